What follows belongs to an exercise in optimizing a design on an open flow for a short achievable clock period and few clock cycles; a production flow would make more cautious choices.
RTL that was checked went through simulation tests only; none was proved equivalent to the original.
Runs are listed by start time; runs that overlapped did not see each other's results, and the first one shown may already differ from the original design.
The series may have gaps, and a smaller design here may also do less where the tests do not look.
For runs 2 and 3, only the layout was checked, not whether the RTL still works.
Power figures rest on the tool's default switching activity, not on a simulated workload.

`flow/run.sh`:
```
#!/bin/bash
# synth_recipe.tcl (not shown) runs the flow's synth.tcl, then flattens the netlist and writes it again
# the make line also repeats each setting of config.mk as NAME=value (left out here)
make -C /OpenROAD-flow-scripts/flow DESIGN_CONFIG=/design/flow/config.mk WORK_HOME=/design/flow/orfs CLKGATE_MAP_FILE= SYNTH_SCRIPT=/design/flow/synth_recipe.tcl finish
```
`flow/config.mk`:
```
export PLATFORM = sky130hd
export DESIGN_NAME = PMIPS_TOP
export DESIGN_NICKNAME = PMIPS_TOP
export VERILOG_FILES = /design/flow/design.v
export SDC_FILE = /design/flow/constraint.sdc
export NUM_CORES = 4
export LEC_CHECK = 0
export ABC_CLOCK_PERIOD_IN_PS = 3000
export CAP_MARGIN = 20
export CORE_MARGIN = 2
export CORE_UTILIZATION = 30
export GPL_ROUTABILITY_DRIVEN = 1
export PLACE_DENSITY = 0.5
export SETUP_SLACK_MARGIN = 5
export SLEW_MARGIN = 20
```
`flow/constraint.sdc`:
```
create_clock -name core_clock -period 12.0 [get_ports {CLK}]
set_input_delay 2.4000 -clock core_clock [delete_from_list [all_inputs] [get_ports {CLK}]]
set_output_delay 2.4000 -clock core_clock [all_outputs]
set_load 0.01 [all_outputs]
```
`flow/design.v`:
```
module mul_tree1 (
  input  wire [31:0] a,
  input  wire [31:0] b,
  output wire [176:0] q
);
  wire pp0_0 = b[0] & a[0];
  wire pp0_1 = b[0] & a[1];
  wire pp1_0 = b[1] & a[0];
  wire pp0_2 = b[0] & a[2];
  wire pp1_1 = b[1] & a[1];
  wire pp2_0 = b[2] & a[0];
  wire pp0_3 = b[0] & a[3];
  wire pp1_2 = b[1] & a[2];
  wire pp2_1 = b[2] & a[1];
  wire pp3_0 = b[3] & a[0];
  wire pp0_4 = b[0] & a[4];
  wire pp1_3 = b[1] & a[3];
  wire pp2_2 = b[2] & a[2];
  wire pp3_1 = b[3] & a[1];
  wire pp4_0 = b[4] & a[0];
  wire pp0_5 = b[0] & a[5];
  wire pp1_4 = b[1] & a[4];
  wire pp2_3 = b[2] & a[3];
  wire pp3_2 = b[3] & a[2];
  wire pp4_1 = b[4] & a[1];
  wire pp5_0 = b[5] & a[0];
  wire pp0_6 = b[0] & a[6];
  wire pp1_5 = b[1] & a[5];
  wire pp2_4 = b[2] & a[4];
  wire pp3_3 = b[3] & a[3];
  wire pp4_2 = b[4] & a[2];
  wire pp5_1 = b[5] & a[1];
  wire pp6_0 = b[6] & a[0];
  wire pp0_7 = b[0] & a[7];
  wire pp1_6 = b[1] & a[6];
  wire pp2_5 = b[2] & a[5];
  wire pp3_4 = b[3] & a[4];
  wire pp4_3 = b[4] & a[3];
  wire pp5_2 = b[5] & a[2];
  wire pp6_1 = b[6] & a[1];
  wire pp7_0 = b[7] & a[0];
  wire pp0_8 = b[0] & a[8];
  wire pp1_7 = b[1] & a[7];
  wire pp2_6 = b[2] & a[6];
  wire pp3_5 = b[3] & a[5];
  wire pp4_4 = b[4] & a[4];
  wire pp5_3 = b[5] & a[3];
  wire pp6_2 = b[6] & a[2];
  wire pp7_1 = b[7] & a[1];
  wire pp8_0 = b[8] & a[0];
  wire pp0_9 = b[0] & a[9];
  wire pp1_8 = b[1] & a[8];
  wire pp2_7 = b[2] & a[7];
  wire pp3_6 = b[3] & a[6];
  wire pp4_5 = b[4] & a[5];
  wire pp5_4 = b[5] & a[4];
  wire pp6_3 = b[6] & a[3];
  wire pp7_2 = b[7] & a[2];
  wire pp8_1 = b[8] & a[1];
  wire pp9_0 = b[9] & a[0];
  wire pp0_10 = b[0] & a[10];
  wire pp1_9 = b[1] & a[9];
  wire pp2_8 = b[2] & a[8];
  wire pp3_7 = b[3] & a[7];
  wire pp4_6 = b[4] & a[6];
  wire pp5_5 = b[5] & a[5];
  wire pp6_4 = b[6] & a[4];
  wire pp7_3 = b[7] & a[3];
  wire pp8_2 = b[8] & a[2];
  wire pp9_1 = b[9] & a[1];
  wire pp10_0 = b[10] & a[0];
  wire pp0_11 = b[0] & a[11];
  wire pp1_10 = b[1] & a[10];
  wire pp2_9 = b[2] & a[9];
  wire pp3_8 = b[3] & a[8];
  wire pp4_7 = b[4] & a[7];
  wire pp5_6 = b[5] & a[6];
  wire pp6_5 = b[6] & a[5];
  wire pp7_4 = b[7] & a[4];
  wire pp8_3 = b[8] & a[3];
  wire pp9_2 = b[9] & a[2];
  wire pp10_1 = b[10] & a[1];
  wire pp11_0 = b[11] & a[0];
  wire pp0_12 = b[0] & a[12];
  wire pp1_11 = b[1] & a[11];
  wire pp2_10 = b[2] & a[10];
  wire pp3_9 = b[3] & a[9];
  wire pp4_8 = b[4] & a[8];
  wire pp5_7 = b[5] & a[7];
  wire pp6_6 = b[6] & a[6];
  wire pp7_5 = b[7] & a[5];
  wire pp8_4 = b[8] & a[4];
  wire pp9_3 = b[9] & a[3];
  wire pp10_2 = b[10] & a[2];
  wire pp11_1 = b[11] & a[1];
  wire pp12_0 = b[12] & a[0];
  wire pp0_13 = b[0] & a[13];
  wire pp1_12 = b[1] & a[12];
  wire pp2_11 = b[2] & a[11];
  wire pp3_10 = b[3] & a[10];
  wire pp4_9 = b[4] & a[9];
  wire pp5_8 = b[5] & a[8];
  wire pp6_7 = b[6] & a[7];
  wire pp7_6 = b[7] & a[6];
  wire pp8_5 = b[8] & a[5];
  wire pp9_4 = b[9] & a[4];
  wire pp10_3 = b[10] & a[3];
  wire pp11_2 = b[11] & a[2];
  wire pp12_1 = b[12] & a[1];
  wire pp13_0 = b[13] & a[0];
  wire pp0_14 = b[0] & a[14];
  wire pp1_13 = b[1] & a[13];
  wire pp2_12 = b[2] & a[12];
  wire pp3_11 = b[3] & a[11];
  wire pp4_10 = b[4] & a[10];
  wire pp5_9 = b[5] & a[9];
  wire pp6_8 = b[6] & a[8];
  wire pp7_7 = b[7] & a[7];
  wire pp8_6 = b[8] & a[6];
  wire pp9_5 = b[9] & a[5];
  wire pp10_4 = b[10] & a[4];
  wire pp11_3 = b[11] & a[3];
  wire pp12_2 = b[12] & a[2];
  wire pp13_1 = b[13] & a[1];
  wire pp14_0 = b[14] & a[0];
  wire pp0_15 = b[0] & a[15];
  wire pp1_14 = b[1] & a[14];
  wire pp2_13 = b[2] & a[13];
  wire pp3_12 = b[3] & a[12];
  wire pp4_11 = b[4] & a[11];
  wire pp5_10 = b[5] & a[10];
  wire pp6_9 = b[6] & a[9];
  wire pp7_8 = b[7] & a[8];
  wire pp8_7 = b[8] & a[7];
  wire pp9_6 = b[9] & a[6];
  wire pp10_5 = b[10] & a[5];
  wire pp11_4 = b[11] & a[4];
  wire pp12_3 = b[12] & a[3];
  wire pp13_2 = b[13] & a[2];
  wire pp14_1 = b[14] & a[1];
  wire pp15_0 = b[15] & a[0];
  wire pp0_16 = b[0] & a[16];
  wire pp1_15 = b[1] & a[15];
  wire pp2_14 = b[2] & a[14];
  wire pp3_13 = b[3] & a[13];
  wire pp4_12 = b[4] & a[12];
  wire pp5_11 = b[5] & a[11];
  wire pp6_10 = b[6] & a[10];
  wire pp7_9 = b[7] & a[9];
  wire pp8_8 = b[8] & a[8];
  wire pp9_7 = b[9] & a[7];
  wire pp10_6 = b[10] & a[6];
  wire pp11_5 = b[11] & a[5];
  wire pp12_4 = b[12] & a[4];
  wire pp13_3 = b[13] & a[3];
  wire pp14_2 = b[14] & a[2];
  wire pp15_1 = b[15] & a[1];
  wire pp16_0 = b[16] & a[0];
  wire pp0_17 = b[0] & a[17];
  wire pp1_16 = b[1] & a[16];
  wire pp2_15 = b[2] & a[15];
  wire pp3_14 = b[3] & a[14];
  wire pp4_13 = b[4] & a[13];
  wire pp5_12 = b[5] & a[12];
  wire pp6_11 = b[6] & a[11];
  wire pp7_10 = b[7] & a[10];
  wire pp8_9 = b[8] & a[9];
  wire pp9_8 = b[9] & a[8];
  wire pp10_7 = b[10] & a[7];
  wire pp11_6 = b[11] & a[6];
  wire pp12_5 = b[12] & a[5];
  wire pp13_4 = b[13] & a[4];
  wire pp14_3 = b[14] & a[3];
  wire pp15_2 = b[15] & a[2];
  wire pp16_1 = b[16] & a[1];
  wire pp17_0 = b[17] & a[0];
  wire pp0_18 = b[0] & a[18];
  wire pp1_17 = b[1] & a[17];
  wire pp2_16 = b[2] & a[16];
  wire pp3_15 = b[3] & a[15];
  wire pp4_14 = b[4] & a[14];
  wire pp5_13 = b[5] & a[13];
  wire pp6_12 = b[6] & a[12];
  wire pp7_11 = b[7] & a[11];
  wire pp8_10 = b[8] & a[10];
  wire pp9_9 = b[9] & a[9];
  wire pp10_8 = b[10] & a[8];
  wire pp11_7 = b[11] & a[7];
  wire pp12_6 = b[12] & a[6];
  wire pp13_5 = b[13] & a[5];
  wire pp14_4 = b[14] & a[4];
  wire pp15_3 = b[15] & a[3];
  wire pp16_2 = b[16] & a[2];
  wire pp17_1 = b[17] & a[1];
  wire pp18_0 = b[18] & a[0];
  wire pp0_19 = b[0] & a[19];
  wire pp1_18 = b[1] & a[18];
  wire pp2_17 = b[2] & a[17];
  wire pp3_16 = b[3] & a[16];
  wire pp4_15 = b[4] & a[15];
  wire pp5_14 = b[5] & a[14];
  wire pp6_13 = b[6] & a[13];
  wire pp7_12 = b[7] & a[12];
  wire pp8_11 = b[8] & a[11];
  wire pp9_10 = b[9] & a[10];
  wire pp10_9 = b[10] & a[9];
  wire pp11_8 = b[11] & a[8];
  wire pp12_7 = b[12] & a[7];
  wire pp13_6 = b[13] & a[6];
  wire pp14_5 = b[14] & a[5];
  wire pp15_4 = b[15] & a[4];
  wire pp16_3 = b[16] & a[3];
  wire pp17_2 = b[17] & a[2];
  wire pp18_1 = b[18] & a[1];
  wire pp19_0 = b[19] & a[0];
  wire pp0_20 = b[0] & a[20];
  wire pp1_19 = b[1] & a[19];
  wire pp2_18 = b[2] & a[18];
  wire pp3_17 = b[3] & a[17];
  wire pp4_16 = b[4] & a[16];
  wire pp5_15 = b[5] & a[15];
  wire pp6_14 = b[6] & a[14];
  wire pp7_13 = b[7] & a[13];
  wire pp8_12 = b[8] & a[12];
  wire pp9_11 = b[9] & a[11];
  wire pp10_10 = b[10] & a[10];
  wire pp11_9 = b[11] & a[9];
  wire pp12_8 = b[12] & a[8];
  wire pp13_7 = b[13] & a[7];
  wire pp14_6 = b[14] & a[6];
  wire pp15_5 = b[15] & a[5];
  wire pp16_4 = b[16] & a[4];
  wire pp17_3 = b[17] & a[3];
  wire pp18_2 = b[18] & a[2];
  wire pp19_1 = b[19] & a[1];
  wire pp20_0 = b[20] & a[0];
  wire pp0_21 = b[0] & a[21];
  wire pp1_20 = b[1] & a[20];
  wire pp2_19 = b[2] & a[19];
  wire pp3_18 = b[3] & a[18];
  wire pp4_17 = b[4] & a[17];
  wire pp5_16 = b[5] & a[16];
  wire pp6_15 = b[6] & a[15];
  wire pp7_14 = b[7] & a[14];
  wire pp8_13 = b[8] & a[13];
  wire pp9_12 = b[9] & a[12];
  wire pp10_11 = b[10] & a[11];
  wire pp11_10 = b[11] & a[10];
  wire pp12_9 = b[12] & a[9];
  wire pp13_8 = b[13] & a[8];
  wire pp14_7 = b[14] & a[7];
  wire pp15_6 = b[15] & a[6];
  wire pp16_5 = b[16] & a[5];
  wire pp17_4 = b[17] & a[4];
  wire pp18_3 = b[18] & a[3];
  wire pp19_2 = b[19] & a[2];
  wire pp20_1 = b[20] & a[1];
  wire pp21_0 = b[21] & a[0];
  wire pp0_22 = b[0] & a[22];
  wire pp1_21 = b[1] & a[21];
  wire pp2_20 = b[2] & a[20];
  wire pp3_19 = b[3] & a[19];
  wire pp4_18 = b[4] & a[18];
  wire pp5_17 = b[5] & a[17];
  wire pp6_16 = b[6] & a[16];
  wire pp7_15 = b[7] & a[15];
  wire pp8_14 = b[8] & a[14];
  wire pp9_13 = b[9] & a[13];
  wire pp10_12 = b[10] & a[12];
  wire pp11_11 = b[11] & a[11];
  wire pp12_10 = b[12] & a[10];
  wire pp13_9 = b[13] & a[9];
  wire pp14_8 = b[14] & a[8];
  wire pp15_7 = b[15] & a[7];
  wire pp16_6 = b[16] & a[6];
  wire pp17_5 = b[17] & a[5];
  wire pp18_4 = b[18] & a[4];
  wire pp19_3 = b[19] & a[3];
  wire pp20_2 = b[20] & a[2];
  wire pp21_1 = b[21] & a[1];
  wire pp22_0 = b[22] & a[0];
  wire pp0_23 = b[0] & a[23];
  wire pp1_22 = b[1] & a[22];
  wire pp2_21 = b[2] & a[21];
  wire pp3_20 = b[3] & a[20];
  wire pp4_19 = b[4] & a[19];
  wire pp5_18 = b[5] & a[18];
  wire pp6_17 = b[6] & a[17];
  wire pp7_16 = b[7] & a[16];
  wire pp8_15 = b[8] & a[15];
  wire pp9_14 = b[9] & a[14];
  wire pp10_13 = b[10] & a[13];
  wire pp11_12 = b[11] & a[12];
  wire pp12_11 = b[12] & a[11];
  wire pp13_10 = b[13] & a[10];
  wire pp14_9 = b[14] & a[9];
  wire pp15_8 = b[15] & a[8];
  wire pp16_7 = b[16] & a[7];
  wire pp17_6 = b[17] & a[6];
  wire pp18_5 = b[18] & a[5];
  wire pp19_4 = b[19] & a[4];
  wire pp20_3 = b[20] & a[3];
  wire pp21_2 = b[21] & a[2];
  wire pp22_1 = b[22] & a[1];
  wire pp23_0 = b[23] & a[0];
  wire pp0_24 = b[0] & a[24];
  wire pp1_23 = b[1] & a[23];
  wire pp2_22 = b[2] & a[22];
  wire pp3_21 = b[3] & a[21];
  wire pp4_20 = b[4] & a[20];
  wire pp5_19 = b[5] & a[19];
  wire pp6_18 = b[6] & a[18];
  wire pp7_17 = b[7] & a[17];
  wire pp8_16 = b[8] & a[16];
  wire pp9_15 = b[9] & a[15];
  wire pp10_14 = b[10] & a[14];
  wire pp11_13 = b[11] & a[13];
  wire pp12_12 = b[12] & a[12];
  wire pp13_11 = b[13] & a[11];
  wire pp14_10 = b[14] & a[10];
  wire pp15_9 = b[15] & a[9];
  wire pp16_8 = b[16] & a[8];
  wire pp17_7 = b[17] & a[7];
  wire pp18_6 = b[18] & a[6];
  wire pp19_5 = b[19] & a[5];
  wire pp20_4 = b[20] & a[4];
  wire pp21_3 = b[21] & a[3];
  wire pp22_2 = b[22] & a[2];
  wire pp23_1 = b[23] & a[1];
  wire pp24_0 = b[24] & a[0];
  wire pp0_25 = b[0] & a[25];
  wire pp1_24 = b[1] & a[24];
  wire pp2_23 = b[2] & a[23];
  wire pp3_22 = b[3] & a[22];
  wire pp4_21 = b[4] & a[21];
  wire pp5_20 = b[5] & a[20];
  wire pp6_19 = b[6] & a[19];
  wire pp7_18 = b[7] & a[18];
  wire pp8_17 = b[8] & a[17];
  wire pp9_16 = b[9] & a[16];
  wire pp10_15 = b[10] & a[15];
  wire pp11_14 = b[11] & a[14];
  wire pp12_13 = b[12] & a[13];
  wire pp13_12 = b[13] & a[12];
  wire pp14_11 = b[14] & a[11];
  wire pp15_10 = b[15] & a[10];
  wire pp16_9 = b[16] & a[9];
  wire pp17_8 = b[17] & a[8];
  wire pp18_7 = b[18] & a[7];
  wire pp19_6 = b[19] & a[6];
  wire pp20_5 = b[20] & a[5];
  wire pp21_4 = b[21] & a[4];
  wire pp22_3 = b[22] & a[3];
  wire pp23_2 = b[23] & a[2];
  wire pp24_1 = b[24] & a[1];
  wire pp25_0 = b[25] & a[0];
  wire pp0_26 = b[0] & a[26];
  wire pp1_25 = b[1] & a[25];
  wire pp2_24 = b[2] & a[24];
  wire pp3_23 = b[3] & a[23];
  wire pp4_22 = b[4] & a[22];
  wire pp5_21 = b[5] & a[21];
  wire pp6_20 = b[6] & a[20];
  wire pp7_19 = b[7] & a[19];
  wire pp8_18 = b[8] & a[18];
  wire pp9_17 = b[9] & a[17];
  wire pp10_16 = b[10] & a[16];
  wire pp11_15 = b[11] & a[15];
  wire pp12_14 = b[12] & a[14];
  wire pp13_13 = b[13] & a[13];
  wire pp14_12 = b[14] & a[12];
  wire pp15_11 = b[15] & a[11];
  wire pp16_10 = b[16] & a[10];
  wire pp17_9 = b[17] & a[9];
  wire pp18_8 = b[18] & a[8];
  wire pp19_7 = b[19] & a[7];
  wire pp20_6 = b[20] & a[6];
  wire pp21_5 = b[21] & a[5];
  wire pp22_4 = b[22] & a[4];
  wire pp23_3 = b[23] & a[3];
  wire pp24_2 = b[24] & a[2];
  wire pp25_1 = b[25] & a[1];
  wire pp26_0 = b[26] & a[0];
  wire pp0_27 = b[0] & a[27];
  wire pp1_26 = b[1] & a[26];
  wire pp2_25 = b[2] & a[25];
  wire pp3_24 = b[3] & a[24];
  wire pp4_23 = b[4] & a[23];
  wire pp5_22 = b[5] & a[22];
  wire pp6_21 = b[6] & a[21];
  wire pp7_20 = b[7] & a[20];
  wire pp8_19 = b[8] & a[19];
  wire pp9_18 = b[9] & a[18];
  wire pp10_17 = b[10] & a[17];
  wire pp11_16 = b[11] & a[16];
  wire pp12_15 = b[12] & a[15];
  wire pp13_14 = b[13] & a[14];
  wire pp14_13 = b[14] & a[13];
  wire pp15_12 = b[15] & a[12];
  wire pp16_11 = b[16] & a[11];
  wire pp17_10 = b[17] & a[10];
  wire pp18_9 = b[18] & a[9];
  wire pp19_8 = b[19] & a[8];
  wire pp20_7 = b[20] & a[7];
  wire pp21_6 = b[21] & a[6];
  wire pp22_5 = b[22] & a[5];
  wire pp23_4 = b[23] & a[4];
  wire pp24_3 = b[24] & a[3];
  wire pp25_2 = b[25] & a[2];
  wire pp26_1 = b[26] & a[1];
  wire pp27_0 = b[27] & a[0];
  wire pp0_28 = b[0] & a[28];
  wire pp1_27 = b[1] & a[27];
  wire pp2_26 = b[2] & a[26];
  wire pp3_25 = b[3] & a[25];
  wire pp4_24 = b[4] & a[24];
  wire pp5_23 = b[5] & a[23];
  wire pp6_22 = b[6] & a[22];
  wire pp7_21 = b[7] & a[21];
  wire pp8_20 = b[8] & a[20];
  wire pp9_19 = b[9] & a[19];
  wire pp10_18 = b[10] & a[18];
  wire pp11_17 = b[11] & a[17];
  wire pp12_16 = b[12] & a[16];
  wire pp13_15 = b[13] & a[15];
  wire pp14_14 = b[14] & a[14];
  wire pp15_13 = b[15] & a[13];
  wire pp16_12 = b[16] & a[12];
  wire pp17_11 = b[17] & a[11];
  wire pp18_10 = b[18] & a[10];
  wire pp19_9 = b[19] & a[9];
  wire pp20_8 = b[20] & a[8];
  wire pp21_7 = b[21] & a[7];
  wire pp22_6 = b[22] & a[6];
  wire pp23_5 = b[23] & a[5];
  wire pp24_4 = b[24] & a[4];
  wire pp25_3 = b[25] & a[3];
  wire pp26_2 = b[26] & a[2];
  wire pp27_1 = b[27] & a[1];
  wire pp28_0 = b[28] & a[0];
  wire pp0_29 = b[0] & a[29];
  wire pp1_28 = b[1] & a[28];
  wire pp2_27 = b[2] & a[27];
  wire pp3_26 = b[3] & a[26];
  wire pp4_25 = b[4] & a[25];
  wire pp5_24 = b[5] & a[24];
  wire pp6_23 = b[6] & a[23];
  wire pp7_22 = b[7] & a[22];
  wire pp8_21 = b[8] & a[21];
  wire pp9_20 = b[9] & a[20];
  wire pp10_19 = b[10] & a[19];
  wire pp11_18 = b[11] & a[18];
  wire pp12_17 = b[12] & a[17];
  wire pp13_16 = b[13] & a[16];
  wire pp14_15 = b[14] & a[15];
  wire pp15_14 = b[15] & a[14];
  wire pp16_13 = b[16] & a[13];
  wire pp17_12 = b[17] & a[12];
  wire pp18_11 = b[18] & a[11];
  wire pp19_10 = b[19] & a[10];
  wire pp20_9 = b[20] & a[9];
  wire pp21_8 = b[21] & a[8];
  wire pp22_7 = b[22] & a[7];
  wire pp23_6 = b[23] & a[6];
  wire pp24_5 = b[24] & a[5];
  wire pp25_4 = b[25] & a[4];
  wire pp26_3 = b[26] & a[3];
  wire pp27_2 = b[27] & a[2];
  wire pp28_1 = b[28] & a[1];
  wire pp29_0 = b[29] & a[0];
  wire pp0_30 = b[0] & a[30];
  wire pp1_29 = b[1] & a[29];
  wire pp2_28 = b[2] & a[28];
  wire pp3_27 = b[3] & a[27];
  wire pp4_26 = b[4] & a[26];
  wire pp5_25 = b[5] & a[25];
  wire pp6_24 = b[6] & a[24];
  wire pp7_23 = b[7] & a[23];
  wire pp8_22 = b[8] & a[22];
  wire pp9_21 = b[9] & a[21];
  wire pp10_20 = b[10] & a[20];
  wire pp11_19 = b[11] & a[19];
  wire pp12_18 = b[12] & a[18];
  wire pp13_17 = b[13] & a[17];
  wire pp14_16 = b[14] & a[16];
  wire pp15_15 = b[15] & a[15];
  wire pp16_14 = b[16] & a[14];
  wire pp17_13 = b[17] & a[13];
  wire pp18_12 = b[18] & a[12];
  wire pp19_11 = b[19] & a[11];
  wire pp20_10 = b[20] & a[10];
  wire pp21_9 = b[21] & a[9];
  wire pp22_8 = b[22] & a[8];
  wire pp23_7 = b[23] & a[7];
  wire pp24_6 = b[24] & a[6];
  wire pp25_5 = b[25] & a[5];
  wire pp26_4 = b[26] & a[4];
  wire pp27_3 = b[27] & a[3];
  wire pp28_2 = b[28] & a[2];
  wire pp29_1 = b[29] & a[1];
  wire pp30_0 = b[30] & a[0];
  wire pp0_31 = b[0] & a[31];
  wire pp1_30 = b[1] & a[30];
  wire pp2_29 = b[2] & a[29];
  wire pp3_28 = b[3] & a[28];
  wire pp4_27 = b[4] & a[27];
  wire pp5_26 = b[5] & a[26];
  wire pp6_25 = b[6] & a[25];
  wire pp7_24 = b[7] & a[24];
  wire pp8_23 = b[8] & a[23];
  wire pp9_22 = b[9] & a[22];
  wire pp10_21 = b[10] & a[21];
  wire pp11_20 = b[11] & a[20];
  wire pp12_19 = b[12] & a[19];
  wire pp13_18 = b[13] & a[18];
  wire pp14_17 = b[14] & a[17];
  wire pp15_16 = b[15] & a[16];
  wire pp16_15 = b[16] & a[15];
  wire pp17_14 = b[17] & a[14];
  wire pp18_13 = b[18] & a[13];
  wire pp19_12 = b[19] & a[12];
  wire pp20_11 = b[20] & a[11];
  wire pp21_10 = b[21] & a[10];
  wire pp22_9 = b[22] & a[9];
  wire pp23_8 = b[23] & a[8];
  wire pp24_7 = b[24] & a[7];
  wire pp25_6 = b[25] & a[6];
  wire pp26_5 = b[26] & a[5];
  wire pp27_4 = b[27] & a[4];
  wire pp28_3 = b[28] & a[3];
  wire pp29_2 = b[29] & a[2];
  wire pp30_1 = b[30] & a[1];
  wire pp31_0 = b[31] & a[0];
  wire p1 = pp0_28 ^ pp1_27;
  wire p2 = pp0_28 & pp1_27;
  wire p3 = pp0_29 ^ pp1_28 ^ pp2_27;
  wire p4 = (pp0_29 & pp1_28) | (pp0_29 & pp2_27) | (pp1_28 & pp2_27);
  wire p5 = pp3_26 ^ pp4_25;
  wire p6 = pp3_26 & pp4_25;
  wire p7 = pp0_30 ^ pp1_29 ^ pp2_28;
  wire p8 = (pp0_30 & pp1_29) | (pp0_30 & pp2_28) | (pp1_29 & pp2_28);
  wire p9 = pp3_27 ^ pp4_26 ^ pp5_25;
  wire p10 = (pp3_27 & pp4_26) | (pp3_27 & pp5_25) | (pp4_26 & pp5_25);
  wire p11 = pp6_24 ^ pp7_23;
  wire p12 = pp6_24 & pp7_23;
  wire p13 = pp0_31 ^ pp1_30 ^ pp2_29;
  wire p14 = (pp0_31 & pp1_30) | (pp0_31 & pp2_29) | (pp1_30 & pp2_29);
  wire p15 = pp3_28 ^ pp4_27 ^ pp5_26;
  wire p16 = (pp3_28 & pp4_27) | (pp3_28 & pp5_26) | (pp4_27 & pp5_26);
  wire p17 = pp6_25 ^ pp7_24 ^ pp8_23;
  wire p18 = (pp6_25 & pp7_24) | (pp6_25 & pp8_23) | (pp7_24 & pp8_23);
  wire p19 = pp9_22 ^ pp10_21;
  wire p20 = pp9_22 & pp10_21;
  wire p21 = pp0_19 ^ pp1_18;
  wire p22 = pp0_19 & pp1_18;
  wire p23 = pp0_20 ^ pp1_19 ^ pp2_18;
  wire p24 = (pp0_20 & pp1_19) | (pp0_20 & pp2_18) | (pp1_19 & pp2_18);
  wire p25 = pp3_17 ^ pp4_16;
  wire p26 = pp3_17 & pp4_16;
  wire p27 = pp0_21 ^ pp1_20 ^ pp2_19;
  wire p28 = (pp0_21 & pp1_20) | (pp0_21 & pp2_19) | (pp1_20 & pp2_19);
  wire p29 = pp3_18 ^ pp4_17 ^ pp5_16;
  wire p30 = (pp3_18 & pp4_17) | (pp3_18 & pp5_16) | (pp4_17 & pp5_16);
  wire p31 = pp6_15 ^ pp7_14;
  wire p32 = pp6_15 & pp7_14;
  wire p33 = pp0_22 ^ pp1_21 ^ pp2_20;
  wire p34 = (pp0_22 & pp1_21) | (pp0_22 & pp2_20) | (pp1_21 & pp2_20);
  wire p35 = pp3_19 ^ pp4_18 ^ pp5_17;
  wire p36 = (pp3_19 & pp4_18) | (pp3_19 & pp5_17) | (pp4_18 & pp5_17);
  wire p37 = pp6_16 ^ pp7_15 ^ pp8_14;
  wire p38 = (pp6_16 & pp7_15) | (pp6_16 & pp8_14) | (pp7_15 & pp8_14);
  wire p39 = pp9_13 ^ pp10_12;
  wire p40 = pp9_13 & pp10_12;
  wire p41 = pp0_23 ^ pp1_22 ^ pp2_21;
  wire p42 = (pp0_23 & pp1_22) | (pp0_23 & pp2_21) | (pp1_22 & pp2_21);
  wire p43 = pp3_20 ^ pp4_19 ^ pp5_18;
  wire p44 = (pp3_20 & pp4_19) | (pp3_20 & pp5_18) | (pp4_19 & pp5_18);
  wire p45 = pp6_17 ^ pp7_16 ^ pp8_15;
  wire p46 = (pp6_17 & pp7_16) | (pp6_17 & pp8_15) | (pp7_16 & pp8_15);
  wire p47 = pp9_14 ^ pp10_13 ^ pp11_12;
  wire p48 = (pp9_14 & pp10_13) | (pp9_14 & pp11_12) | (pp10_13 & pp11_12);
  wire p49 = pp12_11 ^ pp13_10;
  wire p50 = pp12_11 & pp13_10;
  wire p51 = pp0_24 ^ pp1_23 ^ pp2_22;
  wire p52 = (pp0_24 & pp1_23) | (pp0_24 & pp2_22) | (pp1_23 & pp2_22);
  wire p53 = pp3_21 ^ pp4_20 ^ pp5_19;
  wire p54 = (pp3_21 & pp4_20) | (pp3_21 & pp5_19) | (pp4_20 & pp5_19);
  wire p55 = pp6_18 ^ pp7_17 ^ pp8_16;
  wire p56 = (pp6_18 & pp7_17) | (pp6_18 & pp8_16) | (pp7_17 & pp8_16);
  wire p57 = pp9_15 ^ pp10_14 ^ pp11_13;
  wire p58 = (pp9_15 & pp10_14) | (pp9_15 & pp11_13) | (pp10_14 & pp11_13);
  wire p59 = pp12_12 ^ pp13_11 ^ pp14_10;
  wire p60 = (pp12_12 & pp13_11) | (pp12_12 & pp14_10) | (pp13_11 & pp14_10);
  wire p61 = pp15_9 ^ pp16_8;
  wire p62 = pp15_9 & pp16_8;
  wire p63 = pp0_25 ^ pp1_24 ^ pp2_23;
  wire p64 = (pp0_25 & pp1_24) | (pp0_25 & pp2_23) | (pp1_24 & pp2_23);
  wire p65 = pp3_22 ^ pp4_21 ^ pp5_20;
  wire p66 = (pp3_22 & pp4_21) | (pp3_22 & pp5_20) | (pp4_21 & pp5_20);
  wire p67 = pp6_19 ^ pp7_18 ^ pp8_17;
  wire p68 = (pp6_19 & pp7_18) | (pp6_19 & pp8_17) | (pp7_18 & pp8_17);
  wire p69 = pp9_16 ^ pp10_15 ^ pp11_14;
  wire p70 = (pp9_16 & pp10_15) | (pp9_16 & pp11_14) | (pp10_15 & pp11_14);
  wire p71 = pp12_13 ^ pp13_12 ^ pp14_11;
  wire p72 = (pp12_13 & pp13_12) | (pp12_13 & pp14_11) | (pp13_12 & pp14_11);
  wire p73 = pp15_10 ^ pp16_9 ^ pp17_8;
  wire p74 = (pp15_10 & pp16_9) | (pp15_10 & pp17_8) | (pp16_9 & pp17_8);
  wire p75 = pp18_7 ^ pp19_6;
  wire p76 = pp18_7 & pp19_6;
  wire p77 = pp0_26 ^ pp1_25 ^ pp2_24;
  wire p78 = (pp0_26 & pp1_25) | (pp0_26 & pp2_24) | (pp1_25 & pp2_24);
  wire p79 = pp3_23 ^ pp4_22 ^ pp5_21;
  wire p80 = (pp3_23 & pp4_22) | (pp3_23 & pp5_21) | (pp4_22 & pp5_21);
  wire p81 = pp6_20 ^ pp7_19 ^ pp8_18;
  wire p82 = (pp6_20 & pp7_19) | (pp6_20 & pp8_18) | (pp7_19 & pp8_18);
  wire p83 = pp9_17 ^ pp10_16 ^ pp11_15;
  wire p84 = (pp9_17 & pp10_16) | (pp9_17 & pp11_15) | (pp10_16 & pp11_15);
  wire p85 = pp12_14 ^ pp13_13 ^ pp14_12;
  wire p86 = (pp12_14 & pp13_13) | (pp12_14 & pp14_12) | (pp13_13 & pp14_12);
  wire p87 = pp15_11 ^ pp16_10 ^ pp17_9;
  wire p88 = (pp15_11 & pp16_10) | (pp15_11 & pp17_9) | (pp16_10 & pp17_9);
  wire p89 = pp18_8 ^ pp19_7 ^ pp20_6;
  wire p90 = (pp18_8 & pp19_7) | (pp18_8 & pp20_6) | (pp19_7 & pp20_6);
  wire p91 = pp21_5 ^ pp22_4;
  wire p92 = pp21_5 & pp22_4;
  wire p93 = pp0_27 ^ pp1_26 ^ pp2_25;
  wire p94 = (pp0_27 & pp1_26) | (pp0_27 & pp2_25) | (pp1_26 & pp2_25);
  wire p95 = pp3_24 ^ pp4_23 ^ pp5_22;
  wire p96 = (pp3_24 & pp4_23) | (pp3_24 & pp5_22) | (pp4_23 & pp5_22);
  wire p97 = pp6_21 ^ pp7_20 ^ pp8_19;
  wire p98 = (pp6_21 & pp7_20) | (pp6_21 & pp8_19) | (pp7_20 & pp8_19);
  wire p99 = pp9_18 ^ pp10_17 ^ pp11_16;
  wire p100 = (pp9_18 & pp10_17) | (pp9_18 & pp11_16) | (pp10_17 & pp11_16);
  wire p101 = pp12_15 ^ pp13_14 ^ pp14_13;
  wire p102 = (pp12_15 & pp13_14) | (pp12_15 & pp14_13) | (pp13_14 & pp14_13);
  wire p103 = pp15_12 ^ pp16_11 ^ pp17_10;
  wire p104 = (pp15_12 & pp16_11) | (pp15_12 & pp17_10) | (pp16_11 & pp17_10);
  wire p105 = pp18_9 ^ pp19_8 ^ pp20_7;
  wire p106 = (pp18_9 & pp19_8) | (pp18_9 & pp20_7) | (pp19_8 & pp20_7);
  wire p107 = pp21_6 ^ pp22_5 ^ pp23_4;
  wire p108 = (pp21_6 & pp22_5) | (pp21_6 & pp23_4) | (pp22_5 & pp23_4);
  wire p109 = pp24_3 ^ pp25_2;
  wire p110 = pp24_3 & pp25_2;
  wire p111 = pp2_26 ^ pp3_25 ^ pp4_24;
  wire p112 = (pp2_26 & pp3_25) | (pp2_26 & pp4_24) | (pp3_25 & pp4_24);
  wire p113 = pp5_23 ^ pp6_22 ^ pp7_21;
  wire p114 = (pp5_23 & pp6_22) | (pp5_23 & pp7_21) | (pp6_22 & pp7_21);
  wire p115 = pp8_20 ^ pp9_19 ^ pp10_18;
  wire p116 = (pp8_20 & pp9_19) | (pp8_20 & pp10_18) | (pp9_19 & pp10_18);
  wire p117 = pp11_17 ^ pp12_16 ^ pp13_15;
  wire p118 = (pp11_17 & pp12_16) | (pp11_17 & pp13_15) | (pp12_16 & pp13_15);
  wire p119 = pp14_14 ^ pp15_13 ^ pp16_12;
  wire p120 = (pp14_14 & pp15_13) | (pp14_14 & pp16_12) | (pp15_13 & pp16_12);
  wire p121 = pp17_11 ^ pp18_10 ^ pp19_9;
  wire p122 = (pp17_11 & pp18_10) | (pp17_11 & pp19_9) | (pp18_10 & pp19_9);
  wire p123 = pp20_8 ^ pp21_7 ^ pp22_6;
  wire p124 = (pp20_8 & pp21_7) | (pp20_8 & pp22_6) | (pp21_7 & pp22_6);
  wire p125 = pp23_5 ^ pp24_4 ^ pp25_3;
  wire p126 = (pp23_5 & pp24_4) | (pp23_5 & pp25_3) | (pp24_4 & pp25_3);
  wire p127 = pp26_2 ^ pp27_1 ^ pp28_0;
  wire p128 = (pp26_2 & pp27_1) | (pp26_2 & pp28_0) | (pp27_1 & pp28_0);
  wire p129 = pp5_24 ^ pp6_23 ^ pp7_22;
  wire p130 = (pp5_24 & pp6_23) | (pp5_24 & pp7_22) | (pp6_23 & pp7_22);
  wire p131 = pp8_21 ^ pp9_20 ^ pp10_19;
  wire p132 = (pp8_21 & pp9_20) | (pp8_21 & pp10_19) | (pp9_20 & pp10_19);
  wire p133 = pp11_18 ^ pp12_17 ^ pp13_16;
  wire p134 = (pp11_18 & pp12_17) | (pp11_18 & pp13_16) | (pp12_17 & pp13_16);
  wire p135 = pp14_15 ^ pp15_14 ^ pp16_13;
  wire p136 = (pp14_15 & pp15_14) | (pp14_15 & pp16_13) | (pp15_14 & pp16_13);
  wire p137 = pp17_12 ^ pp18_11 ^ pp19_10;
  wire p138 = (pp17_12 & pp18_11) | (pp17_12 & pp19_10) | (pp18_11 & pp19_10);
  wire p139 = pp20_9 ^ pp21_8 ^ pp22_7;
  wire p140 = (pp20_9 & pp21_8) | (pp20_9 & pp22_7) | (pp21_8 & pp22_7);
  wire p141 = pp23_6 ^ pp24_5 ^ pp25_4;
  wire p142 = (pp23_6 & pp24_5) | (pp23_6 & pp25_4) | (pp24_5 & pp25_4);
  wire p143 = pp26_3 ^ pp27_2 ^ pp28_1;
  wire p144 = (pp26_3 & pp27_2) | (pp26_3 & pp28_1) | (pp27_2 & pp28_1);
  wire p145 = pp29_0 ^ p3 ^ p5;
  wire p146 = (pp29_0 & p3) | (pp29_0 & p5) | (p3 & p5);
  wire p147 = pp8_22 ^ pp9_21 ^ pp10_20;
  wire p148 = (pp8_22 & pp9_21) | (pp8_22 & pp10_20) | (pp9_21 & pp10_20);
  wire p149 = pp11_19 ^ pp12_18 ^ pp13_17;
  wire p150 = (pp11_19 & pp12_18) | (pp11_19 & pp13_17) | (pp12_18 & pp13_17);
  wire p151 = pp14_16 ^ pp15_15 ^ pp16_14;
  wire p152 = (pp14_16 & pp15_15) | (pp14_16 & pp16_14) | (pp15_15 & pp16_14);
  wire p153 = pp17_13 ^ pp18_12 ^ pp19_11;
  wire p154 = (pp17_13 & pp18_12) | (pp17_13 & pp19_11) | (pp18_12 & pp19_11);
  wire p155 = pp20_10 ^ pp21_9 ^ pp22_8;
  wire p156 = (pp20_10 & pp21_9) | (pp20_10 & pp22_8) | (pp21_9 & pp22_8);
  wire p157 = pp23_7 ^ pp24_6 ^ pp25_5;
  wire p158 = (pp23_7 & pp24_6) | (pp23_7 & pp25_5) | (pp24_6 & pp25_5);
  wire p159 = pp26_4 ^ pp27_3 ^ pp28_2;
  wire p160 = (pp26_4 & pp27_3) | (pp26_4 & pp28_2) | (pp27_3 & pp28_2);
  wire p161 = pp29_1 ^ pp30_0 ^ p7;
  wire p162 = (pp29_1 & pp30_0) | (pp29_1 & p7) | (pp30_0 & p7);
  wire p163 = p9 ^ p11 ^ p4;
  wire p164 = (p9 & p11) | (p9 & p4) | (p11 & p4);
  wire p165 = pp11_20 ^ pp12_19 ^ pp13_18;
  wire p166 = (pp11_20 & pp12_19) | (pp11_20 & pp13_18) | (pp12_19 & pp13_18);
  wire p167 = pp14_17 ^ pp15_16 ^ pp16_15;
  wire p168 = (pp14_17 & pp15_16) | (pp14_17 & pp16_15) | (pp15_16 & pp16_15);
  wire p169 = pp17_14 ^ pp18_13 ^ pp19_12;
  wire p170 = (pp17_14 & pp18_13) | (pp17_14 & pp19_12) | (pp18_13 & pp19_12);
  wire p171 = pp20_11 ^ pp21_10 ^ pp22_9;
  wire p172 = (pp20_11 & pp21_10) | (pp20_11 & pp22_9) | (pp21_10 & pp22_9);
  wire p173 = pp23_8 ^ pp24_7 ^ pp25_6;
  wire p174 = (pp23_8 & pp24_7) | (pp23_8 & pp25_6) | (pp24_7 & pp25_6);
  wire p175 = pp26_5 ^ pp27_4 ^ pp28_3;
  wire p176 = (pp26_5 & pp27_4) | (pp26_5 & pp28_3) | (pp27_4 & pp28_3);
  wire p177 = pp29_2 ^ pp30_1 ^ pp31_0;
  wire p178 = (pp29_2 & pp30_1) | (pp29_2 & pp31_0) | (pp30_1 & pp31_0);
  wire p179 = p13 ^ p15 ^ p17;
  wire p180 = (p13 & p15) | (p13 & p17) | (p15 & p17);
  wire p181 = p19 ^ p8 ^ p10;
  wire p182 = (p19 & p8) | (p19 & p10) | (p8 & p10);
  wire p183 = pp0_13 ^ pp1_12;
  wire p184 = pp0_13 & pp1_12;
  wire p185 = pp0_14 ^ pp1_13 ^ pp2_12;
  wire p186 = (pp0_14 & pp1_13) | (pp0_14 & pp2_12) | (pp1_13 & pp2_12);
  wire p187 = pp3_11 ^ pp4_10;
  wire p188 = pp3_11 & pp4_10;
  wire p189 = pp0_15 ^ pp1_14 ^ pp2_13;
  wire p190 = (pp0_15 & pp1_14) | (pp0_15 & pp2_13) | (pp1_14 & pp2_13);
  wire p191 = pp3_12 ^ pp4_11 ^ pp5_10;
  wire p192 = (pp3_12 & pp4_11) | (pp3_12 & pp5_10) | (pp4_11 & pp5_10);
  wire p193 = pp6_9 ^ pp7_8;
  wire p194 = pp6_9 & pp7_8;
  wire p195 = pp0_16 ^ pp1_15 ^ pp2_14;
  wire p196 = (pp0_16 & pp1_15) | (pp0_16 & pp2_14) | (pp1_15 & pp2_14);
  wire p197 = pp3_13 ^ pp4_12 ^ pp5_11;
  wire p198 = (pp3_13 & pp4_12) | (pp3_13 & pp5_11) | (pp4_12 & pp5_11);
  wire p199 = pp6_10 ^ pp7_9 ^ pp8_8;
  wire p200 = (pp6_10 & pp7_9) | (pp6_10 & pp8_8) | (pp7_9 & pp8_8);
  wire p201 = pp9_7 ^ pp10_6;
  wire p202 = pp9_7 & pp10_6;
  wire p203 = pp0_17 ^ pp1_16 ^ pp2_15;
  wire p204 = (pp0_17 & pp1_16) | (pp0_17 & pp2_15) | (pp1_16 & pp2_15);
  wire p205 = pp3_14 ^ pp4_13 ^ pp5_12;
  wire p206 = (pp3_14 & pp4_13) | (pp3_14 & pp5_12) | (pp4_13 & pp5_12);
  wire p207 = pp6_11 ^ pp7_10 ^ pp8_9;
  wire p208 = (pp6_11 & pp7_10) | (pp6_11 & pp8_9) | (pp7_10 & pp8_9);
  wire p209 = pp9_8 ^ pp10_7 ^ pp11_6;
  wire p210 = (pp9_8 & pp10_7) | (pp9_8 & pp11_6) | (pp10_7 & pp11_6);
  wire p211 = pp12_5 ^ pp13_4;
  wire p212 = pp12_5 & pp13_4;
  wire p213 = pp0_18 ^ pp1_17 ^ pp2_16;
  wire p214 = (pp0_18 & pp1_17) | (pp0_18 & pp2_16) | (pp1_17 & pp2_16);
  wire p215 = pp3_15 ^ pp4_14 ^ pp5_13;
  wire p216 = (pp3_15 & pp4_14) | (pp3_15 & pp5_13) | (pp4_14 & pp5_13);
  wire p217 = pp6_12 ^ pp7_11 ^ pp8_10;
  wire p218 = (pp6_12 & pp7_11) | (pp6_12 & pp8_10) | (pp7_11 & pp8_10);
  wire p219 = pp9_9 ^ pp10_8 ^ pp11_7;
  wire p220 = (pp9_9 & pp10_8) | (pp9_9 & pp11_7) | (pp10_8 & pp11_7);
  wire p221 = pp12_6 ^ pp13_5 ^ pp14_4;
  wire p222 = (pp12_6 & pp13_5) | (pp12_6 & pp14_4) | (pp13_5 & pp14_4);
  wire p223 = pp15_3 ^ pp16_2;
  wire p224 = pp15_3 & pp16_2;
  wire p225 = pp2_17 ^ pp3_16 ^ pp4_15;
  wire p226 = (pp2_17 & pp3_16) | (pp2_17 & pp4_15) | (pp3_16 & pp4_15);
  wire p227 = pp5_14 ^ pp6_13 ^ pp7_12;
  wire p228 = (pp5_14 & pp6_13) | (pp5_14 & pp7_12) | (pp6_13 & pp7_12);
  wire p229 = pp8_11 ^ pp9_10 ^ pp10_9;
  wire p230 = (pp8_11 & pp9_10) | (pp8_11 & pp10_9) | (pp9_10 & pp10_9);
  wire p231 = pp11_8 ^ pp12_7 ^ pp13_6;
  wire p232 = (pp11_8 & pp12_7) | (pp11_8 & pp13_6) | (pp12_7 & pp13_6);
  wire p233 = pp14_5 ^ pp15_4 ^ pp16_3;
  wire p234 = (pp14_5 & pp15_4) | (pp14_5 & pp16_3) | (pp15_4 & pp16_3);
  wire p235 = pp17_2 ^ pp18_1 ^ pp19_0;
  wire p236 = (pp17_2 & pp18_1) | (pp17_2 & pp19_0) | (pp18_1 & pp19_0);
  wire p237 = pp5_15 ^ pp6_14 ^ pp7_13;
  wire p238 = (pp5_15 & pp6_14) | (pp5_15 & pp7_13) | (pp6_14 & pp7_13);
  wire p239 = pp8_12 ^ pp9_11 ^ pp10_10;
  wire p240 = (pp8_12 & pp9_11) | (pp8_12 & pp10_10) | (pp9_11 & pp10_10);
  wire p241 = pp11_9 ^ pp12_8 ^ pp13_7;
  wire p242 = (pp11_9 & pp12_8) | (pp11_9 & pp13_7) | (pp12_8 & pp13_7);
  wire p243 = pp14_6 ^ pp15_5 ^ pp16_4;
  wire p244 = (pp14_6 & pp15_5) | (pp14_6 & pp16_4) | (pp15_5 & pp16_4);
  wire p245 = pp17_3 ^ pp18_2 ^ pp19_1;
  wire p246 = (pp17_3 & pp18_2) | (pp17_3 & pp19_1) | (pp18_2 & pp19_1);
  wire p247 = pp20_0 ^ p23 ^ p25;
  wire p248 = (pp20_0 & p23) | (pp20_0 & p25) | (p23 & p25);
  wire p249 = pp8_13 ^ pp9_12 ^ pp10_11;
  wire p250 = (pp8_13 & pp9_12) | (pp8_13 & pp10_11) | (pp9_12 & pp10_11);
  wire p251 = pp11_10 ^ pp12_9 ^ pp13_8;
  wire p252 = (pp11_10 & pp12_9) | (pp11_10 & pp13_8) | (pp12_9 & pp13_8);
  wire p253 = pp14_7 ^ pp15_6 ^ pp16_5;
  wire p254 = (pp14_7 & pp15_6) | (pp14_7 & pp16_5) | (pp15_6 & pp16_5);
  wire p255 = pp17_4 ^ pp18_3 ^ pp19_2;
  wire p256 = (pp17_4 & pp18_3) | (pp17_4 & pp19_2) | (pp18_3 & pp19_2);
  wire p257 = pp20_1 ^ pp21_0 ^ p27;
  wire p258 = (pp20_1 & pp21_0) | (pp20_1 & p27) | (pp21_0 & p27);
  wire p259 = p29 ^ p31 ^ p24;
  wire p260 = (p29 & p31) | (p29 & p24) | (p31 & p24);
  wire p261 = pp11_11 ^ pp12_10 ^ pp13_9;
  wire p262 = (pp11_11 & pp12_10) | (pp11_11 & pp13_9) | (pp12_10 & pp13_9);
  wire p263 = pp14_8 ^ pp15_7 ^ pp16_6;
  wire p264 = (pp14_8 & pp15_7) | (pp14_8 & pp16_6) | (pp15_7 & pp16_6);
  wire p265 = pp17_5 ^ pp18_4 ^ pp19_3;
  wire p266 = (pp17_5 & pp18_4) | (pp17_5 & pp19_3) | (pp18_4 & pp19_3);
  wire p267 = pp20_2 ^ pp21_1 ^ pp22_0;
  wire p268 = (pp20_2 & pp21_1) | (pp20_2 & pp22_0) | (pp21_1 & pp22_0);
  wire p269 = p33 ^ p35 ^ p37;
  wire p270 = (p33 & p35) | (p33 & p37) | (p35 & p37);
  wire p271 = p39 ^ p28 ^ p30;
  wire p272 = (p39 & p28) | (p39 & p30) | (p28 & p30);
  wire p273 = pp14_9 ^ pp15_8 ^ pp16_7;
  wire p274 = (pp14_9 & pp15_8) | (pp14_9 & pp16_7) | (pp15_8 & pp16_7);
  wire p275 = pp17_6 ^ pp18_5 ^ pp19_4;
  wire p276 = (pp17_6 & pp18_5) | (pp17_6 & pp19_4) | (pp18_5 & pp19_4);
  wire p277 = pp20_3 ^ pp21_2 ^ pp22_1;
  wire p278 = (pp20_3 & pp21_2) | (pp20_3 & pp22_1) | (pp21_2 & pp22_1);
  wire p279 = pp23_0 ^ p41 ^ p43;
  wire p280 = (pp23_0 & p41) | (pp23_0 & p43) | (p41 & p43);
  wire p281 = p45 ^ p47 ^ p49;
  wire p282 = (p45 & p47) | (p45 & p49) | (p47 & p49);
  wire p283 = p34 ^ p36 ^ p38;
  wire p284 = (p34 & p36) | (p34 & p38) | (p36 & p38);
  wire p285 = pp17_7 ^ pp18_6 ^ pp19_5;
  wire p286 = (pp17_7 & pp18_6) | (pp17_7 & pp19_5) | (pp18_6 & pp19_5);
  wire p287 = pp20_4 ^ pp21_3 ^ pp22_2;
  wire p288 = (pp20_4 & pp21_3) | (pp20_4 & pp22_2) | (pp21_3 & pp22_2);
  wire p289 = pp23_1 ^ pp24_0 ^ p51;
  wire p290 = (pp23_1 & pp24_0) | (pp23_1 & p51) | (pp24_0 & p51);
  wire p291 = p53 ^ p55 ^ p57;
  wire p292 = (p53 & p55) | (p53 & p57) | (p55 & p57);
  wire p293 = p59 ^ p61 ^ p42;
  wire p294 = (p59 & p61) | (p59 & p42) | (p61 & p42);
  wire p295 = p44 ^ p46 ^ p48;
  wire p296 = (p44 & p46) | (p44 & p48) | (p46 & p48);
  wire p297 = pp20_5 ^ pp21_4 ^ pp22_3;
  wire p298 = (pp20_5 & pp21_4) | (pp20_5 & pp22_3) | (pp21_4 & pp22_3);
  wire p299 = pp23_2 ^ pp24_1 ^ pp25_0;
  wire p300 = (pp23_2 & pp24_1) | (pp23_2 & pp25_0) | (pp24_1 & pp25_0);
  wire p301 = p63 ^ p65 ^ p67;
  wire p302 = (p63 & p65) | (p63 & p67) | (p65 & p67);
  wire p303 = p69 ^ p71 ^ p73;
  wire p304 = (p69 & p71) | (p69 & p73) | (p71 & p73);
  wire p305 = p75 ^ p52 ^ p54;
  wire p306 = (p75 & p52) | (p75 & p54) | (p52 & p54);
  wire p307 = p56 ^ p58 ^ p60;
  wire p308 = (p56 & p58) | (p56 & p60) | (p58 & p60);
  wire p309 = pp23_3 ^ pp24_2 ^ pp25_1;
  wire p310 = (pp23_3 & pp24_2) | (pp23_3 & pp25_1) | (pp24_2 & pp25_1);
  wire p311 = pp26_0 ^ p77 ^ p79;
  wire p312 = (pp26_0 & p77) | (pp26_0 & p79) | (p77 & p79);
  wire p313 = p81 ^ p83 ^ p85;
  wire p314 = (p81 & p83) | (p81 & p85) | (p83 & p85);
  wire p315 = p87 ^ p89 ^ p91;
  wire p316 = (p87 & p89) | (p87 & p91) | (p89 & p91);
  wire p317 = p64 ^ p66 ^ p68;
  wire p318 = (p64 & p66) | (p64 & p68) | (p66 & p68);
  wire p319 = p70 ^ p72 ^ p74;
  wire p320 = (p70 & p72) | (p70 & p74) | (p72 & p74);
  wire p321 = pp26_1 ^ pp27_0 ^ p93;
  wire p322 = (pp26_1 & pp27_0) | (pp26_1 & p93) | (pp27_0 & p93);
  wire p323 = p95 ^ p97 ^ p99;
  wire p324 = (p95 & p97) | (p95 & p99) | (p97 & p99);
  wire p325 = p101 ^ p103 ^ p105;
  wire p326 = (p101 & p103) | (p101 & p105) | (p103 & p105);
  wire p327 = p107 ^ p109 ^ p78;
  wire p328 = (p107 & p109) | (p107 & p78) | (p109 & p78);
  wire p329 = p80 ^ p82 ^ p84;
  wire p330 = (p80 & p82) | (p80 & p84) | (p82 & p84);
  wire p331 = p86 ^ p88 ^ p90;
  wire p332 = (p86 & p88) | (p86 & p90) | (p88 & p90);
  wire p333 = p1 ^ p111 ^ p113;
  wire p334 = (p1 & p111) | (p1 & p113) | (p111 & p113);
  wire p335 = p115 ^ p117 ^ p119;
  wire p336 = (p115 & p117) | (p115 & p119) | (p117 & p119);
  wire p337 = p121 ^ p123 ^ p125;
  wire p338 = (p121 & p123) | (p121 & p125) | (p123 & p125);
  wire p339 = p127 ^ p94 ^ p96;
  wire p340 = (p127 & p94) | (p127 & p96) | (p94 & p96);
  wire p341 = p98 ^ p100 ^ p102;
  wire p342 = (p98 & p100) | (p98 & p102) | (p100 & p102);
  wire p343 = p104 ^ p106 ^ p108;
  wire p344 = (p104 & p106) | (p104 & p108) | (p106 & p108);
  wire p345 = p2 ^ p129 ^ p131;
  wire p346 = (p2 & p129) | (p2 & p131) | (p129 & p131);
  wire p347 = p133 ^ p135 ^ p137;
  wire p348 = (p133 & p135) | (p133 & p137) | (p135 & p137);
  wire p349 = p139 ^ p141 ^ p143;
  wire p350 = (p139 & p141) | (p139 & p143) | (p141 & p143);
  wire p351 = p145 ^ p112 ^ p114;
  wire p352 = (p145 & p112) | (p145 & p114) | (p112 & p114);
  wire p353 = p116 ^ p118 ^ p120;
  wire p354 = (p116 & p118) | (p116 & p120) | (p118 & p120);
  wire p355 = p122 ^ p124 ^ p126;
  wire p356 = (p122 & p124) | (p122 & p126) | (p124 & p126);
  wire p357 = p6 ^ p147 ^ p149;
  wire p358 = (p6 & p147) | (p6 & p149) | (p147 & p149);
  wire p359 = p151 ^ p153 ^ p155;
  wire p360 = (p151 & p153) | (p151 & p155) | (p153 & p155);
  wire p361 = p157 ^ p159 ^ p161;
  wire p362 = (p157 & p159) | (p157 & p161) | (p159 & p161);
  wire p363 = p163 ^ p130 ^ p132;
  wire p364 = (p163 & p130) | (p163 & p132) | (p130 & p132);
  wire p365 = p134 ^ p136 ^ p138;
  wire p366 = (p134 & p136) | (p134 & p138) | (p136 & p138);
  wire p367 = p140 ^ p142 ^ p144;
  wire p368 = (p140 & p142) | (p140 & p144) | (p142 & p144);
  wire p369 = p12 ^ p165 ^ p167;
  wire p370 = (p12 & p165) | (p12 & p167) | (p165 & p167);
  wire p371 = p169 ^ p171 ^ p173;
  wire p372 = (p169 & p171) | (p169 & p173) | (p171 & p173);
  wire p373 = p175 ^ p177 ^ p179;
  wire p374 = (p175 & p177) | (p175 & p179) | (p177 & p179);
  wire p375 = p181 ^ p148 ^ p150;
  wire p376 = (p181 & p148) | (p181 & p150) | (p148 & p150);
  wire p377 = p152 ^ p154 ^ p156;
  wire p378 = (p152 & p154) | (p152 & p156) | (p154 & p156);
  wire p379 = p158 ^ p160 ^ p162;
  wire p380 = (p158 & p160) | (p158 & p162) | (p160 & p162);
  wire p381 = pp0_9 ^ pp1_8;
  wire p382 = pp0_9 & pp1_8;
  wire p383 = pp0_10 ^ pp1_9 ^ pp2_8;
  wire p384 = (pp0_10 & pp1_9) | (pp0_10 & pp2_8) | (pp1_9 & pp2_8);
  wire p385 = pp3_7 ^ pp4_6;
  wire p386 = pp3_7 & pp4_6;
  wire p387 = pp0_11 ^ pp1_10 ^ pp2_9;
  wire p388 = (pp0_11 & pp1_10) | (pp0_11 & pp2_9) | (pp1_10 & pp2_9);
  wire p389 = pp3_8 ^ pp4_7 ^ pp5_6;
  wire p390 = (pp3_8 & pp4_7) | (pp3_8 & pp5_6) | (pp4_7 & pp5_6);
  wire p391 = pp6_5 ^ pp7_4;
  wire p392 = pp6_5 & pp7_4;
  wire p393 = pp0_12 ^ pp1_11 ^ pp2_10;
  wire p394 = (pp0_12 & pp1_11) | (pp0_12 & pp2_10) | (pp1_11 & pp2_10);
  wire p395 = pp3_9 ^ pp4_8 ^ pp5_7;
  wire p396 = (pp3_9 & pp4_8) | (pp3_9 & pp5_7) | (pp4_8 & pp5_7);
  wire p397 = pp6_6 ^ pp7_5 ^ pp8_4;
  wire p398 = (pp6_6 & pp7_5) | (pp6_6 & pp8_4) | (pp7_5 & pp8_4);
  wire p399 = pp9_3 ^ pp10_2;
  wire p400 = pp9_3 & pp10_2;
  wire p401 = pp2_11 ^ pp3_10 ^ pp4_9;
  wire p402 = (pp2_11 & pp3_10) | (pp2_11 & pp4_9) | (pp3_10 & pp4_9);
  wire p403 = pp5_8 ^ pp6_7 ^ pp7_6;
  wire p404 = (pp5_8 & pp6_7) | (pp5_8 & pp7_6) | (pp6_7 & pp7_6);
  wire p405 = pp8_5 ^ pp9_4 ^ pp10_3;
  wire p406 = (pp8_5 & pp9_4) | (pp8_5 & pp10_3) | (pp9_4 & pp10_3);
  wire p407 = pp11_2 ^ pp12_1 ^ pp13_0;
  wire p408 = (pp11_2 & pp12_1) | (pp11_2 & pp13_0) | (pp12_1 & pp13_0);
  wire p409 = pp5_9 ^ pp6_8 ^ pp7_7;
  wire p410 = (pp5_9 & pp6_8) | (pp5_9 & pp7_7) | (pp6_8 & pp7_7);
  wire p411 = pp8_6 ^ pp9_5 ^ pp10_4;
  wire p412 = (pp8_6 & pp9_5) | (pp8_6 & pp10_4) | (pp9_5 & pp10_4);
  wire p413 = pp11_3 ^ pp12_2 ^ pp13_1;
  wire p414 = (pp11_3 & pp12_2) | (pp11_3 & pp13_1) | (pp12_2 & pp13_1);
  wire p415 = pp14_0 ^ p185 ^ p187;
  wire p416 = (pp14_0 & p185) | (pp14_0 & p187) | (p185 & p187);
  wire p417 = pp8_7 ^ pp9_6 ^ pp10_5;
  wire p418 = (pp8_7 & pp9_6) | (pp8_7 & pp10_5) | (pp9_6 & pp10_5);
  wire p419 = pp11_4 ^ pp12_3 ^ pp13_2;
  wire p420 = (pp11_4 & pp12_3) | (pp11_4 & pp13_2) | (pp12_3 & pp13_2);
  wire p421 = pp14_1 ^ pp15_0 ^ p189;
  wire p422 = (pp14_1 & pp15_0) | (pp14_1 & p189) | (pp15_0 & p189);
  wire p423 = p191 ^ p193 ^ p186;
  wire p424 = (p191 & p193) | (p191 & p186) | (p193 & p186);
  wire p425 = pp11_5 ^ pp12_4 ^ pp13_3;
  wire p426 = (pp11_5 & pp12_4) | (pp11_5 & pp13_3) | (pp12_4 & pp13_3);
  wire p427 = pp14_2 ^ pp15_1 ^ pp16_0;
  wire p428 = (pp14_2 & pp15_1) | (pp14_2 & pp16_0) | (pp15_1 & pp16_0);
  wire p429 = p195 ^ p197 ^ p199;
  wire p430 = (p195 & p197) | (p195 & p199) | (p197 & p199);
  wire p431 = p201 ^ p190 ^ p192;
  wire p432 = (p201 & p190) | (p201 & p192) | (p190 & p192);
  wire p433 = pp14_3 ^ pp15_2 ^ pp16_1;
  wire p434 = (pp14_3 & pp15_2) | (pp14_3 & pp16_1) | (pp15_2 & pp16_1);
  wire p435 = pp17_0 ^ p203 ^ p205;
  wire p436 = (pp17_0 & p203) | (pp17_0 & p205) | (p203 & p205);
  wire p437 = p207 ^ p209 ^ p211;
  wire p438 = (p207 & p209) | (p207 & p211) | (p209 & p211);
  wire p439 = p196 ^ p198 ^ p200;
  wire p440 = (p196 & p198) | (p196 & p200) | (p198 & p200);
  wire p441 = pp17_1 ^ pp18_0 ^ p213;
  wire p442 = (pp17_1 & pp18_0) | (pp17_1 & p213) | (pp18_0 & p213);
  wire p443 = p215 ^ p217 ^ p219;
  wire p444 = (p215 & p217) | (p215 & p219) | (p217 & p219);
  wire p445 = p221 ^ p223 ^ p204;
  wire p446 = (p221 & p223) | (p221 & p204) | (p223 & p204);
  wire p447 = p206 ^ p208 ^ p210;
  wire p448 = (p206 & p208) | (p206 & p210) | (p208 & p210);
  wire p449 = p21 ^ p225 ^ p227;
  wire p450 = (p21 & p225) | (p21 & p227) | (p225 & p227);
  wire p451 = p229 ^ p231 ^ p233;
  wire p452 = (p229 & p231) | (p229 & p233) | (p231 & p233);
  wire p453 = p235 ^ p214 ^ p216;
  wire p454 = (p235 & p214) | (p235 & p216) | (p214 & p216);
  wire p455 = p218 ^ p220 ^ p222;
  wire p456 = (p218 & p220) | (p218 & p222) | (p220 & p222);
  wire p457 = p22 ^ p237 ^ p239;
  wire p458 = (p22 & p237) | (p22 & p239) | (p237 & p239);
  wire p459 = p241 ^ p243 ^ p245;
  wire p460 = (p241 & p243) | (p241 & p245) | (p243 & p245);
  wire p461 = p247 ^ p226 ^ p228;
  wire p462 = (p247 & p226) | (p247 & p228) | (p226 & p228);
  wire p463 = p230 ^ p232 ^ p234;
  wire p464 = (p230 & p232) | (p230 & p234) | (p232 & p234);
  wire p465 = p26 ^ p249 ^ p251;
  wire p466 = (p26 & p249) | (p26 & p251) | (p249 & p251);
  wire p467 = p253 ^ p255 ^ p257;
  wire p468 = (p253 & p255) | (p253 & p257) | (p255 & p257);
  wire p469 = p259 ^ p238 ^ p240;
  wire p470 = (p259 & p238) | (p259 & p240) | (p238 & p240);
  wire p471 = p242 ^ p244 ^ p246;
  wire p472 = (p242 & p244) | (p242 & p246) | (p244 & p246);
  wire p473 = p32 ^ p261 ^ p263;
  wire p474 = (p32 & p261) | (p32 & p263) | (p261 & p263);
  wire p475 = p265 ^ p267 ^ p269;
  wire p476 = (p265 & p267) | (p265 & p269) | (p267 & p269);
  wire p477 = p271 ^ p250 ^ p252;
  wire p478 = (p271 & p250) | (p271 & p252) | (p250 & p252);
  wire p479 = p254 ^ p256 ^ p258;
  wire p480 = (p254 & p256) | (p254 & p258) | (p256 & p258);
  wire p481 = p40 ^ p273 ^ p275;
  wire p482 = (p40 & p273) | (p40 & p275) | (p273 & p275);
  wire p483 = p277 ^ p279 ^ p281;
  wire p484 = (p277 & p279) | (p277 & p281) | (p279 & p281);
  wire p485 = p283 ^ p262 ^ p264;
  wire p486 = (p283 & p262) | (p283 & p264) | (p262 & p264);
  wire p487 = p266 ^ p268 ^ p270;
  wire p488 = (p266 & p268) | (p266 & p270) | (p268 & p270);
  wire p489 = p50 ^ p285 ^ p287;
  wire p490 = (p50 & p285) | (p50 & p287) | (p285 & p287);
  wire p491 = p289 ^ p291 ^ p293;
  wire p492 = (p289 & p291) | (p289 & p293) | (p291 & p293);
  wire p493 = p295 ^ p274 ^ p276;
  wire p494 = (p295 & p274) | (p295 & p276) | (p274 & p276);
  wire p495 = p278 ^ p280 ^ p282;
  wire p496 = (p278 & p280) | (p278 & p282) | (p280 & p282);
  wire p497 = p62 ^ p297 ^ p299;
  wire p498 = (p62 & p297) | (p62 & p299) | (p297 & p299);
  wire p499 = p301 ^ p303 ^ p305;
  wire p500 = (p301 & p303) | (p301 & p305) | (p303 & p305);
  wire p501 = p307 ^ p286 ^ p288;
  wire p502 = (p307 & p286) | (p307 & p288) | (p286 & p288);
  wire p503 = p290 ^ p292 ^ p294;
  wire p504 = (p290 & p292) | (p290 & p294) | (p292 & p294);
  wire p505 = p76 ^ p309 ^ p311;
  wire p506 = (p76 & p309) | (p76 & p311) | (p309 & p311);
  wire p507 = p313 ^ p315 ^ p317;
  wire p508 = (p313 & p315) | (p313 & p317) | (p315 & p317);
  wire p509 = p319 ^ p298 ^ p300;
  wire p510 = (p319 & p298) | (p319 & p300) | (p298 & p300);
  wire p511 = p302 ^ p304 ^ p306;
  wire p512 = (p302 & p304) | (p302 & p306) | (p304 & p306);
  wire p513 = p92 ^ p321 ^ p323;
  wire p514 = (p92 & p321) | (p92 & p323) | (p321 & p323);
  wire p515 = p325 ^ p327 ^ p329;
  wire p516 = (p325 & p327) | (p325 & p329) | (p327 & p329);
  wire p517 = p331 ^ p310 ^ p312;
  wire p518 = (p331 & p310) | (p331 & p312) | (p310 & p312);
  wire p519 = p314 ^ p316 ^ p318;
  wire p520 = (p314 & p316) | (p314 & p318) | (p316 & p318);
  wire p521 = p110 ^ p333 ^ p335;
  wire p522 = (p110 & p333) | (p110 & p335) | (p333 & p335);
  wire p523 = p337 ^ p339 ^ p341;
  wire p524 = (p337 & p339) | (p337 & p341) | (p339 & p341);
  wire p525 = p343 ^ p322 ^ p324;
  wire p526 = (p343 & p322) | (p343 & p324) | (p322 & p324);
  wire p527 = p326 ^ p328 ^ p330;
  wire p528 = (p326 & p328) | (p326 & p330) | (p328 & p330);
  wire p529 = p128 ^ p345 ^ p347;
  wire p530 = (p128 & p345) | (p128 & p347) | (p345 & p347);
  wire p531 = p349 ^ p351 ^ p353;
  wire p532 = (p349 & p351) | (p349 & p353) | (p351 & p353);
  wire p533 = p355 ^ p334 ^ p336;
  wire p534 = (p355 & p334) | (p355 & p336) | (p334 & p336);
  wire p535 = p338 ^ p340 ^ p342;
  wire p536 = (p338 & p340) | (p338 & p342) | (p340 & p342);
  wire p537 = p146 ^ p357 ^ p359;
  wire p538 = (p146 & p357) | (p146 & p359) | (p357 & p359);
  wire p539 = p361 ^ p363 ^ p365;
  wire p540 = (p361 & p363) | (p361 & p365) | (p363 & p365);
  wire p541 = p367 ^ p346 ^ p348;
  wire p542 = (p367 & p346) | (p367 & p348) | (p346 & p348);
  wire p543 = p350 ^ p352 ^ p354;
  wire p544 = (p350 & p352) | (p350 & p354) | (p352 & p354);
  wire p545 = p164 ^ p369 ^ p371;
  wire p546 = (p164 & p369) | (p164 & p371) | (p369 & p371);
  wire p547 = p373 ^ p375 ^ p377;
  wire p548 = (p373 & p375) | (p373 & p377) | (p375 & p377);
  wire p549 = p379 ^ p358 ^ p360;
  wire p550 = (p379 & p358) | (p379 & p360) | (p358 & p360);
  wire p551 = p362 ^ p364 ^ p366;
  wire p552 = (p362 & p364) | (p362 & p366) | (p364 & p366);
  wire p553 = pp0_6 ^ pp1_5;
  wire p554 = pp0_6 & pp1_5;
  wire p555 = pp0_7 ^ pp1_6 ^ pp2_5;
  wire p556 = (pp0_7 & pp1_6) | (pp0_7 & pp2_5) | (pp1_6 & pp2_5);
  wire p557 = pp3_4 ^ pp4_3;
  wire p558 = pp3_4 & pp4_3;
  wire p559 = pp0_8 ^ pp1_7 ^ pp2_6;
  wire p560 = (pp0_8 & pp1_7) | (pp0_8 & pp2_6) | (pp1_7 & pp2_6);
  wire p561 = pp3_5 ^ pp4_4 ^ pp5_3;
  wire p562 = (pp3_5 & pp4_4) | (pp3_5 & pp5_3) | (pp4_4 & pp5_3);
  wire p563 = pp6_2 ^ pp7_1;
  wire p564 = pp6_2 & pp7_1;
  wire p565 = pp2_7 ^ pp3_6 ^ pp4_5;
  wire p566 = (pp2_7 & pp3_6) | (pp2_7 & pp4_5) | (pp3_6 & pp4_5);
  wire p567 = pp5_4 ^ pp6_3 ^ pp7_2;
  wire p568 = (pp5_4 & pp6_3) | (pp5_4 & pp7_2) | (pp6_3 & pp7_2);
  wire p569 = pp8_1 ^ pp9_0 ^ p381;
  wire p570 = (pp8_1 & pp9_0) | (pp8_1 & p381) | (pp9_0 & p381);
  wire p571 = pp5_5 ^ pp6_4 ^ pp7_3;
  wire p572 = (pp5_5 & pp6_4) | (pp5_5 & pp7_3) | (pp6_4 & pp7_3);
  wire p573 = pp8_2 ^ pp9_1 ^ pp10_0;
  wire p574 = (pp8_2 & pp9_1) | (pp8_2 & pp10_0) | (pp9_1 & pp10_0);
  wire p575 = p383 ^ p385 ^ p382;
  wire p576 = (p383 & p385) | (p383 & p382) | (p385 & p382);
  wire p577 = pp8_3 ^ pp9_2 ^ pp10_1;
  wire p578 = (pp8_3 & pp9_2) | (pp8_3 & pp10_1) | (pp9_2 & pp10_1);
  wire p579 = pp11_0 ^ p387 ^ p389;
  wire p580 = (pp11_0 & p387) | (pp11_0 & p389) | (p387 & p389);
  wire p581 = p391 ^ p384 ^ p386;
  wire p582 = (p391 & p384) | (p391 & p386) | (p384 & p386);
  wire p583 = pp11_1 ^ pp12_0 ^ p393;
  wire p584 = (pp11_1 & pp12_0) | (pp11_1 & p393) | (pp12_0 & p393);
  wire p585 = p395 ^ p397 ^ p399;
  wire p586 = (p395 & p397) | (p395 & p399) | (p397 & p399);
  wire p587 = p388 ^ p390 ^ p392;
  wire p588 = (p388 & p390) | (p388 & p392) | (p390 & p392);
  wire p589 = p183 ^ p401 ^ p403;
  wire p590 = (p183 & p401) | (p183 & p403) | (p401 & p403);
  wire p591 = p405 ^ p407 ^ p394;
  wire p592 = (p405 & p407) | (p405 & p394) | (p407 & p394);
  wire p593 = p396 ^ p398 ^ p400;
  wire p594 = (p396 & p398) | (p396 & p400) | (p398 & p400);
  wire p595 = p184 ^ p409 ^ p411;
  wire p596 = (p184 & p409) | (p184 & p411) | (p409 & p411);
  wire p597 = p413 ^ p415 ^ p402;
  wire p598 = (p413 & p415) | (p413 & p402) | (p415 & p402);
  wire p599 = p404 ^ p406 ^ p408;
  wire p600 = (p404 & p406) | (p404 & p408) | (p406 & p408);
  wire p601 = p188 ^ p417 ^ p419;
  wire p602 = (p188 & p417) | (p188 & p419) | (p417 & p419);
  wire p603 = p421 ^ p423 ^ p410;
  wire p604 = (p421 & p423) | (p421 & p410) | (p423 & p410);
  wire p605 = p412 ^ p414 ^ p416;
  wire p606 = (p412 & p414) | (p412 & p416) | (p414 & p416);
  wire p607 = p194 ^ p425 ^ p427;
  wire p608 = (p194 & p425) | (p194 & p427) | (p425 & p427);
  wire p609 = p429 ^ p431 ^ p418;
  wire p610 = (p429 & p431) | (p429 & p418) | (p431 & p418);
  wire p611 = p420 ^ p422 ^ p424;
  wire p612 = (p420 & p422) | (p420 & p424) | (p422 & p424);
  wire p613 = p202 ^ p433 ^ p435;
  wire p614 = (p202 & p433) | (p202 & p435) | (p433 & p435);
  wire p615 = p437 ^ p439 ^ p426;
  wire p616 = (p437 & p439) | (p437 & p426) | (p439 & p426);
  wire p617 = p428 ^ p430 ^ p432;
  wire p618 = (p428 & p430) | (p428 & p432) | (p430 & p432);
  wire p619 = p212 ^ p441 ^ p443;
  wire p620 = (p212 & p441) | (p212 & p443) | (p441 & p443);
  wire p621 = p445 ^ p447 ^ p434;
  wire p622 = (p445 & p447) | (p445 & p434) | (p447 & p434);
  wire p623 = p436 ^ p438 ^ p440;
  wire p624 = (p436 & p438) | (p436 & p440) | (p438 & p440);
  wire p625 = p224 ^ p449 ^ p451;
  wire p626 = (p224 & p449) | (p224 & p451) | (p449 & p451);
  wire p627 = p453 ^ p455 ^ p442;
  wire p628 = (p453 & p455) | (p453 & p442) | (p455 & p442);
  wire p629 = p444 ^ p446 ^ p448;
  wire p630 = (p444 & p446) | (p444 & p448) | (p446 & p448);
  wire p631 = p236 ^ p457 ^ p459;
  wire p632 = (p236 & p457) | (p236 & p459) | (p457 & p459);
  wire p633 = p461 ^ p463 ^ p450;
  wire p634 = (p461 & p463) | (p461 & p450) | (p463 & p450);
  wire p635 = p452 ^ p454 ^ p456;
  wire p636 = (p452 & p454) | (p452 & p456) | (p454 & p456);
  wire p637 = p248 ^ p465 ^ p467;
  wire p638 = (p248 & p465) | (p248 & p467) | (p465 & p467);
  wire p639 = p469 ^ p471 ^ p458;
  wire p640 = (p469 & p471) | (p469 & p458) | (p471 & p458);
  wire p641 = p460 ^ p462 ^ p464;
  wire p642 = (p460 & p462) | (p460 & p464) | (p462 & p464);
  wire p643 = p260 ^ p473 ^ p475;
  wire p644 = (p260 & p473) | (p260 & p475) | (p473 & p475);
  wire p645 = p477 ^ p479 ^ p466;
  wire p646 = (p477 & p479) | (p477 & p466) | (p479 & p466);
  wire p647 = p468 ^ p470 ^ p472;
  wire p648 = (p468 & p470) | (p468 & p472) | (p470 & p472);
  wire p649 = p272 ^ p481 ^ p483;
  wire p650 = (p272 & p481) | (p272 & p483) | (p481 & p483);
  wire p651 = p485 ^ p487 ^ p474;
  wire p652 = (p485 & p487) | (p485 & p474) | (p487 & p474);
  wire p653 = p476 ^ p478 ^ p480;
  wire p654 = (p476 & p478) | (p476 & p480) | (p478 & p480);
  wire p655 = p284 ^ p489 ^ p491;
  wire p656 = (p284 & p489) | (p284 & p491) | (p489 & p491);
  wire p657 = p493 ^ p495 ^ p482;
  wire p658 = (p493 & p495) | (p493 & p482) | (p495 & p482);
  wire p659 = p484 ^ p486 ^ p488;
  wire p660 = (p484 & p486) | (p484 & p488) | (p486 & p488);
  wire p661 = p296 ^ p497 ^ p499;
  wire p662 = (p296 & p497) | (p296 & p499) | (p497 & p499);
  wire p663 = p501 ^ p503 ^ p490;
  wire p664 = (p501 & p503) | (p501 & p490) | (p503 & p490);
  wire p665 = p492 ^ p494 ^ p496;
  wire p666 = (p492 & p494) | (p492 & p496) | (p494 & p496);
  wire p667 = p308 ^ p505 ^ p507;
  wire p668 = (p308 & p505) | (p308 & p507) | (p505 & p507);
  wire p669 = p509 ^ p511 ^ p498;
  wire p670 = (p509 & p511) | (p509 & p498) | (p511 & p498);
  wire p671 = p500 ^ p502 ^ p504;
  wire p672 = (p500 & p502) | (p500 & p504) | (p502 & p504);
  wire p673 = p320 ^ p513 ^ p515;
  wire p674 = (p320 & p513) | (p320 & p515) | (p513 & p515);
  wire p675 = p517 ^ p519 ^ p506;
  wire p676 = (p517 & p519) | (p517 & p506) | (p519 & p506);
  wire p677 = p508 ^ p510 ^ p512;
  wire p678 = (p508 & p510) | (p508 & p512) | (p510 & p512);
  wire p679 = p332 ^ p521 ^ p523;
  wire p680 = (p332 & p521) | (p332 & p523) | (p521 & p523);
  wire p681 = p525 ^ p527 ^ p514;
  wire p682 = (p525 & p527) | (p525 & p514) | (p527 & p514);
  wire p683 = p516 ^ p518 ^ p520;
  wire p684 = (p516 & p518) | (p516 & p520) | (p518 & p520);
  wire p685 = p344 ^ p529 ^ p531;
  wire p686 = (p344 & p529) | (p344 & p531) | (p529 & p531);
  wire p687 = p533 ^ p535 ^ p522;
  wire p688 = (p533 & p535) | (p533 & p522) | (p535 & p522);
  wire p689 = p524 ^ p526 ^ p528;
  wire p690 = (p524 & p526) | (p524 & p528) | (p526 & p528);
  wire p691 = p356 ^ p537 ^ p539;
  wire p692 = (p356 & p537) | (p356 & p539) | (p537 & p539);
  wire p693 = p541 ^ p543 ^ p530;
  wire p694 = (p541 & p543) | (p541 & p530) | (p543 & p530);
  wire p695 = p532 ^ p534 ^ p536;
  wire p696 = (p532 & p534) | (p532 & p536) | (p534 & p536);
  wire p697 = p368 ^ p545 ^ p547;
  wire p698 = (p368 & p545) | (p368 & p547) | (p545 & p547);
  wire p699 = p549 ^ p551 ^ p538;
  wire p700 = (p549 & p551) | (p549 & p538) | (p551 & p538);
  wire p701 = p540 ^ p542 ^ p544;
  wire p702 = (p540 & p542) | (p540 & p544) | (p542 & p544);
  assign q[0] = pp0_0;
  assign q[1] = pp0_1;
  assign q[2] = pp1_0;
  assign q[3] = pp0_2;
  assign q[4] = pp1_1;
  assign q[5] = pp2_0;
  assign q[6] = pp0_3;
  assign q[7] = pp1_2;
  assign q[8] = pp2_1;
  assign q[9] = pp3_0;
  assign q[10] = pp0_4;
  assign q[11] = pp1_3;
  assign q[12] = pp2_2;
  assign q[13] = pp3_1;
  assign q[14] = pp4_0;
  assign q[15] = pp0_5;
  assign q[16] = pp1_4;
  assign q[17] = pp2_3;
  assign q[18] = pp3_2;
  assign q[19] = pp4_1;
  assign q[20] = pp5_0;
  assign q[21] = pp2_4;
  assign q[22] = pp3_3;
  assign q[23] = pp4_2;
  assign q[24] = pp5_1;
  assign q[25] = pp6_0;
  assign q[26] = p553;
  assign q[27] = pp5_2;
  assign q[28] = pp6_1;
  assign q[29] = pp7_0;
  assign q[30] = p555;
  assign q[31] = p557;
  assign q[32] = p554;
  assign q[33] = pp8_0;
  assign q[34] = p559;
  assign q[35] = p561;
  assign q[36] = p563;
  assign q[37] = p556;
  assign q[38] = p558;
  assign q[39] = p565;
  assign q[40] = p567;
  assign q[41] = p569;
  assign q[42] = p560;
  assign q[43] = p562;
  assign q[44] = p564;
  assign q[45] = p571;
  assign q[46] = p573;
  assign q[47] = p575;
  assign q[48] = p566;
  assign q[49] = p568;
  assign q[50] = p570;
  assign q[51] = p577;
  assign q[52] = p579;
  assign q[53] = p581;
  assign q[54] = p572;
  assign q[55] = p574;
  assign q[56] = p576;
  assign q[57] = p583;
  assign q[58] = p585;
  assign q[59] = p587;
  assign q[60] = p578;
  assign q[61] = p580;
  assign q[62] = p582;
  assign q[63] = p589;
  assign q[64] = p591;
  assign q[65] = p593;
  assign q[66] = p584;
  assign q[67] = p586;
  assign q[68] = p588;
  assign q[69] = p595;
  assign q[70] = p597;
  assign q[71] = p599;
  assign q[72] = p590;
  assign q[73] = p592;
  assign q[74] = p594;
  assign q[75] = p601;
  assign q[76] = p603;
  assign q[77] = p605;
  assign q[78] = p596;
  assign q[79] = p598;
  assign q[80] = p600;
  assign q[81] = p607;
  assign q[82] = p609;
  assign q[83] = p611;
  assign q[84] = p602;
  assign q[85] = p604;
  assign q[86] = p606;
  assign q[87] = p613;
  assign q[88] = p615;
  assign q[89] = p617;
  assign q[90] = p608;
  assign q[91] = p610;
  assign q[92] = p612;
  assign q[93] = p619;
  assign q[94] = p621;
  assign q[95] = p623;
  assign q[96] = p614;
  assign q[97] = p616;
  assign q[98] = p618;
  assign q[99] = p625;
  assign q[100] = p627;
  assign q[101] = p629;
  assign q[102] = p620;
  assign q[103] = p622;
  assign q[104] = p624;
  assign q[105] = p631;
  assign q[106] = p633;
  assign q[107] = p635;
  assign q[108] = p626;
  assign q[109] = p628;
  assign q[110] = p630;
  assign q[111] = p637;
  assign q[112] = p639;
  assign q[113] = p641;
  assign q[114] = p632;
  assign q[115] = p634;
  assign q[116] = p636;
  assign q[117] = p643;
  assign q[118] = p645;
  assign q[119] = p647;
  assign q[120] = p638;
  assign q[121] = p640;
  assign q[122] = p642;
  assign q[123] = p649;
  assign q[124] = p651;
  assign q[125] = p653;
  assign q[126] = p644;
  assign q[127] = p646;
  assign q[128] = p648;
  assign q[129] = p655;
  assign q[130] = p657;
  assign q[131] = p659;
  assign q[132] = p650;
  assign q[133] = p652;
  assign q[134] = p654;
  assign q[135] = p661;
  assign q[136] = p663;
  assign q[137] = p665;
  assign q[138] = p656;
  assign q[139] = p658;
  assign q[140] = p660;
  assign q[141] = p667;
  assign q[142] = p669;
  assign q[143] = p671;
  assign q[144] = p662;
  assign q[145] = p664;
  assign q[146] = p666;
  assign q[147] = p673;
  assign q[148] = p675;
  assign q[149] = p677;
  assign q[150] = p668;
  assign q[151] = p670;
  assign q[152] = p672;
  assign q[153] = p679;
  assign q[154] = p681;
  assign q[155] = p683;
  assign q[156] = p674;
  assign q[157] = p676;
  assign q[158] = p678;
  assign q[159] = p685;
  assign q[160] = p687;
  assign q[161] = p689;
  assign q[162] = p680;
  assign q[163] = p682;
  assign q[164] = p684;
  assign q[165] = p691;
  assign q[166] = p693;
  assign q[167] = p695;
  assign q[168] = p686;
  assign q[169] = p688;
  assign q[170] = p690;
  assign q[171] = p697;
  assign q[172] = p699;
  assign q[173] = p701;
  assign q[174] = p692;
  assign q[175] = p694;
  assign q[176] = p696;
endmodule
module mul_tree2 (
  input  wire [176:0] q,
  output wire [31:0] x,
  output wire [31:0] y
);
  wire t1 = q[10] ^ q[11];
  wire t2 = q[10] & q[11];
  wire t3 = q[15] ^ q[16] ^ q[17];
  wire t4 = (q[15] & q[16]) | (q[15] & q[17]) | (q[16] & q[17]);
  wire t5 = q[18] ^ q[19];
  wire t6 = q[18] & q[19];
  wire t7 = q[21] ^ q[22] ^ q[23];
  wire t8 = (q[21] & q[22]) | (q[21] & q[23]) | (q[22] & q[23]);
  wire t9 = q[24] ^ q[25] ^ q[26];
  wire t10 = (q[24] & q[25]) | (q[24] & q[26]) | (q[25] & q[26]);
  wire t11 = q[27] ^ q[28] ^ q[29];
  wire t12 = (q[27] & q[28]) | (q[27] & q[29]) | (q[28] & q[29]);
  wire t13 = q[30] ^ q[31] ^ q[32];
  wire t14 = (q[30] & q[31]) | (q[30] & q[32]) | (q[31] & q[32]);
  wire t15 = q[33] ^ q[34] ^ q[35];
  wire t16 = (q[33] & q[34]) | (q[33] & q[35]) | (q[34] & q[35]);
  wire t17 = q[36] ^ q[37] ^ q[38];
  wire t18 = (q[36] & q[37]) | (q[36] & q[38]) | (q[37] & q[38]);
  wire t19 = q[39] ^ q[40] ^ q[41];
  wire t20 = (q[39] & q[40]) | (q[39] & q[41]) | (q[40] & q[41]);
  wire t21 = q[42] ^ q[43] ^ q[44];
  wire t22 = (q[42] & q[43]) | (q[42] & q[44]) | (q[43] & q[44]);
  wire t23 = q[45] ^ q[46] ^ q[47];
  wire t24 = (q[45] & q[46]) | (q[45] & q[47]) | (q[46] & q[47]);
  wire t25 = q[48] ^ q[49] ^ q[50];
  wire t26 = (q[48] & q[49]) | (q[48] & q[50]) | (q[49] & q[50]);
  wire t27 = q[51] ^ q[52] ^ q[53];
  wire t28 = (q[51] & q[52]) | (q[51] & q[53]) | (q[52] & q[53]);
  wire t29 = q[54] ^ q[55] ^ q[56];
  wire t30 = (q[54] & q[55]) | (q[54] & q[56]) | (q[55] & q[56]);
  wire t31 = q[57] ^ q[58] ^ q[59];
  wire t32 = (q[57] & q[58]) | (q[57] & q[59]) | (q[58] & q[59]);
  wire t33 = q[60] ^ q[61] ^ q[62];
  wire t34 = (q[60] & q[61]) | (q[60] & q[62]) | (q[61] & q[62]);
  wire t35 = q[63] ^ q[64] ^ q[65];
  wire t36 = (q[63] & q[64]) | (q[63] & q[65]) | (q[64] & q[65]);
  wire t37 = q[66] ^ q[67] ^ q[68];
  wire t38 = (q[66] & q[67]) | (q[66] & q[68]) | (q[67] & q[68]);
  wire t39 = q[69] ^ q[70] ^ q[71];
  wire t40 = (q[69] & q[70]) | (q[69] & q[71]) | (q[70] & q[71]);
  wire t41 = q[72] ^ q[73] ^ q[74];
  wire t42 = (q[72] & q[73]) | (q[72] & q[74]) | (q[73] & q[74]);
  wire t43 = q[75] ^ q[76] ^ q[77];
  wire t44 = (q[75] & q[76]) | (q[75] & q[77]) | (q[76] & q[77]);
  wire t45 = q[78] ^ q[79] ^ q[80];
  wire t46 = (q[78] & q[79]) | (q[78] & q[80]) | (q[79] & q[80]);
  wire t47 = q[81] ^ q[82] ^ q[83];
  wire t48 = (q[81] & q[82]) | (q[81] & q[83]) | (q[82] & q[83]);
  wire t49 = q[84] ^ q[85] ^ q[86];
  wire t50 = (q[84] & q[85]) | (q[84] & q[86]) | (q[85] & q[86]);
  wire t51 = q[87] ^ q[88] ^ q[89];
  wire t52 = (q[87] & q[88]) | (q[87] & q[89]) | (q[88] & q[89]);
  wire t53 = q[90] ^ q[91] ^ q[92];
  wire t54 = (q[90] & q[91]) | (q[90] & q[92]) | (q[91] & q[92]);
  wire t55 = q[93] ^ q[94] ^ q[95];
  wire t56 = (q[93] & q[94]) | (q[93] & q[95]) | (q[94] & q[95]);
  wire t57 = q[96] ^ q[97] ^ q[98];
  wire t58 = (q[96] & q[97]) | (q[96] & q[98]) | (q[97] & q[98]);
  wire t59 = q[99] ^ q[100] ^ q[101];
  wire t60 = (q[99] & q[100]) | (q[99] & q[101]) | (q[100] & q[101]);
  wire t61 = q[102] ^ q[103] ^ q[104];
  wire t62 = (q[102] & q[103]) | (q[102] & q[104]) | (q[103] & q[104]);
  wire t63 = q[105] ^ q[106] ^ q[107];
  wire t64 = (q[105] & q[106]) | (q[105] & q[107]) | (q[106] & q[107]);
  wire t65 = q[108] ^ q[109] ^ q[110];
  wire t66 = (q[108] & q[109]) | (q[108] & q[110]) | (q[109] & q[110]);
  wire t67 = q[111] ^ q[112] ^ q[113];
  wire t68 = (q[111] & q[112]) | (q[111] & q[113]) | (q[112] & q[113]);
  wire t69 = q[114] ^ q[115] ^ q[116];
  wire t70 = (q[114] & q[115]) | (q[114] & q[116]) | (q[115] & q[116]);
  wire t71 = q[117] ^ q[118] ^ q[119];
  wire t72 = (q[117] & q[118]) | (q[117] & q[119]) | (q[118] & q[119]);
  wire t73 = q[120] ^ q[121] ^ q[122];
  wire t74 = (q[120] & q[121]) | (q[120] & q[122]) | (q[121] & q[122]);
  wire t75 = q[123] ^ q[124] ^ q[125];
  wire t76 = (q[123] & q[124]) | (q[123] & q[125]) | (q[124] & q[125]);
  wire t77 = q[126] ^ q[127] ^ q[128];
  wire t78 = (q[126] & q[127]) | (q[126] & q[128]) | (q[127] & q[128]);
  wire t79 = q[129] ^ q[130] ^ q[131];
  wire t80 = (q[129] & q[130]) | (q[129] & q[131]) | (q[130] & q[131]);
  wire t81 = q[132] ^ q[133] ^ q[134];
  wire t82 = (q[132] & q[133]) | (q[132] & q[134]) | (q[133] & q[134]);
  wire t83 = q[135] ^ q[136] ^ q[137];
  wire t84 = (q[135] & q[136]) | (q[135] & q[137]) | (q[136] & q[137]);
  wire t85 = q[138] ^ q[139] ^ q[140];
  wire t86 = (q[138] & q[139]) | (q[138] & q[140]) | (q[139] & q[140]);
  wire t87 = q[141] ^ q[142] ^ q[143];
  wire t88 = (q[141] & q[142]) | (q[141] & q[143]) | (q[142] & q[143]);
  wire t89 = q[144] ^ q[145] ^ q[146];
  wire t90 = (q[144] & q[145]) | (q[144] & q[146]) | (q[145] & q[146]);
  wire t91 = q[147] ^ q[148] ^ q[149];
  wire t92 = (q[147] & q[148]) | (q[147] & q[149]) | (q[148] & q[149]);
  wire t93 = q[150] ^ q[151] ^ q[152];
  wire t94 = (q[150] & q[151]) | (q[150] & q[152]) | (q[151] & q[152]);
  wire t95 = q[153] ^ q[154] ^ q[155];
  wire t96 = (q[153] & q[154]) | (q[153] & q[155]) | (q[154] & q[155]);
  wire t97 = q[156] ^ q[157] ^ q[158];
  wire t98 = (q[156] & q[157]) | (q[156] & q[158]) | (q[157] & q[158]);
  wire t99 = q[159] ^ q[160] ^ q[161];
  wire t100 = (q[159] & q[160]) | (q[159] & q[161]) | (q[160] & q[161]);
  wire t101 = q[162] ^ q[163] ^ q[164];
  wire t102 = (q[162] & q[163]) | (q[162] & q[164]) | (q[163] & q[164]);
  wire t103 = q[165] ^ q[166] ^ q[167];
  wire t104 = (q[165] & q[166]) | (q[165] & q[167]) | (q[166] & q[167]);
  wire t105 = q[168] ^ q[169] ^ q[170];
  wire t106 = (q[168] & q[169]) | (q[168] & q[170]) | (q[169] & q[170]);
  wire t107 = q[171] ^ q[172] ^ q[173];
  wire t108 = (q[171] & q[172]) | (q[171] & q[173]) | (q[172] & q[173]);
  wire t109 = q[174] ^ q[175] ^ q[176];
  wire t110 = (q[174] & q[175]) | (q[174] & q[176]) | (q[175] & q[176]);
  wire t111 = q[6] ^ q[7];
  wire t112 = q[6] & q[7];
  wire t113 = q[12] ^ q[13] ^ q[14];
  wire t114 = (q[12] & q[13]) | (q[12] & q[14]) | (q[13] & q[14]);
  wire t115 = q[20] ^ t3 ^ t5;
  wire t116 = (q[20] & t3) | (q[20] & t5) | (t3 & t5);
  wire t117 = t7 ^ t9 ^ t4;
  wire t118 = (t7 & t9) | (t7 & t4) | (t9 & t4);
  wire t119 = t11 ^ t13 ^ t8;
  wire t120 = (t11 & t13) | (t11 & t8) | (t13 & t8);
  wire t121 = t15 ^ t17 ^ t12;
  wire t122 = (t15 & t17) | (t15 & t12) | (t17 & t12);
  wire t123 = t19 ^ t21 ^ t16;
  wire t124 = (t19 & t21) | (t19 & t16) | (t21 & t16);
  wire t125 = t23 ^ t25 ^ t20;
  wire t126 = (t23 & t25) | (t23 & t20) | (t25 & t20);
  wire t127 = t27 ^ t29 ^ t24;
  wire t128 = (t27 & t29) | (t27 & t24) | (t29 & t24);
  wire t129 = t31 ^ t33 ^ t28;
  wire t130 = (t31 & t33) | (t31 & t28) | (t33 & t28);
  wire t131 = t35 ^ t37 ^ t32;
  wire t132 = (t35 & t37) | (t35 & t32) | (t37 & t32);
  wire t133 = t39 ^ t41 ^ t36;
  wire t134 = (t39 & t41) | (t39 & t36) | (t41 & t36);
  wire t135 = t43 ^ t45 ^ t40;
  wire t136 = (t43 & t45) | (t43 & t40) | (t45 & t40);
  wire t137 = t47 ^ t49 ^ t44;
  wire t138 = (t47 & t49) | (t47 & t44) | (t49 & t44);
  wire t139 = t51 ^ t53 ^ t48;
  wire t140 = (t51 & t53) | (t51 & t48) | (t53 & t48);
  wire t141 = t55 ^ t57 ^ t52;
  wire t142 = (t55 & t57) | (t55 & t52) | (t57 & t52);
  wire t143 = t59 ^ t61 ^ t56;
  wire t144 = (t59 & t61) | (t59 & t56) | (t61 & t56);
  wire t145 = t63 ^ t65 ^ t60;
  wire t146 = (t63 & t65) | (t63 & t60) | (t65 & t60);
  wire t147 = t67 ^ t69 ^ t64;
  wire t148 = (t67 & t69) | (t67 & t64) | (t69 & t64);
  wire t149 = t71 ^ t73 ^ t68;
  wire t150 = (t71 & t73) | (t71 & t68) | (t73 & t68);
  wire t151 = t75 ^ t77 ^ t72;
  wire t152 = (t75 & t77) | (t75 & t72) | (t77 & t72);
  wire t153 = t79 ^ t81 ^ t76;
  wire t154 = (t79 & t81) | (t79 & t76) | (t81 & t76);
  wire t155 = t83 ^ t85 ^ t80;
  wire t156 = (t83 & t85) | (t83 & t80) | (t85 & t80);
  wire t157 = t87 ^ t89 ^ t84;
  wire t158 = (t87 & t89) | (t87 & t84) | (t89 & t84);
  wire t159 = t91 ^ t93 ^ t88;
  wire t160 = (t91 & t93) | (t91 & t88) | (t93 & t88);
  wire t161 = t95 ^ t97 ^ t92;
  wire t162 = (t95 & t97) | (t95 & t92) | (t97 & t92);
  wire t163 = t99 ^ t101 ^ t96;
  wire t164 = (t99 & t101) | (t99 & t96) | (t101 & t96);
  wire t165 = t103 ^ t105 ^ t100;
  wire t166 = (t103 & t105) | (t103 & t100) | (t105 & t100);
  wire t167 = t107 ^ t109 ^ t104;
  wire t168 = (t107 & t109) | (t107 & t104) | (t109 & t104);
  wire t169 = q[3] ^ q[4];
  wire t170 = q[3] & q[4];
  wire t171 = q[8] ^ q[9] ^ t111;
  wire t172 = (q[8] & q[9]) | (q[8] & t111) | (q[9] & t111);
  wire t173 = t1 ^ t113 ^ t112;
  wire t174 = (t1 & t113) | (t1 & t112) | (t113 & t112);
  wire t175 = t2 ^ t115 ^ t114;
  wire t176 = (t2 & t115) | (t2 & t114) | (t115 & t114);
  wire t177 = t6 ^ t117 ^ t116;
  wire t178 = (t6 & t117) | (t6 & t116) | (t117 & t116);
  wire t179 = t10 ^ t119 ^ t118;
  wire t180 = (t10 & t119) | (t10 & t118) | (t119 & t118);
  wire t181 = t14 ^ t121 ^ t120;
  wire t182 = (t14 & t121) | (t14 & t120) | (t121 & t120);
  wire t183 = t18 ^ t123 ^ t122;
  wire t184 = (t18 & t123) | (t18 & t122) | (t123 & t122);
  wire t185 = t22 ^ t125 ^ t124;
  wire t186 = (t22 & t125) | (t22 & t124) | (t125 & t124);
  wire t187 = t26 ^ t127 ^ t126;
  wire t188 = (t26 & t127) | (t26 & t126) | (t127 & t126);
  wire t189 = t30 ^ t129 ^ t128;
  wire t190 = (t30 & t129) | (t30 & t128) | (t129 & t128);
  wire t191 = t34 ^ t131 ^ t130;
  wire t192 = (t34 & t131) | (t34 & t130) | (t131 & t130);
  wire t193 = t38 ^ t133 ^ t132;
  wire t194 = (t38 & t133) | (t38 & t132) | (t133 & t132);
  wire t195 = t42 ^ t135 ^ t134;
  wire t196 = (t42 & t135) | (t42 & t134) | (t135 & t134);
  wire t197 = t46 ^ t137 ^ t136;
  wire t198 = (t46 & t137) | (t46 & t136) | (t137 & t136);
  wire t199 = t50 ^ t139 ^ t138;
  wire t200 = (t50 & t139) | (t50 & t138) | (t139 & t138);
  wire t201 = t54 ^ t141 ^ t140;
  wire t202 = (t54 & t141) | (t54 & t140) | (t141 & t140);
  wire t203 = t58 ^ t143 ^ t142;
  wire t204 = (t58 & t143) | (t58 & t142) | (t143 & t142);
  wire t205 = t62 ^ t145 ^ t144;
  wire t206 = (t62 & t145) | (t62 & t144) | (t145 & t144);
  wire t207 = t66 ^ t147 ^ t146;
  wire t208 = (t66 & t147) | (t66 & t146) | (t147 & t146);
  wire t209 = t70 ^ t149 ^ t148;
  wire t210 = (t70 & t149) | (t70 & t148) | (t149 & t148);
  wire t211 = t74 ^ t151 ^ t150;
  wire t212 = (t74 & t151) | (t74 & t150) | (t151 & t150);
  wire t213 = t78 ^ t153 ^ t152;
  wire t214 = (t78 & t153) | (t78 & t152) | (t153 & t152);
  wire t215 = t82 ^ t155 ^ t154;
  wire t216 = (t82 & t155) | (t82 & t154) | (t155 & t154);
  wire t217 = t86 ^ t157 ^ t156;
  wire t218 = (t86 & t157) | (t86 & t156) | (t157 & t156);
  wire t219 = t90 ^ t159 ^ t158;
  wire t220 = (t90 & t159) | (t90 & t158) | (t159 & t158);
  wire t221 = t94 ^ t161 ^ t160;
  wire t222 = (t94 & t161) | (t94 & t160) | (t161 & t160);
  wire t223 = t98 ^ t163 ^ t162;
  wire t224 = (t98 & t163) | (t98 & t162) | (t163 & t162);
  wire t225 = t102 ^ t165 ^ t164;
  wire t226 = (t102 & t165) | (t102 & t164) | (t165 & t164);
  wire t227 = t106 ^ t167 ^ t166;
  wire t228 = (t106 & t167) | (t106 & t166) | (t167 & t166);
  assign x[0] = q[0];
  assign y[0] = 1'b0;
  assign x[1] = q[1];
  assign y[1] = q[2];
  assign x[2] = q[5];
  assign y[2] = t169;
  assign x[3] = t171;
  assign y[3] = t170;
  assign x[4] = t173;
  assign y[4] = t172;
  assign x[5] = t175;
  assign y[5] = t174;
  assign x[6] = t177;
  assign y[6] = t176;
  assign x[7] = t179;
  assign y[7] = t178;
  assign x[8] = t181;
  assign y[8] = t180;
  assign x[9] = t183;
  assign y[9] = t182;
  assign x[10] = t185;
  assign y[10] = t184;
  assign x[11] = t187;
  assign y[11] = t186;
  assign x[12] = t189;
  assign y[12] = t188;
  assign x[13] = t191;
  assign y[13] = t190;
  assign x[14] = t193;
  assign y[14] = t192;
  assign x[15] = t195;
  assign y[15] = t194;
  assign x[16] = t197;
  assign y[16] = t196;
  assign x[17] = t199;
  assign y[17] = t198;
  assign x[18] = t201;
  assign y[18] = t200;
  assign x[19] = t203;
  assign y[19] = t202;
  assign x[20] = t205;
  assign y[20] = t204;
  assign x[21] = t207;
  assign y[21] = t206;
  assign x[22] = t209;
  assign y[22] = t208;
  assign x[23] = t211;
  assign y[23] = t210;
  assign x[24] = t213;
  assign y[24] = t212;
  assign x[25] = t215;
  assign y[25] = t214;
  assign x[26] = t217;
  assign y[26] = t216;
  assign x[27] = t219;
  assign y[27] = t218;
  assign x[28] = t221;
  assign y[28] = t220;
  assign x[29] = t223;
  assign y[29] = t222;
  assign x[30] = t225;
  assign y[30] = t224;
  assign x[31] = t227;
  assign y[31] = t226;
endmodule
module PMIPS_TOP (
    input  wire CLK,RST,
    output wire [31:0] imem_addr,
    input  wire [31:0] imem_rdata,
    output wire [31:0] dmem_addr,
    output wire [31:0] dmem_wdata,
    output wire        dmem_we,
    input  wire [31:0] dmem_rdata
);
reg  [31:2] pc_f;
reg  [31:0] ins_d;
reg  [31:2] pcp4_d;
reg         v_d;
reg  [31:0] opa_e, opb_e, ops_e;
reg         fam_e, faw_e, fbm_e, fbw_e, fsm_e, fsw_e;
reg         sub_e, slt_e;
reg         we_e, slow_e, lw_e, mul_e, sw_e, br_e;
reg  [4:0]  dst_e;
reg  [31:2] btgt_e;
reg  [31:0] alu_m, st_m;
reg         we_m, slow_m, lw_m, mul_m, sw_m;
reg  [4:0]  dst_m;
reg  [31:0] res_w;
reg         we_w;
reg  [4:0]  dst_w;
wire [32*32-1:0] rf_flat;
assign rf_flat[31:0] = 32'd0;
genvar gi;
generate
  for (gi = 1; gi < 32; gi = gi + 1) begin : RF
    reg [31:0] r;
    always @(posedge CLK or negedge RST) begin
      if (!RST) r <= 32'd0;
      else if (we_w && dst_w == gi) r <= res_w;
    end
    assign rf_flat[gi*32 +: 32] = r;
  end
endgenerate
wire [31:2] pcp4_f = pc_f + 30'd1;
assign imem_addr = {pc_f, 2'b00};
wire [5:0]  op_d = ins_d[31:26];
wire [4:0]  rs_d = ins_d[25:21];
wire [4:0]  rt_d = ins_d[20:16];
wire [4:0]  rd_d = ins_d[15:11];
wire [5:0]  fn_d = ins_d[5:0];
wire [31:0] imm_d = {{16{ins_d[15]}}, ins_d[15:0]};
wire is_r    = (op_d == 6'b000000);
wire is_addi = (op_d == 6'b001000);
wire is_lw   = (op_d == 6'b100011);
wire is_sw   = (op_d == 6'b101011);
wire is_beq  = (op_d == 6'b000100);
wire is_j    = (op_d == 6'b000010);
wire same_d  = (rs_d == rt_d);
wire is_sub  = is_r && (fn_d == 6'b100010);
wire is_slt  = is_r && (fn_d == 6'b101010);
wire is_mul  = is_r && (fn_d == 6'b011100);
wire [4:0] dst_d = is_r ? rd_d : rt_d;
wire wr_d   = (is_r || is_addi || is_lw) && (dst_d != 5'd0);
wire use_rs = is_r || is_addi || is_lw || is_sw || (is_beq && !same_d);
wire use_rt = is_r || is_sw || (is_beq && !same_d);
wire use_imm = is_addi || is_lw || is_sw;
wire rs_e = we_e && (dst_e == rs_d);
wire rs_m = we_m && (dst_m == rs_d);
wire rs_w = we_w && (dst_w == rs_d);
wire rt_e = we_e && (dst_e == rt_d);
wire rt_m = we_m && (dst_m == rt_d);
wire rt_w = we_w && (dst_w == rt_d);
wire stall_d = v_d && slow_e && ((use_rs && rs_e) || (use_rt && rt_e));
wire [31:0] rf_rs = rf_flat[rs_d*32 +: 32];
wire [31:0] rf_rt = rf_flat[rt_d*32 +: 32];
wire [31:0] rsv_d = (rs_m && !slow_m) ? alu_m : rs_w ? res_w : rf_rs;
wire [31:0] rtv_d = (rt_m && !slow_m) ? alu_m : rt_w ? res_w : rf_rt;
wire [31:2] btgt_d = pcp4_d + imm_d[29:0];
wire [31:2] jtgt_d = {pcp4_d[31:28], ins_d[25:0]};
wire jmp_d   = is_j && (ins_d[25:0] != pcp4_d[27:2]);
wire bsame_d = is_beq && same_d && (ins_d[15:0] != 16'd0);
wire bdiff_d = is_beq && !same_d && (ins_d[15:0] != 16'd0);
wire [31:2] jtgt_d_sel = is_j ? jtgt_d : btgt_d;
wire [31:0] srca = fam_e ? alu_m : faw_e ? res_w : opa_e;
wire [31:0] srcb = fbm_e ? alu_m : fbw_e ? res_w : opb_e;
wire [31:0] stv  = fsm_e ? alu_m : fsw_e ? res_w : ops_e;
wire [31:0] sum_e = srca + srcb;
wire [31:0] dif_e = srca - srcb;
wire        ltu_e = srca < srcb;
wire [31:0] alu_e = sub_e ? dif_e : slt_e ? {32{ltu_e}} : sum_e;
wire redirect_e = br_e && (srca == srcb);
wire redirect_d = v_d && (jmp_d || bsame_d) && !redirect_e;
wire [176:0] mq_e;
mul_tree1 MT1 (.a(srca), .b(srcb), .q(mq_e));
reg  [176:0] mq_m;
assign dmem_addr  = alu_m;
assign dmem_wdata = st_m;
assign dmem_we    = sw_m;
wire [31:0] mx_m, my_m;
mul_tree2 MT2 (.q(mq_m), .x(mx_m), .y(my_m));
wire [31:0] mul_res_m = mx_m + my_m;
wire go_d = v_d && !stall_d && !redirect_e;    
always @(posedge CLK or negedge RST) begin
  if (!RST) begin
    pc_f <= 30'd0;
    v_d  <= 1'b0;
    we_e <= 1'b0; slow_e <= 1'b0; sw_e <= 1'b0; br_e <= 1'b0;
    we_m <= 1'b0; slow_m <= 1'b0; sw_m <= 1'b0;
    we_w <= 1'b0;
  end else begin
    if (redirect_e)      pc_f <= btgt_e;
    else if (redirect_d) pc_f <= jtgt_d_sel;
    else if (!stall_d)   pc_f <= pcp4_f;
    if (redirect_e || redirect_d) v_d <= 1'b0;
    else if (!stall_d)            v_d <= 1'b1;
    we_e   <= go_d && wr_d;
    slow_e <= go_d && wr_d && (is_lw || is_mul);
    sw_e   <= go_d && is_sw;
    br_e   <= go_d && bdiff_d;
    we_m   <= we_e;
    slow_m <= slow_e;
    sw_m   <= sw_e;
    we_w   <= we_m;
  end
end
always @(posedge CLK) begin
  if (!stall_d) begin
    ins_d  <= imem_rdata;
    pcp4_d <= pcp4_f;
  end
  opa_e  <= rsv_d;
  opb_e  <= use_imm ? imm_d : rtv_d;
  ops_e  <= rtv_d;
  fam_e  <= rs_e;
  faw_e  <= !rs_e && rs_m && slow_m;
  fbm_e  <= !use_imm && rt_e;
  fbw_e  <= !use_imm && !rt_e && rt_m && slow_m;
  fsm_e  <= rt_e;
  fsw_e  <= !rt_e && rt_m && slow_m;
  sub_e  <= is_sub || is_beq;
  slt_e  <= is_slt;
  lw_e   <= is_lw;
  mul_e  <= is_mul;
  dst_e  <= dst_d;
  btgt_e <= btgt_d;
  alu_m  <= alu_e;
  st_m   <= stv;
  lw_m   <= lw_e;
  mul_m  <= mul_e;
  dst_m  <= dst_e;
  mq_m   <= mq_e;
  res_w  <= lw_m ? dmem_rdata : mul_m ? mul_res_m : alu_m;
  dst_w  <= dst_m;
end
endmodule
```
==> impl_results.md, run 1 <==
- Status: finished clean
- Crit path max-delay family: simple AND/OR/NAND/NOR gates
- Vias in the first global route: 64,960
- Clk slew on worst S/H paths: 0.06 ns
- Non-filler cells, final: 11,570
- Final hold violation count: 0
- Max frequency: 175.0 MHz
- Largest net degree at the start of global routing: 171
- Root buf cell: clkbuf_16
- I/O pin cnt: 163
- # hold bufs at CTS: 0
- Setup WS pre-CTS: 6.359 ns
- Part of the power in the clock network: 44.5%
- Final setup violation count: 0
- Worst-margin pin slew: 1.159 ns
- Max-slew headroom: 22.75%
- Area leader, netlist: dfrtp_1
- Critical path arrival: 6.52 ns
- Mapped cell area: 90,990 um2
- CP Buf/Inv Count: 5
- Initial DRC Count: 5,706
- Psw: 3545 uW
- Clock H-tree levels: 4
- Clk Latency, worst-skew pair: 0.90 ns
- Post-synth ARST share: 67.87%
- Clock Sinks: 1,519
- Layout fillers: 29,810
- Tmin final: 5.715 ns
- PostCTS Resize Cnt: 0
- Ys flop type: dfrtp_1
- First-pass GRT wire length: 488,000 um
- Row Count: 202
- Initial core utilization: 30.10%
- PD cells: 125.2 nW/um2
- Mapped Cells: 7,519
- Largest buffer count on any clock path: 4
- Crit. End Element: flip-flop
- Via Count: 62,590
- WHS Path Cells: 0
- CTS tree: yes
- Crit-path cells: buf_4 -> mux2i_1 -> nor2_1 -> a21oi_2 -> inv_1 -> ha_1 -> nand2_1 -> nor3_1 -> nand4_1 -> buf_4 -> nand2_1 -> buf_4 -> inv_2 -> nand2_1 -> o221ai_1 -> a31oi_1
- Final ANT Viol Nets: 0
- FF-to-FF path depth: 16
- Hold Path End: mul_m
- Combinational power share: 12.4%
- Fin nets: 8,058
- Die H: 554.7 um
- Sequential area share after synthesis: 39.77%
- DR WL/cell: 29.39 um
- Port bufs: 160
- Layout cells sized above 1: 29.55%
- Ranking of synthesized cells by area: dfrtp_1, mux4_2, mux2_2
- Post-DP HPWL: 220,900 um
- Hold Path Class: flip-flop to flip-flop
- Final setup skew: 0.09013 ns
- Post-route cell area: 103,200 um2
- Post-synth EDFFs: 62
- FF-to-FF End: pc_f[23]
- Die width: 554.7 um
- Power Internal: 9373 uW
- Initial antenna violation count: 15
- Placed Instances: 11,220
- CP max stage cell: a21oi_2
- P_leak: 0.04605 uW
- Max-Cap Viols: 0
- Flop pwr share: 43.1%
- CP Data Required Time: 12.81 ns
- TritonCTS buffer count: 182
- Max VDD drop: 138.3 uV
- Area post-placement: 96,980 um2
- Final worst-path cycle share: 47.63%
- Netlist cell types: 88
- Router iterations before antenna repair: 6
- RSZ-0062 raised after global routing: false
- Final WS setup: 6.285 ns
- Routability congestion estimate: 0.9162
- Net Sw Frac: 27.44%
- Area delta synth->final: 13.37%
- #FFs+latches synth: 1,519
- Total GRT Usage: 21.79%
- Crit Path Max Fanout: 32
- R2r startpoint: faw_e
- Synthesis Warnings: 1
- Synth top area share: 28.35%
- Crit path launch type: flip-flop
- Max stage delay on crit path: 0.82 ns
- R2r setup slk: 6.28 ns
- HP Start: mul_e
- Remaining Overflow, GRT: 0
- Syn avg cell area: 12.10 um2
- Setup TNS: 0 ns
- Setup bufs post-CTS: 0
- Final WL: 340,000 um
- Count of final max-slew check failures: 0
- DRC Markers: 0
- CP Class: flip-flop to flip-flop
- Total power: 12,920 uW
- Total core area: 302,300 um2
- Vias/cell: 5.410
- Die area: 307,700 um2
[power by group through the flow]
stage	sequential, uW	combinational (uW)	clock (uW)
after detailed placement	5660	1590	0
after CTS	5560	1600	5880
after global routing	5580	1730	6080
after global placement	5660	1590	0
after floorplan	5580	978	0
final	5560	1600	5750
[logic make-up (layout without fill, tap and decap cells)]
group | count (synthesis) | in the layout | synth area share, %
adder cells (fa/ha/maj) | 562 | 562 | 11.11
flip-flops | 1519 | 1519 | 39.77
other | 1 | 18 | 0.004121
buffers and inverters | 1267 | 1323 | 5.350
XOR/XNOR | 192 | 192 | 1.848
AND/OR/NAND/NOR | 1264 | 1264 | 5.866
AO/OA/AOI/OAI | 848 | 848 | 6.098
multiplexers | 1866 | 1866 | 29.95
[stage by stage]
| stage | hold slack [ns] | utilization (%) |
|---|---|---|
| after CTS | 0.3281 | 34.11 |
| after detailed placement | 0.3149 | 32.08 |
| after floorplan | 0.3096 | - |
| final | 0.3268 | 34.13 |
| after global routing | 0.3365 | 34.12 |
| after global placement | 0.3117 | 32.06 |
[sequential cells by signal, indices dropped and copies added, names as in the netlist, 32 cells and up]
signal  cells
ins_d      32
st_m       32
mq_m      177
res_w      32
RF.r      992
alu_m      32
opa_e      32
ops_e      32
opb_e      32
[cell usage after synthesis, types with 24 or more instances]
library cell  count
clkbuf_1        399
ha_1            152
nand2_1         367
a22o_1           63
xnor2_1         123
o21ai_1          36
buf_2            67
xor2_1           69
edfxtp_1         62
dfxtp_1         426
mux4_2          576
nor2b_1          26
nor2_1          654
dfrtp_1        1031
buf_1           145
mux2i_1         195
o21ai_0         151
a21o_1           54
o21a_1           60
nand3_1          47
inv_1           630
and3_1           24
o211ai_1         31
nor3_1           26
fa_1            410
a21oi_1         238
mux2_2         1086
a31oi_1          29
[layer usage]
| layer | routed length, um | global-route usage [%] | share of wire (%) |
|---|---|---|---|
| met1 | 145500 | 29.15 | 43 |
| met2 | 159700 | 35.33 | 47 |
| met3 | 19550 | 3.203 | 5.7 |
| met4 | 15240 | 8.826 | 4.5 |
| met5 | 22 | 0 | 0.0065 |
[layout by cell type, fill, tap and decap left out, types with 186 or more instances in the layout]
master	netlist	layout
a21oi_1	238	228
clkbuf_16	0	186
dfrtp_1	1031	1031
dfxtp_1	426	415
fa_1	410	410
inv_1	630	630
mux2_2	1086	1086
mux2i_1	195	195
mux4_2	576	576
nand2_1	367	356
nor2_1	654	640
[cell type report]
| cell class | instances | area [um2] | area share (%) |
|---|---|---|---|
| Inverter | 641 | 2406 | 2.332 |
| Sequential cell | 1519 | 36200 | 35.09 |
| Clock buffer | 265 | 5331 | 5.168 |
| Multi-Input combinational cell | 4734 | 50230 | 48.69 |
| Antenna cell | 16 | 40.04 | 0.03881 |
| Tap cell | 3978 | 4977 | 4.825 |
| Clock inverter | 65 | 812.0 | 0.7871 |
| Timing Repair Buffer | 352 | 3168 | 3.071 |
[worst max-delay path by stage]
stage / start / endpoint / cells after the start
final: faw_e / pc_f[23] / 16
after global routing: faw_e / pc_f[23] / 16
after floorplan: fbw_e / alu_m[29] / 19
after global placement: faw_e / pc_f[25] / 16
after detailed placement: faw_e / pc_f[23] / 16
after CTS: faw_e / pc_f[23] / 16
Testbench counts, summed over its fixed seeds: cycles 36,707.
## Run 2: large edit since run 1, in outline
flow/design.v: 1861 -> 2083 lines; modules unchanged: 0
  mul_tree1: edited, 1413 -> 1252 lines, not shown
  mul_tree2: edited, 298 -> 620 lines, shown in part
  PMIPS_TOP: edited, 150 -> 211 lines
==> module mul_tree2 as of run 2, first 41 of 620 lines <==
module mul_tree2 (
  input  wire [337:0] q,
  output wire [31:0] x,
  output wire [31:0] y
);
  wire t1 = q[45] ^ q[46];
  wire t2 = q[45] & q[46];
  wire t3 = q[55] ^ q[56] ^ q[57];
  wire t4 = (q[55] & q[56]) | (q[55] & q[57]) | (q[56] & q[57]);
  wire t5 = q[58] ^ q[59];
  wire t6 = q[58] & q[59];
  wire t7 = q[66] ^ q[67] ^ q[68];
  wire t8 = (q[66] & q[67]) | (q[66] & q[68]) | (q[67] & q[68]);
  wire t9 = q[69] ^ q[70] ^ q[71];
  wire t10 = (q[69] & q[70]) | (q[69] & q[71]) | (q[70] & q[71]);
  wire t11 = q[72] ^ q[73];
  wire t12 = q[72] & q[73];
  wire t13 = q[78] ^ q[79] ^ q[80];
  wire t14 = (q[78] & q[79]) | (q[78] & q[80]) | (q[79] & q[80]);
  wire t15 = q[81] ^ q[82] ^ q[83];
  wire t16 = (q[81] & q[82]) | (q[81] & q[83]) | (q[82] & q[83]);
  wire t17 = q[84] ^ q[85] ^ q[86];
  wire t18 = (q[84] & q[85]) | (q[84] & q[86]) | (q[85] & q[86]);
  wire t19 = q[87] ^ q[88];
  wire t20 = q[87] & q[88];
  wire t21 = q[91] ^ q[92] ^ q[93];
  wire t22 = (q[91] & q[92]) | (q[91] & q[93]) | (q[92] & q[93]);
  wire t23 = q[94] ^ q[95] ^ q[96];
  wire t24 = (q[94] & q[95]) | (q[94] & q[96]) | (q[95] & q[96]);
  wire t25 = q[97] ^ q[98] ^ q[99];
  wire t26 = (q[97] & q[98]) | (q[97] & q[99]) | (q[98] & q[99]);
  wire t27 = q[100] ^ q[101] ^ q[102];
  wire t28 = (q[100] & q[101]) | (q[100] & q[102]) | (q[101] & q[102]);
  wire t29 = q[104] ^ q[105] ^ q[106];
  wire t30 = (q[104] & q[105]) | (q[104] & q[106]) | (q[105] & q[106]);
  wire t31 = q[107] ^ q[108] ^ q[109];
  wire t32 = (q[107] & q[108]) | (q[107] & q[109]) | (q[108] & q[109]);
  wire t33 = q[110] ^ q[111] ^ q[112];
  wire t34 = (q[110] & q[111]) | (q[110] & q[112]) | (q[111] & q[112]);
  wire t35 = q[113] ^ q[114] ^ q[115];
  wire t36 = (q[113] & q[114]) | (q[113] & q[115]) | (q[114] & q[115]);
==> module PMIPS_TOP as of run 2 <==
module PMIPS_TOP (
    input  wire CLK,RST,
    output wire [31:0] imem_addr,
    input  wire [31:0] imem_rdata,
    output wire [31:0] dmem_addr,
    output wire [31:0] dmem_wdata,
    output wire        dmem_we,
    input  wire [31:0] dmem_rdata
);
localparam MQW = 338;    
reg  [31:2] pc_f;
reg         bv [0:3];
reg  [11:2] btag [0:3];
reg  [31:2] bdst [0:3];
reg  [1:0]  brr;
reg  [31:0] ins_d;
reg  [31:2] pc_d, pcp4_d, npc_d;
reg         v_d, hit_d;
reg  [1:0]  hidx_d;
reg  [31:0] opa_e, opb_e, ops_e;
reg         fa_e, fb_e, fs_e, na_e, nb_e, ns_e;
reg         add_e, sub_e, slt_e;
reg         we_e, lw_e, mul_e, sw_e, br_e;
reg  [4:0]  dst_e;
reg  [31:2] btgt_e, pcp4_e;
reg  [11:2] pc_e;
reg         pt_e, hit_e;
reg  [1:0]  hidx_e;
reg  [31:0] alu_m, st_m;
reg         we_m, lw_m, mul_m, sw_m;
reg  [4:0]  dst_m;
reg  [MQW-1:0] mq_m;
reg  [31:0] res_w, mx_w, my_w;
reg         we_w, mul_w;
reg  [4:0]  dst_w;
wire [31:0] mul_w_res = mx_w + my_w;
wire [31:0] wres = mul_w ? mul_w_res : res_w;
wire [32*32-1:0] rf_flat;
assign rf_flat[31:0] = 32'd0;
genvar gi;
generate
  for (gi = 1; gi < 32; gi = gi + 1) begin : RF
    reg [31:0] r;
    always @(posedge CLK or negedge RST) begin
      if (!RST) r <= 32'd0;
      else if (we_w && dst_w == gi) r <= wres;
    end
    assign rf_flat[gi*32 +: 32] = r;
  end
endgenerate
wire [31:2] pcp4_f = pc_f + 30'd1;
assign imem_addr = {pc_f, 2'b00};
wire [3:0] bhit;
genvar gb;
generate
  for (gb = 0; gb < 4; gb = gb + 1) begin : BH
    assign bhit[gb] = bv[gb] && (btag[gb] == pc_f[11:2]);
  end
endgenerate
wire        hit_f  = |bhit;
wire [1:0]  hidx_f = {bhit[3] | bhit[2], bhit[3] | bhit[1]};
wire [31:2] ptgt_f = ({30{bhit[0]}} & bdst[0]) | ({30{bhit[1]}} & bdst[1]) |
                     ({30{bhit[2]}} & bdst[2]) | ({30{bhit[3]}} & bdst[3]);
wire [31:2] npc_f  = hit_f ? ptgt_f : pcp4_f;
wire [5:0]  op_d = ins_d[31:26];
wire [4:0]  rs_d = ins_d[25:21];
wire [4:0]  rt_d = ins_d[20:16];
wire [4:0]  rd_d = ins_d[15:11];
wire [5:0]  fn_d = ins_d[5:0];
wire [31:0] imm_d = {{16{ins_d[15]}}, ins_d[15:0]};
wire is_r    = (op_d == 6'b000000);
wire is_addi = (op_d == 6'b001000);
wire is_lw   = (op_d == 6'b100011);
wire is_sw   = (op_d == 6'b101011);
wire is_beq  = (op_d == 6'b000100);
wire is_j    = (op_d == 6'b000010);
wire same_d  = (rs_d == rt_d);
wire is_sub  = is_r && (fn_d == 6'b100010);
wire is_slt  = is_r && (fn_d == 6'b101010);
wire is_mul  = is_r && (fn_d == 6'b011100);
wire [4:0] dst_d = is_r ? rd_d : rt_d;
wire wr_d   = (is_r || is_addi || is_lw) && (dst_d != 5'd0);
wire use_rs = is_r || is_addi || is_lw || is_sw || (is_beq && !same_d);
wire use_rt = is_r || is_sw || (is_beq && !same_d);
wire use_imm = is_addi || is_lw || is_sw;
wire rs_e = we_e && (dst_e == rs_d);
wire rs_m = we_m && (dst_m == rs_d);
wire rs_w = we_w && (dst_w == rs_d);
wire rt_e = we_e && (dst_e == rt_d);
wire rt_m = we_m && (dst_m == rt_d);
wire rt_w = we_w && (dst_w == rt_d);
wire slow_e = lw_e || mul_e;
wire stall_d = v_d && ((use_rs && rs_e && slow_e) || (use_rt && rt_e && slow_e) ||
                       (use_rs && rs_m && !rs_e && mul_m) || (use_rt && rt_m && !rt_e && mul_m));
wire [31:0] mval = lw_m ? dmem_rdata : alu_m;
wire [31:0] rf_rs = rf_flat[rs_d*32 +: 32];
wire [31:0] rf_rt = rf_flat[rt_d*32 +: 32];
wire [31:0] rsv_d = rs_m ? mval : rs_w ? wres : rf_rs;
wire [31:0] rtv_d = rt_m ? mval : rt_w ? wres : rf_rt;
wire [31:2] btgt_d = pcp4_d + imm_d[29:0];
wire [31:2] jtgt_d = {pcp4_d[31:28], ins_d[25:0]};
wire bsame_d = is_beq && same_d;
wire bdiff_d = is_beq && !same_d && (ins_d[15:0] != 16'd0);
wire [31:2] ca = pcp4_d, cb = imm_d[29:0], cc = npc_d;
wire [31:2] cgen = (ca & cb) | ((ca | cb) & ~cc);
wire tk_ok = ((ca ^ cb ^ cc) == {cgen[30:2], 1'b0});
wire nt_ok = (npc_d == pcp4_d);
wire jp_ok = (npc_d == jtgt_d);
wire ok_d  = is_j ? jp_ok : bsame_d ? tk_ok : bdiff_d ? (tk_ok || nt_ok) : nt_ok;
wire [31:2] rtgt_d = is_j ? jtgt_d : bsame_d ? btgt_d : pcp4_d;
wire [31:0] srca = ({32{fa_e}} & alu_m) | ({32{na_e}} & opa_e);
wire [31:0] srcb = ({32{fb_e}} & alu_m) | ({32{nb_e}} & opb_e);
wire [31:0] stv  = ({32{fs_e}} & alu_m) | ({32{ns_e}} & ops_e);
wire [31:0] sum_e = srca + srcb;
wire [32:0] dif_e = {1'b0, srca} + {1'b0, ~srcb} + 33'd1;
wire        ltu_e = !dif_e[32];
wire [31:0] alu_e = ({32{add_e}} & sum_e) | ({32{sub_e}} & dif_e[31:0]) | {32{slt_e && ltu_e}};
wire eq_e       = (srca == srcb);
wire redirect_e = br_e && (eq_e != pt_e);
wire [31:2] etgt_e = pt_e ? pcp4_e : btgt_e;
wire redirect_d = v_d && !ok_d && !redirect_e;
wire bins_e = br_e && eq_e && !pt_e;
wire bins_d = redirect_d && (is_j || bsame_d);
wire [MQW-1:0] mq_e;
mul_tree1 MT1 (.a(srca), .b(srcb), .q(mq_e));
assign dmem_addr  = alu_m;
assign dmem_wdata = st_m;
assign dmem_we    = sw_m;
wire [31:0] mx_m, my_m;
mul_tree2 MT2 (.q(mq_m), .x(mx_m), .y(my_m));
wire go_d = v_d && !stall_d && !redirect_e;    
always @(posedge CLK or negedge RST) begin
  if (!RST) begin
    pc_f <= 30'd0;
    v_d  <= 1'b0;
    bv[0] <= 1'b0; bv[1] <= 1'b0; bv[2] <= 1'b0; bv[3] <= 1'b0;
    brr  <= 2'd0;
    we_e <= 1'b0; lw_e <= 1'b0; mul_e <= 1'b0; sw_e <= 1'b0; br_e <= 1'b0;
    we_m <= 1'b0; lw_m <= 1'b0; mul_m <= 1'b0; sw_m <= 1'b0;
    we_w <= 1'b0; mul_w <= 1'b0;
  end else begin
    if (redirect_e)      pc_f <= etgt_e;
    else if (redirect_d) pc_f <= rtgt_d;
    else if (!stall_d)   pc_f <= npc_f;
    if (bins_e) begin
      bv[hit_e ? hidx_e : brr] <= 1'b1;
      if (!hit_e) brr <= brr + 2'd1;
    end else if (bins_d) begin
      bv[hit_d ? hidx_d : brr] <= 1'b1;
      if (!hit_d) brr <= brr + 2'd1;
    end
    if (redirect_e || redirect_d) v_d <= 1'b0;
    else if (!stall_d)            v_d <= 1'b1;
    we_e   <= go_d && wr_d;
    lw_e   <= go_d && wr_d && is_lw;
    mul_e  <= go_d && wr_d && is_mul;
    sw_e   <= go_d && is_sw;
    br_e   <= go_d && bdiff_d;
    we_m   <= we_e;
    lw_m   <= lw_e;
    mul_m  <= mul_e;
    sw_m   <= sw_e;
    we_w   <= we_m;
    mul_w  <= mul_m;
  end
end
always @(posedge CLK) begin
  if (!stall_d) begin
    ins_d  <= imem_rdata;
    pc_d   <= pc_f;
    pcp4_d <= pcp4_f;
    npc_d  <= npc_f;
    hit_d  <= hit_f;
    hidx_d <= hidx_f;
  end
  if (bins_e) begin
    btag[hit_e ? hidx_e : brr] <= pc_e;
    bdst[hit_e ? hidx_e : brr] <= btgt_e;
  end else if (bins_d) begin
    btag[hit_d ? hidx_d : brr] <= pc_d[11:2];
    bdst[hit_d ? hidx_d : brr] <= rtgt_d;
  end
  opa_e  <= rsv_d;
  opb_e  <= use_imm ? imm_d : rtv_d;
  ops_e  <= rtv_d;
  fa_e   <= rs_e;
  na_e   <= !rs_e;
  fb_e   <= !use_imm && rt_e;
  nb_e   <= use_imm || !rt_e;
  fs_e   <= rt_e;
  ns_e   <= !rt_e;
  add_e  <= !(is_sub || is_slt);
  sub_e  <= is_sub;
  slt_e  <= is_slt;
  dst_e  <= dst_d;
  btgt_e <= btgt_d;
  pcp4_e <= pcp4_d;
  pc_e   <= pc_d[11:2];
  pt_e   <= tk_ok;
  hit_e  <= hit_d;
  hidx_e <= hidx_d;
  alu_m  <= alu_e;
  st_m   <= stv;
  dst_m  <= dst_e;
  mq_m   <= mq_e;
  res_w  <= mval;
  mx_w   <= mx_m;
  my_w   <= my_m;
  dst_w  <= dst_m;
end
endmodule
removed: flow/run.sh
==> flow/flow/run.sh (new file) <==
#!/bin/bash
set -euo pipefail
MARGIN=8.4
bash standard.sh SETUP_SLACK_MARGIN=$MARGIN finish > standard.log 2>&1
==> flow/standard.sh (new file) <==
#!/bin/bash
# synth_recipe.tcl (not shown) runs the flow's synth.tcl, then flattens the netlist and writes it again
# the make line also repeats each setting of config.mk as NAME=value (left out here)
make -C /OpenROAD-flow-scripts/flow DESIGN_CONFIG=/design/flow/config.mk WORK_HOME=/design/flow/orfs CLKGATE_MAP_FILE= SYNTH_SCRIPT=/design/flow/synth_recipe.tcl "${@:-finish}"
--- a/flow/config.mk
+++ b/flow/config.mk
@@ -8,8 +8,9 @@
 export ABC_CLOCK_PERIOD_IN_PS = 3000
 export CAP_MARGIN = 20
 export CORE_MARGIN = 2
-export CORE_UTILIZATION = 30
+export CORE_UTILIZATION = 45
+export CTS_CLUSTER_DIAMETER = 60
+export CTS_CLUSTER_SIZE = 30
 export GPL_ROUTABILITY_DRIVEN = 1
-export PLACE_DENSITY = 0.5
-export SETUP_SLACK_MARGIN = 5
+export PLACE_DENSITY = 0.65
 export SLEW_MARGIN = 20
==> impl_results.md, run 2 <==
- Status: finished clean
- Total GRT Usage: 33.17%
- Synthesis Warnings: 2
- Number of flip-flops in the largest register: 992
- Root buf cell: clkbuf_16
- Fin util: 53.77%
- Combinational power share: 20.4%
- I/O pin cnt: 163
- Final setup violation count: 0
- Post-synth EDFFs: 265
- FF-to-FF End: pc_f[7]
- Initial antenna violation count: 17
- PD cells: 137.5 nW/um2
- CP max stage cell: dfxtp_4
- Largest regs: RF.r (992), mq_m (338), bdst (120)
- Largest buffer count on any clock path: 3
- Power Internal: 11,370 uW
- Via Count: 80,070
- Top post-synthesis cells by count: nand2_1, dfrtp_1, o21ai_0
- Max stage delay on crit path: 0.39 ns
- Clock H-tree levels: 4
- Die area: 236,100 um2
- CP Data Required Time: 12.79 ns
- Commonest non-fill, non-tap cell in the layout: nand2_1
- Tmin final: 4.110 ns
- Crit-path cells: buf_6 -> buf_16 -> a22oi_2 -> buf_12 -> clkinvlp_4 -> ha_4 -> and3_4 -> nand4_1 -> nor4_4 -> xor2_1 -> buf_4 -> buf_6 -> nand2_4 -> buf_12 -> buf_12 -> nand2_8 -> clkinvlp_4 -> nand2_8 -> buf_12 -> o22ai_1 -> a21oi_1
- Max frequency: 243.3 MHz
- Clk slew on worst S/H paths: 0.11 ns
- Syn avg cell area: 11.07 um2
- Vias in the first global route: 79,400
- Clk Latency, worst-skew pair: 0.89 ns
- Total core area: 230,600 um2
- Fin nets: 10,340
- Net Sw Frac: 33.31%
- CP Class: flip-flop to flip-flop
- Clock Sinks: 1,996
- First-pass GRT wire length: 567,200 um
- DRC Markers: 0
- Row Count: 176
- Port bufs: 160
- Crit Path Max Fanout: 8
- Layout cells sized above 1: 24.13%
- Psw: 5675 uW
- Largest net degree at the start of global routing: 192
- Initial DRC Count: 9,880
- R2r setup slk: 7.89 ns
- Setup TNS: 0 ns
- Die H: 485.9 um
- DR WL/cell: 30.95 um
- Max VDD drop: 113.1 uV
- TritonCTS buffer count: 150
- R2r startpoint: fa_e
- Post-DP HPWL: 247,100 um
- CTS tree: yes
- P_leak: 0.05116 uW
- Die width: 485.9 um
- Ranking of synthesized cells by area: dfrtp_1, dfxtp_1, mux4_2
- Area leader, netlist: dfrtp_1
- Worst-margin pin slew: 1.137 ns
- HP Start: mq_m[2]
- Final WL: 396,800 um
- Hold Path End: my_w[1]
- Remaining Overflow, GRT: 0
- Area delta synth->final: 18.61%
- CP Buf/Inv Count: 10
- Final setup skew: 0.1014 ns
- Router iterations before antenna repair: 7
- Routability congestion estimate: 1.008
- CP Launch Point: fa_e
- Synth top area share: 24.90%
- Cell mode on critical path: buf_12
- Post-synth ARST share: 52.10%
- Netlist cell types: 93
- Initial core utilization: 45.33%
- Critical path arrival: 4.90 ns
- Crit. End Element: flip-flop
- Part of the power in the clock network: 33.9%
- Total power: 17,040 uW
- Final worst-path cycle share: 34.25%
- Flop pwr share: 45.7%
- Final hold violation count: 0
- Setup WS pre-CTS: 6.235 ns
- Final ANT Viol Nets: 0
- Layout fillers: 19,130
- Final WS setup: 7.890 ns
- Most frequent cells in the layout: nand2_1, dfrtp_1, o21ai_0
- Count of final max-slew check failures: 0
- Largest reg by FF count: RF.r
- Ys flop type: dfrtp_1
- Sequential area share after synthesis: 45.75%
- Crit path launch type: flip-flop
- Max-slew headroom: 23.95%
- RSZ-0062 raised after global routing: true
- Max-Cap Viols: 0
- Mapped Cells: 9,444
- Hold Path Class: flip-flop to flip-flop
- Mapped cell area: 104,500 um2
- Crit path max-delay family: buffers and inverters
- Vias/cell: 6.245
- #FFs+latches synth: 1,996
- FF-to-FF path depth: 21
- WHS Path Cells: 0
- Most common cell in the netlist: nand2_1
- # hold bufs at CTS: 0
-- run 2: cell count changes after synthesis, moves of 83 or more --
| cell | before | now |
|---|---|---|
| a22oi_1 | 14 | 97 |
| buf_1 | 145 | 44 |
| clkbuf_1 | 399 | 506 |
| dfxtp_1 | 426 | 691 |
| edfxtp_1 | 62 | 265 |
| mux2_2 | 1086 | 196 |
| mux2i_1 | 195 | 87 |
| nand2_1 | 367 | 1323 |
| o21ai_0 | 151 | 1023 |
-- run 2: metrics by stage --
stage               cells  hold WS, ns  area, um2
global placement    12100       0.3151     109300
finish              12820       0.3407     124000
detailed placement  12100       0.3143     109300
CTS                 12730       0.3489     122100
floorplan            9445       0.3096     105200
global route        12810       0.3421     123900
-- run 2: power groups by stage --
| stage | Combinational (uW) | Clock [uW] | Sequential [uW] |
|---|---|---|---|
| floorplan | 1780 | 0 | 7680 |
| global placement | 2680 | 0 | 7950 |
| detailed placement | 2720 | 0 | 7950 |
| CTS | 3240 | 5820 | 7750 |
| global route | 3640 | 6070 | 7810 |
| finish | 3480 | 5780 | 7780 |
-- run 2: cell families (layout without fill, tap and decap cells) --
family	Yosys count	after routing	synth area share (%)
mux	847	847	15.10
xor+xnor	289	289	2.422
compound gates	2005	2019	11.76
fa+ha+maj	620	620	10.58
simple gates	2370	2373	9.428
other cells	1	12	0.003588
buf+inv	1316	1639	4.955
flops	1996	1996	45.75
-- run 2: worst max-delay path by stage --
| stage | end | slack (ns) | depth (start not counted) |
|---|---|---|---|
| finish | pc_f[7] | 7.89 | 21 |
| global route | pc_f[19] | 7.76 | 22 |
| floorplan | bdst[1][0] | 7.99 | 15 |
| global placement | alu_m[17] | 6.26 | 14 |
| detailed placement | alu_m[17] | 6.24 | 14 |
| CTS | bdst[3][28] | 7.86 | 19 |
-- run 2: per-layer routing --
layer	track usage [%]	vias up	share of wire (%)
met5	0	-	0.045
met4	18.88	14	6.9
met3	9.183	1222	12
met2	49.78	4979	44
met1	43.33	40400	37
li1	-	33450	-
-- run 2: cell type report --
| cell class | instances | area, um2 | share of cell area (%) |
|---|---|---|---|
| diodes | 10 | 25.02 | 0.02019 |
| clock buffers | 158 | 3867 | 3.120 |
| clock inverters | 121 | 1842 | 1.486 |
| inverters | 625 | 2510 | 2.025 |
| multi-input cells | 6150 | 54840 | 44.24 |
| flip-flops and latches | 1996 | 48020 | 38.73 |
| well taps | 3026 | 3786 | 3.054 |
| repair buffers | 735 | 9081 | 7.326 |
-- run 2: repair_timing --
action                                  in CTS  in global routing
pin swaps                                  113                 64
resized for setup                         1287                215
cloned                                      69                 12
buffers inserted                           284                 64
endpoints found under the setup margin    1290               1001
==> run 3: changes to the inputs <==
--- a/flow/design.v
+++ b/flow/design.v
@@ -1880,17 +1880,23 @@
     input  wire [31:0] dmem_rdata
 );
 localparam MQW = 338;    
-reg  [31:2] pc_f;
+reg  [31:2] pc_f, pcx_f;
 reg         bv [0:3];
 reg  [11:2] btag [0:3];
 reg  [31:2] bdst [0:3];
 reg  [1:0]  brr;
+reg         bw_v;
+reg  [1:0]  bw_i;
+reg  [11:2] bw_tag;
+reg  [31:2] bw_dst;
 reg  [31:0] ins_d;
 reg  [31:2] pc_d, pcp4_d, npc_d;
 reg         v_d, hit_d;
 reg  [1:0]  hidx_d;
 reg  [31:0] opa_e, opb_e, ops_e;
 reg         fa_e, fb_e, fs_e, na_e, nb_e, ns_e;
+reg         fam_e, nam_e, fbm_e, nbm_e;      
+reg         kill_e;                          
 reg         add_e, sub_e, slt_e;
 reg         we_e, lw_e, mul_e, sw_e, br_e;
 reg  [4:0]  dst_e;
@@ -1898,7 +1904,7 @@
 reg  [11:2] pc_e;
 reg         pt_e, hit_e;
 reg  [1:0]  hidx_e;
-reg  [31:0] alu_m, st_m;
+reg  [31:0] alu_m, st_m, addr_m;
 reg         we_m, lw_m, mul_m, sw_m;
 reg  [4:0]  dst_m;
 reg  [MQW-1:0] mq_m;
@@ -1921,7 +1927,7 @@
   end
 endgenerate
 wire [31:2] pcp4_f = pc_f + 30'd1;
-assign imem_addr = {pc_f, 2'b00};
+assign imem_addr = {pcx_f, 2'b00};
 wire [3:0] bhit;
 genvar gb;
 generate
@@ -1987,24 +1993,35 @@
 wire [32:0] dif_e = {1'b0, srca} + {1'b0, ~srcb} + 33'd1;
 wire        ltu_e = !dif_e[32];
 wire [31:0] alu_e = ({32{add_e}} & sum_e) | ({32{sub_e}} & dif_e[31:0]) | {32{slt_e && ltu_e}};
-wire eq_e       = (srca == srcb);
-wire redirect_e = br_e && (eq_e != pt_e);
+wire eq_ab = (opa_e == opb_e);
+wire eq_mb = (alu_m == opb_e);
+wire eq_am = (opa_e == alu_m);
+wire eq_e  = (fa_e && fb_e) || (fa_e && nb_e && eq_mb) || (na_e && fb_e && eq_am) ||
+             (na_e && nb_e && eq_ab);
+wire redirect_e = br_e && !kill_e && (eq_e != pt_e);
 wire [31:2] etgt_e = pt_e ? pcp4_e : btgt_e;
 wire redirect_d = v_d && !ok_d && !redirect_e;
-wire bins_e = br_e && eq_e && !pt_e;
+wire bins_e = br_e && !kill_e && eq_e && !pt_e;
 wire bins_d = redirect_d && (is_j || bsame_d);
 wire [MQW-1:0] mq_e;
-mul_tree1 MT1 (.a(srca), .b(srcb), .q(mq_e));
-assign dmem_addr  = alu_m;
+wire [31:0] mula = ({32{fam_e}} & alu_m) | ({32{nam_e}} & opa_e);
+wire [31:0] mulb = ({32{fbm_e}} & alu_m) | ({32{nbm_e}} & opb_e);
+mul_tree1 MT1 (.a(mula), .b(mulb), .q(mq_e));
+assign dmem_addr  = addr_m;
 assign dmem_wdata = st_m;
 assign dmem_we    = sw_m;
 wire [31:0] mx_m, my_m;
 mul_tree2 MT2 (.q(mq_m), .x(mx_m), .y(my_m));
-wire go_d = v_d && !stall_d && !redirect_e;    
+wire go_d = v_d && !stall_d;    
+wire        redir = redirect_e || redirect_d;
+wire [31:2] rtgt  = redirect_e ? etgt_e : rtgt_d;
 always @(posedge CLK or negedge RST) begin
   if (!RST) begin
     pc_f <= 30'd0;
+    pcx_f <= 30'd0;
     v_d  <= 1'b0;
+    kill_e <= 1'b0;
+    bw_v <= 1'b0;
     bv[0] <= 1'b0; bv[1] <= 1'b0; bv[2] <= 1'b0; bv[3] <= 1'b0;
     brr  <= 2'd0;
     we_e <= 1'b0; lw_e <= 1'b0; mul_e <= 1'b0; sw_e <= 1'b0; br_e <= 1'b0;
@@ -2014,13 +2031,18 @@
     if (redirect_e)      pc_f <= etgt_e;
     else if (redirect_d) pc_f <= rtgt_d;
     else if (!stall_d)   pc_f <= npc_f;
+    if (redir)           pcx_f <= rtgt;
+    else if (!stall_d)   pcx_f <= npc_f;
+    bw_v <= bins_e || bins_d;
     if (bins_e) begin
-      bv[hit_e ? hidx_e : brr] <= 1'b1;
+      bw_i <= hit_e ? hidx_e : brr;
       if (!hit_e) brr <= brr + 2'd1;
     end else if (bins_d) begin
-      bv[hit_d ? hidx_d : brr] <= 1'b1;
+      bw_i <= hit_d ? hidx_d : brr;
       if (!hit_d) brr <= brr + 2'd1;
     end
+    if (bw_v) bv[bw_i] <= 1'b1;
+    kill_e <= redirect_e;
     if (redirect_e || redirect_d) v_d <= 1'b0;
     else if (!stall_d)            v_d <= 1'b1;
     we_e   <= go_d && wr_d;
@@ -2028,10 +2050,10 @@
     mul_e  <= go_d && wr_d && is_mul;
     sw_e   <= go_d && is_sw;
     br_e   <= go_d && bdiff_d;
-    we_m   <= we_e;
-    lw_m   <= lw_e;
-    mul_m  <= mul_e;
-    sw_m   <= sw_e;
+    we_m   <= we_e && !kill_e;
+    lw_m   <= lw_e && !kill_e;
+    mul_m  <= mul_e && !kill_e;
+    sw_m   <= sw_e && !kill_e;
     we_w   <= we_m;
     mul_w  <= mul_m;
   end
@@ -2046,11 +2068,15 @@
     hidx_d <= hidx_f;
   end
   if (bins_e) begin
-    btag[hit_e ? hidx_e : brr] <= pc_e;
-    bdst[hit_e ? hidx_e : brr] <= btgt_e;
-  end else if (bins_d) begin
-    btag[hit_d ? hidx_d : brr] <= pc_d[11:2];
-    bdst[hit_d ? hidx_d : brr] <= rtgt_d;
+    bw_tag <= pc_e;
+    bw_dst <= btgt_e;
+  end else begin
+    bw_tag <= pc_d[11:2];
+    bw_dst <= rtgt_d;
+  end
+  if (bw_v) begin
+    btag[bw_i] <= bw_tag;
+    bdst[bw_i] <= bw_dst;
   end
   opa_e  <= rsv_d;
   opb_e  <= use_imm ? imm_d : rtv_d;
@@ -2061,6 +2087,10 @@
   nb_e   <= use_imm || !rt_e;
   fs_e   <= rt_e;
   ns_e   <= !rt_e;
+  fam_e  <= is_mul && rs_e;
+  nam_e  <= is_mul && !rs_e;
+  fbm_e  <= is_mul && rt_e;
+  nbm_e  <= is_mul && !rt_e;
   add_e  <= !(is_sub || is_slt);
   sub_e  <= is_sub;
   slt_e  <= is_slt;
@@ -2072,6 +2102,7 @@
   hit_e  <= hit_d;
   hidx_e <= hidx_d;
   alu_m  <= alu_e;
+  addr_m <= sum_e;
   st_m   <= stv;
   dst_m  <= dst_e;
   mq_m   <= mq_e;
==> flow/flow/run.sh (replaced) <==
#!/bin/bash
set -euo pipefail
MARGIN=8.3
bash standard.sh SETUP_SLACK_MARGIN=$MARGIN finish > standard.log 2>&1
==> impl_results.md, run 3 <==
- Status: finished clean
- Worst-margin pin slew: 1.204 ns
- Sequential area share after synthesis: 46.17%
- R2r startpoint: nb_e
- Setup TNS: 0 ns
- P_leak: 0.05072 uW
- # hold bufs at CTS: 0
- Root buf cell: clkbuf_16
- I/O pin cnt: 163
- Total power: 17,750 uW
- Port bufs: 160
- FF-to-FF End: alu_m[1]
- Most frequent cells in the layout: nand2_1, o21ai_0, dfrtp_1
- Die H: 495.6 um
- Via Count: 81,100
- Area leader, netlist: dfrtp_1
- Max stage delay on crit path: 0.50 ns
- TritonCTS buffer count: 158
- CTS tree: yes
- Final ANT Viol Nets: 0
- Largest reg by FF count: RF.r
- Netlist cell types: 90
- Ys flop type: dfrtp_1
- Final hold violation count: 0
- Initial core utilization: 45.25%
- Die width: 495.6 um
- Vias/cell: 6.162
- Largest net degree at the start of global routing: 183
- Crit path max-delay family: flip-flops
- Total GRT Usage: 31.94%
- Count of final max-slew check failures: 0
- DRC Markers: 0
- DR WL/cell: 30.33 um
- Synth top area share: 24.67%
- Row Count: 180
- Post-synth EDFFs: 267
- CP Launch Point: pcx_f[13]
- PD cells: 143.6 nW/um2
- Layout cells sized above 1: 18.85%
- Max VDD drop: 175.5 uV
- Fin util: 51.42%
- Final setup skew: 0.05812 ns
- First-pass GRT wire length: 568,000 um
- Max-slew headroom: 19.71%
- Hold Path End: mx_w[1]
- Mapped cell area: 108,700 um2
- Max frequency: 253.0 MHz
- Largest regs: RF.r (992), mq_m (338), bdst (120)
- Synthesis Warnings: 2
- #FFs+latches synth: 2,106
- Final worst-path cycle share: 32.94%
- Mapped Cells: 9,857
- Remaining Overflow, GRT: 0
- Largest buffer count on any clock path: 3
- Ranking of synthesized cells by area: dfrtp_1, dfxtp_1, mux4_2
- Critical path arrival: 1.55 ns
- Final WS setup: 8.048 ns
- Crit. End Element: primary output
- Clock Sinks: 2,106
- Clk slew on worst S/H paths: 0.10 ns
- Post-synth ARST share: 50.90%
- Router iterations before antenna repair: 8
- CP Data Required Time: 9.60 ns
- Final WL: 399,200 um
- RSZ-0062 raised after global routing: true
- Total core area: 240,300 um2
- Most common cell in the netlist: nand2_1
- Hold Path Class: flip-flop to flip-flop
- Final setup violation count: 0
- CP max stage cell: dfrtp_2
- Fin nets: 10,520
- Crit-path cells: buf_6
- Commonest non-fill, non-tap cell in the layout: nand2_1
- Crit path launch type: flip-flop
- WHS Path Cells: 0
- Area delta synth->final: 13.65%
- CP Class: flip-flop to primary output
- Number of flip-flops in the largest register: 992
- CP Buf/Inv Count: 1
- Top post-synthesis cells by count: nand2_1, o21ai_0, dfrtp_1
- R2r setup slk: 8.23 ns
- Layout fillers: 20,850
- Initial DRC Count: 9,442
- Vias in the first global route: 80,230
- Routability congestion estimate: 0.9894
- Initial antenna violation count: 23
- Max-Cap Viols: 0
- Post-DP HPWL: 254,200 um
- Setup WS pre-CTS: 6.594 ns
- Syn avg cell area: 11.03 um2
- FF-to-FF path depth: 14
- Clk Latency, worst-skew pair: 0.88 ns
- Crit Path Max Fanout: 2
- HP Start: mq_m[1]
- Die area: 245,600 um2
- Clock H-tree levels: 4
- Tmin final: 3.952 ns
==> run 3: changes by cell type after synthesis, moves of 55 or more <==
cell / change
mux2_2: -115
a21oi_1: +106
clkbuf_1: +90
xor2_1: +81
mux2i_1: +78
dfxtp_1: +76
xnor2_1: +75
o21ai_0: +55
==> run 3: metal layers <==
metal  share of wire [%]  up-vias  global-route usage, %
met3                  10     1075                  7.378
met4                 6.3        8                  17.03
met2                  45     4488                  48.83
met1                  39    41350                  42.43
li1                    -    34180                      -
met5               0.013        -                      0
==> run 3: cell type report <==
type | count | area (um2) | share of cell area [%]
antenna | 11 | 27.53 | 0.02227
clock inverter | 117 | 1764 | 1.428
tap | 3185 | 3985 | 3.225
sequential | 2106 | 50500 | 40.87
clock buffer | 175 | 4217 | 3.412
timing repair buffer | 557 | 5961 | 4.824
inverter | 615 | 2320 | 1.877
timing repair inverter | 1 | 7.507 | 0.006075
multi-input combinational | 6395 | 54790 | 44.34
==> run 3: what timing repair did <==
item	in CTS	in global routing
setup endpoints to repair	683	586
cloned	20	18
pin swaps	30	44
buffers inserted	90	69
gates resized for setup	798	146
==> run 3: where the power goes <==
group	switching (uW)	internal (uW)	leakage [uW]
clock	3170	2940	0.00289
sequential	655	7790	0.0235
combinational	1860	1330	0.0243
==> run 3: logic make-up after synthesis <==
| logic type | Yosys count | synth area share [%] |
|---|---|---|
| and+or+nand+nor | 2361 | 9.045 |
| AOI/OAI and AO/OA | 2143 | 11.94 |
| DFF | 2106 | 46.17 |
| buffers and inverters | 1359 | 4.808 |
| muxes | 822 | 14.29 |
| adders and majority gates | 620 | 10.17 |
| xor gates and xnor gates | 445 | 3.584 |
| other | 1 | 0.003449 |
==> run 3: how the worst max path moves through the flow <==
stage / to / slack, ns / cells past startpoint
after floorplan: pc_f[27] / 8.11 / 12
after global placement: pc_d[4] / 6.59 / 9
after detailed placement: pcp4_d[6] / 6.59 / 9
after CTS: imem_addr[13] / 8.02 / 1
after global routing: imem_addr[15] / 8.02 / 1
final: imem_addr[13] / 8.05 / 1
==> run 3: stage by stage <==
| step | instance area [um2] | instances | hold slack (ns) |
|---|---|---|---|
| finish | 123600 | 13160 | 0.3364 |
| CTS | 122000 | 13060 | 0.3326 |
| detailed placement | 113700 | 12660 | 0.3128 |
| global route | 123600 | 13160 | 0.3378 |
| floorplan | 109000 | 9858 | 0.3096 |
| global placement | 113700 | 12660 | 0.3114 |
==> run 4: changes to the inputs <==
--- a/flow/design.v
+++ b/flow/design.v
@@ -1939,7 +1939,9 @@
 wire [1:0]  hidx_f = {bhit[3] | bhit[2], bhit[3] | bhit[1]};
 wire [31:2] ptgt_f = ({30{bhit[0]}} & bdst[0]) | ({30{bhit[1]}} & bdst[1]) |
                      ({30{bhit[2]}} & bdst[2]) | ({30{bhit[3]}} & bdst[3]);
-wire [31:2] npc_f  = hit_f ? ptgt_f : pcp4_f;
+wire        jmp_f  = (imem_rdata[31:26] == 6'b000010);
+wire [31:2] jtgt_f = {pcp4_f[31:28], imem_rdata[25:0]};
+wire [31:2] npc_f  = jmp_f ? jtgt_f : hit_f ? ptgt_f : pcp4_f;
 wire [5:0]  op_d = ins_d[31:26];
 wire [4:0]  rs_d = ins_d[25:21];
 wire [4:0]  rt_d = ins_d[20:16];
==> impl_results.md, run 4 <==
- Post-synth EDFFs: 267
- FF-to-FF End: alu_m[23]
- Final setup violation count: 0
- Root buf cell: clkbuf_16
- DR WL/cell: 29.32 um
- Mapped cell area: 109,500 um2
- Crit. End Element: flip-flop
- Final hold violation count: 0
- Commonest non-fill, non-tap cell in the layout: nand2_1
- Largest net degree at the start of global routing: 171
- CP Class: flip-flop to flip-flop
- Router iterations before antenna repair: 8
- Crit-path cells: buf_12 -> a22oi_2 -> ha_4 -> inv_2 -> fa_2 -> nor2b_4 -> o211ai_1 -> a311oi_2 -> a211o_1 -> nand4_1 -> a31o_4 -> o21bai_4 -> a211o_1 -> a31oi_4 -> buf_6 -> buf_16 -> a221o_1
- Area delta synth->final: 13.62%
- Multiplexer share of the synthesized area: 14.30%
- Syn avg cell area: 10.97 um2
- Fin nets: 10,640
- Ys flop type: dfrtp_1
- Crit path max-delay family: compound AO/OA/AOI/OAI gates
- Via Count: 82,540
- CP Launch Point: na_e
- Max frequency: 251.8 MHz
- CTS tree: yes
- Netlist cell types: 90
- CP Buf/Inv Count: 4
- Remaining Overflow, GRT: 0
- First-pass GRT wire length: 564,800 um
- Layer with the highest usage: met2
- Setup crit end: alu_m[23]
- Sequential area share after synthesis: 45.83%
- #FFs+latches synth: 2,106
- Post-Synth XOR/XNOR Area: 3.526%
- Worst path depth: 17
- CP Data Required Time: 12.80 ns
- Final WL: 390,100 um
- Number of flip-flops in the largest register: 992
- Hold Path Class: flip-flop to flip-flop
- Total core area: 242,500 um2
- Routability congestion estimate: 0.9884
- Worst-margin pin slew: 1.217 ns
- Adder-Cell Fraction of Synth Area: 10.09%
- Cell mode on critical path: a211o_1
- Total GRT Usage: 30.93%
- Most common cell in the netlist: nand2_1
- Largest reg by FF count: RF.r
- Max-Cap Viols: 0
- Initial DRC Count: 9,917
- Vias in the first global route: 82,280
- FF-to-FF path depth: 17
- Largest buffer count on any clock path: 3
- Total power: 17,640 uW
- Simple-Gate Fraction of Synth Area: 9.396%
- Count of final max-slew check failures: 0
- Die area: 247,400 um2
- Max stage delay on crit path: 0.40 ns
- Final ANT Viol Nets: 0
- R2r setup slk: 8.03 ns
- Initial core utilization: 45.16%
- Synthesis Warnings: 2
- Grt met2 use: 47.08%
- Post-synth ARST share: 50.90%
- # hold bufs at CTS: 0
- P_leak: 0.05089 uW
- Largest family of logic cells by synthesized area: multiplexers
- PD cells: 141.7 nW/um2
- Die H: 497.4 um
- Final worst-path cycle share: 33.09%
- Clock H-tree levels: 4
- Vias/cell: 6.205
- Met1 Resource Use GR: 40.65%
- Max-slew headroom: 18.40%
- Max VDD drop: 126.9 uV
- Crit Path Max Fanout: 5
- Most frequent cells in the layout: nand2_1, o21ai_0, dfrtp_1
- Setup TNS: 0 ns
- Ranking of synthesized cells by area: dfrtp_1, dfxtp_1, mux4_2
- Area leader, netlist: dfrtp_1
- CP max stage cell: dfxtp_4
- Die width: 497.4 um
- RSZ-0062 raised after global routing: true
- Post-synthesis compound-gate area fraction: 11.85%
- R2r startpoint: na_e
- DRC Markers: 0
- Row Count: 181
- Synth top area share: 24.49%
- Port bufs: 160
- Post-DP HPWL: 248,200 um
- Critical path arrival: 4.77 ns
- I/O pin cnt: 163
- Mapped Cells: 9,986
- Clk slew on worst S/H paths: 0.09 ns
- Status: finished clean
- Layout cells sized above 1: 18.90%
- Largest regs: RF.r (992), mq_m (338), bdst (120)
- Tmin final: 3.971 ns
- Clock Sinks: 2,106
- Clk Latency, worst-skew pair: 0.87 ns
- Top post-synthesis cells by count: nand2_1, o21ai_0, dfrtp_1
- GRT met3 Usage: 7.146%
- Final setup skew: 0.05045 ns
- Initial antenna violation count: 18
- TritonCTS buffer count: 156
- Crit path launch type: flip-flop
-- run 4: where the power goes --
part | switching [uW] | internal, uW
sequential | 639 | 7790
combinational | 1840 | 1350
clock | 3200 | 2820
-- run 4: kinds of logic (layout without fill, tap and decap cells) --
kind of cell             count (synthesis)  count (layout)
XOR/XNOR                               441             441
multiplexers                           831             831
AND/OR/NAND/NOR                       2435            2437
flip-flops                            2106            2106
AO/OA/AOI/OAI                         2160            2167
buffers and inverters                 1392            1488
other                                    1              11
adder cells (fa/ha/maj)                620             620
-- run 4: final cells by class --
cell class,count,area (um2)
Antenna cell,9,22.52
Clock buffer,170,4093
Clock inverter,122,1744
Fill cell,21000,118100
Inverter,626,2390
Multi-Input combinational cell,6498,55850
Sequential cell,2106,50320
Tap cell,3202,4006
Timing Repair Buffer,569,6033
Timing Repair inverter,1,5.005
-- run 4: per-stage QoR --
stage,hold WS [ns],instance area (um2),instances,util [%],worst slack (ns)
3_3_place_gp,0.3130,114000,12780,47.01,6.375
6_report,0.3301,124500,13300,51.31,8.029
4_1_cts,0.3338,122700,13220,50.58,8.069
3_5_place_dp,0.3143,114000,12780,47.02,6.411
2_1_floorplan,0.3096,109700,9987,-,8.016
5_1_grt,0.3332,124400,13300,51.31,8.004
-- run 4: worst min path at each step --
stage               startpoint      end  slack (ns)  cells past startpoint
global route           mq_m[1]  mx_w[1]        0.33                      0
detailed placement     mq_m[1]  mx_w[1]        0.31                      0
global placement       mq_m[0]  mx_w[0]        0.31                      0
CTS                    mq_m[1]  mx_w[1]        0.33                      0
finish                 mq_m[1]  mx_w[1]        0.33                      0
floorplan              mq_m[0]  mx_w[0]        0.31                      0
-- run 4: timing repair --
| action | in CTS | in global routing |
|---|---|---|
| buffers inserted | 123 | 57 |
| pin swaps | 53 | 61 |
| resized for setup | 738 | 246 |
| setup endpoints to repair | 896 | 782 |
| gates cloned | 31 | 14 |
-- run 4: layer usage --
layer | share of wire (%) | up-vias
met5 | 0.020 | -
met4 | 6.9 | 12
met3 | 11 | 1120
met2 | 45 | 4896
met1 | 38 | 41890
li1 | - | 34630
Testbench counts for the RTL of run 4, summed over its fixed seeds: cycles 34,777.
==> run 5: changes to the inputs <==
--- a/flow/design.v
+++ b/flow/design.v
@@ -1890,27 +1890,37 @@
 reg  [11:2] bw_tag;
 reg  [31:2] bw_dst;
 reg  [31:0] ins_d;
-reg  [31:2] pc_d, pcp4_d, npc_d;
+reg  [31:2] pcp4_d;
+reg  [11:2] pc_d;
 reg         v_d, hit_d;
+reg  [31:0] rsoh_d, rtoh_d;      
+reg         seq_d, tk_ok_d;      
 reg  [1:0]  hidx_d;
 reg  [31:0] opa_e, opb_e, ops_e;
-reg         fa_e, fb_e, fs_e, na_e, nb_e, ns_e;
+reg         fs_e, ns_e;
+reg         c_ab, c_Ab, c_aB, c_AB;
+reg         eqab_e;                          
+reg         s_ab, s_Ab, s_aB, s_AB, d_ab, d_Ab, d_aB;
 reg         fam_e, nam_e, fbm_e, nbm_e;      
 reg         kill_e;                          
-reg         add_e, sub_e, slt_e;
-reg         we_e, lw_e, mul_e, sw_e, br_e;
+reg         slt_e;
+reg         we_e, lw_e, mul_e, sltw_e, sw_e, br_e;
 reg  [4:0]  dst_e;
 reg  [31:2] btgt_e, pcp4_e;
 reg  [11:2] pc_e;
 reg         pt_e, hit_e;
 reg  [1:0]  hidx_e;
 reg  [31:0] alu_m, st_m, addr_m;
+reg         sltv_m;              
 reg         we_m, lw_m, mul_m, sw_m;
 reg  [4:0]  dst_m;
 reg  [MQW-1:0] mq_m;
 reg  [31:0] res_w, mx_w, my_w;
 reg         we_w, mul_w;
 reg  [4:0]  dst_w;
+reg  [31:0] res_x;
+reg         we_x;
+reg  [4:0]  dst_x;
 wire [31:0] mul_w_res = mx_w + my_w;
 wire [31:0] wres = mul_w ? mul_w_res : res_w;
 wire [32*32-1:0] rf_flat;
@@ -1921,7 +1931,7 @@
     reg [31:0] r;
     always @(posedge CLK or negedge RST) begin
       if (!RST) r <= 32'd0;
-      else if (we_w && dst_w == gi) r <= wres;
+      else if (we_x && dst_x == gi) r <= res_x;
     end
     assign rf_flat[gi*32 +: 32] = r;
   end
@@ -1942,6 +1952,17 @@
 wire        jmp_f  = (imem_rdata[31:26] == 6'b000010);
 wire [31:2] jtgt_f = {pcp4_f[31:28], imem_rdata[25:0]};
 wire [31:2] npc_f  = jmp_f ? jtgt_f : hit_f ? ptgt_f : pcp4_f;
+wire [31:2] ka = pcp4_f, kb = {{14{imem_rdata[15]}}, imem_rdata[15:0]};
+wire [3:0] tk_f;
+generate
+  for (gb = 0; gb < 4; gb = gb + 1) begin : TK
+    wire [31:2] kc = bdst[gb];
+    wire [31:2] kgen = (ka & kb) | ((ka | kb) & ~kc);
+    assign tk_f[gb] = ((ka ^ kb ^ kc) == {kgen[30:2], 1'b0});
+  end
+endgenerate
+wire tk_ok_f = hit_f ? |(bhit & tk_f) : (imem_rdata[15:0] == 16'd0);
+wire seq_f   = !jmp_f && !hit_f;
 wire [5:0]  op_d = ins_d[31:26];
 wire [4:0]  rs_d = ins_d[25:21];
 wire [4:0]  rt_d = ins_d[20:16];
@@ -1963,47 +1984,62 @@
 wire use_rs = is_r || is_addi || is_lw || is_sw || (is_beq && !same_d);
 wire use_rt = is_r || is_sw || (is_beq && !same_d);
 wire use_imm = is_addi || is_lw || is_sw;
+wire add_d   = !(is_sub || is_slt);
 wire rs_e = we_e && (dst_e == rs_d);
 wire rs_m = we_m && (dst_m == rs_d);
 wire rs_w = we_w && (dst_w == rs_d);
+wire rs_x = we_x && (dst_x == rs_d);
 wire rt_e = we_e && (dst_e == rt_d);
 wire rt_m = we_m && (dst_m == rt_d);
 wire rt_w = we_w && (dst_w == rt_d);
-wire slow_e = lw_e || mul_e;
+wire rt_x = we_x && (dst_x == rt_d);
+wire fwa_d = rs_e;
+wire fwb_d = !use_imm && rt_e;
+wire slow_e = lw_e || mul_e || sltw_e;
 wire stall_d = v_d && ((use_rs && rs_e && slow_e) || (use_rt && rt_e && slow_e) ||
                        (use_rs && rs_m && !rs_e && mul_m) || (use_rt && rt_m && !rt_e && mul_m));
-wire [31:0] mval = lw_m ? dmem_rdata : alu_m;
-wire [31:0] rf_rs = rf_flat[rs_d*32 +: 32];
-wire [31:0] rf_rt = rf_flat[rt_d*32 +: 32];
-wire [31:0] rsv_d = rs_m ? mval : rs_w ? wres : rf_rs;
-wire [31:0] rtv_d = rt_m ? mval : rt_w ? wres : rf_rt;
+wire [31:0] aluv_m = alu_m | {32{sltv_m}};
+wire [31:0] mval = lw_m ? dmem_rdata : aluv_m;
+reg  [31:0] rf_rs, rf_rt;
+integer ri;
+always @(*) begin
+  rf_rs = 32'd0;
+  rf_rt = 32'd0;
+  for (ri = 1; ri < 32; ri = ri + 1) begin
+    rf_rs = rf_rs | ({32{rsoh_d[ri]}} & rf_flat[ri*32 +: 32]);
+    rf_rt = rf_rt | ({32{rtoh_d[ri]}} & rf_flat[ri*32 +: 32]);
+  end
+end
+wire [31:0] rsv_d = rs_m ? mval : rs_w ? wres : rs_x ? res_x : rf_rs;
+wire [31:0] rtv_d = rt_m ? mval : rt_w ? wres : rt_x ? res_x : rf_rt;
 wire [31:2] btgt_d = pcp4_d + imm_d[29:0];
 wire [31:2] jtgt_d = {pcp4_d[31:28], ins_d[25:0]};
 wire bsame_d = is_beq && same_d;
 wire bdiff_d = is_beq && !same_d && (ins_d[15:0] != 16'd0);
-wire [31:2] ca = pcp4_d, cb = imm_d[29:0], cc = npc_d;
-wire [31:2] cgen = (ca & cb) | ((ca | cb) & ~cc);
-wire tk_ok = ((ca ^ cb ^ cc) == {cgen[30:2], 1'b0});
-wire nt_ok = (npc_d == pcp4_d);
-wire jp_ok = (npc_d == jtgt_d);
-wire ok_d  = is_j ? jp_ok : bsame_d ? tk_ok : bdiff_d ? (tk_ok || nt_ok) : nt_ok;
+wire ok_d  = is_j || (bsame_d ? tk_ok_d : bdiff_d ? (tk_ok_d || seq_d) : seq_d);
 wire [31:2] rtgt_d = is_j ? jtgt_d : bsame_d ? btgt_d : pcp4_d;
-wire [31:0] srca = ({32{fa_e}} & alu_m) | ({32{na_e}} & opa_e);
-wire [31:0] srcb = ({32{fb_e}} & alu_m) | ({32{nb_e}} & opb_e);
 wire [31:0] stv  = ({32{fs_e}} & alu_m) | ({32{ns_e}} & ops_e);
-wire [31:0] sum_e = srca + srcb;
-wire [32:0] dif_e = {1'b0, srca} + {1'b0, ~srcb} + 33'd1;
-wire        ltu_e = !dif_e[32];
-wire [31:0] alu_e = ({32{add_e}} & sum_e) | ({32{sub_e}} & dif_e[31:0]) | {32{slt_e && ltu_e}};
-wire eq_ab = (opa_e == opb_e);
+wire [31:0] sum_ab = opa_e + opb_e;
+wire [31:0] sum_Ab = alu_m + opb_e;
+wire [31:0] sum_aB = opa_e + alu_m;
+wire [31:0] sum_AB = {alu_m[30:0], 1'b0};
+wire [32:0] dif_ab = {1'b0, opa_e} - {1'b0, opb_e};
+wire [32:0] dif_Ab = {1'b0, alu_m} - {1'b0, opb_e};
+wire [32:0] dif_aB = {1'b0, opa_e} - {1'b0, alu_m};
+wire [31:0] alu_e = ({32{s_ab}} & sum_ab) | ({32{s_Ab}} & sum_Ab) | ({32{s_aB}} & sum_aB) |
+                    ({32{s_AB}} & sum_AB) | ({32{d_ab}} & dif_ab[31:0]) |
+                    ({32{d_Ab}} & dif_Ab[31:0]) | ({32{d_aB}} & dif_aB[31:0]);
+wire [31:0] sum_e = ({32{c_ab}} & sum_ab) | ({32{c_Ab}} & sum_Ab) | ({32{c_aB}} & sum_aB) |
+                    ({32{c_AB}} & sum_AB);
+wire        ltu_e = (c_ab && dif_ab[32]) || (c_Ab && dif_Ab[32]) || (c_aB && dif_aB[32]);
 wire eq_mb = (alu_m == opb_e);
 wire eq_am = (opa_e == alu_m);
-wire eq_e  = (fa_e && fb_e) || (fa_e && nb_e && eq_mb) || (na_e && fb_e && eq_am) ||
-             (na_e && nb_e && eq_ab);
+wire eq_e  = c_AB || (c_Ab && eq_mb) || (c_aB && eq_am) || (c_ab && eqab_e);
 wire redirect_e = br_e && !kill_e && (eq_e != pt_e);
 wire [31:2] etgt_e = pt_e ? pcp4_e : btgt_e;
-wire redirect_d = v_d && !ok_d && !redirect_e;
-wire bins_e = br_e && !kill_e && eq_e && !pt_e;
+wire redirect_d = v_d && !ok_d && !redirect_e && !stall_d;
+wire esel   = br_e && !kill_e;
+wire bins_e = esel && eq_e && !pt_e;
 wire bins_d = redirect_d && (is_j || bsame_d);
 wire [MQW-1:0] mq_e;
 wire [31:0] mula = ({32{fam_e}} & alu_m) | ({32{nam_e}} & opa_e);
@@ -2020,29 +2056,22 @@
 always @(posedge CLK or negedge RST) begin
   if (!RST) begin
     pc_f <= 30'd0;
-    pcx_f <= 30'd0;
     v_d  <= 1'b0;
     kill_e <= 1'b0;
     bw_v <= 1'b0;
     bv[0] <= 1'b0; bv[1] <= 1'b0; bv[2] <= 1'b0; bv[3] <= 1'b0;
     brr  <= 2'd0;
-    we_e <= 1'b0; lw_e <= 1'b0; mul_e <= 1'b0; sw_e <= 1'b0; br_e <= 1'b0;
-    we_m <= 1'b0; lw_m <= 1'b0; mul_m <= 1'b0; sw_m <= 1'b0;
+    we_e <= 1'b0; lw_e <= 1'b0; mul_e <= 1'b0; sltw_e <= 1'b0; sw_e <= 1'b0; br_e <= 1'b0;
+    we_m <= 1'b0; lw_m <= 1'b0; mul_m <= 1'b0;
     we_w <= 1'b0; mul_w <= 1'b0;
+    we_x <= 1'b0;
   end else begin
     if (redirect_e)      pc_f <= etgt_e;
     else if (redirect_d) pc_f <= rtgt_d;
     else if (!stall_d)   pc_f <= npc_f;
-    if (redir)           pcx_f <= rtgt;
-    else if (!stall_d)   pcx_f <= npc_f;
-    bw_v <= bins_e || bins_d;
-    if (bins_e) begin
-      bw_i <= hit_e ? hidx_e : brr;
-      if (!hit_e) brr <= brr + 2'd1;
-    end else if (bins_d) begin
-      bw_i <= hit_d ? hidx_d : brr;
-      if (!hit_d) brr <= brr + 2'd1;
-    end
+    bw_v <= bins_e || (bins_d && !esel);
+    bw_i <= esel ? (hit_e ? hidx_e : brr) : (hit_d ? hidx_d : brr);
+    if ((bins_e && !hit_e) || (bins_d && !esel && !hit_d)) brr <= brr + 2'd1;
     if (bw_v) bv[bw_i] <= 1'b1;
     kill_e <= redirect_e;
     if (redirect_e || redirect_d) v_d <= 1'b0;
@@ -2050,30 +2079,43 @@
     we_e   <= go_d && wr_d;
     lw_e   <= go_d && wr_d && is_lw;
     mul_e  <= go_d && wr_d && is_mul;
+    sltw_e <= go_d && wr_d && is_slt;
     sw_e   <= go_d && is_sw;
     br_e   <= go_d && bdiff_d;
     we_m   <= we_e && !kill_e;
     lw_m   <= lw_e && !kill_e;
     mul_m  <= mul_e && !kill_e;
-    sw_m   <= sw_e && !kill_e;
     we_w   <= we_m;
     mul_w  <= mul_m;
+    we_x   <= we_w;
   end
 end
 always @(posedge CLK) begin
+  if (!RST) sw_m <= 1'b0;
+  else      sw_m <= sw_e && !kill_e;
+end
+always @(posedge CLK) begin
+  if (!RST)            pcx_f <= 30'd0;
+  else if (redir)      pcx_f <= rtgt;
+  else if (!stall_d)   pcx_f <= npc_f;
+end
+always @(posedge CLK) begin
   if (!stall_d) begin
     ins_d  <= imem_rdata;
-    pc_d   <= pc_f;
+    pc_d   <= pc_f[11:2];
     pcp4_d <= pcp4_f;
-    npc_d  <= npc_f;
     hit_d  <= hit_f;
     hidx_d <= hidx_f;
+    rsoh_d <= 32'd1 << imem_rdata[25:21];
+    rtoh_d <= 32'd1 << imem_rdata[20:16];
+    seq_d  <= seq_f;
+    tk_ok_d <= tk_ok_f;
   end
-  if (bins_e) begin
+  if (esel) begin
     bw_tag <= pc_e;
     bw_dst <= btgt_e;
   end else begin
-    bw_tag <= pc_d[11:2];
+    bw_tag <= pc_d;
     bw_dst <= rtgt_d;
   end
   if (bw_v) begin
@@ -2083,27 +2125,34 @@
   opa_e  <= rsv_d;
   opb_e  <= use_imm ? imm_d : rtv_d;
   ops_e  <= rtv_d;
-  fa_e   <= rs_e;
-  na_e   <= !rs_e;
-  fb_e   <= !use_imm && rt_e;
-  nb_e   <= use_imm || !rt_e;
+  eqab_e <= (rsv_d == rtv_d);
+  c_ab   <= !fwa_d && !fwb_d;
+  c_Ab   <=  fwa_d && !fwb_d;
+  c_aB   <= !fwa_d &&  fwb_d;
+  c_AB   <=  fwa_d &&  fwb_d;
+  s_ab   <= add_d && !fwa_d && !fwb_d;
+  s_Ab   <= add_d &&  fwa_d && !fwb_d;
+  s_aB   <= add_d && !fwa_d &&  fwb_d;
+  s_AB   <= add_d &&  fwa_d &&  fwb_d;
+  d_ab   <= is_sub && !fwa_d && !fwb_d;
+  d_Ab   <= is_sub &&  fwa_d && !fwb_d;
+  d_aB   <= is_sub && !fwa_d &&  fwb_d;
   fs_e   <= rt_e;
   ns_e   <= !rt_e;
   fam_e  <= is_mul && rs_e;
   nam_e  <= is_mul && !rs_e;
   fbm_e  <= is_mul && rt_e;
   nbm_e  <= is_mul && !rt_e;
-  add_e  <= !(is_sub || is_slt);
-  sub_e  <= is_sub;
   slt_e  <= is_slt;
   dst_e  <= dst_d;
   btgt_e <= btgt_d;
   pcp4_e <= pcp4_d;
-  pc_e   <= pc_d[11:2];
-  pt_e   <= tk_ok;
+  pc_e   <= pc_d;
+  pt_e   <= tk_ok_d;
   hit_e  <= hit_d;
   hidx_e <= hidx_d;
   alu_m  <= alu_e;
+  sltv_m <= slt_e && ltu_e;
   addr_m <= sum_e;
   st_m   <= stv;
   dst_m  <= dst_e;
@@ -2112,5 +2161,7 @@
   mx_w   <= mx_m;
   my_w   <= my_m;
   dst_w  <= dst_m;
+  res_x  <= wres;
+  dst_x  <= dst_w;
 end
 endmodule
==> flow/flow/run.sh (replaced) <==
#!/bin/bash
set -euo pipefail
MARGIN=8.25
bash standard.sh SETUP_SLACK_MARGIN=$MARGIN POST_RESIZE_TCL=$PWD/flow/pins.tcl finish > standard.log 2>&1
==> flow/flow/pins.tcl (new file) <==
# POST_RESIZE hook: put each flip-flop that drives an output port's buffer right next to that
# buffer, so the register-to-pin wire is short. Detailed placement legalizes afterwards.
set block [ord::get_db_block]
set die [$block getDieArea]
set dx0 [$die xMin]; set dy0 [$die yMin]; set dx1 [$die xMax]; set dy1 [$die yMax]
set moved 0
foreach bt [$block getBTerms] {
  if {[$bt getIoType] != "OUTPUT"} { continue }
  set net [$bt getNet]
  set buf ""
  foreach it [$net getITerms] { if {[$it isOutputSignal]} { set buf [$it getInst] } }
  if {$buf == ""} { continue }
  set n2 ""
  foreach it [$buf getITerms] { if {[$it isInputSignal] && [$it getNet] != "NULL" && [[$it getNet] getSigType] == "SIGNAL"} { set n2 [$it getNet] } }
  if {$n2 == ""} { continue }
  set ff ""
  set nsinks 0
  foreach it [$n2 getITerms] {
    if {[$it isOutputSignal]} { set ff [$it getInst] } else { incr nsinks }
  }
  if {$ff == "" || ![[$ff getMaster] isSequential]} { continue }
  set bl [$buf getLocation]
  set bx [lindex $bl 0]; set by [lindex $bl 1]
  # step inward from the nearest die edge
  set d [list [expr {$bx - $dx0}] [expr {$dx1 - $bx}] [expr {$by - $dy0}] [expr {$dy1 - $by}]]
  set m [lsearch $d [tcl::mathfunc::min {*}$d]]
  set off 6000
  switch $m {
    0 { set nx [expr {$bx + $off}]; set ny $by }
    1 { set nx [expr {$bx - $off}]; set ny $by }
    2 { set nx $bx; set ny [expr {$by + $off}] }
    3 { set nx $bx; set ny [expr {$by - $off}] }
  }
  $ff setLocation $nx $ny
  incr moved
  puts "pins.tcl: moved [$ff getName] next to [$buf getName] ([$bt getName]), $nsinks sinks on its net"
}
puts "pins.tcl: moved $moved flip-flops"
--- a/flow/config.mk
+++ b/flow/config.mk
@@ -9,8 +9,6 @@
 export CAP_MARGIN = 20
 export CORE_MARGIN = 2
 export CORE_UTILIZATION = 45
-export CTS_CLUSTER_DIAMETER = 60
-export CTS_CLUSTER_SIZE = 30
 export GPL_ROUTABILITY_DRIVEN = 1
 export PLACE_DENSITY = 0.65
 export SLEW_MARGIN = 20
==> impl_results.md, run 5 <==
- FF-to-FF path depth: 14
- Crit. End Element: flip-flop
- Post-synth ARST share: 47.71%
- Met2 Wirelength: 215,300 um
- Final WL: 534,600 um
- Tmin final: 4.254 ns
- Clk Latency, worst-skew pair: 0.93 ns
- Top sig layer: met5
- Routability congestion estimate: 1.014
- Final setup violation count: 0
- Combinational power share: 22.4%
- Sequential area share after synthesis: 44.54%
- Final worst-path cycle share: 35.45%
- Met3 wire length: 77,940 um
- Number of flip-flops in the largest register: 992
- Most common cell in the netlist: dfrtp_1
- Remaining Overflow, GRT: 0
- Max-Cap Viols: 0
- RSZ-0062 raised after global routing: true
- Net Sw Frac: 31.92%
- Setup TNS: 0 ns
- FF-to-FF End: addr_m[31]
- Layout fillers: 22,000
- First-pass GRT wire length: 741,500 um
- Initial DRC Count: 16,950
- Max-slew headroom: 20.31%
- Top post-synthesis cells by count: dfrtp_1, mux2_2, dfxtp_1
- Crit Path Max Fanout: 8
- Netlist cell types: 91
- I/O pin cnt: 163
- CP Data Required Time: 12.76 ns
- Part of the power in the clock network: 36.9%
- Power Internal: 14,540 uW
- Total GRT Usage: 39.33%
- Largest regs: RF.r (992), mq_m (338), bdst (120)
- Final ANT Viol Nets: 0
- Total core area: 257,400 um2
- Max VDD drop: 173.6 uV
- CTS tree: yes
- Hold Path End: my_w[1]
- P_leak: 0.05880 uW
- # hold bufs at CTS: 0
- R2r setup slk: 7.75 ns
- Final hold violation count: 0
- Ranking of synthesized cells by area: dfrtp_1, dfxtp_1, mux2_2
- Layout cells sized above 1: 25.80%
- Wl on met1: 192,900 um
- Worst-margin pin slew: 1.186 ns
- Post-DP HPWL: 331,500 um
- Largest buffer count on any clock path: 3
- Synthesis Warnings: 2
- Row Count: 186
- Flop pwr share: 40.7%
- Initial core utilization: 45.35%
- Fin nets: 11,810
- Most frequent cells in the layout: dfrtp_1, mux2_2, nor2_1
- Psw: 6818 uW
- Hold Path Class: flip-flop to flip-flop
- HP Start: mq_m[2]
- Area delta synth->final: 17.78%
- Critical path arrival: 5.01 ns
- Synth top area share: 22.36%
- R2r startpoint: alu_m[3]
- Vias/cell: 6.902
- Clock Sinks: 2,186
- Count of final max-slew check failures: 0
- TritonCTS buffer count: 230
- Root buf cell: clkbuf_16
- Initial antenna violation count: 30
- Ys flop type: dfrtp_1
- Die width: 513.3 um
- Max frequency: 235.1 MHz
- Area leader, netlist: dfrtp_1
- PD cells: 155.3 nW/um2
- DRC Markers: 0
- CP Class: flip-flop to flip-flop
- Largest net degree at the start of global routing: 176
- #FFs+latches synth: 2,186
- Die area: 263,500 um2
- Clk slew on worst S/H paths: 0.07 ns
- WHS Path Cells: 0
- Post-synth EDFFs: 301
- Commonest non-fill, non-tap cell in the layout: dfrtp_1
- Die H: 513.3 um
- Clock H-tree levels: 4
- Mapped cell area: 116,700 um2
- Router iterations before antenna repair: 14
- Syn avg cell area: 10.92 um2
- Mapped Cells: 10,690
- Crit path launch type: flip-flop
- Port bufs: 160
- Total power: 21,360 uW
- Final setup skew: 0.05303 ns
- DR WL/cell: 36.77 um
- Status: finished clean
- Via Count: 100,400
- Largest reg by FF count: RF.r
- Vias in the first global route: 98,980
==> run 5: cell types whose count changed in the layout (fill, tap and decap cells not counted), sizes merged, moves of 214 or more <==
cell and change:
mux2 +916, mux4 -576, a22oi +408, a22o +214, nand2 -729, buf +224, a221oi +282, o21ai -888
==> run 5: area by class of cell <==
type | instances | area, um2 | area share, %
well taps | 3384 | 4234 | 3.080
repair buffers | 766 | 7018 | 5.105
diodes | 16 | 40.04 | 0.02912
clock buffers | 317 | 6619 | 4.814
flip-flops and latches | 2186 | 52330 | 38.06
repair inverters | 1 | 7.507 | 0.005460
multi-input cells | 7072 | 62890 | 45.75
inverters | 678 | 2584 | 1.879
clock inverters | 120 | 1759 | 1.280
==> run 5: kinds of logic after synthesis <==
| group | synth area share [%] |
|---|---|
| fa+ha+maj | 12.07 |
| xor+xnor | 3.773 |
| flops | 44.54 |
| mux | 10.12 |
| buf+inv | 4.667 |
| other cells | 0.003212 |
| compound gates | 16.23 |
| simple gates | 8.597 |
==> run 5: stage by stage <==
step                      cell area [um2]  std cells  worst slack [ns]  hold WS [ns]  util (%)
after detailed placement           122300      13770             5.571        0.3143     47.53
final                              137500      14540             7.746        0.3313     53.41
after global routing               137500      14530             7.645        0.3395     53.40
after CTS                          134800      14400             7.865        0.3316     52.38
after global placement             122300      13770             5.556        0.3097     47.51
after floorplan                    116900      10690             6.054        0.3096         -
==> run 5: what timing repair did <==
item / in CTS / in global routing
pin swaps: 122 / 158
resized for setup: 1182 / 368
setup buffers: 181 / 122
gates cloned: 8 / 2
endpoints found under the setup margin: 686 / 429
==> run 5: critical path: stages, from the launching register on <==
cell	delay [ns]
dfxtp_4	0.36
inv_1	0.07
ha_4	0.33
nor2b_1	0.06
o21ai_1	0.18
o311a_4	0.25
o21ai_4	0.07
a221o_2	0.45
a2111oi_4	0.36
o31a_1	0.26
o211ai_1	0.24
a221o_1	0.45
a221o_1	0.36
xnor2_2	0.16
a221o_2	0.49
==> run 5: worst max path at each step <==
stage | slack [ns] | end | start
2_1_floorplan | 6.05 | tk_ok_d | imem_rdata[15]
3_3_place_gp | 5.56 | tk_ok_d | imem_rdata[15]
3_5_place_dp | 5.57 | tk_ok_d | imem_rdata[15]
4_1_cts | 7.86 | tk_ok_d | imem_rdata[14]
5_1_grt | 7.64 | tk_ok_d | pc_f[11]
6_report | 7.75 | addr_m[31] | alu_m[3]
==> run 5: power by group through the flow <==
stage	clock [uW]	sequential [uW]	combinational, uW
floorplan	0	8490	2620
global placement	0	8800	3940
detailed placement	0	8830	3980
CTS	7890	8670	4440
global route	8180	8740	5020
finish	7880	8690	4780
==> run 5: per-layer routing <==
metal  GRT usage, %  up-vias
met1          49.49    49950
met4          27.47       24
li1               -    39200
met3          15.61     2664
met5         0.3288        -
met2          54.91     8518
Testbench counts for the RTL of run 5, summed over its fixed seeds: cycles 34,942.
==> run 6: changes to the inputs <==
--- a/flow/design.v
+++ b/flow/design.v
@@ -1905,6 +1905,7 @@
 reg         kill_e;                          
 reg         slt_e;
 reg         we_e, lw_e, mul_e, sltw_e, sw_e, br_e;
+reg         xadd_e;                          
 reg  [4:0]  dst_e;
 reg  [31:2] btgt_e, pcp4_e;
 reg  [11:2] pc_e;
@@ -1952,13 +1953,13 @@
 wire        jmp_f  = (imem_rdata[31:26] == 6'b000010);
 wire [31:2] jtgt_f = {pcp4_f[31:28], imem_rdata[25:0]};
 wire [31:2] npc_f  = jmp_f ? jtgt_f : hit_f ? ptgt_f : pcp4_f;
-wire [31:2] ka = pcp4_f, kb = {{14{imem_rdata[15]}}, imem_rdata[15:0]};
+wire [31:2] ka = pc_f, kb = {{14{imem_rdata[15]}}, imem_rdata[15:0]};
 wire [3:0] tk_f;
 generate
   for (gb = 0; gb < 4; gb = gb + 1) begin : TK
     wire [31:2] kc = bdst[gb];
     wire [31:2] kgen = (ka & kb) | ((ka | kb) & ~kc);
-    assign tk_f[gb] = ((ka ^ kb ^ kc) == {kgen[30:2], 1'b0});
+    assign tk_f[gb] = ((ka ^ kb ^ kc) == {kgen[30:2], 1'b1});
   end
 endgenerate
 wire tk_ok_f = hit_f ? |(bhit & tk_f) : (imem_rdata[15:0] == 16'd0);
@@ -2016,8 +2017,12 @@
 wire [31:2] jtgt_d = {pcp4_d[31:28], ins_d[25:0]};
 wire bsame_d = is_beq && same_d;
 wire bdiff_d = is_beq && !same_d && (ins_d[15:0] != 16'd0);
-wire ok_d  = is_j || (bsame_d ? tk_ok_d : bdiff_d ? (tk_ok_d || seq_d) : seq_d);
-wire [31:2] rtgt_d = is_j ? jtgt_d : bsame_d ? btgt_d : pcp4_d;
+wire zero_e;
+wire bz_d  = bdiff_d && xadd_e && ((rt_d == 5'd0 && rs_e) || (rs_d == 5'd0 && rt_e));
+wire bzt_d = bz_d && zero_e;
+wire ok_d  = is_j || (bsame_d ? tk_ok_d : bz_d ? (zero_e ? tk_ok_d : seq_d) :
+                      bdiff_d ? (tk_ok_d || seq_d) : seq_d);
+wire [31:2] rtgt_d = is_j ? jtgt_d : (bsame_d || bzt_d) ? btgt_d : pcp4_d;
 wire [31:0] stv  = ({32{fs_e}} & alu_m) | ({32{ns_e}} & ops_e);
 wire [31:0] sum_ab = opa_e + opb_e;
 wire [31:0] sum_Ab = alu_m + opb_e;
@@ -2032,6 +2037,11 @@
 wire [31:0] sum_e = ({32{c_ab}} & sum_ab) | ({32{c_Ab}} & sum_Ab) | ({32{c_aB}} & sum_aB) |
                     ({32{c_AB}} & sum_AB);
 wire        ltu_e = (c_ab && dif_ab[32]) || (c_Ab && dif_Ab[32]) || (c_aB && dif_aB[32]);
+wire z_ab = ((opa_e ^ opb_e) == {(opa_e[30:0] | opb_e[30:0]), 1'b0});
+wire z_Ab = ((alu_m ^ opb_e) == {(alu_m[30:0] | opb_e[30:0]), 1'b0});
+wire z_aB = ((opa_e ^ alu_m) == {(opa_e[30:0] | alu_m[30:0]), 1'b0});
+wire z_AB = (alu_m[30:0] == 31'd0);
+assign zero_e = (c_ab && z_ab) || (c_Ab && z_Ab) || (c_aB && z_aB) || (c_AB && z_AB);
 wire eq_mb = (alu_m == opb_e);
 wire eq_am = (opa_e == alu_m);
 wire eq_e  = c_AB || (c_Ab && eq_mb) || (c_aB && eq_am) || (c_ab && eqab_e);
@@ -2062,6 +2072,7 @@
     bv[0] <= 1'b0; bv[1] <= 1'b0; bv[2] <= 1'b0; bv[3] <= 1'b0;
     brr  <= 2'd0;
     we_e <= 1'b0; lw_e <= 1'b0; mul_e <= 1'b0; sltw_e <= 1'b0; sw_e <= 1'b0; br_e <= 1'b0;
+    xadd_e <= 1'b0;
     we_m <= 1'b0; lw_m <= 1'b0; mul_m <= 1'b0;
     we_w <= 1'b0; mul_w <= 1'b0;
     we_x <= 1'b0;
@@ -2081,7 +2092,8 @@
     mul_e  <= go_d && wr_d && is_mul;
     sltw_e <= go_d && wr_d && is_slt;
     sw_e   <= go_d && is_sw;
-    br_e   <= go_d && bdiff_d;
+    br_e   <= go_d && bdiff_d && !bz_d;
+    xadd_e <= go_d && wr_d && (is_addi || (is_r && !is_sub && !is_slt && !is_mul));
     we_m   <= we_e && !kill_e;
     lw_m   <= lw_e && !kill_e;
     mul_m  <= mul_e && !kill_e;
--- a/flow/config.mk
+++ b/flow/config.mk
@@ -8,7 +8,7 @@
 export ABC_CLOCK_PERIOD_IN_PS = 3000
 export CAP_MARGIN = 20
 export CORE_MARGIN = 2
-export CORE_UTILIZATION = 45
+export CORE_UTILIZATION = 38
 export GPL_ROUTABILITY_DRIVEN = 1
-export PLACE_DENSITY = 0.65
+export PLACE_DENSITY = 0.6
 export SLEW_MARGIN = 20
==> impl_results.md, run 6 <==
- Vias/cell: 6.465
- Ys flop type: dfrtp_1
- Largest reg by FF count: RF.r
- Initial DRC Count: 16,070
- Die H: 563.4 um
- Die area: 317,400 um2
- Post-synth ARST share: 47.74%
- Largest net degree at the start of global routing: 169
- Initial core utilization: 38.16%
- Final WL: 561,100 um
- Final setup skew: 0.07249 ns
- Status: finished clean
- First-pass GRT wire length: 771,600 um
- Netlist cell types: 90
- Mapped cell area: 118,900 um2
- Min Hold Slack: 0.3283 ns
- Post-synth EDFFs: 301
- Critical path arrival: 5.31 ns
- Psw: 6002 uW
- Max frequency: 223.5 MHz
- CP Class: primary input to flip-flop
- Clk Latency, worst-skew pair: 0.97 ns
- DR WL/cell: 35.52 um
- Largest buffer count on any clock path: 4
- Syn avg cell area: 10.73 um2
- Non-filler cells, final: 15,800
- Root buf cell: clkbuf_16
- CP Data Required Time: 12.84 ns
- Fin nets: 12,400
- Router iterations before antenna repair: 14
- Commonest non-fill, non-tap cell in the layout: dfrtp_1
- Routability congestion estimate: 1.043
- Largest regs: RF.r (992), mq_m (338), bdst (120)
- Fin util: 45.85%
- WHS Path Cells: 0
- Clock Sinks: 2,187
- Worst-margin pin slew: 1.265 ns
- Number of flip-flops in the largest register: 992
- Area leader, netlist: dfrtp_1
- Crit path launch type: primary input
- Register area: 52,410 um2
- Area post-placement: 125,500 um2
- Most common cell in the netlist: dfrtp_1
- Layout fillers: 28,470
- Die width: 563.4 um
- Post-route cell area: 142,900 um2
- CTS tree: yes
- Crit. End Element: flip-flop
- Max-Cap Viols: 0
- Crit-path cells: clkdlybuf4s50_1 -> o22a_1 -> and2_1 -> a221o_1 -> xor2_1 -> nor2_1 -> nand4_1 -> nor4_1 -> and4_1 -> nand4_1 -> nor4_2
- Net Sw Frac: 30.23%
- Row Count: 205
- Sequential area share after synthesis: 43.75%
- Mapped Cells: 11,080
- Setup TNS: 0 ns
- Max stage delay on crit path: 0.58 ns
- Total core area: 311,600 um2
- FF-to-FF path depth: 15
- Via Count: 102,100
- Part of the power in the clock network: 39.1%
- Final hold violation count: 0
- Remaining Overflow, GRT: 0
- Clock H-tree levels: 4
- Final ANT Viol Nets: 0
- Synth top area share: 21.97%
- Final setup violation count: 0
- Hold Path Class: flip-flop to flip-flop
- RSZ-0062 raised after global routing: true
- Combinational power share: 17.6%
- Synthesis Warnings: 2
- Tmin final: 4.475 ns
- DRC Markers: 0
- Area delta synth->final: 20.17%
- Power Internal: 13,850 uW
- Layout cells sized above 1: 27.08%
- P_leak: 0.06126 uW
- TritonCTS buffer count: 239
- Total GRT Usage: 34.10%
- Placed Instances: 14,890
- Initial antenna violation count: 37
- Post-DP HPWL: 356,400 um
- Vias in the first global route: 100,400
- Area of the multi-input gates: 66,310 um2
- Max VDD drop: 143.6 uV
- Most frequent cells in the layout: dfrtp_1, mux2_2, nor2_1
- Crit Path Max Fanout: 3
- # hold bufs at CTS: 0
- Top post-synthesis cells by count: dfrtp_1, mux2_2, nor2_1
- PD cells: 139.0 nW/um2
- Final worst-path cycle share: 37.29%
- Clk slew on worst S/H paths: 0.06 ns
- R2r setup slk: 7.56 ns
- Max-slew headroom: 15.00%
- Port bufs: 160
- I/O pin cnt: 163
- Ranking of synthesized cells by area: dfrtp_1, dfxtp_1, mux2_2
- Flop pwr share: 43.3%
- #FFs+latches synth: 2,187
- Count of final max-slew check failures: 0
- CP max stage cell: clkdlybuf4s50_1
- Cell mode on critical path: nand4_1
## run 6: changes by cell type after synthesis, moves of 35 or more
cell,change
nand2_1,+105
ha_1,+93
a22o_1,-66
nor4_1,+35
a221oi_1,-46
inv_1,+85
a22oi_1,+104
clkbuf_1,+53
nor2_1,+36
xnor2_1,+90
## run 6: layer usage
metal | up-vias | track usage [%] | wire length, um
met5 | - | 0.1807 | 323
met2 | 8028 | 47.84 | 224900
met3 | 2394 | 11.45 | 74860
met1 | 51470 | 44.29 | 211000
met4 | 38 | 22.96 | 50050
li1 | 40200 | - | -
## run 6: cells by family after synthesis
group	Yosys count	share of synthesized area (%)
AND/OR/NAND/NOR	2366	9.049
AO/OA/AOI/OAI	2383	14.79
adder cells (fa/ha/maj)	901	12.83
flip-flops	2187	43.75
other	1	0.003154
buffers and inverters	1544	4.893
XOR/XNOR	621	4.574
multiplexers	1076	10.12
## run 6: stage by stage
| stage | total power, uW | worst slack (ns) |
|---|---|---|
| global route | 20440 | 7.562 |
| detailed placement | 11520 | 5.923 |
| CTS | 19470 | 7.644 |
| floorplan | 10240 | 7.786 |
| finish | 19860 | 7.525 |
| global placement | 11480 | 6.098 |
## run 6: worst paths after layout
kind,endpoint,start
min reg2reg,mx_w[2],mq_m[5]
max in group asynchronous,RF[17].r[23],RST
min,mx_w[2],mq_m[5]
max reg2reg,eqab_e,rsoh_d[14]
max,eqab_e,dmem_rdata[6]
min in group asynchronous,RF[25].r[30],RST
## run 6: area by class of cell
| type | instances | share of cell area [%] |
|---|---|---|
| inverter | 760 | 2.040 |
| timing repair inverter | 1 | 0.005254 |
| clock inverter | 118 | 0.9859 |
| clock buffer | 328 | 4.680 |
| timing repair buffer | 891 | 5.550 |
| antenna | 21 | 0.03677 |
| multi-input combinational | 7352 | 46.40 |
| tap | 4140 | 3.625 |
| sequential | 2187 | 36.67 |
## run 6: worst max-delay path, delay by kind of cell
kind            cells  cell delay [ns]
compound gates      2             0.78
xor+xnor            1             0.20
buf+inv             1             0.58
simple gates        7             1.34
## run 6: power by group through the flow
| stage | Clock [uW] | Combinational, uW | Sequential, uW |
|---|---|---|---|
| 2_1_floorplan | 0 | 1800 | 8440 |
| 3_3_place_gp | 0 | 2740 | 8730 |
| 3_5_place_dp | 0 | 2770 | 8740 |
| 4_1_cts | 7780 | 3100 | 8590 |
| 5_1_grt | 8090 | 3710 | 8640 |
| 6_report | 7770 | 3490 | 8600 |
## run 6: what timing repair did
action	4_1_cts	5_1_grt
endpoints found under the hold margin	0	0
cloned	12	12
endpoints found under the setup margin	472	473
gates resized for setup	1264	550
pin swaps	165	278
setup buffers	190	219
Testbench counts for the RTL of run 6, summed over its fixed seeds: cycles 34,601.
==> run 7: changes to the inputs <==
--- a/flow/design.v
+++ b/flow/design.v
@@ -1897,10 +1897,8 @@
 reg         seq_d, tk_ok_d;      
 reg  [1:0]  hidx_d;
 reg  [31:0] opa_e, opb_e, ops_e;
-reg         fs_e, ns_e;
-reg         c_ab, c_Ab, c_aB, c_AB;
-reg         eqab_e;                          
-reg         s_ab, s_Ab, s_aB, s_AB, d_ab, d_Ab, d_aB;
+reg         fa_e, fb_e, fs_e, na_e, nb_e, ns_e;
+reg         add_e, sub_e;
 reg         fam_e, nam_e, fbm_e, nbm_e;      
 reg         kill_e;                          
 reg         slt_e;
@@ -2023,28 +2021,24 @@
 wire ok_d  = is_j || (bsame_d ? tk_ok_d : bz_d ? (zero_e ? tk_ok_d : seq_d) :
                       bdiff_d ? (tk_ok_d || seq_d) : seq_d);
 wire [31:2] rtgt_d = is_j ? jtgt_d : (bsame_d || bzt_d) ? btgt_d : pcp4_d;
+wire [31:0] srca = ({32{fa_e}} & alu_m) | ({32{na_e}} & opa_e);
+wire [31:0] srcb = ({32{fb_e}} & alu_m) | ({32{nb_e}} & opb_e);
 wire [31:0] stv  = ({32{fs_e}} & alu_m) | ({32{ns_e}} & ops_e);
-wire [31:0] sum_ab = opa_e + opb_e;
-wire [31:0] sum_Ab = alu_m + opb_e;
-wire [31:0] sum_aB = opa_e + alu_m;
-wire [31:0] sum_AB = {alu_m[30:0], 1'b0};
-wire [32:0] dif_ab = {1'b0, opa_e} - {1'b0, opb_e};
-wire [32:0] dif_Ab = {1'b0, alu_m} - {1'b0, opb_e};
-wire [32:0] dif_aB = {1'b0, opa_e} - {1'b0, alu_m};
-wire [31:0] alu_e = ({32{s_ab}} & sum_ab) | ({32{s_Ab}} & sum_Ab) | ({32{s_aB}} & sum_aB) |
-                    ({32{s_AB}} & sum_AB) | ({32{d_ab}} & dif_ab[31:0]) |
-                    ({32{d_Ab}} & dif_Ab[31:0]) | ({32{d_aB}} & dif_aB[31:0]);
-wire [31:0] sum_e = ({32{c_ab}} & sum_ab) | ({32{c_Ab}} & sum_Ab) | ({32{c_aB}} & sum_aB) |
-                    ({32{c_AB}} & sum_AB);
-wire        ltu_e = (c_ab && dif_ab[32]) || (c_Ab && dif_Ab[32]) || (c_aB && dif_aB[32]);
+wire [31:0] sum_e = srca + srcb;
+wire [32:0] dif_e = {1'b0, srca} - {1'b0, srcb};
+wire        ltu_e = dif_e[32];
+wire [31:0] alu_e = ({32{add_e}} & sum_e) | ({32{sub_e}} & dif_e[31:0]);
 wire z_ab = ((opa_e ^ opb_e) == {(opa_e[30:0] | opb_e[30:0]), 1'b0});
 wire z_Ab = ((alu_m ^ opb_e) == {(alu_m[30:0] | opb_e[30:0]), 1'b0});
 wire z_aB = ((opa_e ^ alu_m) == {(opa_e[30:0] | alu_m[30:0]), 1'b0});
 wire z_AB = (alu_m[30:0] == 31'd0);
-assign zero_e = (c_ab && z_ab) || (c_Ab && z_Ab) || (c_aB && z_aB) || (c_AB && z_AB);
+assign zero_e = (na_e && nb_e && z_ab) || (fa_e && nb_e && z_Ab) || (na_e && fb_e && z_aB) ||
+                (fa_e && fb_e && z_AB);
+wire eq_ab = (opa_e == opb_e);
 wire eq_mb = (alu_m == opb_e);
 wire eq_am = (opa_e == alu_m);
-wire eq_e  = c_AB || (c_Ab && eq_mb) || (c_aB && eq_am) || (c_ab && eqab_e);
+wire eq_e  = (fa_e && fb_e) || (fa_e && nb_e && eq_mb) || (na_e && fb_e && eq_am) ||
+             (na_e && nb_e && eq_ab);
 wire redirect_e = br_e && !kill_e && (eq_e != pt_e);
 wire [31:2] etgt_e = pt_e ? pcp4_e : btgt_e;
 wire redirect_d = v_d && !ok_d && !redirect_e && !stall_d;
@@ -2137,18 +2131,12 @@
   opa_e  <= rsv_d;
   opb_e  <= use_imm ? imm_d : rtv_d;
   ops_e  <= rtv_d;
-  eqab_e <= (rsv_d == rtv_d);
-  c_ab   <= !fwa_d && !fwb_d;
-  c_Ab   <=  fwa_d && !fwb_d;
-  c_aB   <= !fwa_d &&  fwb_d;
-  c_AB   <=  fwa_d &&  fwb_d;
-  s_ab   <= add_d && !fwa_d && !fwb_d;
-  s_Ab   <= add_d &&  fwa_d && !fwb_d;
-  s_aB   <= add_d && !fwa_d &&  fwb_d;
-  s_AB   <= add_d &&  fwa_d &&  fwb_d;
-  d_ab   <= is_sub && !fwa_d && !fwb_d;
-  d_Ab   <= is_sub &&  fwa_d && !fwb_d;
-  d_aB   <= is_sub && !fwa_d &&  fwb_d;
+  fa_e   <= fwa_d;
+  na_e   <= !fwa_d;
+  fb_e   <= fwb_d;
+  nb_e   <= !fwb_d;
+  add_e  <= add_d;
+  sub_e  <= is_sub;
   fs_e   <= rt_e;
   ns_e   <= !rt_e;
   fam_e  <= is_mul && rs_e;
--- a/flow/config.mk
+++ b/flow/config.mk
@@ -8,7 +8,7 @@
 export ABC_CLOCK_PERIOD_IN_PS = 3000
 export CAP_MARGIN = 20
 export CORE_MARGIN = 2
-export CORE_UTILIZATION = 38
+export CORE_UTILIZATION = 35
 export GPL_ROUTABILITY_DRIVEN = 1
 export PLACE_DENSITY = 0.6
 export SLEW_MARGIN = 20
==> impl_results.md, run 7 <==
- Crit-path cells: inv_1 -> ha_1 -> xor2_2 -> nand4_1 -> nor4_2 -> nand4_1 -> nand4_4 -> o211a_1 -> nand4bb_4 -> buf_12 -> buf_12 -> o2111a_1 -> a211oi_2 -> nor2_1
- Clk slew on worst S/H paths: 0.07 ns
- Critical path arrival: 4.70 ns
- Part of the power in the clock network: 41.0%
- FF-to-FF path depth: 14
- Final ANT Viol Nets: 0
- Max stage delay on crit path: 0.50 ns
- Syn avg cell area: 11.27 um2
- Wl on met1: 191,800 um
- DR WL/cell: 35.19 um
- Min Hold Slack: 0.3115 ns
- Psw: 5554 uW
- P_leak: 0.05634 uW
- Fin util: 41.02%
- PD cells: 145.9 nW/um2
- #FFs+latches synth: 2,181
- Power Internal: 13,620 uW
- Clk Latency, worst-skew pair: 0.96 ns
- Crit Path Max Fanout: 4
- Final setup skew: 0.05644 ns
- I/O pin cnt: 163
- Remaining Overflow, GRT: 0
- Largest net degree at the start of global routing: 190
- Commonest non-fill, non-tap cell in the layout: dfrtp_1
- Die H: 570.9 um
- WHS Path Cells: 0
- Clock H-tree levels: 4
- RSZ-0062 raised after global routing: true
- CP Class: flip-flop to flip-flop
- Count of final max-slew check failures: 0
- Combinational power share: 14.9%
- Die width: 570.9 um
- Top sig layer: met5
- Final WL: 515,500 um
- Post-synth ARST share: 47.87%
- Max-Cap Viols: 0
- Largest reg by FF count: RF.r
- Crit path launch type: flip-flop
- Initial DRC Count: 14,290
- Die area: 325,900 um2
- Netlist cell types: 99
- Total GRT Usage: 30.68%
- Max frequency: 252.8 MHz
- Largest regs: RF.r (992), mq_m (338), bdst (120)
- Initial antenna violation count: 36
- Status: finished clean
- Layout cells sized above 1: 24.30%
- Final worst-path cycle share: 32.97%
- Area delta synth->final: 16.85%
- Met2 Wirelength: 214,200 um
- Top post-synthesis cells by count: dfrtp_1, mux2_2, dfxtp_1
- Port bufs: 160
- Row Count: 208
- Routability congestion estimate: 0.9981
- Max-slew headroom: 9.113%
- Net Sw Frac: 28.97%
- Ys flop type: dfrtp_1
- TritonCTS buffer count: 234
- Ranking of synthesized cells by area: dfrtp_1, dfxtp_1, mux2_2
- First-pass GRT wire length: 707,800 um
- Mapped Cells: 9,983
- Total core area: 320,400 um2
- Met3 wire length: 68,550 um
- DRC Markers: 0
- CP Data Required Time: 12.75 ns
- Layout fillers: 30,300
- Sequential area share after synthesis: 46.14%
- Final hold violation count: 0
- CTS tree: yes
- Flop pwr share: 44.1%
- Via Count: 92,050
- Final setup violation count: 0
- Most common cell in the netlist: dfrtp_1
- Area leader, netlist: dfrtp_1
- # hold bufs at CTS: 0
- Initial core utilization: 35.11%
- Post-synth EDFFs: 301
- Worst-margin pin slew: 1.357 ns
- Mapped cell area: 112,500 um2
- Max VDD drop: 155.5 uV
- Crit. End Element: flip-flop
- Clock Sinks: 2,181
- Post-DP HPWL: 323,400 um
- Vias/cell: 6.284
- Largest buffer count on any clock path: 4
- Fin nets: 10,960
- Root buf cell: clkbuf_16
- Synth top area share: 23.23%
- Tmin final: 3.956 ns
- Vias in the first global route: 91,510
- Router iterations before antenna repair: 14
- Setup TNS: 0 ns
- Most frequent cells in the layout: dfrtp_1, mux2_2, inv_1
- Synthesis Warnings: 2
- Number of flip-flops in the largest register: 992
- CP max stage cell: nor2_1
- Hold Path Class: flip-flop to flip-flop
-- run 7: cell count changes in the layout (fill, tap and decap cells not counted), moves of 40 or more --
cell	before	now
o21ai_0	178	222
a22o_1	295	446
a222oi_1	112	66
ha_1	268	207
nand2_1	658	502
a221oi_1	217	313
buf_4	624	396
a21oi_1	275	170
xnor2_1	381	253
buf_6	130	76
ha_4	89	20
nand4_1	248	208
a22oi_1	623	365
nor2_1	812	653
-- run 7: worst max-delay path: cells and delay by family (launching register included) --
family / cells / cell delay, ns
compound gates: 3 / 0.56
xor+xnor: 1 / 0.29
fa+ha+maj: 1 / 0.37
buf+inv: 3 / 0.38
flops: 1 / 0.44
simple gates: 6 / 1.74
-- run 7: power groups by stage --
stage,Sequential [uW],Clock [uW],Combinational (uW)
floorplan,8350,0,1560
global placement,8600,0,2500
detailed placement,8600,0,2520
CTS,8450,7890,2680
global route,8480,8190,3010
finish,8450,7870,2860
-- run 7: path summary, 6_finish.rpt --
path                           from      endpoint  slack [ns]
hold / removal              mq_m[0]       mx_w[0]        0.31
setup reg to reg           opb_e[2]      pcx_f[5]        8.04
min in group asynchronous       RST   RF[29].r[1]        1.46
setup / recovery           opb_e[2]      pcx_f[5]        8.04
max in group asynchronous       RST  RF[19].r[26]        8.71
hold reg to reg             mq_m[0]       mx_w[0]        0.31
-- run 7: layer usage --
metal	global-route usage [%]	vias up
met4	18.97	26
li1	-	36070
met5	0.7496	-
met2	44.52	7136
met1	39.23	46740
met3	10.19	2073
-- run 7: area by class of cell --
class,count,area (um2),area share (%)
Multi-Input combinational cell,6360,57270,43.58
Sequential cell,2181,52190,39.71
Clock buffer,310,6680,5.083
Timing Repair Buffer,602,5430,4.132
Tap cell,4305,5386,4.098
Inverter,745,2839,2.160
Clock inverter,128,1577,1.200
Antenna cell,16,40.04,0.03046
Timing Repair inverter,1,8.758,0.006664
-- run 7: logic make-up (layout without fill, tap and decap cells) --
logic type,Yosys count,after routing,share of synthesized area (%)
simple gates,1925,1931,8.033
buf+inv,1449,1786,4.946
compound gates,2069,2069,14.06
other cells,1,18,0.003334
xor+xnor,491,491,3.823
flops,2181,2181,46.14
mux,1096,1096,10.90
fa+ha+maj,771,771,12.09
-- run 7: timing repair --
item,CTS,global route
setup endpoints to repair,417,632
gates cloned,13,7
resized for setup,808,279
endpoints found under the hold margin,0,0
buffers inserted,58,94
pin swaps,52,69
-- run 7: metrics by stage --
| stage | std cells | instance area, um2 | setup slack, ns | power, uW |
|---|---|---|---|---|
| 2_1_floorplan | 9984 | 112500 | 7.899 | 9910 |
| 3_3_place_gp | 14020 | 119200 | 6.074 | 11100 |
| 3_5_place_dp | 14020 | 119200 | 6.124 | 11120 |
| 4_1_cts | 14530 | 129100 | 8.146 | 19020 |
| 5_1_grt | 14640 | 131400 | 8.054 | 19690 |
| 6_report | 14650 | 131400 | 8.044 | 19170 |
Testbench counts for the RTL of run 7, summed over its fixed seeds: cycles 34,601.
==> run 8: changes to the inputs <==
--- a/flow/design.v
+++ b/flow/design.v
@@ -1894,6 +1894,7 @@
 reg  [11:2] pc_d;
 reg         v_d, hit_d;
 reg  [31:0] rsoh_d, rtoh_d;      
+reg  [4:0]  rsf_d, rtf_d;        
 reg         seq_d, tk_ok_d;      
 reg  [1:0]  hidx_d;
 reg  [31:0] opa_e, opb_e, ops_e;
@@ -1963,8 +1964,8 @@
 wire tk_ok_f = hit_f ? |(bhit & tk_f) : (imem_rdata[15:0] == 16'd0);
 wire seq_f   = !jmp_f && !hit_f;
 wire [5:0]  op_d = ins_d[31:26];
-wire [4:0]  rs_d = ins_d[25:21];
-wire [4:0]  rt_d = ins_d[20:16];
+wire [4:0]  rs_d = rsf_d;
+wire [4:0]  rt_d = rtf_d;
 wire [4:0]  rd_d = ins_d[15:11];
 wire [5:0]  fn_d = ins_d[5:0];
 wire [31:0] imm_d = {{16{ins_d[15]}}, ins_d[15:0]};
@@ -2112,8 +2113,6 @@
     pcp4_d <= pcp4_f;
     hit_d  <= hit_f;
     hidx_d <= hidx_f;
-    rsoh_d <= 32'd1 << imem_rdata[25:21];
-    rtoh_d <= 32'd1 << imem_rdata[20:16];
     seq_d  <= seq_f;
     tk_ok_d <= tk_ok_f;
   end
@@ -2128,6 +2127,10 @@
     btag[bw_i] <= bw_tag;
     bdst[bw_i] <= bw_dst;
   end
+  rsoh_d <= stall_d ? (32'd1 << ins_d[25:21]) : (32'd1 << imem_rdata[25:21]);
+  rtoh_d <= stall_d ? (32'd1 << ins_d[20:16]) : (32'd1 << imem_rdata[20:16]);
+  rsf_d  <= stall_d ? ins_d[25:21] : imem_rdata[25:21];
+  rtf_d  <= stall_d ? ins_d[20:16] : imem_rdata[20:16];
   opa_e  <= rsv_d;
   opb_e  <= use_imm ? imm_d : rtv_d;
   ops_e  <= rtv_d;
==> impl_results.md, run 8 <==
- Register area: 51,870 um2
- Syn avg cell area: 11.15 um2
- TritonCTS buffer count: 233
- Crit path max-delay family: compound AO/OA/AOI/OAI gates
- Worst path depth: 9
- Sequential area share after synthesis: 45.93%
- Synth top area share: 23.31%
- Cell mode on critical path: a21oi_1
- Final setup violation count: 0
- Clock Sinks: 2,191
- Crit Path Max Fanout: 23
- Critical path arrival: 4.80 ns
- Die width: 569.9 um
- Max-slew headroom: 14.40%
- PD cells: 147.5 nW/um2
- FF-to-FF path depth: 9
- Post-DP HPWL: 324,800 um
- Placed Instances: 13,950
- Crit. End Element: flip-flop
- Largest regs: RF.r (992), mq_m (338), bdst (120)
- Layout cells sized above 1: 23.58%
- Count of final max-slew check failures: 0
- Commonest non-fill, non-tap cell in the layout: dfrtp_1
- DRC Markers: 0
- Via Count: 91,980
- First-pass GRT wire length: 706,300 um
- Router iterations before antenna repair: 10
- Routability congestion estimate: 0.9987
- Mapped Cells: 10,050
- Final ANT Viol Nets: 0
- Root buf cell: clkbuf_16
- I/O pin cnt: 163
- Synthesis Warnings: 2
- Area of the multi-input gates: 57,020 um2
- CP Launch Point: rtoh_d[12]
- Total core area: 318,300 um2
- FF-to-FF End: opb_e[29]
- R2r setup slk: 8.04 ns
- Most common cell in the netlist: dfrtp_1
- CP Data Required Time: 12.84 ns
- Ys flop type: dfrtp_1
- Final worst-path cycle share: 32.97%
- Area delta synth->final: 15.82%
- Final hold violation count: 0
- Max-Cap Viols: 0
- Netlist cell types: 99
- Setup crit end: opb_e[29]
- Max VDD drop: 142.7 uV
- Largest buffer count on any clock path: 4
- CP Buf/Inv Count: 1
- Initial core utilization: 35.21%
- Post-synth ARST share: 47.65%
- Max frequency: 252.8 MHz
- CTS tree: yes
- DR WL/cell: 35.31 um
- CP max stage cell: nor3_1
- Largest net degree at the start of global routing: 185
- Max stage delay on crit path: 0.91 ns
- Initial antenna violation count: 20
- Post-synth EDFFs: 239
- Ranking of synthesized cells by area: dfrtp_1, dfxtp_1, mux2_2
- Total power: 19,150 uW
- Total GRT Usage: 30.63%
- Crit-path cells: buf_4 -> a22o_1 -> a221oi_1 -> nand4_1 -> nor3_1 -> a21oi_1 -> a21oi_1 -> a31oi_2 -> a21o_1
- Setup TNS: 0 ns
- Clk slew on worst S/H paths: 0.07 ns
- R2r startpoint: rtoh_d[12]
- Status: finished clean
- Fin nets: 10,950
- Area leader, netlist: dfrtp_1
- Initial DRC Count: 14,150
- Port bufs: 160
- Vias in the first global route: 91,400
- Final setup skew: 0.08239 ns
- Largest reg by FF count: RF.r
- Layout fillers: 29,890
- Die H: 569.9 um
- Remaining Overflow, GRT: 0
- P_leak: 0.05510 uW
- CP Class: flip-flop to flip-flop
- Top post-synthesis cells by count: dfrtp_1, mux2_2, dfxtp_1
- Final WL: 512,400 um
- Tmin final: 3.956 ns
- Most frequent cells in the layout: dfrtp_1, mux2_2, inv_1
- #FFs+latches synth: 2,191
- Clock H-tree levels: 4
- Worst-margin pin slew: 1.278 ns
- RSZ-0062 raised after global routing: true
- Mapped cell area: 112,100 um2
- Row Count: 207
- Number of flip-flops in the largest register: 992
- Non-filler cells, final: 14,510
- Hold Path Class: flip-flop to flip-flop
- Vias/cell: 6.338
- Fin util: 40.78%
- Clk Latency, worst-skew pair: 0.97 ns
- Die area: 324,800 um2
- Crit path launch type: flip-flop
-- run 8: logic make-up (layout without fill, tap and decap cells) --
group	count (synthesis)	count (layout)	share of synthesized area (%)
AND/OR/NAND/NOR	2010	2013	8.322
AO/OA/AOI/OAI	2062	2062	14.11
adder cells (fa/ha/maj)	771	771	12.13
buffers and inverters	1450	1709	4.941
other	1	23	0.003346
multiplexers	1081	1081	10.80
XOR/XNOR	482	482	3.767
flip-flops	2191	2191	45.93
-- run 8: worst min path at each step --
stage                        from      end  slack (ns)  cells past startpoint
after global placement    mq_m[5]  mx_w[2]        0.31                      0
after detailed placement  mq_m[5]  mx_w[2]        0.31                      0
after CTS                 mq_m[5]  mx_w[2]        0.33                      0
after global routing      mq_m[5]  mx_w[2]        0.34                      0
final                     mq_m[5]  mx_w[2]        0.33                      0
after floorplan           mq_m[0]  mx_w[0]        0.31                      0
-- run 8: worst reg2reg max path, stage by stage (launching register included) --
cell and delay (ns):
dfxtp_2 0.55, buf_4 0.48, a22o_1 0.34, a221oi_1 0.26
nand4_1 0.13, nor3_1 0.91, a21oi_1 0.37, a21oi_1 0.28
a31oi_2 0.30, a21o_1 0.27
-- run 8: cell type report --
type                       instances  share of cell area, %
clock buffer                     325                  5.157
sequential                      2191                  39.96
tap                             4180                  4.029
inverter                         757                  2.189
antenna                           21                0.04048
multi-input combinational       6411                  43.93
clock inverter                   111                  1.071
timing repair buffer             516                  3.629
-- run 8: through the flow --
stage | area (um2) | worst slack, ns | hold slack [ns]
finish | 129800 | 8.044 | 0.3303
global route | 129800 | 8.121 | 0.3363
CTS | 128100 | 8.095 | 0.3304
detailed placement | 118600 | 6.180 | 0.3144
global placement | 118500 | 6.005 | 0.3125
floorplan | 112100 | 7.918 | 0.3096
-- run 8: power breakdown --
group	total [uW]	internal (uW)	switching, uW
logic	2870	1150	1710
registers	8560	7950	604
clock network	7720	4440	3280
total	19200	13600	5600
-- run 8: metal layers --
metal / share of wire, % / wire [um] / GRT usage [%]
met5: 0.061 / 310 / 0.07437
met4: 8.5 / 43550 / 20.07
met3: 13 / 68210 / 11.04
met2: 42 / 212800 / 44.52
met1: 37 / 187500 / 38.18
-- run 8: timing repair --
| item | 4_1_cts | 5_1_grt |
|---|---|---|
| setup buffers | 61 | 32 |
| resized for setup | 815 | 251 |
| setup endpoints to repair | 752 | 787 |
| gates cloned | 9 | 6 |
| hold buffers | 0 | 0 |
| hold endpoints to repair | 0 | 0 |
| pin swaps | 43 | 65 |
Testbench counts for the RTL of run 8, summed over its fixed seeds: cycles 34,601.
==> run 9: changes to the inputs <==
--- a/flow/design.v
+++ b/flow/design.v
@@ -1870,6 +1870,32 @@
   assign x[31] = t549;
   assign y[31] = t548;
 endmodule
+module Control_Unit (
+    input  wire [31:0] ins,
+    output wire [20:0] dec       
+);
+wire [5:0] op = ins[31:26];
+wire [5:0] fn = ins[5:0];
+wire is_r    = (op == 6'b000000);
+wire is_addi = (op == 6'b001000);
+wire is_lw   = (op == 6'b100011);
+wire is_sw   = (op == 6'b101011);
+wire is_beq  = (op == 6'b000100);
+wire is_j    = (op == 6'b000010);
+wire same    = (ins[25:21] == ins[20:16]);
+wire is_sub  = is_r && (fn == 6'b100010);
+wire is_slt  = is_r && (fn == 6'b101010);
+wire is_mul  = is_r && (fn == 6'b011100);
+wire [4:0] dst = is_r ? ins[15:11] : ins[20:16];
+wire wr      = (is_r || is_addi || is_lw) && (dst != 5'd0);
+wire use_rs  = is_r || is_addi || is_lw || is_sw || (is_beq && !same);
+wire use_rt  = is_r || is_sw || (is_beq && !same);
+wire use_imm = is_addi || is_lw || is_sw;
+wire bsame   = is_beq && same;
+wire bdiff   = is_beq && !same && (ins[15:0] != 16'd0);
+assign dec = {bdiff, bsame, use_imm, use_rt, use_rs, wr, dst,
+              is_mul, is_slt, is_sub, is_j, is_beq, is_sw, is_lw, is_addi, is_r};
+endmodule
 module PMIPS_TOP (
     input  wire CLK,RST,
     output wire [31:0] imem_addr,
@@ -1895,6 +1921,7 @@
 reg         v_d, hit_d;
 reg  [31:0] rsoh_d, rtoh_d;      
 reg  [4:0]  rsf_d, rtf_d;        
+reg  [20:0] dec_d;               
 reg         seq_d, tk_ok_d;      
 reg  [1:0]  hidx_d;
 reg  [31:0] opa_e, opb_e, ops_e;
@@ -1963,27 +1990,26 @@
 endgenerate
 wire tk_ok_f = hit_f ? |(bhit & tk_f) : (imem_rdata[15:0] == 16'd0);
 wire seq_f   = !jmp_f && !hit_f;
-wire [5:0]  op_d = ins_d[31:26];
+wire [20:0] dec_f, dec_hold;
+Control_Unit DEC_F (.ins(imem_rdata), .dec(dec_f));
+Control_Unit DEC_D (.ins(ins_d), .dec(dec_hold));
 wire [4:0]  rs_d = rsf_d;
 wire [4:0]  rt_d = rtf_d;
-wire [4:0]  rd_d = ins_d[15:11];
-wire [5:0]  fn_d = ins_d[5:0];
 wire [31:0] imm_d = {{16{ins_d[15]}}, ins_d[15:0]};
-wire is_r    = (op_d == 6'b000000);
-wire is_addi = (op_d == 6'b001000);
-wire is_lw   = (op_d == 6'b100011);
-wire is_sw   = (op_d == 6'b101011);
-wire is_beq  = (op_d == 6'b000100);
-wire is_j    = (op_d == 6'b000010);
-wire same_d  = (rs_d == rt_d);
-wire is_sub  = is_r && (fn_d == 6'b100010);
-wire is_slt  = is_r && (fn_d == 6'b101010);
-wire is_mul  = is_r && (fn_d == 6'b011100);
-wire [4:0] dst_d = is_r ? rd_d : rt_d;
-wire wr_d   = (is_r || is_addi || is_lw) && (dst_d != 5'd0);
-wire use_rs = is_r || is_addi || is_lw || is_sw || (is_beq && !same_d);
-wire use_rt = is_r || is_sw || (is_beq && !same_d);
-wire use_imm = is_addi || is_lw || is_sw;
+wire is_r    = dec_d[0];
+wire is_addi = dec_d[1];
+wire is_lw   = dec_d[2];
+wire is_sw   = dec_d[3];
+wire is_beq  = dec_d[4];
+wire is_j    = dec_d[5];
+wire is_sub  = dec_d[6];
+wire is_slt  = dec_d[7];
+wire is_mul  = dec_d[8];
+wire [4:0] dst_d = dec_d[13:9];
+wire wr_d    = dec_d[14];
+wire use_rs  = dec_d[15];
+wire use_rt  = dec_d[16];
+wire use_imm = dec_d[17];
 wire add_d   = !(is_sub || is_slt);
 wire rs_e = we_e && (dst_e == rs_d);
 wire rs_m = we_m && (dst_m == rs_d);
@@ -2014,8 +2040,8 @@
 wire [31:0] rtv_d = rt_m ? mval : rt_w ? wres : rt_x ? res_x : rf_rt;
 wire [31:2] btgt_d = pcp4_d + imm_d[29:0];
 wire [31:2] jtgt_d = {pcp4_d[31:28], ins_d[25:0]};
-wire bsame_d = is_beq && same_d;
-wire bdiff_d = is_beq && !same_d && (ins_d[15:0] != 16'd0);
+wire bsame_d = dec_d[18];
+wire bdiff_d = dec_d[19];
 wire zero_e;
 wire bz_d  = bdiff_d && xadd_e && ((rt_d == 5'd0 && rs_e) || (rs_d == 5'd0 && rt_e));
 wire bzt_d = bz_d && zero_e;
@@ -2130,6 +2156,7 @@
   rsoh_d <= stall_d ? (32'd1 << ins_d[25:21]) : (32'd1 << imem_rdata[25:21]);
   rtoh_d <= stall_d ? (32'd1 << ins_d[20:16]) : (32'd1 << imem_rdata[20:16]);
   rsf_d  <= stall_d ? ins_d[25:21] : imem_rdata[25:21];
+  dec_d  <= stall_d ? dec_hold : dec_f;
   rtf_d  <= stall_d ? ins_d[20:16] : imem_rdata[20:16];
   opa_e  <= rsv_d;
   opb_e  <= use_imm ? imm_d : rtv_d;
==> impl_results.md, run 9 <==
- Status: finished clean
- Initial core utilization: 35.16%
- Total GRT Usage: 30.14%
- Routability congestion estimate: 0.9819
- Worst-margin pin slew: 1.337 ns
- Root buf cell: clkbuf_16
- Largest reg by FF count: RF.r
- Row Count: 208
- Combinational power share: 14.7%
- Layout cells sized above 1: 24.34%
- DRC Markers: 0
- Top post-synthesis cells by count: dfrtp_1, mux2_2, dfxtp_1
- Power Internal: 13,870 uW
- Sequential area share after synthesis: 45.93%
- R2r setup slk: 8.15 ns
- Die H: 572.0 um
- PD cells: 148.2 nW/um2
- Largest net degree at the start of global routing: 193
- Crit. End Element: flip-flop
- Largest buffer count on any clock path: 4
- Max-slew headroom: 9.459%
- FF-to-FF End: opb_e[15]
- Post-Synth XOR/XNOR Area: 3.785%
- R2r startpoint: rtoh_d[16]
- First-pass GRT wire length: 702,800 um
- Final hold violation count: 0
- I/O pin cnt: 163
- HP Start: dec_d[12]
- Crit path max-delay family: compound AO/OA/AOI/OAI gates
- Crit path launch type: flip-flop
- Most frequent cells in the layout: dfrtp_1, mux2_2, inv_1
- Fin util: 41.04%
- Area delta synth->final: 16.74%
- P_leak: 0.05634 uW
- Ranking of synthesized cells by area: dfrtp_1, dfxtp_1, mux2_2
- Synth top area share: 23.14%
- RSZ-0062 raised after global routing: true
- Adder-Cell Fraction of Synth Area: 12.04%
- #FFs+latches synth: 2,210
- Synthesis Warnings: 2
- Crit Path Max Fanout: 19
- Die area: 327,200 um2
- CTS tree: yes
- Hold Path Class: flip-flop to flip-flop
- Max-Cap Viols: 0
- Psw: 5659 uW
- Vias in the first global route: 91,790
- Post-DP HPWL: 316,200 um
- Mapped cell area: 112,900 um2
- Ys flop type: dfrtp_1
- Critical path arrival: 4.61 ns
- Max stage delay on crit path: 0.96 ns
- Flop pwr share: 44.4%
- Multiplexer share of the synthesized area: 11.18%
- CP Data Required Time: 12.76 ns
- Die width: 572.0 um
- Final setup skew: 0.1168 ns
- Largest regs: RF.r (992), mq_m (338), bdst (120)
- Initial antenna violation count: 33
- DR WL/cell: 34.42 um
- Max VDD drop: 164.5 uV
- Simple-Gate Fraction of Synth Area: 7.855%
- Part of the power in the clock network: 40.9%
- # hold bufs at CTS: 0
- Syn avg cell area: 11.22 um2
- Final ANT Viol Nets: 0
- CP Class: flip-flop to flip-flop
- Clock H-tree levels: 4
- Tmin final: 3.849 ns
- TritonCTS buffer count: 239
- CP max stage cell: nor3_1
- Via Count: 92,910
- Max frequency: 259.8 MHz
- Port bufs: 160
- Hold Path End: dst_e[3]
- WHS Path Cells: 0
- Clk Latency, worst-skew pair: 0.98 ns
- Clk slew on worst S/H paths: 0.06 ns
- Crit-path cells: buf_4 -> a22o_1 -> a221oi_1 -> nand4_1 -> nor3_1 -> a211oi_1 -> a21o_1 -> a21oi_1 -> o21ai_0
- Area leader, netlist: dfrtp_1
- Largest family of logic cells by synthesized area: compound AO/OA/AOI/OAI gates
- CP Buf/Inv Count: 1
- Clock Sinks: 2,210
- Layout fillers: 30,290
- Net Sw Frac: 28.98%
- Router iterations before antenna repair: 10
- Commonest non-fill, non-tap cell in the layout: dfrtp_1
- Count of final max-slew check failures: 0
- Number of flip-flops in the largest register: 992
- Vias/cell: 6.307
- Total core area: 321,100 um2
- Fin nets: 11,030
- Mapped Cells: 10,060
- Netlist cell types: 90
- Post-synth EDFFs: 239
- Remaining Overflow, GRT: 0
- Final WL: 507,100 um
- Final worst-path cycle share: 32.07%
- FF-to-FF path depth: 9
- Most common cell in the netlist: dfrtp_1
- Setup TNS: 0 ns
- Final setup violation count: 0
- Post-synth ARST share: 47.24%
- Initial DRC Count: 14,750
- Post-synthesis compound-gate area fraction: 14.19%
run 9: cell count changes in the layout (fill, tap and decap cells not counted), sizes merged, moves of 17 or more:
cell	previous run	this run
buf	456	530
xor2	203	146
xnor2	279	342
mux2i	59	92
nand2	564	482
nor2	689	655
o21ai	198	158
dfxtp	908	927
inv	764	794
a221oi	309	287
mux2	1022	1039
a22oi	414	480
run 9: stage by stage:
| step | cell area [um2] | cells | power [uW] | setup WS (ns) | hold WS [ns] |
|---|---|---|---|---|---|
| 2_1_floorplan | 112900 | 10060 | 10110 | 7.978 | 0.3096 |
| 3_3_place_gp | 119400 | 14060 | 11250 | 5.996 | 0.3106 |
| 3_5_place_dp | 119400 | 14060 | 11310 | 6.186 | 0.3146 |
| 4_1_cts | 129500 | 14600 | 19350 | 8.152 | 0.2714 |
| 5_1_grt | 131700 | 14710 | 20090 | 8.134 | 0.2823 |
| 6_report | 131800 | 14730 | 19530 | 8.151 | 0.2699 |
run 9: layout make-up:
type	instances	area (um2)	area share [%]
Sequential cell	2210	52410	39.76
Timing Repair Buffer	586	5364	4.069
Inverter	782	2943	2.233
Clock buffer	338	6944	5.268
Antenna cell	27	67.56	0.05126
Clock inverter	110	1450	1.100
Tap cell	4305	5386	4.087
Multi-Input combinational cell	6374	57250	43.43
run 9: cell families after synthesis:
family	after synthesis
simple gates	1901
buf+inv	1487
fa+ha+maj	771
flops	2210
compound gates	2074
other cells	1
mux	1131
xor+xnor	488
run 9: per-layer routing:
| metal | track usage, % | routed length (um) | up-vias |
|---|---|---|---|
| met1 | 38.17 | 187400 | 46810 |
| li1 | - | - | 36280 |
| met4 | 19.06 | 41170 | 22 |
| met2 | 43.60 | 209800 | 7524 |
| met5 | 0 | 179 | - |
| met3 | 10.67 | 68560 | 2268 |
run 9: worst max-delay path by stage:
| stage | to | slack, ns | cells after the start | start |
|---|---|---|---|---|
| floorplan | tk_ok_d | 7.98 | 8 | imem_rdata[15] |
| global route | tk_ok_d | 8.13 | 10 | imem_rdata[15] |
| global placement | tk_ok_d | 6.00 | 10 | imem_rdata[15] |
| finish | opb_e[15] | 8.15 | 9 | rtoh_d[16] |
| CTS | imem_addr[16] | 8.15 | 1 | pcx_f[16] |
| detailed placement | tk_ok_d | 6.19 | 10 | imem_rdata[15] |
run 9: power by group through the flow:
| stage | Combinational (uW) | Clock [uW] | Sequential [uW] |
|---|---|---|---|
| after floorplan | 1670 | 0 | 8440 |
| after global placement | 2430 | 0 | 8820 |
| after detailed placement | 2480 | 0 | 8830 |
| after CTS | 2680 | 8010 | 8660 |
| after global routing | 3060 | 8330 | 8700 |
| final | 2870 | 7990 | 8670 |
run 9: what timing repair did:
action                     CTS  global route
resized for setup          856           258
buffers inserted            81           101
pin swaps                   48            70
cloned                      10             5
setup endpoints to repair  514           516
Testbench counts for the RTL of run 9, summed over its fixed seeds: cycles 34,601.

[afterwards: timing with drivers on the ports]
Ports are ideal in the flow. The routed layouts listed here were re-timed in OpenROAD.
Step 1, drivers: a clkbuf_16 drives CLK and a buf_2 each remaining input, both assumed.
Step 2, shift: input delay + t, output delay - t, t = (earliest + latest rising clock arrival at the registers) / 2. This alone moves slack from input paths to output paths.
a / b / c = ideal ports / drivers / drivers and shift; a / b = the first two.
run	t, ns	setup slack, ns	pins driven straight from the clock port
run 1	0.950	6.285 / 6.285 / 6.285	1
run 2	0.925	7.890 / 7.890 / 7.438	1
run 3	0.942	8.048 / 7.956 / 7.536	1
run 4	0.934	8.029 / 8.003 / 7.512	1
run 5	0.998	7.746 / 7.746 / 6.932	1
run 6	1.036	7.525 / 7.561 / 6.553	1
run 7	1.036	8.044 / 8.044 / 7.119	1
run 8	1.037	8.044 / 8.044 / 7.094	1
run 9	1.015	8.151 / 8.086 / 7.140	1
After both steps every run listed still meets setup and hold. The setup slack of run 9, which loses most, moves by -0.065 ns with the drivers and by -1.011 ns with both steps.
